From an optimization exercise on the open Yosys and OpenROAD flow, aimed at small area and a short achievable clock period; shortcuts taken in it are not production practice.
Where RTL was checked, it was by simulation tests only, not by an equivalence proof against the original.
Runs are listed by start time; runs that overlapped did not see each other's results, and the first one shown may already differ from the original design.
Some runs may be left out. An edit can pass the tests and still lose a function that they never use.
Function not checked in runs 2 to 4, 11, 12, 14, 15, 21, 25 and 26: the RTL went through the layout flow alone.
Power is estimated from default activity; no workload was simulated.

$ cat design/flow/design.v
`timescale 1ns / 1ps
module FourBitBP(
    input clk,
    input [2:0] branchID,
    input outcome,
    input reset,
    output reg miss
    );
    integer i;
    reg [3:0] BHT [7:0];        
    reg [1:0] Counters [127:0];             
    always @ (posedge clk)
    begin
    if(reset == 1)
    begin
    for(i=0;i<128;i=i+1)                    
    begin
        if(i < 8)
            BHT[i] <= 4'b0000;
        Counters[i] <= 2'b00;
    end
    miss <= 0;
    end
    else
    begin
    if(Counters[{branchID,BHT[branchID]}][1] == outcome)             
    begin
        miss <= 0;
        if(outcome == 0 && Counters[{branchID,BHT[branchID]}] == 2'b01)
            Counters[{branchID,BHT[branchID]}] <= 2'b00;
        if(outcome == 1 && Counters[{branchID,BHT[branchID]}] == 2'b10)
            Counters[{branchID,BHT[branchID]}] <= 2'b11;
        BHT[branchID] <= {BHT[branchID][2], BHT[branchID][1], BHT[branchID][0], outcome};    
    end
    if(Counters[{branchID,BHT[branchID]}][1] != outcome)             
    begin
        miss <= 1;
        if(outcome == 0)                                                
            Counters[{branchID,BHT[branchID]}] <= Counters[{branchID,BHT[branchID]}] - 2'b01;    
        if(outcome == 1)
            Counters[{branchID,BHT[branchID]}] <= Counters[{branchID,BHT[branchID]}] + 2'b01;
        BHT[branchID] <= {BHT[branchID][2], BHT[branchID][1], BHT[branchID][0], outcome};
    end        
    end
  end
endmodule
$ cat design/flow/run.sh
#!/bin/bash
# synth_recipe.tcl (not shown) runs the flow's synth.tcl, then flattens the netlist and writes it again
# the make line also repeats each setting of config.mk as NAME=value (left out here)
make -C /OpenROAD-flow-scripts/flow DESIGN_CONFIG=/design/flow/config.mk WORK_HOME=/design/flow/orfs CLKGATE_MAP_FILE= SYNTH_SCRIPT=/design/flow/synth_recipe.tcl finish
$ cat design/flow/config.mk
export PLATFORM = sky130hd
export DESIGN_NAME = FourBitBP
export DESIGN_NICKNAME = FourBitBP
export VERILOG_FILES = /design/flow/design.v
export SDC_FILE = /design/flow/constraint.sdc
export NUM_CORES = 4
export LEC_CHECK = 0
export CAP_MARGIN = 20
export CORE_MARGIN = 2
export CORE_UTILIZATION = 40
export SLEW_MARGIN = 20
$ cat design/flow/constraint.sdc
create_clock -name core_clock -period 6.0 [get_ports {clk}]
set_input_delay 1.2000 -clock core_clock [delete_from_list [all_inputs] [get_ports {clk}]]
set_output_delay 1.2000 -clock core_clock [all_outputs]
set_load 0.01 [all_outputs]
==> results of run 1 <==
[area by class of cell]
class,instances,area [um^2]
repair buffers,224,2073
clock inverters,18,191.4
inverters,7,26.28
clock buffers,41,898.4
flip-flops and latches,289,8348
fillers,3381,19060
multi-input cells,934,6160
well taps,511,639.4
[tightest hold or removal path: stages (launching register included)]
cell and delay [ps]:
dfxtp_1 320, nand2_1 60, a21oi_1 50
[power by group]
part           leakage, uW  internal, uW  switching, uW  total, uW
combinational      0.00288           239            390        629
clock             0.000529          1240            829       2070
sequential         0.00291          2250           26.2       2270
[stage by stage]
step                power (uW)  area [um^2]  setup TNS, ps  hold WS (ps)  utilization
floorplan                 2640        15060              0         444.4            -
global placement          2921        17170        -211580         460.6       0.4590
detailed placement        2925        17170        -254720         477.6       0.4591
CTS                       4975        18270              0         482.8       0.4884
global route              5110        18340         -122.9         502.9       0.4903
finish                    4967        18340              0         479.6       0.4903
[logic make-up after synthesis]
group,count (synthesis),share of synthesized area
and+or+nand+nor,578,0.2025
DFF,289,0.5544
adders and majority gates,4,0.003324
muxes,87,0.06473
buffers and inverters,131,0.04479
AOI/OAI and AO/OA,265,0.1302
[cell usage in the layout, fill, tap and decap left out, types with 5 or more instances in the layout]
cell type / n
edfxtp_1: 256
nor2_1: 202
buf_4: 188
nand2_1: 149
o21bai_1: 82
nor3_2: 77
mux2i_1: 69
nand3_1: 39
clkbuf_16: 35
dfxtp_1: 33
a21o_1: 33
a21oi_1: 30
nor3_1: 30
buf_12: 30
nand2b_1: 20
o21ai_0: 17
a22oi_1: 17
a32oi_1: 16
nor4_2: 16
nand4_1: 10
mux2_2: 10
a211oi_1: 9
nor4_1: 8
inv_1: 7
mux4_2: 7
a22o_1: 6
clkbuf_1: 6
clkinv_1: 6
a221oi_1: 5
clkinv_2: 5
clkdlybuf4s50_1: 5
[path summary, 6_finish.rpt]
path                from          endpoint  slack, ps  cells past startpoint
min reg2reg    BHT[7][2]         BHT[7][2]        480                      2
max reg2reg    BHT[6][1]  Counters[115][0]       1240                     21
max          branchID[1]  Counters[115][0]        160                     25
min            BHT[7][2]         BHT[7][2]        480                      2
[state kept, by name (all words and copies together), names as in the netlist]
signal    flops
Counters    256
miss          1
BHT          32
[layer usage]
metal | track usage | part of all wire | vias up
li1 | - | - | 5284
met1 | 0.3416 | 0.41 | 5809
met2 | 0.4143 | 0.47 | 522
met3 | 0.04156 | 0.076 | 133
met4 | 0.1014 | 0.040 | 0
met5 | 0 | 0 | -
[what timing repair did]
| item | in CTS | in global routing |
|---|---|---|
| endpoints found under the setup margin | 142 | 435 |
| buffers inserted | 0 | 2 |
| gates resized for setup | 1 | 13 |
| pin swaps | 0 | 2 |
==> results.tsv, run 1 <==
metric	value	unit
Crit path max-delay family	buffers and inverters	
Most common cell on crit path	buf_4	
final setup fails	0	
DP HPWL	35620	um
GR Util All Layers	0.2550	
top-area cell type share of the netlist area	0.5106	
grt ovf	0	
clock latency on the worst-skew pair	520	ps
status	no timing/DRC/antenna violations	
n_diodes	0	
TritonCTS clock tree	built	
Max Cap Viol	0	
number of DRC markers in iteration 0	1246	
Final ANT Viol Nets	0	
pre-CTS WS	-697.2	ps
Avg WL per Cell	24.27	um
DR pass1 iterations	6	
YS warnings	2	
Worst Max-Slew Pin Slew	901.1	ps
Peak Freq	171.2	MHz
via count	11750	
first-pass GRT wire length	74180	um
HP Class	flop to flop	
EDFF count, synth	256	
count leader, synth	edfxtp_1	
period utilisation layout	0.9736	
Die Width	198.0	um
Synth Cell Area	15060	um^2
asr flop ratio synth	0	
Hold Fails Final Rpt	0	
crit-path max FO	16	
Top FF cell, synth	edfxtp_1	
die area	39210	um^2
port buffer count	6	
ranking of synthesized cells by area	edfxtp_1, nor2_1, nor3_2	
crit-path max cell delay	500	ps
placed insts	1963	
pin count of the biggest net entering global routing	78	
Slowest-stage cell, CP	clkdlybuf4s50_1	
PD cells	270.9	nW/um^2
Final Max Tran Viols	0	
Final Instance Count excl. Fillers	2024	
hold_buf cts	0	
post-route setup slack	158.6	ps
worst path bufs/invs	10	
FF+latch count, synth	289	
clk slew on worst S/H paths	60	ps
via/cell ratio	5.804	
Core ar.	37400	um^2
mean post-synth cell area	11.12	um^2
Setup crit start kind	primary input	
Post-Syn Nets	1364	
top cells by count, synth	edfxtp_1, nor2_1, nand2_1	
Placer Congestion	0.9857	
post-synth top area cell	edfxtp_1	
WP data arrival	6160	ps
Post-route DRC	0	
Mapped Cells	1354	
critical path capture point type	flop	
peak supply drop	195.6	uV
Die Ht	198.0	um
DRT Wirelength	49120	um
Clock Skew	15.09	ps
kind of critical path	primary input to flop	
I/O pin count	7	
vias in the first global route	11850	
Final min period	5841	ps
Lkg Pwr	0.006328	uW
initial antenna violation count	0	
TritonCTS Buffers	34	
cell row count	71	
CP Data Required Time	6320	ps
Nets	1500	
slew margin rel.	0.3960	
Area growth syn-to-layout	21.78	%
layout cells sized above 1	0.2670	
clk sink count	289	
CTS H-tree depth	2	
Starting Density	0.4026	
clock buffer depth	3	
register area share after synthesis	0.5544	
library cells used by synthesis	65	
root buffer cell	clkbuf_16	
==> inputs of run 2 (changes only) <==
==> design/flow/design.v (replaced) <==
module FourBitBP(
    input clk,
    input [2:0] branchID,
    input outcome,
    input reset,
    output reg miss
    );
    reg [3:0] BHT [0:7];
    reg [1:0] Counters [0:127];
    wire [1:0] cb [0:7];
    genvar b, j;
    generate
        for (b = 0; b < 8; b = b + 1) begin : g_rd
            assign cb[b] = Counters[{b[2:0], BHT[b]}];
        end
    endgenerate
    wire [1:0] c = cb[branchID];
    wire [1:0] nc = reset ? 2'b00 :
                    {(c[1] & c[0]) | (outcome & (c[1] | c[0])),
                     (c[1] & ~c[0]) | (outcome & (c[1] | ~c[0]))};
    always @(posedge clk) begin
        miss <= ~reset & (c[1] ^ outcome);
    end
    generate
        for (b = 0; b < 8; b = b + 1) begin : g_bht
            always @(posedge clk) begin
                if (reset)
                    BHT[b] <= 4'b0000;
                else if (branchID == b)
                    BHT[b] <= {BHT[b][2:0], outcome};
            end
            for (j = 0; j < 16; j = j + 1) begin : g_cnt
                always @(posedge clk) begin
                    if (reset | ((branchID == b) & (BHT[b] == j)))
                        Counters[b*16+j] <= nc;
                end
            end
        end
    endgenerate
endmodule
==> results.tsv, run 2 <==
metric	value	unit	change
via count	8719		-26%
Starting Density	0.4059		+0.003333
period utilisation layout	0.6881		-0.2854
pin count of the biggest net entering global routing	81		+3.8%
EDFF count, synth	256		unchanged
Max Cap Viol	0		unchanged
WHS	667.1	ps	+187.4 ps
DR pass1 iterations	7		+1
Total Neg Setup Slack	0	ps	unchanged
die area	34400	um^2	-12%
cell row count	66		-7.0%
peak supply drop	215.6	uV	+10%
first-pass GRT wire length	46790	um	-37%
DRT Wirelength	28970	um	-41%
YS warnings	3		+1
HP Start	BHT[1][2]		
DP HPWL	17720	um	-50%
Mapped Cells	1119		-17%
Post-Syn Nets	1125		-18%
count leader, synth	edfxtp_1		
GR Util All Layers	0.1696		-0.08539
FF+latch count, synth	289		unchanged
HP Class	flop to flop		
Reg with most FFs	Counters		
slew margin rel.	0.3869		-0.009070
RSZ-0062 raised after global routing	false		
post-CTS sizing	0		-1
TritonCTS Buffers	30		-12%
Die Width	185.5	um	-6.3%
Setup crit start kind	primary input		
I/O pin count	7		unchanged
final setup fails	0		unchanged
Power Total	4499	uW	-9.4%
register area share after synthesis	0.6337		+0.07925
Clock Skew	20.45	ps	+5.351 ps
postcts setup bufs	0		unchanged
hold_buf cts	0		unchanged
commonest non-fill, non-tap cells in the layout	edfxtp_1, nand2_1, o21ai_0, nand3_1, a21oi_1		
worst setup path startpoint	branchID[2]		
top cells by count, synth	edfxtp_1, nand2_1, o21ai_0		
n_diodes	0		unchanged
Post-route DRC	0		unchanged
fillers	2917		-14%
Nets	1082		-28%
Final Core Density	0.4444		-0.04584
initial antenna violation count	0		unchanged
Largest regs	Counters: 256 flops, BHT: 32 flops, miss: 1 flops		
CTS H-tree depth	1		-1
post-synth top area cell	edfxtp_1		
Core ar.	32450	um^2	-13%
port buffer count	6		unchanged
post-route setup slack	1871	ps	+1713 ps
Final ANT Viol Nets	0		unchanged
max reg flops	256		unchanged
clock latency on the worst-skew pair	560	ps	+40 ps
CP Data Required Time	6250	ps	-70 ps
critical path capture point type	flop		
Synth Cell Area	13170	um^2	-13%
kind of critical path	primary input to flop		
via/cell ratio	5.654		-2.6%
Peak Freq	242.2	MHz	+41%
library cells used by synthesis	79		+22%
layout cells sized above 1	0.08727		-0.1797
pre-CTS WS	1277	ps	+1974 ps
clk sink count	289		unchanged
root buffer cell	clkbuf_16		
Area growth syn-to-layout	9.488	%	
commonest non-fill, non-tap cell in the layout	edfxtp_1		
TritonCTS clock tree	built		
Hold Fails Final Rpt	0		unchanged
reg2reg start	BHT[4][3]		
WP data arrival	4380	ps	-1780 ps
Die Ht	185.5	um	-6.3%
Placer Congestion	0.8005		-19%
Worst Max-Slew Pin Slew	918.3	ps	+17.26 ps
top-area cell type share of the netlist area	0.5835		+0.07298
asr flop ratio synth	0		unchanged
number of DRC markers in iteration 0	715		-43%
Top FF cell, synth	edfxtp_1		
PD cells	311.9	nW/um^2	+15%
clk slew on worst S/H paths	60	ps	about the same
Avg WL per Cell	18.79	um	-23%
Final min period	4129	ps	-1713 ps
Lkg Pwr	0.004655	uW	-26%
Final Max Tran Viols	0		unchanged
mean post-synth cell area	11.77	um^2	+5.9%
ranking of synthesized cells by area	edfxtp_1, dfxtp_1, nand2_1		
clock buffer depth	3		unchanged
status	no timing/DRC/antenna violations		
vias in the first global route	8494		-28%
grt ovf	0		unchanged
crit-path max FO	76		+60
==> run 2: cell count changes after synthesis, sizes merged, moves of 17 or more <==
cell / previous run / this run
nor2: 204 / 36
nor3: 108 / 9
o21ai: 22 / 107
o21bai: 85 / 1
mux2i: 70 / 29
a21o: 33 / 1
o31ai: 2 / 29
nor4: 24 / 2
a21oi: 31 / 49
buf: 58 / 41
==> run 2: final timing paths <==
kind                                         to  slack (ps)  depth (start not counted)
worst max-delay path            Counters[25][0]        1870                          9
worst min-delay path                  BHT[1][3]         670                          3
worst max register to register  Counters[40][1]        2140                          9
worst min register to register        BHT[1][3]         670                          3
==> run 2: logic make-up after synthesis <==
family                   count (synthesis)  share of synthesized area
flip-flops                             289                     0.6337
AND/OR/NAND/NOR                        379                     0.1451
buffers and inverters                  111                    0.03562
multiplexers                            50                    0.04369
adder cells (fa/ha/maj)                  1                  0.0008547
AO/OA/AOI/OAI                          289                     0.1410
==> run 2: report_power, final <==
group          switching (uW)  internal, uW
clock                     755          1000
sequential               58.0          2430
combinational             179          75.5
==> run 2: layout make-up <==
| type | instances | area [um^2] | share of cell area |
|---|---|---|---|
| flip-flops and latches | 289 | 8348 | 0.5788 |
| multi-input cells | 719 | 4373 | 0.3032 |
| clock buffers | 45 | 877.1 | 0.06081 |
| well taps | 442 | 553.0 | 0.03834 |
| repair buffers | 17 | 137.6 | 0.009542 |
| inverters | 19 | 72.57 | 0.005031 |
| clock inverters | 11 | 62.56 | 0.004337 |
==> run 2: per-layer routing <==
metal	up-vias	global-route usage	wire (um)
li1	4148	-	-
met1	4326	0.2329	13090
met2	200	0.2851	14130
met3	45	0.02270	1201
met4	0	0.04222	546
met5	-	0	0
==> run 2: critical path, stage by stage <==
cell             delay [ps]
clkdlybuf4s50_1         720
nor3_4                  510
nand2_1                 190
or3_1                   380
o22ai_1                 220
a21oi_2                  70
maj3_2                  330
nor2_4                   90
buf_4                   610
==> run 2: stage by stage <==
stage / instance area, um^2 / cells
floorplan: 13180 / 1119
global placement: 13480 / 1486
detailed placement: 13480 / 1486
CTS: 14420 / 1542
global route: 14420 / 1542
finish: 14420 / 1542
==> inputs of run 3 (changes only) <==
==> design/flow/design.v (replaced) <==
module FourBitBP(
    input clk,
    input [2:0] branchID,
    input outcome,
    input reset,
    output reg miss
    );
    reg [3:0] BHT [0:7];
    reg [1:0] Counters [0:127];
    reg       rst_r;             
    reg [2:0] bid_r;             
    reg [3:0] h_r;               
    reg [1:0] c_r;               
    reg       o_r;               
    wire [1:0] nc_r = {(c_r[1] & c_r[0]) | (o_r & (c_r[1] | c_r[0])),
                       (c_r[1] & ~c_r[0]) | (o_r & (c_r[1] | ~c_r[0]))};
    wire       self_r = (h_r == {4{o_r}});
    wire [1:0] cb [0:7];
    genvar b, j;
    generate
        for (b = 0; b < 8; b = b + 1) begin : g_rd
            assign cb[b] = rst_r ? 2'b00 :
                           (self_r && bid_r == b) ? nc_r :
                           Counters[{b[2:0], BHT[b]}];
        end
    endgenerate
    wire [1:0] c = cb[branchID];
    always @(posedge clk) begin
        miss  <= ~reset & (c[1] ^ outcome);
        rst_r <= reset;
        bid_r <= branchID;
        h_r   <= BHT[branchID];
        c_r   <= c;
        o_r   <= outcome;
    end
    generate
        for (b = 0; b < 8; b = b + 1) begin : g_bht
            always @(posedge clk) begin
                if (reset)
                    BHT[b] <= 4'b0000;
                else if (branchID == b)
                    BHT[b] <= {BHT[b][2:0], outcome};
            end
            for (j = 0; j < 16; j = j + 1) begin : g_cnt
                always @(posedge clk) begin
                    if (rst_r)
                        Counters[b*16+j] <= 2'b00;
                    else if (bid_r == b && h_r == j)
                        Counters[b*16+j] <= nc_r;
                end
            end
        end
    endgenerate
endmodule
--- a/design/flow/config.mk
+++ b/design/flow/config.mk
@@ -6,6 +6,8 @@
 export NUM_CORES = 4
 export LEC_CHECK = 0
+export ABC_CLOCK_PERIOD_IN_PS = 2300
 export CAP_MARGIN = 20
 export CORE_MARGIN = 2
 export CORE_UTILIZATION = 40
+export SETUP_SLACK_MARGIN = 3.7
 export SLEW_MARGIN = 20
==> results.tsv, run 3 <==
metric	value	unit	change
vias in the first global route	12390		+46%
clock latency on the worst-skew pair	520	ps	-40 ps
register area share after synthesis	0.4110		-0.2227
Area growth syn-to-layout	12.86	%	
Largest regs	Counters: 256 flops, BHT: 32 flops, h_r: 4 flops		
Die Ht	195.1	um	+5.2%
clock buffer depth	3		unchanged
Total Neg Setup Slack	0	ps	unchanged
Setup crit start kind	flop		
CTS H-tree depth	2		+1
final setup fails	0		unchanged
Slowest-stage cell, CP	or4_4		
initial antenna violation count	2		+2
YS warnings	3		unchanged
TritonCTS clock tree	built		
reg2reg start	h_r[0]		
Mapped Cells	1893		+69%
Worst Max-Slew Pin Slew	1059	ps	+140.9 ps
slew margin rel.	0.2938		-0.09309
WP data arrival	2860	ps	-1520 ps
Post-Syn Nets	1899		+69%
Reg with most FFs	Counters		
post-synth top area cell	dfxtp_1		
Post-route DRC	0		unchanged
Die Width	195.1	um	+5.2%
Final Instance Count excl. Fillers	2288		+48%
DP HPWL	25640	um	+45%
top cells by count, synth	nand2_1, dfxtp_1, a21oi_1, nor2_1, clkbuf_1		
FF+latch count, synth	300		+3.8%
via count	13390		+54%
crit-path max cell delay	540	ps	-180 ps
number of DRC markers in iteration 0	1206		+69%
Avg WL per Cell	19.48	um	+3.7%
HP Start	Counters[48][0]		
post-route setup slack	3527	ps	+1655 ps
placed insts	2190		+47%
peak supply drop	185.9	uV	-14%
Crit path max-delay family	simple AND/OR/NAND/NOR gates		
Final ANT Viol Nets	0		unchanged
commonest non-fill, non-tap cell in the layout	nand2_1		
Lkg Pwr	0.005893	uW	+27%
root buffer cell	clkbuf_16		
period utilisation layout	0.4122		-0.2759
RSZ-0062 raised after global routing	true		
pin count of the biggest net entering global routing	75		-7.4%
HP Class	flop to flop		
clk sink count	300		+3.8%
max reg flops	256		unchanged
crit-path max FO	6		-92%
Starting Density	0.4030		-0.002927
cell row count	70		+6.1%
Core ar.	36260	um^2	+12%
worst setup path startpoint	h_r[0]		
Hold Fails Final Rpt	0		unchanged
clk slew on worst S/H paths	60	ps	about the same
TritonCTS Buffers	35		+17%
worst path bufs/invs	0		-2
CP Cell Sequence	or4_4 -> mux2_4 -> o221ai_2 -> a31oi_2 -> nor4_2 -> nor4b_4 -> or3_1 -> a21oi_1		
port buffer count	6		unchanged
kind of critical path	flop to flop		
DRT Wirelength	44580	um	+54%
status	no timing/DRC/antenna violations		
Top FF cell, synth	dfxtp_1		
mean post-synth cell area	7.719	um^2	-34%
WHS	452.3	ps	-214.7 ps
Final min period	2473	ps	-1655 ps
Max Cap Viol	0		unchanged
Placer Congestion	0.8792		+9.8%
EDFF count, synth	0		-100%
count leader, synth	nand2_1		
first-pass GRT wire length	69820	um	+49%
Synth Cell Area	14610	um^2	+11%
I/O pin count	7		unchanged
ranking of synthesized cells by area	dfxtp_1, mux2i_1, nand2_1		
Nets	1801		+66%
layout cells sized above 1	0.1215		+0.03422
library cells used by synthesis	72		-8.9%
via/cell ratio	5.851		+3.5%
PD cells	266.7	nW/um^2	-15%
commonest non-fill, non-tap cells in the layout	nand2_1, dfxtp_1, a21oi_1, nor2_1, mux2i_1		
GR Util All Layers	0.2287		+0.05909
die area	38080	um^2	+11%
CP Data Required Time	6380	ps	+130 ps
critical path capture point type	flop		
top-area cell type share of the netlist area	0.4110		-0.1725
Final Max Tran Viols	0		unchanged
grt ovf	0		unchanged
DR pass1 iterations	5		-2
pre-CTS WS	1853	ps	+575.9 ps
asr flop ratio synth	0		unchanged
Peak Freq	404.3	MHz	+67%
Clock Skew	10.40	ps	-10.05 ps
## run 3: changes by cell type in the layout (fill, tap and decap cells not counted), moves of 21 or more
cell | previous run | this run
nor2_1 | 34 | 197
nand2_1 | 166 | 312
mux2i_1 | 29 | 157
dfxtp_2 | 0 | 21
a21oi_1 | 46 | 205
buf_4 | 11 | 44
edfxtp_1 | 256 | 0
dfxtp_1 | 33 | 268
o31ai_1 | 29 | 4
nand3_1 | 49 | 109
## run 3: path summary, 6_finish.rpt
kind                                   endpoint  slack, ps  cells past startpoint
worst max register to register             miss       3530                      8
worst min register to register  Counters[48][0]        450                      2
worst min-delay path            Counters[48][0]        450                      2
worst max-delay path                       miss       3530                      8
## run 3: area by class of cell
class,count,area (um^2)
fillers,3629,19770
multi-input cells,1385,8160
flip-flops and latches,300,6073
clock buffers,57,1091
well taps,468,585.6
repair buffers,55,462.9
inverters,18,68.82
clock inverters,4,47.55
diodes,1,2.502
## run 3: layer usage
metal / track usage / share of wire
met5: 0 / 0
met4: 0.08425 / 0.035
met3: 0.04629 / 0.070
met2: 0.3671 / 0.45
met1: 0.3045 / 0.45
## run 3: cells by family (layout without fill, tap and decap cells)
group,after synthesis,count (layout),share of synthesized area
muxes,174,174,0.1224
xor gates and xnor gates,2,2,0.001199
and+or+nand+nor,760,760,0.2350
buffers and inverters,212,134,0.05591
other,0,1,0
AOI/OAI and AO/OA,443,443,0.1732
DFF,300,300,0.4110
adders and majority gates,2,6,0.001370
## run 3: timing repair
item,4_1_cts,5_1_grt
gates resized for setup,91,32
setup buffers,22,10
hold buffers,0,0
pin swaps,14,13
setup endpoints to repair,193,78
gates cloned,4,0
## run 3: where the power goes
group	switching (uW)	internal (uW)	leakage, uW
sequential	34.0	2000	0.00244
combinational	182	70.9	0.00290
clock	831	1280	0.000556
## run 3: worst min-delay path, cell delays in order, from the launching register on
cell	delay [ps]
dfxtp_1	300
nand2_1	50
a21oi_1	50
## run 3: per-stage QoR
step           utilization  power [uW]  cell area [um^2]
5_1_grt             0.4548        4523             16490
4_1_cts             0.4494        4409             16300
2_1_floorplan            -        2218             14670
3_3_place_gp        0.4066        2283             14740
6_report            0.4548        4398             16490
3_5_place_dp        0.4067        2285             14750
==> inputs of run 4 (changes only) <==
--- a/design/flow/config.mk
+++ b/design/flow/config.mk
@@ -6,8 +6,6 @@
 export NUM_CORES = 4
 export LEC_CHECK = 0
-export ABC_CLOCK_PERIOD_IN_PS = 2300
 export CAP_MARGIN = 20
 export CORE_MARGIN = 2
 export CORE_UTILIZATION = 40
-export SETUP_SLACK_MARGIN = 3.7
 export SLEW_MARGIN = 20
==> results.tsv, run 4 <==
metric	value	unit	change
period utilisation layout	0.6146		+0.2024
hold path depth	2		unchanged
DP HPWL	25380	um	-1.0%
die area	38080	um^2	unchanged
HP Class	flop to flop		
Mapped Cells	1893		unchanged
Core ar.	36260	um^2	unchanged
RSZ-0062 raised after global routing	false		
Slowest-stage cell, CP	clkdlybuf4s50_1		
main combinational cell family by area after synthesis	simple AND/OR/NAND/NOR gates		
Post-route DRC	0		unchanged
Avg WL per Cell	18.70	um	-4.0%
asr flop ratio synth	0		unchanged
Total Neg Setup Slack	0	ps	unchanged
Area growth syn-to-layout	8.442	%	
status	no timing/DRC/antenna violations		
CP Cell Sequence	clkdlybuf4s50_1 -> nor2b_1 -> nor2b_1 -> o21ai_0 -> o31ai_1 -> nor4b_4 -> or3_1 -> a21oi_1		
pin count of the biggest net entering global routing	97		+29%
port buffer count	6		unchanged
Crit path max-delay family	simple AND/OR/NAND/NOR gates		
HP Start	Counters[44][1]		
Post-Synth Adder-Cell Area	0.001370		unchanged
kind of critical path	primary input to flop		
commonest non-fill, non-tap cell in the layout	nand2_1		
via count	12930		-3.4%
Reg with most FFs	Counters		
Die Ht	195.1	um	unchanged
Final Core Density	0.4370		-0.01780
cell row count	70		unchanged
slew margin rel.	0.2226		-0.07121
final setup fails	0		unchanged
worst path bufs/invs	1		+1
Starting Density	0.4030		unchanged
DR pass1 iterations	7		+2
Top FF cell, synth	dfxtp_1		
register area share after synthesis	0.4110		unchanged
I/O pin count	7		unchanged
clock latency on the worst-skew pair	520	ps	about the same
Hold Fails Final Rpt	0		unchanged
clock buffer depth	3		unchanged
TritonCTS clock tree	built		
clk sink count	300		unchanged
library cells used by synthesis	72		unchanged
Clock Skew	13.83	ps	+3.436 ps
XOR/XNOR Fraction of Synth Area	0.001199		unchanged
vias in the first global route	12010		-3.1%
count leader, synth	nand2_1		
number of DRC markers in iteration 0	1418		+18%
WP data arrival	4140	ps	+1280 ps
Most common cell on crit path	nor2b_1		
DRT Wirelength	42060	um	-5.6%
reg2reg setup slack	2540	ps	-990 ps
fraction of synthesized area in multiplexers	0.1224		unchanged
root buffer cell	clkbuf_16		
reg2reg start	h_r[1]		
top cells by count, synth	nand2_1, dfxtp_1, a21oi_1, nor2_1, clkbuf_1		
YS warnings	3		unchanged
Synth Area in Simple Gates	0.2350		unchanged
initial antenna violation count	3		+1
crit-path max cell delay	730	ps	+190 ps
ranking of synthesized cells by area	dfxtp_1, mux2i_1, nand2_1		
Final Max Tran Viols	0		unchanged
Die Width	195.1	um	unchanged
worst reg2reg path endpoint	c_r[0]		
peak supply drop	215.0	uV	+16%
layout cells sized above 1	0.06404		-0.05745
first-pass GRT wire length	66480	um	-4.8%
CTS H-tree depth	2		unchanged
Worst Max-Slew Pin Slew	1165	ps	+105.6 ps
Post-Syn Nets	1899		unchanged
Setup crit start kind	primary input		
Final min period	3688	ps	+1214 ps
top-area cell type share of the netlist area	0.4110		unchanged
Final ANT Viol Nets	0		unchanged
via/cell ratio	5.751		-1.7%
Nets	1763		-2.1%
critical path capture point type	flop		
Hold EP	Counters[44][1]		
max reg flops	256		unchanged
PD cells	273.2	nW/um^2	+2.5%
GR Util All Layers	0.2183		-0.01046
Largest regs	Counters: 256 flops, BHT: 32 flops, h_r: 4 flops		
post-synthesis compound-gate area fraction	0.1732		unchanged
Placer Congestion	0.8889		+1.1%
TritonCTS Buffers	34		-2.9%
hold_buf cts	0		unchanged
postcts setup bufs	0		-100%
crit-path max FO	14		+8
EDFF count, synth	0		unchanged
CP Data Required Time	6450	ps	+70 ps
Peak Freq	271.2	MHz	-33%
R2R depth	7		-1
post-CTS sizing	0		-100%
grt ovf	0		unchanged
post-synth top area cell	dfxtp_1		
FF+latch count, synth	300		unchanged
commonest non-fill, non-tap cells in the layout	nand2_1, dfxtp_1, a21oi_1, nor2_1, mux2i_1		
clk slew on worst S/H paths	60	ps	about the same
Synth Cell Area	14610	um^2	unchanged
Lkg Pwr	0.005618	uW	-4.7%
Max Cap Viol	0		unchanged
mean post-synth cell area	7.719	um^2	unchanged
==> run 4: per-stage QoR <==
| stage | setup WS, ps | cell area (um^2) | hold slack (ps) | instances | power (uW) |
|---|---|---|---|---|---|
| final | 2312 | 15850 | 450.1 | 2249 | 4329 |
| after global routing | 2128 | 15840 | 468.5 | 2248 | 4454 |
| after global placement | 1885 | 14700 | 439.3 | 2188 | 2280 |
| after detailed placement | 1821 | 14710 | 443.9 | 2188 | 2281 |
| after floorplan | 3050 | 14610 | 431.2 | 1893 | 2214 |
| after CTS | 2349 | 15820 | 452.2 | 2247 | 4353 |
==> run 4: cell families (layout without fill, tap and decap cells) <==
group,after synthesis,count (layout)
AND/OR/NAND/NOR,760,760
AO/OA/AOI/OAI,443,443
flip-flops,300,300
buffers and inverters,212,99
multiplexers,174,174
adder cells (fa/ha/maj),2,2
XOR/XNOR,2,2
other,0,1
==> run 4: power breakdown <==
part	internal [uW]	switching [uW]
clock network	1240	844
logic	49.4	166
registers	2000	24.5
total	3300	1030
==> run 4: final cells by class <==
cell class,instances,area (um^2)
Fill cell,3651,20410
Multi-Input combinational cell,1381,7883
Sequential cell,300,6010
Clock buffer,48,994.7
Tap cell,468,585.6
Timing Repair Buffer,22,187.7
Clock inverter,11,116.4
Inverter,18,67.56
Antenna cell,1,2.502
==> run 4: worst min-delay path, delay by kind of cell, from the launching register on <==
family,cells,cell delay [ps]
AO/OA/AOI/OAI,1,50
AND/OR/NAND/NOR,1,50
flip-flops,1,300
==> run 4: metal layers <==
layer / GRT usage / wire, um / part of all wire
met5: 0.008940 / 57 / 0.0014
met2: 0.3426 / 18590 / 0.44
met3: 0.03938 / 2872 / 0.068
met4: 0.08482 / 1438 / 0.034
met1: 0.2974 / 19100 / 0.45
==> run 4: how the worst max path moves through the flow <==
stage / startpoint / end / cells after the start / slack [ps]
5_1_grt: branchID[1] / miss / 8 / 2130
4_1_cts: branchID[1] / miss / 8 / 2350
3_3_place_gp: branchID[1] / miss / 8 / 1890
3_5_place_dp: branchID[1] / miss / 8 / 1820
6_report: branchID[1] / miss / 8 / 2310
2_1_floorplan: branchID[1] / miss / 10 / 3050
==> inputs of run 5 (changes only) <==
==> design/flow/design.v (replaced) <==
module FourBitBP(
    input clk,
    input [2:0] branchID,
    input outcome,
    input reset,
    output reg miss
    );
    reg [3:0] BHT [0:7];
    reg [1:0] Counters [0:127];
    reg       rst_r;             
    reg [2:0] bid_r;             
    reg [3:0] h_r;               
    reg [1:0] c_r;               
    reg       o_r;               
    reg       self_r;            
    wire [1:0] wd_r = rst_r ? 2'b00 :
                      {(c_r[1] & c_r[0]) | (o_r & (c_r[1] | c_r[0])),
                       (c_r[1] & ~c_r[0]) | (o_r & (c_r[1] | ~c_r[0]))};
    wire [7:0]  we_b;
    wire [15:0] we_h;
    wire [1:0]  cb [0:7];
    genvar b, j;
    generate
        for (b = 0; b < 8; b = b + 1) begin : g_rd
            assign we_b[b] = rst_r | (bid_r == b);
            assign cb[b] = (rst_r | (self_r & (bid_r == b))) ? wd_r :
                           Counters[{b[2:0], BHT[b]}];
        end
        for (j = 0; j < 16; j = j + 1) begin : g_weh
            assign we_h[j] = rst_r | (h_r == j);
        end
    endgenerate
    wire [1:0] c = cb[branchID];
    wire [3:0] h = BHT[branchID];
    always @(posedge clk) begin
        miss   <= ~reset & (c[1] ^ outcome);
        rst_r  <= reset;
        bid_r  <= branchID;
        h_r    <= h;
        c_r    <= c;
        o_r    <= outcome;
        self_r <= (h == {4{outcome}});
    end
    generate
        for (b = 0; b < 8; b = b + 1) begin : g_bht
            always @(posedge clk) begin
                if (reset)
                    BHT[b] <= 4'b0000;
                else if (branchID == b)
                    BHT[b] <= {BHT[b][2:0], outcome};
            end
            for (j = 0; j < 16; j = j + 1) begin : g_cnt
                always @(posedge clk) begin
                    if (we_b[b] & we_h[j])
                        Counters[b*16+j] <= wd_r;
                end
            end
        end
    endgenerate
endmodule
--- a/design/flow/config.mk
+++ b/design/flow/config.mk
@@ -6,6 +6,8 @@
 export NUM_CORES = 4
 export LEC_CHECK = 0
+export ABC_CLOCK_PERIOD_IN_PS = 2300
 export CAP_MARGIN = 20
 export CORE_MARGIN = 2
 export CORE_UTILIZATION = 40
+export SETUP_SLACK_MARGIN = 3.7
 export SLEW_MARGIN = 20
==> results.tsv, run 5 <==
metric	value	unit	change
pin count of the biggest net entering global routing	102		+5.2%
commonest non-fill, non-tap cells in the layout	edfxtp_1, nor2_1, nand2_1, a21oi_1, buf_4		
clock latency on the worst-skew pair	560	ps	+40 ps
worst setup path startpoint	BHT[5][0]		
Setup crit start kind	flop		
Starting Density	0.4084		+0.005402
status	no timing/DRC/antenna violations		
port buffer count	6		unchanged
Final Max Tran Viols	0		unchanged
I/O pin count	7		unchanged
top-area cell type share of the netlist area	0.5742		+0.1632
PD cells	324.2	nW/um^2	+19%
R2R depth	6		-1
TritonCTS clock tree	built		
FF+latch count, synth	301		+0.33%
reg2reg start	BHT[5][0]		
clock power share	0.417		-0.065
n_diodes	0		-1
number of DRC markers in iteration 0	1131		-20%
layout cells sized above 1	0.1927		+0.1286
period utilisation layout	0.4058		-0.2089
commonest non-fill, non-tap cell in the layout	edfxtp_1		
register area share after synthesis	0.6414		+0.2304
Die Ht	187.0	um	-4.2%
Levels on crit path	6		-2
reg2reg setup slack	3570	ps	+1030 ps
worst path bufs/invs	0		-1
slew margin rel.	0.2474		+0.02477
DRT Wirelength	33840	um	-20%
final setup fails	0		unchanged
CP Data Required Time	6440	ps	about the same
Final ANT Viol Nets	0		unchanged
critical path capture point type	flop		
WP data arrival	2880	ps	-1260 ps
DR pass1 iterations	5		-2
first-pass GRT wire length	50680	um	-24%
Switching Share	0.2211		-0.01778
via/cell ratio	5.765		+0.25%
Final Core Density	0.4700		+0.03301
DP HPWL	20490	um	-19%
cell row count	66		-5.7%
root buffer cell	clkbuf_16		
clk sink count	301		+0.33%
Worst Max-Slew Pin Slew	1129	ps	-35.90 ps
Max Cap Viol	0		unchanged
TritonCTS Buffers	31		-8.8%
crit-path max FO	18		+4
Net Sw Power	1104	uW	+6.8%
Reg with most FFs	Counters		
max reg flops	256		unchanged
Mapped Cells	1086		-43%
pre-CTS WS	2139	ps	+318.3 ps
Synth Cell Area	13390	um^2	-8.4%
Internal	3892	uW	+18%
Top FF cell, synth	edfxtp_1		
Slowest-stage cell, CP	mux4_2		
crit-path max cell delay	520	ps	-210 ps
Post-Syn Nets	1092		-42%
peak supply drop	282.7	uV	+31%
Post-route DRC	0		unchanged
CP Cell Sequence	mux4_2 -> and2_1 -> o31ai_2 -> o221ai_1 -> nand4bb_4 -> mux2_4		
Comb pwr share	0.073		+0.023
asr flop ratio synth	0		unchanged
YS warnings	3		unchanged
ranking of synthesized cells by area	edfxtp_1, dfxtp_1, nor2_1		
worst reg2reg path endpoint	miss		
Crit path max-delay family	multiplexers		
clock buffer depth	3		unchanged
Avg WL per Cell	21.72	um	+16%
clk slew on worst S/H paths	70	ps	about the same
CTS H-tree depth	1		-1
die area	34950	um^2	-8.2%
hold path depth	2		unchanged
Peak Freq	410.7	MHz	+51%
Hold Fails Final Rpt	0		unchanged
count leader, synth	edfxtp_1		
mean post-synth cell area	12.33	um^2	+60%
kind of critical path	flop to flop		
Nets	1098		-38%
Clock Skew	11.93	ps	-1.903 ps
GR Util All Layers	0.1873		-0.03093
Total Neg Setup Slack	0	ps	unchanged
Die Width	187.0	um	-4.2%
post-synth top area cell	edfxtp_1		
Core ar.	32780	um^2	-9.6%
top cells by count, synth	edfxtp_1, nor2_1, nand2_1		
grt ovf	0		unchanged
post-route setup slack	3565	ps	+1253 ps
Placer Congestion	0.8889		unchanged
HP Class	flop to flop		
Lkg Pwr	0.005104	uW	-9.1%
Reg power frac	0.510		+0.042
Final min period	2435	ps	-1253 ps
vias in the first global route	8609		-28%
initial antenna violation count	0		-3
EDFF count, synth	256		+256
Area growth syn-to-layout	15.09	%	
crit path to	miss		
library cells used by synthesis	75		+4.2%
RSZ-0062 raised after global routing	true		
via count	8982		-31%
Largest regs	Counters: 256 flops, BHT: 32 flops, h_r: 4 flops		
hold_buf cts	0		unchanged
Power Total	4996	uW	+15%
run 5: power groups by stage:
| stage | combinational [uW] | sequential, uW | clock, uW |
|---|---|---|---|
| floorplan | 228 | 2570 | 0 |
| global placement | 333 | 2600 | 0 |
| detailed placement | 338 | 2600 | 0 |
| CTS | 353 | 2550 | 2110 |
| global route | 394 | 2560 | 2180 |
| finish | 363 | 2550 | 2080 |
run 5: area by class of cell:
cell class              count  area, um^2
repair buffers             56       536.8
clock inverters            19       274.0
flip-flops and latches    301        8665
fillers                  2924       17370
clock buffers              38       842.1
well taps                 442       553.0
inverters                  17       63.81
multi-input cells         685        4476
run 5: timing repair:
action,CTS,global route
endpoints found under the setup margin,183,106
resized for setup,72,35
setup buffers,17,10
cloned,1,1
pin swaps,13,15
run 5: cell families after synthesis:
group | count (synthesis) | synth area share
and+or+nand+nor | 403 | 0.1474
DFF | 301 | 0.6414
AOI/OAI and AO/OA | 215 | 0.1103
buffers and inverters | 100 | 0.03953
muxes | 67 | 0.06140
run 5: worst min path at each step:
stage / from / end / slack, ps
after floorplan: BHT[0][3] / h_r[3] / 590
after global placement: BHT[7][2] / BHT[7][2] / 640
after detailed placement: BHT[7][2] / BHT[7][2] / 660
after CTS: BHT[0][3] / BHT[0][3] / 560
after global routing: BHT[0][3] / BHT[0][3] / 590
final: BHT[0][3] / BHT[0][3] / 570
run 5: per-stage QoR:
stage | std cells | hold WS, ps | cell area [um^2]
after floorplan | 1086 | 591.7 | 13460
after global placement | 1472 | 639.7 | 13760
after detailed placement | 1472 | 657.8 | 13760
after CTS | 1547 | 564.8 | 15180
after global routing | 1558 | 589.1 | 15410
final | 1558 | 565.7 | 15410
run 5: worst reg2reg max path, stage by stage (launching register included):
cell and delay, ps:
dfxtp_4 470, mux4_2 530, and2_1 190, o31ai_2 370
o221ai_1 190, nand4bb_4 260, mux2_4 310
run 5: per-layer routing:
layer	up-vias	share of wire	track usage
met5	-	0	0
met2	322	0.47	0.3077
li1	4114	-	-
met1	4485	0.43	0.2552
met3	61	0.062	0.02589
met4	0	0.031	0.06654
==> inputs of run 6 (changes only) <==
--- a/design/flow/config.mk
+++ b/design/flow/config.mk
@@ -10,4 +10,6 @@
 export CORE_MARGIN = 2
 export CORE_UTILIZATION = 40
+export CTS_BUF_LIST = sky130_fd_sc_hd__clkbuf_4 sky130_fd_sc_hd__clkbuf_8
+export CTS_CLUSTER_SIZE = 30
 export SETUP_SLACK_MARGIN = 3.7
 export SLEW_MARGIN = 20
==> results.tsv, run 6 <==
metric	value	unit	change
status	no timing/DRC/antenna violations		
crit path to	miss		
CP Data Required Time	6460	ps	+20 ps
reg2reg setup slack	3580	ps	about the same
XOR/XNOR Fraction of Synth Area	0		unchanged
post-synthesis compound-gate area fraction	0.1103		unchanged
fillers	2974		+1.7%
Starting Density	0.4084		unchanged
clk sink count	301		unchanged
Top FF cell, synth	edfxtp_1		
Lkg Pwr	0.005121	uW	+0.32%
Placer Congestion	0.8889		unchanged
port buffer count	6		unchanged
WP data arrival	2880	ps	about the same
commonest non-fill, non-tap cells in the layout	edfxtp_1, nor2_1, nand2_1, clkbuf_8, a21oi_1		
number of DRC markers in iteration 0	1067		-5.7%
kind of critical path	flop to flop		
root buffer cell	clkbuf_8		
Avg WL per Cell	21.44	um	-1.3%
Post-Synth Adder-Cell Area	0		unchanged
layout cells sized above 1	0.2130		+0.02033
Die Width	187.0	um	unchanged
Synth Cell Area	13390	um^2	unchanged
crit-path max FO	18		unchanged
vias in the first global route	8703		+1.1%
reg2reg start	BHT[7][0]		
Final min period	2424	ps	-10.98 ps
Mapped Cells	1086		unchanged
EDFF count, synth	256		unchanged
library cells used by synthesis	75		unchanged
max reg flops	256		unchanged
grt ovf	0		unchanged
Area growth syn-to-layout	14.57	%	
HP Class	flop to flop		
YS warnings	3		unchanged
PD cells	309.2	nW/um^2	-4.6%
peak supply drop	308.0	uV	+9.0%
commonest non-fill, non-tap cell in the layout	edfxtp_1		
Die Ht	187.0	um	unchanged
initial antenna violation count	0		unchanged
critical path capture point type	flop		
pin count of the biggest net entering global routing	102		unchanged
cell area after layout	15340	um^2	-0.45%
Reg with most FFs	Counters		
TritonCTS clock tree	built		
via/cell ratio	5.689		-1.3%
Synth Area in Simple Gates	0.1474		unchanged
slew margin rel.	0.2602		+0.01283
Total Neg Setup Slack	0	ps	unchanged
DR pass1 iterations	5		unchanged
FF+latch count, synth	301		unchanged
Hold Fails Final Rpt	0		unchanged
Nets	1122		+2.2%
Peak Freq	412.6	MHz	+0.45%
placed cell area	13760	um^2	unchanged
clock buffer depth	3		unchanged
Max Cap Viol	0		unchanged
grt met3 use	0.03265		+0.006754
final setup fails	0		unchanged
post-synth top area cell	edfxtp_1		
Worst Max-Slew Pin Slew	1110	ps	-19.24 ps
top-area cell type share of the netlist area	0.5742		unchanged
clk slew on worst S/H paths	70	ps	about the same
first-pass GRT wire length	50940	um	+0.52%
clock latency on the worst-skew pair	570	ps	about the same
n_diodes	0		unchanged
via count	9085		+1.1%
Core ar.	32780	um^2	unchanged
GR Util met1	0.2520		-0.003234
DRT Wirelength	34240	um	+1.2%
main combinational cell family by area after synthesis	simple AND/OR/NAND/NOR gates		
Setup crit start kind	flop		
worst reg2reg path endpoint	miss		
Final ANT Viol Nets	0		unchanged
period utilisation layout	0.4039		-0.001830
top cells by count, synth	edfxtp_1, nor2_1, nand2_1		
TritonCTS Buffers	49		+58%
Final Max Tran Viols	0		unchanged
grt met2 use	0.3054		-0.002288
GR Util All Layers	0.1888		+0.001455
asr flop ratio synth	0		unchanged
cell row count	66		unchanged
hold_buf cts	0		unchanged
worst setup path startpoint	BHT[7][0]		
I/O pin count	7		unchanged
Post-Syn Nets	1092		unchanged
DP HPWL	20490	um	unchanged
R2R depth	7		+1
RSZ-0062 raised after global routing	true		
Clock Skew	23.34	ps	+11.41 ps
ranking of synthesized cells by area	edfxtp_1, dfxtp_1, nor2_1		
register area share after synthesis	0.6414		unchanged
count leader, synth	edfxtp_1		
Post-route DRC	0		unchanged
mean post-synth cell area	12.33	um^2	unchanged
die area	34950	um^2	unchanged
fraction of synthesized area in multiplexers	0.06140		unchanged
layer carrying the most global-route usage	met2		
Largest regs	Counters: 256 flops, BHT: 32 flops, h_r: 4 flops		
CTS H-tree depth	2		+1
==> run 6: cell counts after synthesis <==
Identical to the previous run, type by type.
==> run 6: worst min-delay path by stage <==
stage / start / cells after the start / to
after CTS: BHT[0][3] / 2 / BHT[0][3]
after global placement: BHT[7][2] / 2 / BHT[7][2]
after detailed placement: BHT[7][2] / 2 / BHT[7][2]
after global routing: BHT[0][3] / 2 / BHT[0][3]
after floorplan: BHT[0][3] / 2 / h_r[3]
final: BHT[0][3] / 2 / BHT[0][3]
==> run 6: power by group <==
part / internal (uW) / switching (uW)
logic: 108 / 256
clock network: 1040 / 789
registers: 2490 / 57.5
total: 3640 / 1100
==> run 6: kinds of logic (layout without fill, tap and decap cells) <==
kind of cell / count (synthesis) / in the layout
and+or+nand+nor: 403 / 403
AOI/OAI and AO/OA: 215 / 216
buffers and inverters: 100 / 168
muxes: 67 / 67
DFF: 301 / 301
==> run 6: final cells by class <==
| cell class | count | area, um^2 | share of cell area |
|---|---|---|---|
| Multi-Input combinational cell | 686 | 4471 | 0.2914 |
| Clock inverter | 16 | 120.1 | 0.007830 |
| Tap cell | 442 | 553.0 | 0.03605 |
| Clock buffer | 74 | 899.6 | 0.05865 |
| Sequential cell | 301 | 8662 | 0.5647 |
| Inverter | 17 | 63.81 | 0.004160 |
| Timing Repair Buffer | 61 | 570.5 | 0.03719 |
==> run 6: metrics by stage <==
stage / hold WS (ps) / utilization / worst slack [ps] / instances / power (uW)
floorplan: 591.7 / - / 3105 / 1086 / 2799
global placement: 639.7 / 0.4197 / 2179 / 1472 / 2931
detailed placement: 657.8 / 0.4197 / 2139 / 1472 / 2938
CTS: 561.5 / 0.4592 / 3465 / 1578 / 4761
global route: 588.1 / 0.4679 / 3494 / 1597 / 4906
finish: 560.4 / 0.4679 / 3576 / 1597 / 4744
==> run 6: timing repair <==
| item | in CTS | in global routing |
|---|---|---|
| pin swaps | 12 | 12 |
| hold endpoints to repair | 0 | 0 |
| gates resized for setup | 68 | 35 |
| setup endpoints to repair | 171 | 106 |
| cloned | 1 | 2 |
| buffers inserted | 15 | 17 |
==> run 6: metal layers <==
layer,routed length [um],vias up
met1,14550,4492
met5,0,-
met3,2304,73
li1,-,4182
met2,16180,338
met4,1201,0
==> run 6: critical path, cell delays in order (launching register included) <==
cell and delay (ps):
dfxtp_2 540, mux2_2 390, a21oi_1 170, a22oi_1 110, o31ai_1 370, o221a_2 300, nand4bb_4 120, mux2_4 310
==> inputs of run 7 (changes only) <==
--- a/design/flow/config.mk
+++ b/design/flow/config.mk
@@ -10,6 +10,5 @@
 export CORE_MARGIN = 2
 export CORE_UTILIZATION = 40
-export CTS_BUF_LIST = sky130_fd_sc_hd__clkbuf_4 sky130_fd_sc_hd__clkbuf_8
-export CTS_CLUSTER_SIZE = 30
+export CTS_BUF_LIST = sky130_fd_sc_hd__clkbuf_4
 export SETUP_SLACK_MARGIN = 3.7
 export SLEW_MARGIN = 20
==> results.tsv, run 7 <==
metric	value	unit	change
Nets	1138		+1.4%
TritonCTS Buffers	76		+55%
DRT Wirelength	34600	um	+1.1%
crit-path max FO	19		+1
layout cells sized above 1	0.2334		+0.02037
pin count of the biggest net entering global routing	102		unchanged
RSZ-0062 raised after global routing	true		
Clock Skew	40.32	ps	+16.97 ps
Total Neg Setup Slack	0	ps	unchanged
Reg with most FFs	Counters		
kind of critical path	flop to flop		
Post-route DRC	0		unchanged
status	no timing/DRC/antenna violations		
die area	34950	um^2	unchanged
Final ANT Viol Nets	0		unchanged
Peak Freq	411.6	MHz	-0.25%
worst setup path startpoint	BHT[4][0]		
Synth Cell Area	13390	um^2	unchanged
count leader, synth	edfxtp_1		
port buffer count	6		unchanged
Largest regs	Counters: 256 flops, BHT: 32 flops, h_r: 4 flops		
cell area after layout	15190	um^2	-0.98%
initial antenna violation count	1		+1
met2 wire length	16220	um	+0.25%
met3 WL	2326	um	+0.95%
fillers	3003		+0.98%
DP HPWL	20490	um	unchanged
area of the multi-input gates	4469	um^2	about the same
Lkg Pwr	0.005092	uW	-0.56%
max reg flops	256		unchanged
Area growth syn-to-layout	13.45	%	
I/O pin count	7		unchanged
HP Start	BHT[0][3]		
Core ar.	32780	um^2	unchanged
mean post-synth cell area	12.33	um^2	unchanged
EDFF count, synth	256		unchanged
register area share after synthesis	0.6414		unchanged
Top FF cell, synth	edfxtp_1		
FF+latch count, synth	301		unchanged
Die Ht	187.0	um	unchanged
Die Width	187.0	um	unchanged
post-route setup slack	3570	ps	-6.040 ps
clock buffer depth	3		unchanged
top-area cell type share of the netlist area	0.5742		unchanged
clk slew on worst S/H paths	70	ps	about the same
Placer Congestion	0.8889		unchanged
clock latency on the worst-skew pair	690	ps	+120 ps
number of DRC markers in iteration 0	1025		-3.9%
library cells used by synthesis	75		unchanged
vias in the first global route	9115		+4.7%
first-pass GRT wire length	51760	um	+1.6%
via count	9264		+2.0%
TritonCTS clock tree	built		
WP data arrival	2980	ps	+100 ps
commonest non-fill, non-tap cell in the layout	edfxtp_1		
DRT met1 WL	14510	um	-0.24%
Setup crit start kind	flop		
hold_buf cts	0		unchanged
Final min period	2430	ps	+6.040 ps
cell row count	66		unchanged
ranking of synthesized cells by area	edfxtp_1, dfxtp_1, nor2_1		
WHS	570.8	ps	+10.41 ps
pre-CTS WS	2139	ps	unchanged
YS warnings	3		unchanged
clk sink count	301		unchanged
root buffer cell	clkbuf_4		
placed cell area	13760	um^2	unchanged
grt ovf	0		unchanged
CP Data Required Time	6550	ps	+90 ps
PD cells	305.1	nW/um^2	-1.3%
reg2reg start	BHT[4][0]		
slew margin rel.	0.2676		+0.007390
Avg WL per Cell	21.23	um	-0.99%
Final Max Tran Viols	0		unchanged
GR Util All Layers	0.1926		+0.003766
DR top layer	met4		
Post-Syn Nets	1092		unchanged
post-synth top area cell	edfxtp_1		
via/cell ratio	5.683		about the same
Hold Fails Final Rpt	0		unchanged
peak supply drop	165.2	uV	-46%
DR pass1 iterations	5		unchanged
Mapped Cells	1086		unchanged
final setup fails	0		unchanged
Reg area	8672	um^2	+0.12%
CTS H-tree depth	3		+1
asr flop ratio synth	0		unchanged
period utilisation layout	0.4050		+0.001007
critical path capture point type	flop		
top cells by count, synth	edfxtp_1, nor2_1, nand2_1		
Starting Density	0.4084		unchanged
Max Cap Viol	0		unchanged
Worst Max-Slew Pin Slew	1099	ps	-11.08 ps
HP Class	flop to flop		
commonest non-fill, non-tap cells in the layout	edfxtp_1, nor2_1, clkbuf_4, nand2_1, a21oi_1		
## run 7: critical path: stages, from the launching register on
cell and delay [ps]:
dfxtp_4 490, mux4_2 530, and3_4 200, a2111oi_4 330, o221a_2 310, nand4bb_4 120, mux2_4 310
## run 7: worst paths after layout
kind,end,slack [ps],cells after the start
worst min-delay path,BHT[0][3],570,2
worst max-delay path,miss,3570,6
worst max register to register,miss,3570,6
worst min register to register,BHT[0][3],570,2
## run 7: timing repair
action,in CTS,in global routing
gates cloned,1,1
buffers inserted,17,5
setup endpoints to repair,172,54
gates resized for setup,71,38
pin swaps,11,9
## run 7: cell families after synthesis
logic type | after synthesis | share of synthesized area
and+or+nand+nor | 403 | 0.1474
DFF | 301 | 0.6414
AOI/OAI and AO/OA | 215 | 0.1103
buffers and inverters | 100 | 0.03953
muxes | 67 | 0.06140
## run 7: final cells by class
cell class / count / share of cell area
Sequential cell: 301 / 0.5709
Multi-Input combinational cell: 686 / 0.2942
Clock buffer: 108 / 0.05338
Tap cell: 442 / 0.03641
Timing Repair Buffer: 50 / 0.03040
Clock inverter: 25 / 0.01005
Inverter: 17 / 0.004448
Antenna cell: 1 / 0.0001647
## run 7: where the power goes
| part | total [uW] | switching [uW] | internal (uW) | leakage (uW) |
|---|---|---|---|---|
| clock network | 1730 | 810 | 916 | 0.000578 |
| logic | 361 | 257 | 104 | 0.00163 |
| registers | 2550 | 57.7 | 2490 | 0.00288 |
| total | 4630 | 1120 | 3510 | 0.00509 |
## run 7: per-layer routing
| layer | GRT usage | vias up |
|---|---|---|
| li1 | - | 4266 |
| met1 | 0.2465 | 4544 |
| met2 | 0.3084 | 363 |
| met3 | 0.03959 | 91 |
| met4 | 0.1032 | 0 |
| met5 | 0 | - |
## run 7: stage by stage
step | utilization | power [uW] | instances
floorplan | - | 2799 | 1086
global placement | 0.4197 | 2931 | 1472
detailed placement | 0.4197 | 2938 | 1472
CTS | 0.4584 | 4677 | 1623
global route | 0.4633 | 4826 | 1630
finish | 0.4633 | 4634 | 1630
==> inputs of run 8 (changes only) <==
--- a/design/flow/config.mk
+++ b/design/flow/config.mk
@@ -6,5 +6,5 @@
 export NUM_CORES = 4
 export LEC_CHECK = 0
-export ABC_CLOCK_PERIOD_IN_PS = 2300
+export ABC_AREA = 1
 export CAP_MARGIN = 20
 export CORE_MARGIN = 2
==> results.tsv, run 8 <==
metric	value	unit	change
Final min period	2349	ps	-81.06 ps
I/O pin count	7		unchanged
Nets	1372		+21%
CP Cell Sequence	buf_6		
ranking of synthesized cells by area	edfxtp_1, nand3_1, nor2_1		
TritonCTS Buffers	77		+1.3%
Avg WL per Cell	19.13	um	-9.9%
clk sink count	301		unchanged
crit-path max FO	1		-18
Final Max Tran Viols	0		unchanged
TritonCTS clock tree	built		
DRT Wirelength	34960	um	+1.1%
FF+latch count, synth	301		unchanged
via count	9780		+5.6%
asr flop ratio synth	0		unchanged
die area	33900	um^2	-3.0%
pin count of the biggest net entering global routing	74		-27%
final setup fails	0		unchanged
PD cells	321.5	nW/um^2	+5.4%
peak supply drop	127.4	uV	-23%
hold path depth	2		unchanged
worst path bufs/invs	1		+1
critical path capture point type	primary output		
grt ovf	0		unchanged
Max Cap Viol	0		unchanged
initial antenna violation count	1		unchanged
DR pass1 iterations	6		+1
RSZ-0062 raised after global routing	true		
Final ANT Viol Nets	0		unchanged
mean post-synth cell area	10.08	um^2	-18%
status	no timing/DRC/antenna violations		
commonest non-fill, non-tap cell in the layout	nor2_1		
register area share after synthesis	0.6617		+0.02028
via/cell ratio	5.350		-5.9%
commonest non-fill, non-tap cells in the layout	nor2_1, edfxtp_1, nand3_1, nand2_1, clkbuf_4		
top cells by count, synth	nor2_1, edfxtp_1, nand3_1		
Hold Fails Final Rpt	0		unchanged
Largest regs	Counters: 256 flops, BHT: 32 flops, h_r: 4 flops		
pre-CTS WS	2467	ps	+327.6 ps
period utilisation layout	0.3914		-0.01351
YS warnings	3		unchanged
max reg flops	256		unchanged
kind of critical path	flop to primary output		
Placer Congestion	0.9567		+7.6%
Area growth syn-to-layout	14.35	%	
EDFF count, synth	256		unchanged
Reg with most FFs	Counters		
R2R depth	11		+5
Core ar.	31720	um^2	-3.3%
crit-path max cell delay	350	ps	-180 ps
CTS H-tree depth	3		unchanged
placed insts	1688		+15%
post-route setup slack	3651	ps	+81.06 ps
clk slew on worst S/H paths	60	ps	about the same
DP HPWL	21990	um	+7.3%
Post-route DRC	0		unchanged
Levels on crit path	1		-5
Starting Density	0.4092		+0.0007874
vias in the first global route	9716		+6.6%
clock latency on the worst-skew pair	700	ps	about the same
Total Neg Setup Slack	0	ps	unchanged
number of DRC markers in iteration 0	771		-25%
Post-Syn Nets	1294		+18%
Synth Cell Area	12980	um^2	-3.1%
cell row count	65		-1.5%
Worst Max-Slew Pin Slew	1201	ps	+102.6 ps
Lkg Pwr	0.005840	uW	+15%
layout cells sized above 1	0.1524		-0.08097
Die Ht	184.1	um	-1.5%
count leader, synth	nor2_1		
CP Data Required Time	4800	ps	-1750 ps
GR Util All Layers	0.2097		+0.01711
Top FF cell, synth	edfxtp_1		
first-pass GRT wire length	53310	um	+3.0%
Die Width	184.1	um	-1.5%
post-synth top area cell	edfxtp_1		
root buffer cell	clkbuf_4		
Mapped Cells	1288		+19%
Peak Freq	425.8	MHz	+3.5%
Setup crit start kind	flop		
library cells used by synthesis	34		-55%
top-area cell type share of the netlist area	0.5923		+0.01816
WP data arrival	1150	ps	-1830 ps
HP Class	flop to flop		
Final Instance Count excl. Fillers	1828		+12%
Crit path max-delay family	flip-flops		
clock buffer depth	3		unchanged
Slowest-stage cell, CP	dfxtp_2		
Clock Skew	46.11	ps	+5.799 ps
slew margin rel.	0.1992		-0.06840
port buffer count	6		unchanged
run 8: timing repair:
item | CTS | global route
endpoints found under the setup margin | 21 | 4
endpoints found under the hold margin | 0 | 0
gates resized for setup | 20 | 10
hold buffers | 0 | 0
pin swaps | 1 | 0
setup buffers | 1 | 0
run 8: final timing paths:
check	to	startpoint	slack, ps
max	miss	miss	3650
min	BHT[0][2]	BHT[0][2]	510
max reg2reg	c_r[0]	bid_r[1]	3720
min reg2reg	BHT[0][2]	BHT[0][2]	510
run 8: per-layer routing:
layer | global-route usage | up-vias | routed length, um
li1 | - | 4711 | -
met1 | 0.2766 | 4696 | 15430
met2 | 0.3407 | 313 | 16480
met3 | 0.04051 | 60 | 2189
met4 | 0.08608 | 0 | 861
met5 | 0 | - | 0
run 8: power by group:
group	total, uW	switching, uW	internal, uW
combinational	352	282	70.3
clock	1860	831	1030
sequential	2560	58.8	2500
total	4770	1170	3600
run 8: cells by family after synthesis:
family | after synthesis | synth area share
DFF | 301 | 0.6617
AOI/OAI and AO/OA | 95 | 0.04531
and+or+nand+nor | 765 | 0.2557
buffers and inverters | 127 | 0.03731
run 8: final cells by class:
class	count	area, um^2
multi-input combinational	860	4135
clock inverter	11	95.09
clock buffer	126	945.9
sequential	301	8596
inverter	112	432.9
fill	3041	16880
timing repair buffer	14	128.9
antenna	2	5.005
tap	402	503.0
run 8: through the flow:
step	total power (uW)	instance area, um^2	hold WS (ps)	util
global placement	2946	13730	505.0	0.4328
finish	4772	14840	511.8	0.4679
floorplan	2799	13170	467.8	-
CTS	4809	14820	512.5	0.4673
global route	4973	14840	543.3	0.4679
detailed placement	2955	13750	507.1	0.4334
==> inputs of run 9 (changes only) <==
--- a/design/flow/config.mk
+++ b/design/flow/config.mk
@@ -6,8 +6,8 @@
 export NUM_CORES = 4
 export LEC_CHECK = 0
-export ABC_AREA = 1
+export ABC_CLOCK_PERIOD_IN_PS = 2300
 export CAP_MARGIN = 20
 export CORE_MARGIN = 2
-export CORE_UTILIZATION = 40
+export CORE_UTILIZATION = 65
 export CTS_BUF_LIST = sky130_fd_sc_hd__clkbuf_4
 export SETUP_SLACK_MARGIN = 3.7
==> results.tsv, run 9 <==
metric	value	unit	change
status	no timing/DRC/antenna violations		
Power Total	4636	uW	-2.8%
worst path bufs/invs	1		unchanged
post-synth top area cell	edfxtp_1		
Area growth syn-to-layout	12.16	%	
mean post-synth cell area	12.33	um^2	+22%
vias in the first global route	8916		-8.2%
Largest regs	Counters: 256 flops, BHT: 32 flops, h_r: 4 flops		
RSZ-0062 raised after global routing	true		
Slowest-stage cell, CP	a311oi_1		
clk sink count	301		unchanged
Worst Max-Slew Pin Slew	1167	ps	-34.22 ps
die area	21760	um^2	-36%
peak supply drop	217.3	uV	+71%
worst setup path startpoint	branchID[2]		
layout cells sized above 1	0.2389		+0.08651
GR Util All Layers	0.3124		+0.1028
crit-path max FO	15		+14
Clock Skew	35.09	ps	-11.02 ps
Placer Congestion	0.9638		+0.74%
register area share after synthesis	0.6414		-0.02028
cell row count	52		-20%
PD cells	308.7	nW/um^2	-4.0%
reg2reg start	BHT[1][0]		
root buffer cell	clkbuf_4		
pin count of the biggest net entering global routing	103		+39%
kind of critical path	primary input to flop		
ranking of synthesized cells by area	edfxtp_1, dfxtp_1, nor2_1		
Post-Syn Nets	1092		-16%
asr flop ratio synth	0		unchanged
Mapped Cells	1086		-16%
top-area cell type share of the netlist area	0.5742		-0.01816
HP Class	flop to flop		
clock latency on the worst-skew pair	680	ps	-20 ps
DRT Wirelength	33720	um	-3.6%
Most common cell on crit path	nor2_1		
grt ovf	0		unchanged
YS warnings	3		unchanged
Reg power frac	0.550		+0.014
CP Data Required Time	6560	ps	+1760 ps
commonest non-fill, non-tap cells in the layout	edfxtp_1, nor2_1, clkbuf_4, nand2_1, a21oi_1		
DP HPWL	19790	um	-10%
Starting Density	0.6617		+0.2525
Net Sw Power	1127	uW	-3.9%
WP data arrival	2980	ps	+1830 ps
slew margin rel.	0.2220		+0.02281
TritonCTS clock tree	built		
Core ar.	20230	um^2	-36%
final setup fails	0		unchanged
clock power share	0.368		-0.022
initial antenna violation count	1		unchanged
via/cell ratio	6.460		+21%
CTS H-tree depth	3		unchanged
Internal	3510	uW	-2.5%
TritonCTS Buffers	76		-1.3%
max reg flops	256		unchanged
library cells used by synthesis	75		+120%
Final ANT Viol Nets	0		unchanged
Switching Share	0.2430		-0.002596
Avg WL per Cell	23.03	um	+20%
Peak Freq	413.5	MHz	-2.9%
Max Cap Viol	0		unchanged
critical path capture point type	flop		
Die Width	147.5	um	-20%
number of DRC markers in iteration 0	936		+21%
Reg with most FFs	Counters		
period utilisation layout	0.4030		+0.01158
Top FF cell, synth	edfxtp_1		
via count	9457		-3.3%
crit-path max cell delay	450	ps	+100 ps
clk slew on worst S/H paths	80	ps	+20 ps
commonest non-fill, non-tap cell in the layout	edfxtp_1		
I/O pin count	7		unchanged
EDFF count, synth	256		unchanged
Setup crit start kind	primary input		
FF+latch count, synth	301		unchanged
Die Ht	147.5	um	-20%
DR pass1 iterations	6		unchanged
Crit path max-delay family	simple AND/OR/NAND/NOR gates		
port buffer count	6		unchanged
Synth Cell Area	13390	um^2	+3.2%
Lkg Pwr	0.005126	uW	-12%
Post-route DRC	0		unchanged
Nets	1144		-17%
top cells by count, synth	edfxtp_1, nor2_1, nand2_1		
Total Neg Setup Slack	0	ps	unchanged
Comb pwr share	0.082		+0.008
Final min period	2418	ps	+69.46 ps
hold_buf cts	0		unchanged
Final Max Tran Viols	0		unchanged
clock buffer depth	3		unchanged
CP Cell Sequence	buf_4 -> nor2_1 -> and2_1 -> o21ai_0 -> a311oi_1 -> nor2_1 -> nand4bb_4 -> mux2_4		
HP Start	BHT[0][1]		
Final Core Density	0.7421		+0.2742
Hold Fails Final Rpt	0		unchanged
count leader, synth	edfxtp_1		
first-pass GRT wire length	50870	um	-4.6%
==> run 9: area by class of cell <==
| type | instances | area [um^2] |
|---|---|---|
| flip-flops and latches | 301 | 8665 |
| fillers | 1373 | 5218 |
| multi-input cells | 687 | 4479 |
| clock buffers | 113 | 848.3 |
| repair buffers | 55 | 511.7 |
| well taps | 270 | 337.8 |
| clock inverters | 20 | 108.9 |
| inverters | 17 | 63.81 |
| diodes | 1 | 2.502 |
==> run 9: metrics by stage <==
step / cell area [um^2] / worst slack, ps / hold slack, ps / cells
global placement: 13530 / 2072 / 642.1 / 1297
CTS: 14920 / 3483 / 542.3 / 1458
floorplan: 13460 / 3105 / 591.7 / 1086
global route: 15020 / 3559 / 587.0 / 1464
finish: 15020 / 3582 / 572.1 / 1464
detailed placement: 13530 / 2031 / 648.9 / 1297
==> run 9: power by group through the flow <==
stage	Clock, uW	Sequential (uW)	Combinational [uW]
floorplan	0	2570	228
global placement	0	2600	329
detailed placement	0	2600	333
CTS	1730	2550	367
global route	1840	2560	405
finish	1710	2550	378
==> run 9: tightest hold or removal path, delay by kind of cell, from the launching register on <==
kind	cells	cell delay, ps
compound gates	1	70
flops	1	390
simple gates	1	70
==> run 9: metal layers <==
metal / vias up / share of wire / track usage
met5: - / 0 / 0
met4: 0 / 0.031 / 0.1236
met3: 81 / 0.10 / 0.07747
met2: 502 / 0.46 / 0.4658
met1: 4614 / 0.41 / 0.4488
li1: 4260 / - / -
==> run 9: cells by family (layout without fill, tap and decap cells) <==
logic type	count (synthesis)	after routing	share of synthesized area
buf+inv	100	205	0.03953
simple gates	403	403	0.1474
other cells	0	1	0
mux	67	67	0.06140
flops	301	301	0.6414
compound gates	215	217	0.1103
==> run 9: path summary, 6_finish.rpt <==
kind | to | slack, ps | cells after the start
setup reg to reg | miss | 3590 | 7
hold reg to reg | BHT[0][1] | 570 | 2
hold / removal | BHT[0][1] | 570 | 2
setup / recovery | miss | 3580 | 8
==> run 9: what timing repair did <==
action	CTS	global route
cloned	2	1
setup endpoints to repair	117	107
resized for setup	88	18
pin swaps	13	8
setup buffers	26	4
==> inputs of run 10 (changes only) <==
==> design/flow/config.mk (replaced) <==
export PLATFORM = sky130hd
export DESIGN_NAME = FourBitBP
export DESIGN_NICKNAME = FourBitBP
export VERILOG_FILES = /design/flow/design.v
export SDC_FILE = /design/flow/constraint.sdc
export NUM_CORES = 4
export LEC_CHECK = 0
export ABC_AREA = 1
export CAP_MARGIN = 20
export CORE_MARGIN = 2
export CORE_UTILIZATION = 40
export CTS_BUF_LIST = sky130_fd_sc_hd__clkbuf_16
export CTS_CLUSTER_DIAMETER = 100
export CTS_CLUSTER_SIZE = 16
export SETUP_SLACK_MARGIN = 3.7
export SLEW_MARGIN = 20
==> results.tsv, run 10 <==
metric	value	unit	change
Reg with most FFs	Counters		
EDFF count, synth	256		unchanged
grt met2 use	0.3423		-0.1235
R2R depth	12		+5
CP Data Required Time	6450	ps	-110 ps
I/O pin count	7		unchanged
TritonCTS Buffers	22		-71%
asr flop ratio synth	0		unchanged
Largest regs	Counters: 256 flops, BHT: 32 flops, h_r: 4 flops		
Setup crit start kind	flop		
layout cells sized above 1	0.08440		-0.1545
GR Util All Layers	0.2033		-0.1092
post-synthesis compound-gate area fraction	0.04531		-0.06496
clock buffer depth	3		unchanged
vias in the first global route	9144		+2.6%
Final min period	2316	ps	-102.1 ps
DP HPWL	21990	um	+11%
via/cell ratio	5.410		-16%
count leader, synth	nor2_1		
Crit path max-delay family	simple AND/OR/NAND/NOR gates		
mean post-synth cell area	10.08	um^2	-18%
Placer Congestion	0.9567		-0.74%
HP Start	BHT[0][2]		
area of the multi-input gates	4125	um^2	-7.9%
hold path depth	2		unchanged
Starting Density	0.4092		-0.2525
clk sink count	301		unchanged
root buffer cell	clkbuf_16		
DRT Wirelength	34140	um	+1.2%
Post-Syn Nets	1294		+18%
initial antenna violation count	1		unchanged
WP data arrival	2770	ps	-210 ps
Lkg Pwr	0.005577	uW	+8.8%
slew margin rel.	0.1970		-0.02505
Worst Max-Slew Pin Slew	1205	ps	+37.58 ps
Slowest-stage cell, CP	dfxtp_1		
GR Util met1	0.2837		-0.1651
DR pass1 iterations	6		unchanged
Avg WL per Cell	19.72	um	-14%
worst reg2reg path endpoint	miss		
CTS H-tree depth	1		-2
grt met3 use	0.02371		-0.05376
Area growth syn-to-layout	11.12	%	
ranking of synthesized cells by area	edfxtp_1, nand3_1, nor2_1		
status	no timing/DRC/antenna violations		
Hold Fails Final Rpt	0		unchanged
Reg area	8596	um^2	-0.79%
Peak Freq	431.8	MHz	+4.4%
HP Class	flop to flop		
top-area cell type share of the netlist area	0.5923		+0.01816
CP Cell Sequence	inv_2 -> o31ai_2 -> inv_2 -> nor2_2 -> a21oi_2 -> nand2_1 -> nand2_2 -> nor2_4 -> nand3_2 -> nand2_1 -> inv_1 -> nor2_1		
XOR/XNOR Fraction of Synth Area	0		unchanged
Die Width	184.1	um	+25%
die area	33900	um^2	+56%
Die Ht	184.1	um	+25%
post-synth top area cell	edfxtp_1		
Synth Area in Simple Gates	0.2557		+0.1083
post-route setup slack	3684	ps	+102.1 ps
via count	9364		-0.98%
reg2reg start	bid_r[0]		
reg2reg setup slack	3680	ps	+90 ps
Post-Synth Adder-Cell Area	0		unchanged
number of DRC markers in iteration 0	924		-1.3%
Final Max Tran Viols	0		unchanged
port buffer count	6		unchanged
Hold EP	BHT[0][2]		
final setup fails	0		unchanged
Nets	1318		+15%
grt ovf	0		unchanged
worst path bufs/invs	3		+2
Synth Cell Area	12980	um^2	-3.1%
Post-route DRC	0		unchanged
crit-path max cell delay	570	ps	+120 ps
clock latency on the worst-skew pair	530	ps	-150 ps
kind of critical path	flop to flop		
main combinational cell family by area after synthesis	simple AND/OR/NAND/NOR gates		
critical path capture point type	flop		
YS warnings	3		unchanged
FF+latch count, synth	301		unchanged
commonest non-fill, non-tap cells in the layout	nor2_1, edfxtp_1, nand3_1, nand2_1, inv_1		
pin count of the biggest net entering global routing	74		-28%
top cells by count, synth	nor2_1, edfxtp_1, nand3_1		
Core ar.	31720	um^2	+57%
PD cells	298.2	nW/um^2	-3.4%
Total Neg Setup Slack	0	ps	unchanged
first-pass GRT wire length	52080	um	+2.4%
pre-CTS WS	2467	ps	+435.8 ps
clk slew on worst S/H paths	70	ps	about the same
period utilisation layout	0.3860		-0.01702
crit-path max FO	17		+2
Max Cap Viol	0		unchanged
Final ANT Viol Nets	0		unchanged
Top FF cell, synth	edfxtp_1		
library cells used by synthesis	34		-55%
fraction of synthesized area in multiplexers	0		-0.06140
fillers	3026		+120%
RSZ-0062 raised after global routing	true		
max reg flops	256		unchanged
peak supply drop	182.9	uV	-16%
register area share after synthesis	0.6617		+0.02028
TritonCTS clock tree	built		
Mapped Cells	1288		+19%
commonest non-fill, non-tap cell in the layout	nor2_1		
layer carrying the most global-route usage	met2		
cell row count	65		+25%
Clock Skew	21.07	ps	-14.02 ps
run 10: through the flow:
stage	utilization	hold slack, ps	std cells	area, um^2	total power [uW]
after floorplan	-	467.8	1288	13170	2799
after global placement	0.4328	505.0	1687	13730	2946
after CTS	0.4539	513.5	1727	14400	4325
final	0.4547	515.2	1731	14420	4300
after detailed placement	0.4334	507.1	1688	13750	2955
after global routing	0.4546	544.7	1730	14420	4465
run 10: worst reg2reg max path, cell delays in order, from the launching register on:
cell	delay (ps)
dfxtp_1	570
inv_2	170
o31ai_2	370
inv_2	250
nor2_2	220
a21oi_2	80
nand2_1	130
nand2_2	90
nor2_4	90
nand3_2	70
nand2_1	60
inv_1	50
nor2_1	100
run 10: where the power goes:
| part | internal [uW] | switching [uW] | total [uW] | leakage, uW |
|---|---|---|---|---|
| Sequential | 2500 | 57.8 | 2560 | 0.00287 |
| Combinational | 69.4 | 282 | 352 | 0.00234 |
| Clock | 690 | 701 | 1390 | 0.000367 |
run 10: cell type report:
cell class              instances  area share
multi-input cells             860      0.2860
diodes                          2   0.0003470
inverters                     112     0.03028
clock buffers                  23     0.03991
well taps                     402     0.03488
flip-flops and latches        301      0.5960
clock inverters                16    0.004251
repair buffers                 15    0.008242
run 10: how the worst max path moves through the flow:
stage,slack [ps],startpoint,to,cells past startpoint
final,3680,bid_r[0],miss,12
after global routing,3610,rst_r,miss,11
after CTS,3530,branchID[0],self_r,10
after detailed placement,2470,branchID[0],self_r,10
after global placement,2510,branchID[0],self_r,10
after floorplan,3270,rst_r,miss,13
run 10: logic make-up after synthesis:
logic type / Yosys count
AND/OR/NAND/NOR: 765
flip-flops: 301
buffers and inverters: 127
AO/OA/AOI/OAI: 95
run 10: timing repair:
item	in CTS	in global routing
resized for setup	18	17
cloned	0	0
buffers inserted	0	2
setup endpoints to repair	40	16
hold buffers	0	0
pin swaps	0	1
run 10: metal layers:
metal / up-vias / part of all wire
li1: 4554 / -
met1: 4541 / 0.46
met2: 235 / 0.48
met3: 34 / 0.051
met4: 0 / 0.015
met5: - / 0
==> inputs of run 11 (changes only) <==
--- a/design/flow/design.v
+++ b/design/flow/design.v
@@ -13,5 +13,5 @@
     reg [1:0] c_r;               
     reg       o_r;               
-    reg       self_r;            
+    reg [7:0] byp_r;             
     wire [1:0] wd_r = rst_r ? 2'b00 :
                       {(c_r[1] & c_r[0]) | (o_r & (c_r[1] | c_r[0])),
@@ -24,6 +24,5 @@
         for (b = 0; b < 8; b = b + 1) begin : g_rd
             assign we_b[b] = rst_r | (bid_r == b);
-            assign cb[b] = (rst_r | (self_r & (bid_r == b))) ? wd_r :
-                           Counters[{b[2:0], BHT[b]}];
+            assign cb[b] = byp_r[b] ? wd_r : Counters[{b[2:0], BHT[b]}];
         end
         for (j = 0; j < 16; j = j + 1) begin : g_weh
@@ -32,13 +31,11 @@
     endgenerate
     wire [1:0] c = cb[branchID];
-    wire [3:0] h = BHT[branchID];
     always @(posedge clk) begin
         miss   <= ~reset & (c[1] ^ outcome);
         rst_r  <= reset;
         bid_r  <= branchID;
-        h_r    <= h;
+        h_r    <= BHT[branchID];
         c_r    <= c;
         o_r    <= outcome;
-        self_r <= (h == {4{outcome}});
     end
     generate
@@ -49,4 +46,7 @@
                 else if (branchID == b)
                     BHT[b] <= {BHT[b][2:0], outcome};
+            end
+            always @(posedge clk) begin
+                byp_r[b] <= reset | ((branchID == b) & (BHT[b] == {4{outcome}}));
             end
             for (j = 0; j < 16; j = j + 1) begin : g_cnt
==> results.tsv, run 11 <==
metric	value	unit	change
clk slew on worst S/H paths	80	ps	about the same
grt met2 use	0.3337		-0.008608
vias in the first global route	8964		-2.0%
post-synth top area cell	edfxtp_1		
Placer Congestion	0.9111		-4.8%
I/O pin count	7		unchanged
clock buffer depth	3		unchanged
mean post-synth cell area	9.988	um^2	-0.88%
layer carrying the most global-route usage	met2		
Peak Freq	441.2	MHz	+2.2%
Reg with most FFs	Counters		
layout cells sized above 1	0.06232		-0.02208
kind of critical path	primary input to flop		
GR Util met1	0.2854		+0.001749
Area growth syn-to-layout	10.90	%	
grt met3 use	0.02759		+0.003877
FF+latch count, synth	308		+2.3%
hold_buf cts	0		unchanged
Synth Cell Area	13190	um^2	+1.7%
period utilisation layout	0.3777		-0.008262
register area share after synthesis	0.6615		about the same
grt ovf	0		unchanged
Max Cap Viol	0		unchanged
Post-route DRC	0		unchanged
commonest non-fill, non-tap cells in the layout	nor2_1, edfxtp_1, nand3_1, nand2_1, inv_1		
first-pass GRT wire length	53090	um	+1.9%
pin count of the biggest net entering global routing	80		+8.1%
EDFF count, synth	256		unchanged
port buffer count	6		unchanged
DP HPWL	22450	um	+2.1%
YS warnings	3		unchanged
Largest regs	Counters: 256 flops, BHT: 32 flops, byp_r: 8 flops		
Hold Fails Final Rpt	0		unchanged
GR Util All Layers	0.2053		+0.002013
critical path capture point type	flop		
DR pass1 iterations	7		+1
Post-Syn Nets	1327		+2.6%
TritonCTS clock tree	built		
Avg WL per Cell	19.34	um	-1.9%
max reg flops	256		unchanged
CTS H-tree depth	1		unchanged
Top FF cell, synth	edfxtp_1		
cell row count	66		+1.5%
n_diodes	0		-2
root buffer cell	clkbuf_16		
slew margin rel.	0.2109		+0.01396
Worst Max-Slew Pin Slew	1184	ps	-20.93 ps
Starting Density	0.4055		-0.003677
clock latency on the worst-skew pair	530	ps	about the same
Mapped Cells	1321		+2.6%
Core ar.	32540	um^2	+2.6%
initial antenna violation count	0		-1
Final Max Tran Viols	0		unchanged
Lkg Pwr	0.005745	uW	+3.0%
Final ANT Viol Nets	0		unchanged
CP Data Required Time	6420	ps	-30 ps
clk sink count	308		+2.3%
WP data arrival	2690	ps	-80 ps
status	no timing/DRC/antenna violations		
via/cell ratio	5.311		-1.8%
DRT Wirelength	34930	um	+2.3%
TritonCTS Buffers	23		+4.5%
top cells by count, synth	nor2_1, edfxtp_1, nand3_1		
asr flop ratio synth	0		unchanged
top-area cell type share of the netlist area	0.5826		-0.009661
via count	9591		+2.4%
count leader, synth	nor2_1		
peak supply drop	228.9	uV	+25%
commonest non-fill, non-tap cell in the layout	nor2_1		
Clock Skew	21.45	ps	+0.3804 ps
Setup crit start kind	primary input		
Final min period	2266	ps	-49.57 ps
Total Neg Setup Slack	0	ps	unchanged
Nets	1354		+2.7%
Die Ht	185.6	um	+0.81%
PD cells	296.4	nW/um^2	-0.59%
die area	34450	um^2	+1.6%
crit-path max FO	7		-10
WHS	487.2	ps	-27.96 ps
number of DRC markers in iteration 0	1078		+17%
Die Width	185.6	um	+0.81%
RSZ-0062 raised after global routing	true		
final setup fails	0		unchanged
HP Class	flop to flop		
ranking of synthesized cells by area	edfxtp_1, nand3_1, dfxtp_1		
library cells used by synthesis	31		-8.8%
## run 11: metal layers
metal  vias up  share of wire  wire length, um
met4         0          0.033             1144
met3        60          0.056             1961
met5         -              0                0
li1       4620              -                -
met2       287           0.47            16370
met1      4624           0.44            15450
## run 11: area by class of cell
type	instances	area (um^2)
clock buffer	23	575.6
clock inverter	18	80.08
fill	3104	17900
inverter	121	460.4
multi-input combinational	875	4068
sequential	308	8737
tap	442	553.0
timing repair buffer	19	157.7
## run 11: cell families (layout without fill, tap and decap cells)
logic type,after synthesis,count (layout),synth area share
simple gates,759,759,0.2495
flops,308,308,0.6615
buf+inv,138,181,0.03945
compound gates,116,116,0.04950
## run 11: through the flow
stage / util / setup slack, ps / power [uW] / instances / area, um^2
6_report: 0.4497 / 3734 / 4337 / 1806 / 14630
3_3_place_gp: 0.4279 / 2894 / 2943 / 1761 / 13920
5_1_grt: 0.4497 / 3626 / 4482 / 1806 / 14630
3_5_place_dp: 0.4279 / 2844 / 2950 / 1761 / 13920
4_1_cts: 0.4493 / 3606 / 4370 / 1806 / 14620
2_1_floorplan: - / 3326 / 2799 / 1321 / 13240
## run 11: repair_timing
| item | in CTS | in global routing |
|---|---|---|
| buffers inserted | 4 | 0 |
| gates cloned | 0 | 0 |
| gates resized for setup | 11 | 8 |
| setup endpoints to repair | 108 | 86 |
| pin swaps | 2 | 1 |
## run 11: power by group
part | internal, uW | switching, uW | leakage (uW)
logic | 62.4 | 258 | 0.00243
clock network | 698 | 736 | 0.000381
registers | 2530 | 54.9 | 0.00293
## run 11: critical path, stage by stage
cell,delay (ps)
dlygate4sd2_1,360
inv_2,150
nor3_4,240
inv_2,110
a21oi_1,120
nand2_1,90
nand2_1,70
nor2_1,60
nand3_2,90
nand2_1,50
nand2_1,80
nor2_1,50
## run 11: final timing paths
kind / end / startpoint / depth (start not counted) / slack, ps
setup reg to reg: miss / rst_r / 13 / 3890
hold reg to reg: BHT[0][3] / BHT[0][3] / 2 / 490
setup / recovery: miss / branchID[1] / 12 / 3730
hold / removal: BHT[0][3] / BHT[0][3] / 2 / 490
==> inputs of run 12 (changes only) <==
--- a/design/flow/config.mk
+++ b/design/flow/config.mk
@@ -10,7 +10,7 @@
 export CORE_MARGIN = 2
 export CORE_UTILIZATION = 40
-export CTS_BUF_LIST = sky130_fd_sc_hd__clkbuf_16
-export CTS_CLUSTER_DIAMETER = 100
-export CTS_CLUSTER_SIZE = 16
+export CTS_BUF_LIST = sky130_fd_sc_hd__clkbuf_8
+export CTS_CLUSTER_DIAMETER = 60
+export CTS_CLUSTER_SIZE = 12
 export SETUP_SLACK_MARGIN = 3.7
 export SLEW_MARGIN = 20
==> results.tsv, run 12 <==
metric	value	unit	change
die area	34450	um^2	unchanged
CP Data Required Time	4800	ps	-1620 ps
post-synthesis compound-gate area fraction	0.04950		unchanged
clk slew on worst S/H paths	90	ps	about the same
commonest non-fill, non-tap cell in the layout	nor2_1		
clock latency on the worst-skew pair	620	ps	+90 ps
clock buffer depth	3		unchanged
Synth Cell Area	13190	um^2	unchanged
Hold EP	BHT[0][3]		
slew margin rel.	0.2176		+0.006670
Top FF cell, synth	edfxtp_1		
DR pass1 iterations	5		-2
Switching Share	0.2539		+0.01212
Reg with most FFs	Counters		
Core ar.	32540	um^2	unchanged
port buffer count	6		unchanged
Final ANT Viol Nets	0		unchanged
layout cells sized above 1	0.07458		+0.01227
YS warnings	3		unchanged
clock power share	0.305		-0.026
DP HPWL	22450	um	unchanged
Area growth syn-to-layout	10.36	%	
post-synth top area cell	edfxtp_1		
Placer Congestion	0.9111		unchanged
top-area cell type share of the netlist area	0.5826		unchanged
Mapped Cells	1321		unchanged
commonest non-fill, non-tap cells in the layout	nor2_1, edfxtp_1, nand3_1, nand2_1, inv_1		
kind of critical path	flop to primary output		
Setup crit start kind	flop		
peak supply drop	142.9	uV	-38%
critical path capture point type	primary output		
RSZ-0062 raised after global routing	true		
Die Ht	185.6	um	unchanged
Slowest-stage cell, CP	dfxtp_2		
EDFF count, synth	256		unchanged
via/cell ratio	5.306		about the same
Post-Syn Nets	1327		unchanged
Total Neg Setup Slack	0	ps	unchanged
Clock Skew	39.97	ps	+18.52 ps
final setup fails	0		unchanged
asr flop ratio synth	0		unchanged
Avg WL per Cell	19.28	um	-0.29%
Post-Synth Adder-Cell Area	0		unchanged
Largest regs	Counters: 256 flops, BHT: 32 flops, byp_r: 8 flops		
Net Sw Power	1060	uW	+1.1%
Peak Freq	435.4	MHz	-1.3%
DRT Wirelength	35150	um	+0.65%
TritonCTS Buffers	31		+35%
Final Instance Count excl. Fillers	1823		+0.94%
main combinational cell family by area after synthesis	simple AND/OR/NAND/NOR gates		
Hold Fails Final Rpt	0		unchanged
top cells by count, synth	nor2_1, edfxtp_1, nand3_1		
crit-path max FO	1		-6
R2R depth	14		+1
status	no timing/DRC/antenna violations		
Max Cap Viol	0		unchanged
WP data arrival	1100	ps	-1590 ps
max reg flops	256		unchanged
fraction of synthesized area in multiplexers	0		unchanged
Reg power frac	0.619		+0.023
I/O pin count	7		unchanged
FF+latch count, synth	308		unchanged
period utilisation layout	0.3828		+0.005067
Lkg Pwr	0.005720	uW	-0.44%
cell row count	66		unchanged
crit-path max cell delay	370	ps	about the same
hold path depth	2		unchanged
CTS H-tree depth	1		unchanged
TritonCTS clock tree	built		
Crit path max-delay family	flip-flops		
grt ovf	0		unchanged
Synth Area in Simple Gates	0.2495		unchanged
root buffer cell	clkbuf_8		
library cells used by synthesis	31		unchanged
first-pass GRT wire length	53550	um	+0.87%
Comb pwr share	0.077		+0.003
Die Width	185.6	um	unchanged
HP Class	flop to flop		
reg2reg start	BHT[4][3]		
n_diodes	0		unchanged
via count	9673		+0.85%
pin count of the biggest net entering global routing	80		unchanged
Final Max Tran Viols	0		unchanged
Worst Max-Slew Pin Slew	1174	ps	-10.00 ps
mean post-synth cell area	9.988	um^2	unchanged
number of DRC markers in iteration 0	1058		-1.9%
initial antenna violation count	0		unchanged
worst reg2reg path endpoint	miss		
Internal	3115	uW	-5.3%
register area share after synthesis	0.6615		unchanged
count leader, synth	nor2_1		
Post-route DRC	0		unchanged
HP Start	BHT[0][3]		
clk sink count	308		unchanged
Final min period	2297	ps	+30.40 ps
GR Util All Layers	0.2070		+0.001703
PD cells	286.8	nW/um^2	-3.3%
reg2reg setup slack	3870	ps	-20 ps
XOR/XNOR Fraction of Synth Area	0		unchanged
ranking of synthesized cells by area	edfxtp_1, nand3_1, dfxtp_1		
placed insts	1761		unchanged
worst path bufs/invs	1		-2
vias in the first global route	9108		+1.6%
Nets	1362		+0.59%
CP Cell Sequence	buf_6		
Starting Density	0.4055		unchanged
-- run 12: cell counts after synthesis --
Identical to the previous run, type by type.
-- run 12: cells by family (layout without fill, tap and decap cells) --
family                 count (synthesis)  in the layout
AOI/OAI and AO/OA                    116            116
and+or+nand+nor                      759            759
DFF                                  308            308
buffers and inverters                138            198
-- run 12: metrics by stage --
stage	power (uW)	setup WS, ps	instance area, um^2	utilization	hold WS [ps]
after floorplan	2799	3326	13240	-	458.6
after global placement	2943	2894	13920	0.4279	476.8
after detailed placement	2950	2844	13920	0.4279	473.4
after CTS	4207	3525	14540	0.4467	486.2
after global routing	4331	3668	14560	0.4475	510.2
final	4175	3703	14560	0.4475	488.0
-- run 12: repair_timing --
| action | in CTS | in global routing |
|---|---|---|
| setup endpoints to repair | 96 | 82 |
| gates resized for setup | 10 | 15 |
| setup buffers | 4 | 0 |
| hold buffers | 0 | 0 |
| pin swaps | 2 | 1 |
| hold endpoints to repair | 0 | 0 |
-- run 12: layout make-up --
cell class	instances	area, um^2
fill	3132	17980
sequential	308	8738
multi-input combinational	875	4075
tap	442	553.0
clock buffer	34	467.9
inverter	121	460.4
timing repair buffer	19	157.7
clock inverter	24	107.6
-- run 12: metal layers --
metal,GRT usage,up-vias,wire (um)
met5,0,-,0
met4,0.06740,0,1111
met3,0.02857,70,2475
met2,0.3379,338,16500
met1,0.2860,4633,15070
li1,-,4632,-
-- run 12: power groups by stage --
stage	Combinational (uW)	Sequential (uW)	Clock, uW
after detailed placement	317	2630	0
after floorplan	186	2610	0
final	321	2580	1270
after CTS	322	2580	1300
after global placement	313	2630	0
after global routing	352	2600	1380
-- run 12: worst max path at each step --
| stage | from | slack (ps) | to | cells after the start |
|---|---|---|---|---|
| 6_report | miss | 3700 | miss | 1 |
| 3_5_place_dp | branchID[2] | 2840 | miss | 12 |
| 2_1_floorplan | o_r | 3330 | miss | 11 |
| 4_1_cts | miss | 3530 | miss | 1 |
| 5_1_grt | miss | 3670 | miss | 1 |
| 3_3_place_gp | branchID[2] | 2890 | miss | 12 |
==> inputs of run 13 (changes only) <==
--- a/design/flow/design.v
+++ b/design/flow/design.v
@@ -13,5 +13,5 @@
     reg [1:0] c_r;               
     reg       o_r;               
-    reg [7:0] byp_r;             
+    reg       self_r;            
     wire [1:0] wd_r = rst_r ? 2'b00 :
                       {(c_r[1] & c_r[0]) | (o_r & (c_r[1] | c_r[0])),
@@ -24,5 +24,6 @@
         for (b = 0; b < 8; b = b + 1) begin : g_rd
             assign we_b[b] = rst_r | (bid_r == b);
-            assign cb[b] = byp_r[b] ? wd_r : Counters[{b[2:0], BHT[b]}];
+            assign cb[b] = (rst_r | (self_r & (bid_r == b))) ? wd_r :
+                           Counters[{b[2:0], BHT[b]}];
         end
         for (j = 0; j < 16; j = j + 1) begin : g_weh
@@ -31,11 +32,13 @@
     endgenerate
     wire [1:0] c = cb[branchID];
+    wire [3:0] h = BHT[branchID];
     always @(posedge clk) begin
         miss   <= ~reset & (c[1] ^ outcome);
         rst_r  <= reset;
         bid_r  <= branchID;
-        h_r    <= BHT[branchID];
+        h_r    <= h;
         c_r    <= c;
         o_r    <= outcome;
+        self_r <= (h == {4{outcome}});
     end
     generate
@@ -46,7 +49,4 @@
                 else if (branchID == b)
                     BHT[b] <= {BHT[b][2:0], outcome};
-            end
-            always @(posedge clk) begin
-                byp_r[b] <= reset | ((branchID == b) & (BHT[b] == {4{outcome}}));
             end
             for (j = 0; j < 16; j = j + 1) begin : g_cnt
==> results.tsv, run 13 <==
metric	value	unit	change
Final Core Density	0.4525		+0.004997
Placer Congestion	0.9567		+5.0%
Core ar.	31720	um^2	-2.5%
TritonCTS clock tree	built		
clock buffer depth	3		unchanged
DR top layer	met4		
Final ANT Viol Nets	0		unchanged
Max Cap Viol	0		unchanged
WP data arrival	1040	ps	-60 ps
Avg WL per Cell	19.69	um	+2.1%
Crit path max-delay family	flip-flops		
first-pass GRT wire length	52340	um	-2.3%
cell row count	65		-1.5%
fraction of synthesized area in multiplexers	0		unchanged
Post-Syn Nets	1294		-2.5%
Comb pwr share	0.085		+0.008
TritonCTS Buffers	30		-3.2%
layout cells sized above 1	0.09301		+0.01842
Final min period	2236	ps	-60.42 ps
Post-Synth Adder-Cell Area	0		unchanged
Top FF cell, synth	edfxtp_1		
period utilisation layout	0.3727		-0.01007
via/cell ratio	5.411		+2.0%
die area	33900	um^2	-1.6%
vias in the first global route	9256		+1.6%
Post-route DRC	0		unchanged
CP Data Required Time	4800	ps	about the same
Largest regs	Counters: 256 flops, BHT: 32 flops, h_r: 4 flops		
ranking of synthesized cells by area	edfxtp_1, nand3_1, nor2_1		
Synth Area in Simple Gates	0.2557		+0.006162
Net Sw Power	1052	uW	-0.74%
clk slew on worst S/H paths	90	ps	about the same
post-route setup slack	3764	ps	+60.42 ps
DR pass1 iterations	6		+1
DRT met1 WL	15770	um	+4.7%
CTS H-tree depth	1		unchanged
root buffer cell	clkbuf_8		
YS warnings	3		unchanged
register area share after synthesis	0.6617		about the same
mean post-synth cell area	10.08	um^2	+0.89%
Die Width	184.1	um	-0.80%
DP HPWL	21990	um	-2.0%
via count	9459		-2.2%
RSZ-0062 raised after global routing	true		
number of DRC markers in iteration 0	952		-10%
Starting Density	0.4092		+0.003677
Clock Skew	28.57	ps	-11.40 ps
count leader, synth	nor2_1		
initial antenna violation count	1		+1
pin count of the biggest net entering global routing	74		-7.5%
GR Util All Layers	0.2040		-0.003025
crit-path max cell delay	340	ps	-30 ps
Slowest-stage cell, CP	dfxtp_2		
library cells used by synthesis	34		+9.7%
crit-path max FO	1		unchanged
status	no timing/DRC/antenna violations		
Reg with most FFs	Counters		
post-synthesis compound-gate area fraction	0.04531		-0.004192
Reg power frac	0.617		-0.002
FF+latch count, synth	301		-2.3%
EDFF count, synth	256		unchanged
Switching Share	0.2538		about the same
Final Max Tran Viols	0		unchanged
Area growth syn-to-layout	10.59	%	
commonest non-fill, non-tap cell in the layout	nor2_1		
worst path bufs/invs	1		unchanged
max reg flops	256		unchanged
WHS	515.0	ps	+27.04 ps
hold_buf cts	0		unchanged
clock power share	0.298		-0.007
Setup crit start kind	flop		
DRT Wirelength	34420	um	-2.1%
kind of critical path	flop to primary output		
fillers	3042		-2.9%
Total Neg Setup Slack	0	ps	unchanged
commonest non-fill, non-tap cells in the layout	nor2_1, edfxtp_1, nand3_1, nand2_1, inv_1		
port buffer count	6		unchanged
critical path capture point type	primary output		
Mapped Cells	1288		-2.5%
final setup fails	0		unchanged
Worst Max-Slew Pin Slew	1184	ps	+9.926 ps
top cells by count, synth	nor2_1, edfxtp_1, nand3_1		
XOR/XNOR Fraction of Synth Area	0		unchanged
Internal	3094	uW	-0.69%
slew margin rel.	0.2110		-0.006618
clock latency on the worst-skew pair	600	ps	-20 ps
Lkg Pwr	0.005572	uW	-2.6%
PD cells	288.9	nW/um^2	+0.73%
HP Class	flop to flop		
asr flop ratio synth	0		unchanged
peak supply drop	158.7	uV	+11%
Hold Fails Final Rpt	0		unchanged
pre-CTS WS	2467	ps	-377.4 ps
Peak Freq	447.2	MHz	+2.7%
met3 WL	1744	um	-30%
main combinational cell family by area after synthesis	simple AND/OR/NAND/NOR gates		
post-synth top area cell	edfxtp_1		
CP Cell Sequence	buf_6		
clk sink count	301		-2.3%
Nets	1326		-2.6%
grt ovf	0		unchanged
Die Ht	184.1	um	-0.80%
met2 wire length	16030	um	-2.8%
Synth Cell Area	12980	um^2	-1.6%
top-area cell type share of the netlist area	0.5923		+0.009661
I/O pin count	7		unchanged
run 13: cell types whose count changed in the layout (fill, tap and decap cells not counted), sizes merged, moves of 11 or more:
cell / previous run / this run
nand2: 224 / 208
nand4: 14 / 33
nor2: 268 / 279
o21ai: 28 / 12
run 13: path summary, 6_finish.rpt:
check / start / endpoint / slack (ps) / cells past startpoint
max: miss / miss / 3760 / 1
min: BHT[0][2] / BHT[0][2] / 520 / 2
max reg2reg: rst_r / miss / 3860 / 13
min reg2reg: BHT[0][2] / BHT[0][2] / 520 / 2
run 13: cell families (layout without fill, tap and decap cells):
kind of cell,after synthesis,in the layout
simple gates,765,765
flops,301,301
compound gates,95,95
other cells,0,2
buf+inv,127,183
run 13: power groups by stage:
stage	clock [uW]	sequential [uW]	combinational, uW
after floorplan	0	2580	215
after global placement	0	2600	344
after detailed placement	0	2610	350
after CTS	1260	2560	352
after global routing	1360	2570	384
final	1240	2560	353
run 13: layer usage:
metal  track usage  up-vias
met5             0        -
met4       0.05920        0
met3       0.02588       54
met2        0.3392      234
met1        0.2813     4610
li1              -     4561
run 13: timing repair:
item                                    CTS  global route
endpoints found under the setup margin   32             8
resized for setup                        19            19
cloned                                    0             0
pin swaps                                 0             1
buffers inserted                          0             2
run 13: per-stage QoR:
stage / instance area (um^2) / power, uW / std cells
2_1_floorplan: 13170 / 2799 / 1288
3_3_place_gp: 13730 / 2946 / 1687
3_5_place_dp: 13750 / 2955 / 1688
4_1_cts: 14320 / 4173 / 1744
5_1_grt: 14350 / 4315 / 1747
6_report: 14350 / 4146 / 1748
run 13: layout make-up:
class                      instances  area [um^2]  share of cell area
multi-input combinational        860         4133              0.2879
sequential                       301         8597              0.5990
tap                              402        503.0             0.03504
clock buffer                      31        426.7             0.02973
clock inverter                    25        128.9            0.008979
inverter                         112        436.7             0.03042
timing repair buffer              15        122.6            0.008543
antenna                            2        5.005           0.0003487
==> inputs of run 14 (changes only) <==
--- a/design/flow/design.v
+++ b/design/flow/design.v
@@ -13,5 +13,5 @@
     reg [1:0] c_r;               
     reg       o_r;               
-    reg       self_r;            
+    reg [7:0] byp_r;             
     wire [1:0] wd_r = rst_r ? 2'b00 :
                       {(c_r[1] & c_r[0]) | (o_r & (c_r[1] | c_r[0])),
@@ -24,6 +24,12 @@
         for (b = 0; b < 8; b = b + 1) begin : g_rd
             assign we_b[b] = rst_r | (bid_r == b);
-            assign cb[b] = (rst_r | (self_r & (bid_r == b))) ? wd_r :
-                           Counters[{b[2:0], BHT[b]}];
+            wire [1:0] rd;
+            FourBitBP_rd16 u_rd (
+                .d({Counters[b*16+15], Counters[b*16+14], Counters[b*16+13], Counters[b*16+12],
+                    Counters[b*16+11], Counters[b*16+10], Counters[b*16+9],  Counters[b*16+8],
+                    Counters[b*16+7],  Counters[b*16+6],  Counters[b*16+5],  Counters[b*16+4],
+                    Counters[b*16+3],  Counters[b*16+2],  Counters[b*16+1],  Counters[b*16+0]}),
+                .s(BHT[b]), .y(rd));
+            assign cb[b] = byp_r[b] ? wd_r : rd;
         end
         for (j = 0; j < 16; j = j + 1) begin : g_weh
@@ -32,13 +38,11 @@
     endgenerate
     wire [1:0] c = cb[branchID];
-    wire [3:0] h = BHT[branchID];
     always @(posedge clk) begin
         miss   <= ~reset & (c[1] ^ outcome);
         rst_r  <= reset;
         bid_r  <= branchID;
-        h_r    <= h;
+        h_r    <= BHT[branchID];
         c_r    <= c;
         o_r    <= outcome;
-        self_r <= (h == {4{outcome}});
     end
     generate
@@ -49,4 +53,7 @@
                 else if (branchID == b)
                     BHT[b] <= {BHT[b][2:0], outcome};
+            end
+            always @(posedge clk) begin
+                byp_r[b] <= reset | ((branchID == b) & (BHT[b] == {4{outcome}}));
             end
             for (j = 0; j < 16; j = j + 1) begin : g_cnt
@@ -59,2 +66,9 @@
     endgenerate
 endmodule
+module FourBitBP_rd16(
+    input  [31:0] d,
+    input  [3:0]  s,
+    output [1:0]  y
+    );
+    assign y = d[s*2 +: 2];
+endmodule
--- a/design/flow/config.mk
+++ b/design/flow/config.mk
@@ -6,5 +6,4 @@
 export NUM_CORES = 4
 export LEC_CHECK = 0
-export ABC_AREA = 1
 export CAP_MARGIN = 20
 export CORE_MARGIN = 2
@@ -15,2 +14,3 @@
 export SETUP_SLACK_MARGIN = 3.7
 export SLEW_MARGIN = 20
+export SYNTH_HIERARCHICAL = 1
==> results.tsv, run 14 <==
metric	value	unit	change
n_diodes	0		-2
clock latency on the worst-skew pair	590	ps	about the same
EDFF count, synth	256		unchanged
initial antenna violation count	0		-1
DRT Wirelength	30750	um	-11%
Final Max Tran Viols	0		unchanged
Post-Synth Adder-Cell Area	0.0008591		+0.0008591
crit path to	miss		
Hold Fails Final Rpt	0		unchanged
Final ANT Viol Nets	0		unchanged
crit-path max FO	12		+11
FF+latch count, synth	308		+2.3%
Final min period	2685	ps	+448.2 ps
TritonCTS Buffers	29		-3.3%
worst reg2reg path endpoint	miss		
Worst Max-Slew Pin Slew	1109	ps	-74.77 ps
DP HPWL	18340	um	-17%
Die Ht	185.0	um	+0.48%
grt ovf	0		unchanged
post-synthesis compound-gate area fraction	0.05336		+0.008050
slew margin rel.	0.2608		+0.04985
main combinational cell family by area after synthesis	multiplexers		
Clock Skew	27.24	ps	-1.332 ps
Die Width	185.0	um	+0.48%
kind of critical path	primary input to flop		
GR Util All Layers	0.1813		-0.02266
WP data arrival	3160	ps	+2120 ps
TritonCTS clock tree	built		
vias in the first global route	7554		-18%
R2R depth	8		-5
YS warnings	11		+8
Top FF cell, synth	edfxtp_1		
mean post-synth cell area	14.79	um^2	+47%
reg2reg start	BHT[0][0]		
CP Data Required Time	6480	ps	+1680 ps
Mapped Cells	886		-31%
Synth Cell Area	13110	um^2	+0.99%
register area share after synthesis	0.6659		+0.004185
cell row count	66		+1.5%
root buffer cell	clkbuf_8		
Avg WL per Cell	22.33	um	+13%
Placer Congestion	0.8969		-6.3%
Largest regs	Counters: 256 flops, BHT: 32 flops, byp_r: 8 flops		
Max Cap Viol	0		unchanged
first-pass GRT wire length	45620	um	-13%
hold path depth	2		unchanged
placed cell area	13700	um^2	-0.36%
clk sink count	308		+2.3%
ranking of synthesized cells by area	edfxtp_1, dfxtp_1, mux4_1		
clk slew on worst S/H paths	80	ps	about the same
Setup crit start kind	primary input		
fraction of synthesized area in multiplexers	0.1481		+0.1481
CTS H-tree depth	1		unchanged
via/cell ratio	5.544		+2.5%
Area growth syn-to-layout	11.21	%	
port buffer count	6		unchanged
layout cells sized above 1	0.1829		+0.08988
Post-Syn Nets	892		-31%
clock buffer depth	3		unchanged
worst setup path startpoint	branchID[1]		
hold_buf cts	0		unchanged
period utilisation layout	0.4474		+0.07469
max reg flops	256		unchanged
cell area after layout	14580	um^2	+1.6%
via count	7634		-19%
peak supply drop	226.4	uV	+43%
Total Neg Setup Slack	0	ps	unchanged
Reg with most FFs	Counters		
Post-route DRC	0		unchanged
GR Util met1	0.2388		-0.04252
HP Class	flop to flop		
I/O pin count	7		unchanged
Core ar.	32370	um^2	+2.1%
Peak Freq	372.5	MHz	-17%
die area	34230	um^2	+0.97%
XOR/XNOR Fraction of Synth Area	0		unchanged
Synth Area in Simple Gates	0.1106		-0.1450
count leader, synth	edfxtp_1		
critical path capture point type	flop		
number of DRC markers in iteration 0	690		-28%
RSZ-0062 raised after global routing	true		
Lkg Pwr	0.005059	uW	-9.2%
grt met2 use	0.3233		-0.01587
DR pass1 iterations	7		+1
top cells by count, synth	edfxtp_1, nor2_1, dfxtp_1		
pin count of the biggest net entering global routing	73		-1.4%
status	no timing/DRC/antenna violations		
library cells used by synthesis	49		+44%
layer carrying the most global-route usage	met2		
top-area cell type share of the netlist area	0.5865		-0.005824
grt met3 use	0.01966		-0.006222
final setup fails	0		unchanged
reg2reg setup slack	3330	ps	-530 ps
asr flop ratio synth	0		unchanged
PD cells	285.8	nW/um^2	-1.1%
Starting Density	0.4049		-0.004275
commonest non-fill, non-tap cell in the layout	edfxtp_1		
post-synth top area cell	edfxtp_1		
Nets	920		-31%
commonest non-fill, non-tap cells in the layout	edfxtp_1, nor2_1, nand2_1, nand3_1, mux4_2		
==> run 14: final cells by class <==
class / count / area (um^2)
timing repair buffer: 39 / 355.3
fill: 2942 / 17790
multi-input combinational: 526 / 4339
clock buffer: 29 / 399.1
sequential: 308 / 8772
tap: 442 / 553.0
clock inverter: 23 / 116.4
inverter: 10 / 41.29
==> run 14: power breakdown <==
group	total [uW]	switching [uW]	internal, uW
Combinational	417	262	156
Sequential	2570	58.2	2510
Clock	1180	683	493
Total	4170	1000	3160
==> run 14: logic make-up after synthesis <==
logic type | count (synthesis)
AND/OR/NAND/NOR | 322
buffers and inverters | 54
adder cells (fa/ha/maj) | 1
flip-flops | 308
AO/OA/AOI/OAI | 106
multiplexers | 95
==> run 14: per-stage QoR <==
stage          worst slack (ps)  hold slack (ps)  power, uW  cells    util
2_1_floorplan              3206            470.1       2865    886       -
3_3_place_gp               2127            580.7       3008   1301  0.4229
3_5_place_dp               2065            581.5       3013   1301  0.4231
4_1_cts                    3340            595.0       4191   1370  0.4478
5_1_grt                    3289            635.9       4317   1377  0.4503
6_report                   3315            593.9       4166   1377  0.4503
==> run 14: Yosys stat by module (local to each module, per instance) <==
module | flops+latches | cell area, um^2 | cells inside
FourBitBP_rd16 | 0 | 269.0 | 21
FourBitBP | 308 | 10960 | 718
==> run 14: how the worst min path moves through the flow <==
stage,start,endpoint,slack (ps)
6_report,BHT[5][2],BHT[5][3],590
5_1_grt,BHT[5][2],BHT[5][3],640
4_1_cts,BHT[5][2],BHT[5][3],600
3_5_place_dp,BHT[5][2],BHT[5][3],580
3_3_place_gp,BHT[5][3],BHT[5][3],580
2_1_floorplan,BHT[0][1],BHT[0][2],470
==> run 14: routing by layer <==
| layer | up-vias | share of wire | wire length, um |
|---|---|---|---|
| met1 | 3883 | 0.41 | 12670 |
| met3 | 39 | 0.054 | 1650 |
| li1 | 3491 | - | - |
| met2 | 221 | 0.52 | 15920 |
| met4 | 0 | 0.017 | 514 |
| met5 | - | 0 | 0 |
==> run 14: critical path, stage by stage <==
cell	delay, ps
dlygate4sd2_1	330
buf_12	190
and3b_2	260
a32oi_1	200
o221ai_1	140
or4b_4	540
mux2_4	300
==> run 14: timing repair <==
action                                  CTS  global route
endpoints found under the setup margin  245            76
setup buffers                            14             7
pin swaps                                 7             4
gates resized for setup                  61             9
gates cloned                              3             0
==> inputs of run 15 (changes only) <==
--- a/design/flow/config.mk
+++ b/design/flow/config.mk
@@ -6,4 +6,5 @@
 export NUM_CORES = 4
 export LEC_CHECK = 0
+export ABC_AREA = 1
 export CAP_MARGIN = 20
 export CORE_MARGIN = 2
==> results.tsv, run 15 <==
metric	value	unit	change
Reg with most FFs	Counters		
Post-Syn Nets	1550		+74%
peak supply drop	153.8	uV	-32%
Comb pwr share	0.108		+0.008
Setup crit start kind	flop		
worst path bufs/invs	1		-1
Total Neg Setup Slack	0	ps	unchanged
Area growth syn-to-layout	7.107	%	
grt met3 use	0.02873		+0.009071
via/cell ratio	5.082		-8.3%
top cells by count, synth	nand2_1, edfxtp_1, inv_1		
port buffer count	6		unchanged
n_diodes	0		unchanged
status	no timing/DRC/antenna violations		
via count	10270		+34%
vias in the first global route	9902		+31%
Core ar.	34710	um^2	+7.2%
ranking of synthesized cells by area	edfxtp_1, nand2_1, dfxtp_1		
asr flop ratio synth	0		unchanged
clk slew on worst S/H paths	80	ps	about the same
Worst Max-Slew Pin Slew	1155	ps	+46.29 ps
FF+latch count, synth	308		unchanged
Peak Freq	438.7	MHz	+18%
main combinational cell family by area after synthesis	simple AND/OR/NAND/NOR gates		
CP Data Required Time	4800	ps	-1680 ps
count leader, synth	nand2_1		
top-area cell type share of the netlist area	0.5418		-0.04473
layout cells sized above 1	0.07540		-0.1075
Die Width	192.3	um	+4.0%
GR Util All Layers	0.1922		+0.01085
fraction of synthesized area in multiplexers	0		-0.1481
root buffer cell	clkbuf_8		
kind of critical path	flop to primary output		
Placer Congestion	0.9094		+1.4%
WP data arrival	1080	ps	-2080 ps
RSZ-0062 raised after global routing	true		
I/O pin count	7		unchanged
fillers	3437		+17%
die area	37000	um^2	+8.1%
Internal	3233	uW	+2.2%
Final min period	2279	ps	-405.1 ps
hold_buf cts	0		unchanged
PD cells	286.9	nW/um^2	+0.37%
Lkg Pwr	0.006366	uW	+26%
CP Cell Sequence	buf_6		
mean post-synth cell area	9.190	um^2	-38%
critical path capture point type	primary output		
Mapped Cells	1544		+74%
clk sink count	308		unchanged
HP Class	flop to flop		
clock buffer depth	3		unchanged
CTS H-tree depth	1		unchanged
clock power share	0.296		+0.014
max reg flops	256		unchanged
initial antenna violation count	1		+1
Clock Skew	19.65	ps	-7.583 ps
Final Max Tran Viols	0		unchanged
Synth Cell Area	14190	um^2	+8.3%
DRT Wirelength	34980	um	+14%
final setup fails	0		unchanged
Die Ht	192.3	um	+4.0%
Top FF cell, synth	edfxtp_1		
TritonCTS clock tree	built		
cell area after layout	15200	um^2	+4.3%
Largest regs	Counters: 256 flops, BHT: 32 flops, byp_r: 8 flops		
library cells used by synthesis	37		-24%
post-synthesis compound-gate area fraction	0.03730		-0.01606
Net Sw Power	1127	uW	+12%
layer carrying the most global-route usage	met2		
TritonCTS Buffers	30		+3.4%
Crit path max-delay family	flip-flops		
Post-Synth Adder-Cell Area	0		-0.0008591
slew margin rel.	0.2300		-0.03086
post-synth top area cell	edfxtp_1		
register area share after synthesis	0.6151		-0.05079
Post-route DRC	0		unchanged
Switching Share	0.2585		+0.01780
Final ANT Viol Nets	0		unchanged
first-pass GRT wire length	54180	um	+19%
YS warnings	11		unchanged
pin count of the biggest net entering global routing	69		-5.5%
grt ovf	0		unchanged
Nets	1547		+68%
grt met2 use	0.3200		-0.003290
Avg WL per Cell	17.32	um	-22%
clock latency on the worst-skew pair	610	ps	+20 ps
crit-path max FO	1		-11
period utilisation layout	0.3799		-0.06751
Power Total	4360	uW	+4.6%
cell row count	68		+3.0%
EDFF count, synth	256		unchanged
commonest non-fill, non-tap cell in the layout	nand2_1		
Reg power frac	0.596		-0.022
GR Util met1	0.2556		+0.01683
placed cell area	14560	um^2	+6.3%
DP HPWL	21650	um	+18%
number of DRC markers in iteration 0	961		+39%
crit-path max cell delay	370	ps	-170 ps
Slowest-stage cell, CP	dfxtp_2		
Starting Density	0.4088		+0.003857
XOR/XNOR Fraction of Synth Area	0		unchanged
DR pass1 iterations	6		-1
Synth Area in Simple Gates	0.2441		+0.1334
Max Cap Viol	0		unchanged
commonest non-fill, non-tap cells in the layout	nand2_1, inv_1, edfxtp_1, nand3_1, nor2_1		
Hold Fails Final Rpt	0		unchanged
## run 15: cell types whose count changed in the layout (fill, tap and decap cells not counted), sizes merged, moves of 16 or more
| cell | before | now |
|---|---|---|
| nor2b | 33 | 0 |
| buf | 35 | 8 |
| inv | 30 | 299 |
| mux4 | 69 | 0 |
| mux2i | 23 | 0 |
| a22oi | 17 | 1 |
| nand3 | 45 | 203 |
| nand2 | 47 | 413 |
## run 15: final timing paths
kind                                 from               end  slack [ps]  depth (start not counted)
worst max register to register   bid_r[2]  Counters[110][0]        3830                          4
worst min-delay path            BHT[0][3]         BHT[0][3]         570                          2
worst min register to register  BHT[0][3]         BHT[0][3]         570                          2
worst max-delay path                 miss              miss        3720                          1
## run 15: per-module statistics from Yosys (local to each module, per instance)
module          flops+latches  times used  area (um^2)  cells inside
FourBitBP_rd16              0           8        420.4            98
FourBitBP                 308           1        10830           760
## run 15: kinds of logic (layout without fill, tap and decap cells)
family / after synthesis / count (layout)
AND/OR/NAND/NOR: 820 / 820
buffers and inverters: 332 / 353
flip-flops: 308 / 308
AO/OA/AOI/OAI: 84 / 84
## run 15: repair_timing
action,CTS,global route
setup endpoints to repair,370,38
setup buffers,1,0
gates resized for setup,16,11
gates cloned,2,1
## run 15: per-stage QoR
stage               instances  utilization  setup slack [ps]  hold slack (ps)
floorplan                1544            -              3867            466.6
global placement         1960       0.4188              2535            531.2
detailed placement       1960       0.4195              2316            555.0
CTS                      2019       0.4372              3684            566.9
global route             2020       0.4378              3650            593.8
finish                   2020       0.4378              3721            573.2
## run 15: power by group through the flow
stage | sequential, uW | clock [uW] | combinational (uW)
2_1_floorplan | 2620 | 0 | 337
3_3_place_gp | 2650 | 0 | 455
3_5_place_dp | 2650 | 0 | 462
4_1_cts | 2600 | 1320 | 469
5_1_grt | 2620 | 1410 | 529
6_report | 2600 | 1290 | 469
## run 15: per-layer routing
| metal | wire length [um] | share of wire |
|---|---|---|
| met1 | 15260 | 0.44 |
| met2 | 16210 | 0.46 |
| met3 | 2324 | 0.066 |
| met4 | 1187 | 0.034 |
| met5 | 0 | 0 |
## run 15: cell type report
cell class | count | area (um^2) | area share
Clock inverter | 24 | 143.9 | 0.009467
Multi-Input combinational cell | 904 | 4079 | 0.2684
Clock buffer | 32 | 440.4 | 0.02898
Timing Repair Buffer | 13 | 110.1 | 0.007245
Inverter | 281 | 1087 | 0.07154
Timing Repair inverter | 3 | 22.52 | 0.001482
Sequential cell | 308 | 8746 | 0.5755
Tap cell | 455 | 569.3 | 0.03746
==> inputs of run 16 (changes only) <==
==> design/flow/design.v (replaced) <==
module FourBitBP(
    input clk,
    input [2:0] branchID,
    input outcome,
    input reset,
    output reg miss
    );
    reg [3:0] BHT [0:7];
    reg [1:0] Counters [0:127];
    reg       rst_r;             
    reg [2:0] bid_r;             
    reg [3:0] h_r;               
    reg [1:0] c_r;               
    reg       o_r;               
    reg       self_r;            
    wire [1:0] wd_r = rst_r ? 2'b00 :
                      {(c_r[1] & c_r[0]) | (o_r & (c_r[1] | c_r[0])),
                       (c_r[1] & ~c_r[0]) | (o_r & (c_r[1] | ~c_r[0]))};
    wire [7:0]  we_b;
    wire [15:0] we_h;
    wire [1:0]  cb [0:7];
    genvar b, j;
    generate
        for (b = 0; b < 8; b = b + 1) begin : g_rd
            assign we_b[b] = rst_r | (bid_r == b);
            assign cb[b] = (rst_r | (self_r & (bid_r == b))) ? wd_r :
                           Counters[{b[2:0], BHT[b]}];
        end
        for (j = 0; j < 16; j = j + 1) begin : g_weh
            assign we_h[j] = rst_r | (h_r == j);
        end
    endgenerate
    wire [1:0] c = cb[branchID];
    wire [3:0] h = BHT[branchID];
    always @(posedge clk) begin
        miss   <= ~reset & (c[1] ^ outcome);
        rst_r  <= reset;
        bid_r  <= branchID;
        h_r    <= h;
        c_r    <= c;
        o_r    <= outcome;
        self_r <= (h == {4{outcome}});
    end
    generate
        for (b = 0; b < 8; b = b + 1) begin : g_bht
            always @(posedge clk) begin
                if (reset)
                    BHT[b] <= 4'b0000;
                else if (branchID == b)
                    BHT[b] <= {BHT[b][2:0], outcome};
            end
            for (j = 0; j < 16; j = j + 1) begin : g_cnt
                always @(posedge clk) begin
                    if (we_b[b] & we_h[j])
                        Counters[b*16+j] <= wd_r;
                end
            end
        end
    endgenerate
endmodule
--- a/design/flow/config.mk
+++ b/design/flow/config.mk
@@ -13,5 +13,4 @@
 export CTS_CLUSTER_DIAMETER = 60
 export CTS_CLUSTER_SIZE = 12
-export SETUP_SLACK_MARGIN = 3.7
+export SETUP_SLACK_MARGIN = 3.9
 export SLEW_MARGIN = 20
-export SYNTH_HIERARCHICAL = 1
==> results.tsv, run 16 <==
metric	value	unit	change
CP Cell Sequence	buf_6		
Post-Synth Adder-Cell Area	0		unchanged
hold_buf cts	0		unchanged
met2 wire length	16130	um	-0.46%
DRT met1 WL	15390	um	+0.83%
grt ovf	0		unchanged
slew margin rel.	0.2453		+0.01535
worst path bufs/invs	1		unchanged
Synth Area in Simple Gates	0.2557		+0.01159
commonest non-fill, non-tap cells in the layout	edfxtp_1, nor2_1, nand3_1, nand2_1, inv_1		
TritonCTS clock tree	built		
Die Width	184.1	um	-4.3%
pin count of the biggest net entering global routing	71		+2.9%
Reg with most FFs	Counters		
fillers	3017		-12%
cell row count	65		-4.4%
Slowest-stage cell, CP	dfxtp_2		
area of the multi-input gates	4249	um^2	+4.2%
XOR/XNOR Fraction of Synth Area	0		unchanged
Area growth syn-to-layout	12.50	%	
CP Data Required Time	4800	ps	about the same
YS warnings	3		-8
Final Max Tran Viols	0		unchanged
status	no timing/DRC/antenna violations		
met3 WL	2264	um	-2.6%
Net Sw Power	1049	uW	-7.0%
Mapped Cells	1288		-17%
die area	33900	um^2	-8.4%
commonest non-fill, non-tap cell in the layout	edfxtp_1		
clock buffer depth	3		unchanged
first-pass GRT wire length	53390	um	-1.5%
CTS H-tree depth	1		unchanged
GR Util All Layers	0.2103		+0.01810
post-synthesis compound-gate area fraction	0.04531		+0.008012
Total Neg Setup Slack	0	ps	unchanged
Post-route DRC	0		unchanged
number of DRC markers in iteration 0	1050		+9.3%
Reg power frac	0.618		+0.022
WHS	522.9	ps	-50.33 ps
Nets	1343		-13%
vias in the first global route	9370		-5.4%
ranking of synthesized cells by area	edfxtp_1, nand3_1, nor2_1		
Die Ht	184.1	um	-4.3%
Lkg Pwr	0.005646	uW	-11%
clk slew on worst S/H paths	90	ps	about the same
Avg WL per Cell	19.88	um	+15%
Crit path max-delay family	flip-flops		
Setup crit start kind	flop		
FF+latch count, synth	301		-2.3%
Core ar.	31720	um^2	-8.6%
Placer Congestion	0.9089		about the same
Starting Density	0.4092		+0.0004183
final setup fails	0		unchanged
clk sink count	301		-2.3%
pre-CTS WS	2515	ps	+198.8 ps
fraction of synthesized area in multiplexers	0		unchanged
HP Class	flop to flop		
DRT Wirelength	35010	um	about the same
EDFF count, synth	256		unchanged
max reg flops	256		unchanged
kind of critical path	flop to primary output		
Post-Syn Nets	1294		-17%
crit-path max FO	1		unchanged
Final ANT Viol Nets	0		unchanged
top cells by count, synth	nor2_1, edfxtp_1, nand3_1		
Comb pwr share	0.093		-0.015
Clock Skew	12.93	ps	-6.728 ps
RSZ-0062 raised after global routing	true		
Final min period	2245	ps	-34.38 ps
Hold Fails Final Rpt	0		unchanged
port buffer count	6		unchanged
peak supply drop	146.5	uV	-4.7%
I/O pin count	7		unchanged
initial antenna violation count	0		-1
DR pass1 iterations	8		+2
period utilisation layout	0.3742		-0.005730
library cells used by synthesis	34		-8.1%
Synth Cell Area	12980	um^2	-8.5%
WP data arrival	1050	ps	-30 ps
layout cells sized above 1	0.1288		+0.05337
Top FF cell, synth	edfxtp_1		
post-route setup slack	3755	ps	+34.38 ps
via count	9592		-6.6%
Peak Freq	445.4	MHz	+1.5%
count leader, synth	nor2_1		
post-synth top area cell	edfxtp_1		
clock latency on the worst-skew pair	590	ps	-20 ps
Reg area	8613	um^2	-1.5%
Switching Share	0.2535		-0.005041
Internal	3089	uW	-4.5%
Max Cap Viol	0		unchanged
register area share after synthesis	0.6617		+0.04660
top-area cell type share of the netlist area	0.5923		+0.05056
mean post-synth cell area	10.08	um^2	+9.6%
DP HPWL	22670	um	+4.7%
main combinational cell family by area after synthesis	simple AND/OR/NAND/NOR gates		
clock power share	0.289		-0.007
TritonCTS Buffers	29		-3.3%
root buffer cell	clkbuf_8		
Largest regs	Counters: 256 flops, BHT: 32 flops, h_r: 4 flops		
crit-path max cell delay	360	ps	about the same
critical path capture point type	primary output		
PD cells	283.4	nW/um^2	-1.2%
via/cell ratio	5.447		+7.2%
DR top layer	met4		
n_diodes	0		unchanged
Worst Max-Slew Pin Slew	1132	ps	-23.02 ps
asr flop ratio synth	0		unchanged
## run 16: cell types whose count changed in the layout (fill, tap and decap cells not counted), sizes merged, moves of 5 or more
| cell | before | now |
|---|---|---|
| a211oi | 7 | 1 |
| a21oi | 46 | 63 |
| buf | 8 | 28 |
| clkinvlp | 5 | 0 |
| dfxtp | 52 | 45 |
| inv | 299 | 131 |
| nand2 | 413 | 208 |
| nand3 | 203 | 228 |
| nand4 | 15 | 33 |
| nor2 | 180 | 279 |
| nor3 | 4 | 9 |
| o21ai | 7 | 12 |
## run 16: routing by layer
layer | up-vias | GRT usage
met3 | 69 | 0.03379
li1 | 4596 | -
met5 | - | 0
met1 | 4631 | 0.2883
met2 | 296 | 0.3407
met4 | 0 | 0.07328
## run 16: worst register-to-register path, stage by stage (launching register included)
cell     delay [ps]
dfxtp_4         450
inv_8           130
o21ai_4         140
a21oi_4         180
buf_12          300
inv_1           250
o22ai_1         280
nand2_1         100
nand2_1         100
nor2_1           60
nand3_1          60
## run 16: cell families after synthesis
family,Yosys count
simple gates,765
flops,301
buf+inv,127
compound gates,95
## run 16: power by group through the flow
stage          Clock, uW  Sequential (uW)  Combinational [uW]
2_1_floorplan          0             2580                 215
3_3_place_gp           0             2600                 348
3_5_place_dp           0             2600                 352
4_1_cts             1220             2560                 376
5_1_grt             1310             2570                 420
6_report            1200             2560                 385
## run 16: per-stage QoR
stage          power (uW)  utilization  instances  area [um^2]
2_1_floorplan        2799            -       1288        13170
3_3_place_gp         2948       0.4335       1692        13750
3_5_place_dp         2956       0.4335       1692        13750
4_1_cts              4154       0.4539       1752        14400
5_1_grt              4303       0.4604       1761        14600
6_report             4137       0.4604       1761        14600
## run 16: path summary, 6_finish.rpt
path              from   endpoint  slack [ps]  cells past startpoint
max               miss       miss        3750                      1
min          BHT[1][1]  BHT[1][1]         520                      2
max reg2reg      rst_r     c_r[0]        3900                     10
min reg2reg  BHT[1][1]  BHT[1][1]         520                      2
## run 16: cell type report
type	count	share of cell area
repair buffers	31	0.01825
flip-flops and latches	301	0.5899
well taps	402	0.03445
clock inverters	23	0.007798
clock buffers	30	0.02828
inverters	112	0.03033
multi-input cells	862	0.2910
## run 16: repair_timing
| action | CTS | global route |
|---|---|---|
| setup endpoints to repair | 252 | 45 |
| buffers inserted | 5 | 9 |
| resized for setup | 44 | 53 |
| endpoints found under the hold margin | 0 | 0 |
| cloned | 2 | 0 |
| pin swaps | 3 | 6 |
==> inputs of run 17 (changes only) <==
--- a/design/flow/config.mk
+++ b/design/flow/config.mk
@@ -11,6 +11,6 @@
 export CORE_UTILIZATION = 40
 export CTS_BUF_LIST = sky130_fd_sc_hd__clkbuf_8
-export CTS_CLUSTER_DIAMETER = 60
-export CTS_CLUSTER_SIZE = 12
-export SETUP_SLACK_MARGIN = 3.9
+export CTS_CLUSTER_DIAMETER = 80
+export CTS_CLUSTER_SIZE = 18
+export SETUP_SLACK_MARGIN = 3.7
 export SLEW_MARGIN = 20
==> results.tsv, run 17 <==
metric	value	unit	change
DR pass1 iterations	6		-2
Placer Congestion	0.9567		+5.3%
clock buffer depth	3		unchanged
register area share after synthesis	0.6617		unchanged
TritonCTS clock tree	built		
Hold Fails Final Rpt	0		unchanged
WHS	522.6	ps	-0.2920 ps
clk sink count	301		unchanged
Nets	1316		-2.0%
number of DRC markers in iteration 0	907		-14%
DRT Wirelength	34180	um	-2.4%
clock latency on the worst-skew pair	570	ps	-20 ps
Peak Freq	447.2	MHz	+0.41%
Max Cap Viol	0		unchanged
kind of critical path	flop to primary output		
port buffer count	6		unchanged
CP Cell Sequence	buf_6		
period utilisation layout	0.3727		-0.001523
ranking of synthesized cells by area	edfxtp_1, nand3_1, nor2_1		
Die Ht	184.1	um	unchanged
CTS H-tree depth	1		unchanged
asr flop ratio synth	0		unchanged
TritonCTS Buffers	20		-31%
GR Util All Layers	0.2035		-0.006747
Post-route DRC	0		unchanged
peak supply drop	138.6	uV	-5.4%
Final Instance Count excl. Fillers	1728		-1.9%
RSZ-0062 raised after global routing	true		
Synth Cell Area	12980	um^2	unchanged
first-pass GRT wire length	52120	um	-2.4%
final setup fails	0		unchanged
commonest non-fill, non-tap cells in the layout	nor2_1, edfxtp_1, nand3_1, nand2_1, inv_1		
grt ovf	0		unchanged
critical path capture point type	primary output		
initial antenna violation count	1		+1
clk slew on worst S/H paths	120	ps	+30 ps
Starting Density	0.4092		unchanged
max reg flops	256		unchanged
Final ANT Viol Nets	0		unchanged
Setup crit start kind	flop		
post-route setup slack	3764	ps	+9.140 ps
top-area cell type share of the netlist area	0.5923		unchanged
Clock Skew	17.12	ps	+4.197 ps
slew margin rel.	0.1933		-0.05207
Post-Syn Nets	1294		unchanged
WP data arrival	1040	ps	about the same
Avg WL per Cell	19.78	um	-0.53%
post-synth top area cell	edfxtp_1		
fillers	3071		+1.8%
Reg with most FFs	Counters		
pre-CTS WS	2467	ps	-47.93 ps
via count	9404		-2.0%
Final Max Tran Viols	0		unchanged
Worst Max-Slew Pin Slew	1210	ps	+78.10 ps
Die Width	184.1	um	unchanged
CP Data Required Time	4800	ps	about the same
Slowest-stage cell, CP	dfxtp_2		
Lkg Pwr	0.005441	uW	-3.6%
Mapped Cells	1288		unchanged
commonest non-fill, non-tap cell in the layout	nor2_1		
Total Neg Setup Slack	0	ps	unchanged
FF+latch count, synth	301		unchanged
layout cells sized above 1	0.08384		-0.04493
count leader, synth	nor2_1		
I/O pin count	7		unchanged
status	no timing/DRC/antenna violations		
library cells used by synthesis	34		unchanged
Final min period	2236	ps	-9.140 ps
Largest regs	Counters: 256 flops, BHT: 32 flops, h_r: 4 flops		
cell row count	65		unchanged
via/cell ratio	5.442		about the same
HP Class	flop to flop		
YS warnings	3		unchanged
Crit path max-delay family	flip-flops		
DP HPWL	21990	um	-3.0%
Area growth syn-to-layout	8.946	%	
Core ar.	31720	um^2	unchanged
root buffer cell	clkbuf_8		
top cells by count, synth	nor2_1, edfxtp_1, nand3_1		
hold_buf cts	0		unchanged
EDFF count, synth	256		unchanged
placed insts	1688		-0.24%
worst path bufs/invs	1		unchanged
mean post-synth cell area	10.08	um^2	unchanged
PD cells	274.8	nW/um^2	-3.0%
die area	33900	um^2	unchanged
crit-path max FO	1		unchanged
Top FF cell, synth	edfxtp_1		
crit-path max cell delay	350	ps	about the same
vias in the first global route	9148		-2.4%
pin count of the biggest net entering global routing	74		+4.2%
run 17: path summary, 6_finish.rpt:
| kind | start | to | slack (ps) | cells after the start |
|---|---|---|---|---|
| setup / recovery | miss | miss | 3760 | 1 |
| hold / removal | BHT[0][2] | BHT[0][2] | 520 | 2 |
| setup reg to reg | bid_r[2] | c_r[0] | 3840 | 11 |
| hold reg to reg | BHT[0][2] | BHT[0][2] | 520 | 2 |
run 17: cells by family (layout without fill, tap and decap cells):
family,after synthesis,count (layout),synth area share
and+or+nand+nor,765,765,0.2557
other,0,2,0
DFF,301,301,0.6617
buffers and inverters,127,163,0.03731
AOI/OAI and AO/OA,95,95,0.04531
run 17: report_power, final:
group / total (uW) / switching [uW] / leakage, uW / internal, uW
clock: 977 / 646 / 0.000230 / 330
combinational: 353 / 282 / 0.00234 / 70.3
sequential: 2560 / 58.4 / 0.00287 / 2500
total: 3890 / 987 / 0.00544 / 2900
run 17: cell type report:
class                   count  area, um^2  share of cell area
repair buffers             15       120.1            0.008495
clock buffers              21       289.0             0.02044
clock inverters            15       58.81            0.004159
diodes                      2       5.005           0.0003540
flip-flops and latches    301        8597              0.6080
well taps                 402       503.0             0.03557
inverters                 112       436.7             0.03088
multi-input cells         860        4130              0.2921
run 17: metal layers:
| layer | vias up | wire length [um] | GRT usage | part of all wire |
|---|---|---|---|---|
| met5 | - | 0 | 0 | 0 |
| met4 | 0 | 607 | 0.04416 | 0.018 |
| met3 | 37 | 1890 | 0.02766 | 0.055 |
| met2 | 233 | 16150 | 0.3442 | 0.47 |
| met1 | 4592 | 15530 | 0.2806 | 0.45 |
| li1 | 4542 | - | - | - |
run 17: repair_timing:
item	in CTS	in global routing
gates resized for setup	18	18
hold endpoints to repair	0	0
setup buffers	0	2
pin swaps	0	1
setup endpoints to repair	35	13
run 17: through the flow:
step | utilization | total power, uW | area, um^2
after CTS | 0.4448 | 3913 | 14110
after global placement | 0.4328 | 2946 | 13730
final | 0.4458 | 3886 | 14140
after floorplan | - | 2799 | 13170
after global routing | 0.4457 | 4053 | 14140
after detailed placement | 0.4334 | 2955 | 13750
==> inputs of run 18 (changes only) <==
--- a/design/flow/config.mk
+++ b/design/flow/config.mk
@@ -11,6 +11,6 @@
 export CORE_UTILIZATION = 40
 export CTS_BUF_LIST = sky130_fd_sc_hd__clkbuf_8
-export CTS_CLUSTER_DIAMETER = 80
-export CTS_CLUSTER_SIZE = 18
-export SETUP_SLACK_MARGIN = 3.7
+export CTS_CLUSTER_DIAMETER = 70
+export CTS_CLUSTER_SIZE = 15
+export SETUP_SLACK_MARGIN = 3.55
 export SLEW_MARGIN = 20
==> results.tsv, run 18 <==
metric	value	unit	change
status	no timing/DRC/antenna violations		
pin count of the biggest net entering global routing	89		+20%
I/O pin count	7		unchanged
peak supply drop	213.9	uV	+54%
Area growth syn-to-layout	9.072	%	
Hold Fails Final Rpt	0		unchanged
fillers	3025		-1.5%
Worst Max-Slew Pin Slew	1052	ps	-158.3 ps
worst path bufs/invs	1		unchanged
clock latency on the worst-skew pair	570	ps	about the same
asr flop ratio synth	0		unchanged
clk slew on worst S/H paths	90	ps	-30 ps
via/cell ratio	5.430		-0.22%
via count	9438		+0.36%
CTS H-tree depth	1		unchanged
Starting Density	0.4092		unchanged
hold_buf cts	0		unchanged
first-pass GRT wire length	51980	um	-0.26%
Lkg Pwr	0.005505	uW	+1.2%
WP data arrival	1170	ps	+130 ps
Reg with most FFs	Counters		
number of DRC markers in iteration 0	981		+8.2%
port buffer count	6		unchanged
kind of critical path	flop to primary output		
ranking of synthesized cells by area	edfxtp_1, nand3_1, nor2_1		
n_diodes	0		-2
placed insts	1690		+0.12%
CP Cell Sequence	dlygate4sd2_1		
Placer Congestion	0.9777		+2.2%
RSZ-0062 raised after global routing	true		
vias in the first global route	8934		-2.3%
Total Neg Setup Slack	0	ps	unchanged
grt ovf	0		unchanged
Core ar.	31720	um^2	unchanged
YS warnings	3		unchanged
Post-route DRC	0		unchanged
PD cells	282.1	nW/um^2	+2.7%
Crit path max-delay family	flip-flops		
Avg WL per Cell	19.68	um	-0.50%
Nets	1324		+0.61%
cell row count	65		unchanged
Final min period	2368	ps	+131.9 ps
max reg flops	256		unchanged
TritonCTS Buffers	24		+20%
commonest non-fill, non-tap cell in the layout	nor2_1		
mean post-synth cell area	10.08	um^2	unchanged
layout cells sized above 1	0.07859		-0.005244
clock buffer depth	3		unchanged
register area share after synthesis	0.6617		unchanged
Die Ht	184.1	um	unchanged
critical path capture point type	primary output		
Reg area	8593	um^2	about the same
final setup fails	0		unchanged
top-area cell type share of the netlist area	0.5923		unchanged
EDFF count, synth	256		unchanged
DP HPWL	22190	um	+0.91%
HP Class	flop to flop		
TritonCTS clock tree	built		
crit-path max FO	1		unchanged
slew margin rel.	0.2988		+0.1055
DRT Wirelength	34200	um	about the same
count leader, synth	nor2_1		
Slowest-stage cell, CP	dfxtp_2		
root buffer cell	clkbuf_8		
Final Max Tran Viols	0		unchanged
die area	33900	um^2	unchanged
Setup crit start kind	flop		
GR Util All Layers	0.2022		-0.001312
commonest non-fill, non-tap cells in the layout	nor2_1, edfxtp_1, nand3_1, nand2_1, inv_1		
Power Total	3994	uW	+2.8%
Largest regs	Counters: 256 flops, BHT: 32 flops, h_r: 4 flops		
Post-Syn Nets	1294		unchanged
clk sink count	301		unchanged
Synth Cell Area	12980	um^2	unchanged
Final ANT Viol Nets	0		unchanged
Die Width	184.1	um	unchanged
Clock Skew	27.66	ps	+10.54 ps
crit-path max cell delay	350	ps	about the same
DR pass1 iterations	9		+3
area of the multi-input gates	4050	um^2	-1.9%
FF+latch count, synth	301		unchanged
library cells used by synthesis	34		unchanged
CP Data Required Time	4800	ps	about the same
top cells by count, synth	nor2_1, edfxtp_1, nand3_1		
post-synth top area cell	edfxtp_1		
Peak Freq	422.3	MHz	-5.6%
Final Instance Count excl. Fillers	1738		+0.58%
Mapped Cells	1288		unchanged
initial antenna violation count	0		-1
Max Cap Viol	0		unchanged
period utilisation layout	0.3946		+0.02198
Top FF cell, synth	edfxtp_1		
[run 18: cell counts after synthesis]
Identical to the previous run, type by type.
[run 18: final timing paths]
path / from / end / slack [ps] / depth (start not counted)
setup / recovery: miss / miss / 3630 / 1
hold / removal: BHT[0][2] / BHT[0][2] / 510 / 2
setup reg to reg: c_r[1] / Counters[6][1] / 3680 / 4
hold reg to reg: BHT[0][2] / BHT[0][2] / 510 / 2
[run 18: cell families (layout without fill, tap and decap cells)]
| logic type | Yosys count | in the layout | share of synthesized area |
|---|---|---|---|
| DFF | 301 | 301 | 0.6617 |
| buffers and inverters | 127 | 174 | 0.03731 |
| AOI/OAI and AO/OA | 95 | 96 | 0.04531 |
| and+or+nand+nor | 765 | 765 | 0.2557 |
[run 18: stage by stage]
| stage | utilization | area [um^2] | setup WS, ps | hold slack, ps |
|---|---|---|---|---|
| global placement | 0.4302 | 13640 | 2703 | 500.7 |
| detailed placement | 0.4302 | 13640 | 2615 | 498.1 |
| floorplan | - | 13040 | 3270 | 467.8 |
| CTS | 0.4449 | 14110 | 3547 | 510.9 |
| finish | 0.4463 | 14160 | 3632 | 513.1 |
| global route | 0.4463 | 14160 | 3527 | 538.8 |
[run 18: area by class of cell]
type | count | area share
inverters | 112 | 0.03023
well taps | 402 | 0.03553
clock inverters | 17 | 0.004861
repair buffers | 18 | 0.009988
multi-input cells | 861 | 0.2861
clock buffers | 27 | 0.02625
flip-flops and latches | 301 | 0.6070
[run 18: repair_timing]
action	CTS	global route
pin swaps	0	2
setup buffers	0	2
gates resized for setup	11	11
cloned	0	1
endpoints found under the setup margin	169	6
[run 18: per-layer routing]
metal / routed length (um) / track usage
met5: 0 / 0
met4: 985 / 0.05536
met3: 2055 / 0.02470
met2: 16050 / 0.3295
met1: 15110 / 0.2866
[run 18: report_power, final]
part | total, uW | internal [uW] | switching (uW)
Clock | 1090 | 417 | 670
Combinational | 351 | 69.4 | 281
Sequential | 2560 | 2500 | 59.3
Total | 3990 | 2980 | 1010
==> inputs of run 19 (changes only) <==
--- a/design/flow/config.mk
+++ b/design/flow/config.mk
@@ -7,5 +7,5 @@
 export LEC_CHECK = 0
 export ABC_AREA = 1
-export CAP_MARGIN = 20
+export CAP_MARGIN = 0
 export CORE_MARGIN = 2
 export CORE_UTILIZATION = 40
@@ -13,4 +13,4 @@
 export CTS_CLUSTER_DIAMETER = 70
 export CTS_CLUSTER_SIZE = 15
-export SETUP_SLACK_MARGIN = 3.55
-export SLEW_MARGIN = 20
+export SETUP_SLACK_MARGIN = 3.7
+export SLEW_MARGIN = 0
==> results.tsv, run 19 <==
metric	value	unit	change
Final ANT Viol Nets	0		unchanged
port buffer count	6		unchanged
kind of critical path	primary input to flop		
Final Instance Count excl. Fillers	1731		-0.40%
Peak Freq	439.3	MHz	+4.0%
peak supply drop	165.3	uV	-23%
CP Data Required Time	6450	ps	+1650 ps
register area share after synthesis	0.6617		unchanged
crit-path max cell delay	390	ps	+40 ps
Synth Cell Area	12980	um^2	unchanged
Largest regs	Counters: 256 flops, BHT: 32 flops, h_r: 4 flops		
Most common cell on crit path	a21oi_1		
Max Cap Viol	0		unchanged
status	no timing/DRC/antenna violations		
cell row count	65		unchanged
layout cells sized above 1	0.08810		+0.009510
CTS H-tree depth	1		unchanged
Starting Density	0.4092		unchanged
Die Width	184.1	um	unchanged
grt ovf	0		unchanged
Core ar.	31720	um^2	unchanged
CP Cell Sequence	clkdlybuf4s15_2 -> inv_6 -> nand3_4 -> nor2_1 -> nor4_2 -> nand4_1 -> a21oi_2 -> inv_1 -> a21oi_1 -> a21oi_1		
DP HPWL	21810	um	-1.7%
ranking of synthesized cells by area	edfxtp_1, nand3_1, nor2_1		
RSZ-0062 raised after global routing	true		
final setup fails	0		unchanged
pin count of the biggest net entering global routing	74		-17%
post-route setup slack	3723	ps	+91.25 ps
Total Neg Setup Slack	0	ps	unchanged
Nets	1318		-0.45%
period utilisation layout	0.3794		-0.01521
post-synth top area cell	edfxtp_1		
Final min period	2277	ps	-91.25 ps
clk sink count	301		unchanged
placed cell area	13730	um^2	+0.61%
commonest non-fill, non-tap cell in the layout	nor2_1		
asr flop ratio synth	0		unchanged
clk slew on worst S/H paths	90	ps	about the same
crit-path max FO	7		+6
Final Max Tran Viols	0		unchanged
clock buffer depth	3		unchanged
Placer Congestion	0.9567		-2.1%
Area growth syn-to-layout	9.506	%	
via count	9421		-0.18%
number of DRC markers in iteration 0	981		unchanged
Avg WL per Cell	19.76	um	+0.39%
DRT Wirelength	34200	um	about the same
Post-route DRC	0		unchanged
GR Util All Layers	0.2030		+0.0007593
Slowest-stage cell, CP	clkdlybuf4s15_2		
Worst Max-Slew Pin Slew	1224	ps	+172.3 ps
placed insts	1687		-0.18%
DR pass1 iterations	5		-4
I/O pin count	7		unchanged
count leader, synth	nor2_1		
Hold Fails Final Rpt	0		unchanged
EDFF count, synth	256		unchanged
mean post-synth cell area	10.08	um^2	unchanged
cell area after layout	14210	um^2	+0.40%
clock latency on the worst-skew pair	570	ps	about the same
top cells by count, synth	nor2_1, edfxtp_1, nand3_1		
critical path capture point type	flop		
Mapped Cells	1288		unchanged
YS warnings	3		unchanged
die area	33900	um^2	unchanged
via/cell ratio	5.443		+0.22%
pre-CTS WS	2464	ps	-150.9 ps
first-pass GRT wire length	52000	um	about the same
Top FF cell, synth	edfxtp_1		
HP Class	flop to flop		
top-area cell type share of the netlist area	0.5923		unchanged
Post-Syn Nets	1294		unchanged
Reg with most FFs	Counters		
WP data arrival	2730	ps	+1560 ps
TritonCTS Buffers	24		unchanged
Clock Skew	30.23	ps	+2.577 ps
FF+latch count, synth	301		unchanged
max reg flops	256		unchanged
Setup crit start kind	primary input		
Final Core Density	0.4481		+0.001775
PD cells	282.5	nW/um^2	+0.14%
commonest non-fill, non-tap cells in the layout	nor2_1, edfxtp_1, nand3_1, nand2_1, inv_1		
vias in the first global route	9102		+1.9%
Lkg Pwr	0.005475	uW	-0.53%
TritonCTS clock tree	built		
root buffer cell	clkbuf_8		
initial antenna violation count	0		unchanged
slew margin rel.	0.1839		-0.1149
Die Ht	184.1	um	unchanged
library cells used by synthesis	34		unchanged
-- run 19: cell type report --
| cell class | instances | area [um^2] |
|---|---|---|
| Antenna cell | 1 | 2.502 |
| Clock buffer | 25 | 344.1 |
| Clock inverter | 17 | 97.59 |
| Fill cell | 3068 | 17510 |
| Inverter | 112 | 436.7 |
| Multi-Input combinational cell | 860 | 4130 |
| Sequential cell | 301 | 8597 |
| Tap cell | 402 | 503.0 |
| Timing Repair Buffer | 13 | 101.3 |
-- run 19: cells by family (layout without fill, tap and decap cells) --
group                  Yosys count  in the layout  synth area share
and+or+nand+nor                765            765            0.2557
AOI/OAI and AO/OA               95             95           0.04531
DFF                            301            301            0.6617
buffers and inverters          127            167           0.03731
other                            0              1                 0
-- run 19: worst max-delay path: cells and delay by family --
family	cells	cell delay [ps]
buffers and inverters	3	550
and+or+nand+nor	4	650
AOI/OAI and AO/OA	3	310
-- run 19: per-stage QoR --
stage	hold slack, ps	power [uW]
CTS	512.8	4035
finish	509.8	4015
global placement	505.0	2946
floorplan	467.8	2799
detailed placement	498.3	2953
global route	548.6	4169
-- run 19: worst paths after layout --
| path | end | depth (start not counted) | startpoint | slack (ps) |
|---|---|---|---|---|
| worst min-delay path | BHT[0][2] | 2 | BHT[0][2] | 510 |
| worst max register to register | miss | 13 | rst_r | 3860 |
| worst min register to register | BHT[0][2] | 2 | BHT[0][2] | 510 |
| worst max-delay path | self_r | 10 | branchID[1] | 3720 |
-- run 19: metal layers --
layer | track usage | part of all wire | vias up | wire (um)
met5 | 0 | 0 | - | 0
met4 | 0.05472 | 0.025 | 0 | 871
met3 | 0.03003 | 0.060 | 56 | 2058
met2 | 0.3316 | 0.46 | 313 | 15770
met1 | 0.2839 | 0.45 | 4519 | 15500
li1 | - | - | 4533 | -
-- run 19: repair_timing --
item / 4_1_cts / 5_1_grt
pin swaps: 1 / 0
gates resized for setup: 18 / 18
hold buffers: 0 / 0
setup endpoints to repair: 32 / 8
hold endpoints to repair: 0 / 0
buffers inserted: 1 / 0
gates cloned: 0 / 0
-- run 19: power breakdown --
| group | internal, uW | switching, uW | total, uW |
|---|---|---|---|
| logic | 68.3 | 282 | 350 |
| clock network | 434 | 675 | 1110 |
| registers | 2500 | 58.7 | 2560 |
| total | 3000 | 1020 | 4020 |
==> inputs of run 20 (changes only) <==
--- a/design/flow/config.mk
+++ b/design/flow/config.mk
@@ -7,5 +7,5 @@
 export LEC_CHECK = 0
 export ABC_AREA = 1
-export CAP_MARGIN = 0
+export CAP_MARGIN = 20
 export CORE_MARGIN = 2
 export CORE_UTILIZATION = 40
@@ -14,3 +14,3 @@
 export CTS_CLUSTER_SIZE = 15
 export SETUP_SLACK_MARGIN = 3.7
-export SLEW_MARGIN = 0
+export SLEW_MARGIN = 20
==> results.tsv, run 20 <==
metric	value	unit	change
clock latency on the worst-skew pair	600	ps	+30 ps
clk slew on worst S/H paths	100	ps	about the same
reg2reg setup slack	3850	ps	about the same
I/O pin count	7		unchanged
crit-path max FO	1		-6
Internal	2961	uW	-1.3%
slew margin rel.	0.2232		+0.03929
cell row count	65		unchanged
top cells by count, synth	nor2_1, edfxtp_1, nand3_1		
critical path capture point type	primary output		
Switching Share	0.2574		+0.004557
Max Cap Viol	0		unchanged
DR pass1 iterations	8		+3
period utilisation layout	0.3734		-0.006053
Die Ht	184.1	um	unchanged
WP data arrival	1040	ps	-1690 ps
Peak Freq	446.4	MHz	+1.6%
grt ovf	0		unchanged
final setup fails	0		unchanged
placed insts	1688		+0.059%
status	no timing/DRC/antenna violations		
cell area after layout	14220	um^2	about the same
Final ANT Viol Nets	0		unchanged
Top FF cell, synth	edfxtp_1		
HP Class	flop to flop		
Core ar.	31720	um^2	unchanged
commonest non-fill, non-tap cell in the layout	nor2_1		
Largest regs	Counters: 256 flops, BHT: 32 flops, h_r: 4 flops		
placed cell area	13750	um^2	+0.14%
layout cells sized above 1	0.08634		-0.001766
top-area cell type share of the netlist area	0.5923		unchanged
crit-path max cell delay	350	ps	-40 ps
Die Width	184.1	um	unchanged
R2R depth	13		unchanged
mean post-synth cell area	10.08	um^2	unchanged
Reg area	8597	um^2	unchanged
fillers	3075		+0.23%
Post-Syn Nets	1294		unchanged
post-synth top area cell	edfxtp_1		
EDFF count, synth	256		unchanged
Setup crit start kind	flop		
via/cell ratio	5.394		-0.89%
clock buffer depth	3		unchanged
DP HPWL	21990	um	+0.83%
vias in the first global route	9152		+0.55%
Nets	1320		+0.15%
ranking of synthesized cells by area	edfxtp_1, nand3_1, nor2_1		
RSZ-0062 raised after global routing	true		
Worst Max-Slew Pin Slew	1165	ps	-58.94 ps
die area	33900	um^2	unchanged
layer carrying the most global-route usage	met2		
kind of critical path	flop to primary output		
grt met3 use	0.02786		-0.002173
clk sink count	301		unchanged
Final Core Density	0.4483		about the same
Final Instance Count excl. Fillers	1735		+0.23%
CTS H-tree depth	1		unchanged
root buffer cell	clkbuf_8		
Area growth syn-to-layout	9.563	%	about the same
hold_buf cts	0		unchanged
initial antenna violation count	1		+1
Mapped Cells	1288		unchanged
GR Util met1	0.2801		-0.003766
Power Total	3987	uW	-0.71%
GR Util All Layers	0.2036		+0.0006469
number of DRC markers in iteration 0	921		-6.1%
Synth Cell Area	12980	um^2	unchanged
Final min period	2240	ps	-36.32 ps
CP Cell Sequence	buf_6		
TritonCTS Buffers	24		unchanged
pin count of the biggest net entering global routing	74		unchanged
clock power share	0.270		-0.006
Net Sw Power	1026	uW	+1.1%
Lkg Pwr	0.005494	uW	+0.33%
Slowest-stage cell, CP	dfxtp_2		
TritonCTS clock tree	built		
Hold Fails Final Rpt	0		unchanged
Post-route DRC	0		unchanged
Crit path max-delay family	flip-flops		
port buffer count	6		unchanged
Placer Congestion	0.9567		unchanged
area of the multi-input gates	4130	um^2	unchanged
Reg power frac	0.641		+0.004
Total Neg Setup Slack	0	ps	unchanged
max reg flops	256		unchanged
Avg WL per Cell	19.76	um	about the same
worst path bufs/invs	1		-2
Final Max Tran Viols	0		unchanged
Starting Density	0.4092		unchanged
peak supply drop	151.4	uV	-8.4%
Reg with most FFs	Counters		
PD cells	280.4	nW/um^2	-0.77%
via count	9359		-0.66%
grt met2 use	0.3420		+0.01042
hold path depth	2		unchanged
FF+latch count, synth	301		unchanged
Clock Skew	46.10	ps	+15.86 ps
Levels on crit path	1		-9
commonest non-fill, non-tap cells in the layout	nor2_1, edfxtp_1, nand3_1, nand2_1, inv_1		
Comb pwr share	0.088		about the same
YS warnings	3		unchanged
DRT Wirelength	34280	um	+0.23%
first-pass GRT wire length	52180	um	+0.36%
library cells used by synthesis	34		unchanged
CP Data Required Time	4800	ps	-1650 ps
register area share after synthesis	0.6617		unchanged
count leader, synth	nor2_1		
asr flop ratio synth	0		unchanged
==> run 20: logic make-up (layout without fill, tap and decap cells) <==
logic type      Yosys count  in the layout  synth area share
compound gates           95             95           0.04531
buf+inv                 127            171           0.03731
other cells               0              1                 0
flops                   301            301            0.6617
simple gates            765            765            0.2557
==> run 20: cell type report <==
type | instances | share of cell area
inverter | 112 | 0.03071
antenna | 1 | 0.0001760
clock inverter | 19 | 0.005895
multi-input combinational | 860 | 0.2905
clock buffer | 25 | 0.02420
sequential | 301 | 0.6046
tap | 402 | 0.03537
timing repair buffer | 15 | 0.008623
==> run 20: through the flow <==
stage	hold WS, ps	setup slack [ps]
2_1_floorplan	467.8	3270
3_3_place_gp	505.0	2511
3_5_place_dp	507.1	2467
4_1_cts	517.6	3583
5_1_grt	548.9	3645
6_report	520.4	3760
==> run 20: power by group through the flow <==
| stage | Combinational, uW | Clock [uW] | Sequential [uW] |
|---|---|---|---|
| 2_1_floorplan | 215 | 0 | 2580 |
| 3_3_place_gp | 344 | 0 | 2600 |
| 3_5_place_dp | 350 | 0 | 2610 |
| 4_1_cts | 351 | 1100 | 2560 |
| 5_1_grt | 384 | 1180 | 2570 |
| 6_report | 352 | 1080 | 2560 |
==> run 20: timing repair <==
action	in CTS	in global routing
setup buffers	0	2
setup endpoints to repair	32	11
gates resized for setup	18	19
pin swaps	0	1
==> run 20: path summary, 6_finish.rpt <==
kind / start / endpoint
max reg2reg: rst_r / miss
min reg2reg: BHT[0][2] / BHT[0][2]
min: BHT[0][2] / BHT[0][2]
max: miss / miss
==> run 20: routing by layer <==
layer  wire length, um  vias up
li1                  -     4548
met1             15690     4539
met2             16100      224
met3              1653       48
met4               837        0
met5                 0        -
==> inputs of run 21 (changes only) <==
--- a/design/flow/design.v
+++ b/design/flow/design.v
@@ -10,5 +10,5 @@
     reg       rst_r;             
     reg [2:0] bid_r;             
-    reg [3:0] h_r;               
+    reg       h3_r;              
     reg [1:0] c_r;               
     reg       o_r;               
@@ -17,4 +17,5 @@
                       {(c_r[1] & c_r[0]) | (o_r & (c_r[1] | c_r[0])),
                        (c_r[1] & ~c_r[0]) | (o_r & (c_r[1] | ~c_r[0]))};
+    wire [3:0]  h_r = {h3_r, BHT[bid_r][3:1]};
     wire [7:0]  we_b;
     wire [15:0] we_h;
@@ -31,4 +32,11 @@
         end
     endgenerate
+    wire [7:0] h0, h1;
+    generate
+        for (b = 0; b < 8; b = b + 1) begin : g_hx
+            assign h0[b] = (BHT[b] == 4'b0000);
+            assign h1[b] = (BHT[b] == 4'b1111);
+        end
+    endgenerate
     wire [1:0] c = cb[branchID];
     wire [3:0] h = BHT[branchID];
@@ -37,8 +45,8 @@
         rst_r  <= reset;
         bid_r  <= branchID;
-        h_r    <= h;
+        h3_r   <= h[3];
         c_r    <= c;
         o_r    <= outcome;
-        self_r <= (h == {4{outcome}});
+        self_r <= outcome ? h1[branchID] : h0[branchID];
     end
     generate
==> results.tsv, run 21 <==
metric	value	unit	change
Final ANT Viol Nets	0		unchanged
Post-Synth Adder-Cell Area	0		unchanged
Setup crit start kind	flop		
PD cells	281.8	nW/um^2	+0.52%
slew margin rel.	0.4955		+0.2723
root buffer cell	clkbuf_8		
register area share after synthesis	0.6548		-0.006963
Reg power frac	0.614		-0.027
count leader, synth	nor2_1		
Internal	3053	uW	+3.1%
Top FF cell, synth	edfxtp_1		
Final Instance Count excl. Fillers	1813		+4.5%
Nets	1358		+2.9%
Comb pwr share	0.134		+0.046
clk sink count	298		-1.0%
Post-Syn Nets	1303		+0.70%
die area	34020	um^2	+0.35%
HP Class	flop to flop		
XOR/XNOR Fraction of Synth Area	0		unchanged
Levels on crit path	1		unchanged
TritonCTS Buffers	24		unchanged
worst path bufs/invs	1		unchanged
Mapped Cells	1297		+0.70%
Hold Fails Final Rpt	0		unchanged
crit-path max cell delay	360	ps	about the same
Final Max Tran Viols	0		unchanged
CTS H-tree depth	1		unchanged
post-synthesis compound-gate area fraction	0.06292		+0.01761
Total Neg Setup Slack	0	ps	unchanged
Switching Share	0.2744		+0.01705
layout cells sized above 1	0.1350		+0.04870
hold path depth	2		unchanged
initial antenna violation count	1		unchanged
clock latency on the worst-skew pair	570	ps	-30 ps
clock buffer depth	3		unchanged
commonest non-fill, non-tap cell in the layout	edfxtp_1		
peak supply drop	173.7	uV	+15%
R2R depth	11		-2
Starting Density	0.4034		-0.005797
number of DRC markers in iteration 0	793		-14%
Core ar.	32290	um^2	+1.8%
period utilisation layout	0.3785		+0.005105
ranking of synthesized cells by area	edfxtp_1, nand3_1, nor2_1		
Die Width	184.5	um	+0.17%
Lkg Pwr	0.005736	uW	+4.4%
commonest non-fill, non-tap cells in the layout	edfxtp_1, nand3_1, nor2_1, nand2_1, inv_1		
I/O pin count	7		unchanged
first-pass GRT wire length	54080	um	+3.6%
Clock Skew	18.41	ps	-27.69 ps
Final Core Density	0.4624		+0.01409
kind of critical path	flop to primary output		
pin count of the biggest net entering global routing	77		+4.1%
via count	9729		+4.0%
Area growth syn-to-layout	14.63	%	
final setup fails	0		unchanged
CP Cell Sequence	buf_2		
via/cell ratio	5.366		-0.52%
Post-route DRC	0		unchanged
max reg flops	256		unchanged
hold_buf cts	0		unchanged
port buffer count	6		unchanged
fillers	3025		-1.6%
Slowest-stage cell, CP	dfxtp_2		
RSZ-0062 raised after global routing	true		
main combinational cell family by area after synthesis	simple AND/OR/NAND/NOR gates		
Reg with most FFs	Counters		
TritonCTS clock tree	built		
Placer Congestion	0.8916		-6.8%
placed insts	1731		+2.5%
FF+latch count, synth	298		-1.0%
status	no timing/DRC/antenna violations		
Avg WL per Cell	19.80	um	+0.24%
top cells by count, synth	nor2_1, edfxtp_1, nand3_1		
clock power share	0.253		-0.017
clk slew on worst S/H paths	100	ps	about the same
mean post-synth cell area	10.04	um^2	-0.34%
Net Sw Power	1155	uW	+13%
top-area cell type share of the netlist area	0.5902		-0.002105
DR pass1 iterations	6		-2
WP data arrival	1070	ps	+30 ps
critical path capture point type	primary output		
Final min period	2271	ps	+30.63 ps
Crit path max-delay family	flip-flops		
EDFF count, synth	256		unchanged
Synth Cell Area	13020	um^2	+0.36%
CP Data Required Time	4800	ps	about the same
post-synth top area cell	edfxtp_1		
DRT Wirelength	35910	um	+4.7%
cell row count	66		+1.5%
fraction of synthesized area in multiplexers	0		unchanged
Die Ht	184.5	um	+0.17%
GR Util All Layers	0.2130		+0.009379
crit-path max FO	1		unchanged
library cells used by synthesis	34		unchanged
Largest regs	Counters: 256 flops, BHT: 32 flops, bid_r: 3 flops		
grt ovf	0		unchanged
asr flop ratio synth	0		unchanged
Peak Freq	440.4	MHz	-1.3%
YS warnings	3		unchanged
Max Cap Viol	0		unchanged
Worst Max-Slew Pin Slew	749.8	ps	-415.4 ps
DP HPWL	22870	um	+4.0%
vias in the first global route	9193		+0.45%
Synth Area in Simple Gates	0.2469		-0.008786
==> run 21: cell types whose count changed after synthesis, moves of 5 or more <==
cell / previous run / this run
o21ai_0: 10 / 38
nand2_1: 206 / 190
nand3_1: 225 / 241
o22ai_1: 1 / 13
a21oi_2: 2 / 12
inv_2: 14 / 5
nand4_1: 33 / 24
inv_1: 97 / 89
a21oi_1: 59 / 52
nor2_1: 274 / 267
clkinv_1: 1 / 7
clkbuf_1: 11 / 16
o211ai_1: 6 / 1
==> run 21: area by class of cell <==
type,count,area (um^2),share of cell area
repair buffers,50,589.3,0.03947
multi-input cells,877,4410,0.2954
clock buffers,25,344.1,0.02305
inverters,101,392.9,0.02631
flip-flops and latches,298,8549,0.5726
clock inverters,19,88.84,0.005950
diodes,1,2.502,0.0001676
well taps,442,553.0,0.03704
==> run 21: path summary, 6_finish.rpt <==
check,from,to,slack [ps]
hold reg to reg,BHT[6][0],BHT[6][0],540
setup reg to reg,bid_r[2],Counters[3][0],3740
setup / recovery,miss,miss,3730
hold / removal,BHT[6][0],BHT[6][0],540
==> run 21: cell families (layout without fill, tap and decap cells) <==
kind of cell           Yosys count  in the layout
and+or+nand+nor                744            744
DFF                            298            298
AOI/OAI and AO/OA              133            133
buffers and inverters          122            195
other                            0              1
==> run 21: metal layers <==
metal | vias to the layer above | global-route usage | wire (um)
met1 | 4770 | 0.2933 | 15730
met4 | 0 | 0.07520 | 1220
met2 | 247 | 0.3463 | 17010
met5 | - | 0 | 0
met3 | 58 | 0.02905 | 1953
li1 | 4654 | - | -
==> run 21: power groups by stage <==
stage / sequential, uW / clock (uW) / combinational (uW)
after floorplan: 2610 / 0 / 300
after global placement: 2630 / 0 / 474
after detailed placement: 2630 / 0 / 478
after CTS: 2580 / 1090 / 530
after global routing: 2600 / 1150 / 612
final: 2580 / 1060 / 562
==> run 21: what timing repair did <==
item | CTS | global route
resized for setup | 64 | 59
setup buffers | 30 | 7
pin swaps | 16 | 10
cloned | 0 | 0
endpoints found under the setup margin | 406 | 337
==> run 21: per-stage QoR <==
step	hold WS [ps]	power, uW	setup slack, ps	instance area, um^2
global placement	521.4	3103	2657	13660
CTS	533.1	4203	3697	14670
floorplan	480.6	2908	3068	13080
finish	538.3	4208	3729	14930
global route	580.7	4364	3622	14930
detailed placement	519.5	3110	2706	13660
==> inputs of run 22 (changes only) <==
--- a/design/flow/design.v
+++ b/design/flow/design.v
@@ -10,5 +10,5 @@
     reg       rst_r;             
     reg [2:0] bid_r;             
-    reg       h3_r;              
+    reg [3:0] h_r;               
     reg [1:0] c_r;               
     reg       o_r;               
@@ -17,5 +17,4 @@
                       {(c_r[1] & c_r[0]) | (o_r & (c_r[1] | c_r[0])),
                        (c_r[1] & ~c_r[0]) | (o_r & (c_r[1] | ~c_r[0]))};
-    wire [3:0]  h_r = {h3_r, BHT[bid_r][3:1]};
     wire [7:0]  we_b;
     wire [15:0] we_h;
@@ -32,11 +31,4 @@
         end
     endgenerate
-    wire [7:0] h0, h1;
-    generate
-        for (b = 0; b < 8; b = b + 1) begin : g_hx
-            assign h0[b] = (BHT[b] == 4'b0000);
-            assign h1[b] = (BHT[b] == 4'b1111);
-        end
-    endgenerate
     wire [1:0] c = cb[branchID];
     wire [3:0] h = BHT[branchID];
@@ -45,8 +37,8 @@
         rst_r  <= reset;
         bid_r  <= branchID;
-        h3_r   <= h[3];
+        h_r    <= h;
         c_r    <= c;
         o_r    <= outcome;
-        self_r <= outcome ? h1[branchID] : h0[branchID];
+        self_r <= (h == {4{outcome}});
     end
     generate
--- a/design/flow/config.mk
+++ b/design/flow/config.mk
@@ -13,4 +13,5 @@
 export CTS_CLUSTER_DIAMETER = 70
 export CTS_CLUSTER_SIZE = 15
+export PLACE_DENSITY = 0.75
 export SETUP_SLACK_MARGIN = 3.7
 export SLEW_MARGIN = 20
==> results.tsv, run 22 <==
metric	value	unit	change
root buffer cell	clkbuf_8		
via/cell ratio	5.530		+3.1%
hold_buf cts	0		unchanged
CP Data Required Time	6470	ps	+1670 ps
max reg flops	256		unchanged
top-area cell type share of the netlist area	0.5923		+0.002105
Final Max Tran Viols	0		unchanged
Setup crit start kind	primary input		
HP Start	BHT[6][1]		
FF+latch count, synth	301		+1.0%
XOR/XNOR Fraction of Synth Area	0		unchanged
DP HPWL	21270	um	-7.0%
worst reg2reg path endpoint	c_r[0]		
grt ovf	0		unchanged
Die Ht	184.1	um	-0.17%
kind of critical path	primary input to flop		
mean post-synth cell area	10.08	um^2	+0.34%
Clock Skew	33.92	ps	+15.51 ps
clk sink count	301		+1.0%
Placer Congestion	0.9552		+7.1%
RSZ-0062 raised after global routing	true		
Final min period	2261	ps	-9.600 ps
I/O pin count	7		unchanged
TritonCTS Buffers	24		unchanged
fraction of synthesized area in multiplexers	0		unchanged
library cells used by synthesis	34		unchanged
cell row count	65		-1.5%
Hold EP	BHT[6][1]		
register area share after synthesis	0.6617		+0.006963
asr flop ratio synth	0		unchanged
initial antenna violation count	0		-1
DR pass1 iterations	7		+1
peak supply drop	146.6	uV	-16%
main combinational cell family by area after synthesis	simple AND/OR/NAND/NOR gates		
ranking of synthesized cells by area	edfxtp_1, nand3_1, nor2_1		
pin count of the biggest net entering global routing	74		-3.9%
slew margin rel.	0.2519		-0.2437
Reg with most FFs	Counters		
status	no timing/DRC/antenna violations		
fillers	2939		-2.8%
post-synth top area cell	edfxtp_1		
YS warnings	3		unchanged
period utilisation layout	0.3769		-0.001600
reg2reg setup slack	3850	ps	+110 ps
commonest non-fill, non-tap cells in the layout	nor2_1, edfxtp_1, nand3_1, nand2_1, inv_1		
Final ANT Viol Nets	0		unchanged
number of DRC markers in iteration 0	1235		+56%
Worst Max-Slew Pin Slew	1122	ps	+372.4 ps
top cells by count, synth	nor2_1, edfxtp_1, nand3_1		
Top FF cell, synth	edfxtp_1		
CTS H-tree depth	1		unchanged
n_diodes	0		-1
Core ar.	31720	um^2	-1.8%
vias in the first global route	9353		+1.7%
Largest regs	Counters: 256 flops, BHT: 32 flops, h_r: 4 flops		
clock latency on the worst-skew pair	580	ps	about the same
Starting Density	0.4092		+0.005797
Die Width	184.1	um	-0.17%
Synth Area in Simple Gates	0.2557		+0.008786
commonest non-fill, non-tap cell in the layout	nor2_1		
Max Cap Viol	0		unchanged
critical path capture point type	flop		
via count	9589		-1.4%
reg2reg start	rst_r		
clock buffer depth	3		unchanged
WP data arrival	2730	ps	+1660 ps
Avg WL per Cell	18.90	um	-4.6%
R2R depth	10		-1
Post-route DRC	0		unchanged
Peak Freq	442.2	MHz	+0.42%
layout cells sized above 1	0.08634		-0.04870
crit-path max FO	7		+6
port buffer count	6		unchanged
first-pass GRT wire length	51010	um	-5.7%
Nets	1320		-2.8%
Area growth syn-to-layout	9.476	%	
Synth Cell Area	12980	um^2	-0.36%
HP Class	flop to flop		
post-synthesis compound-gate area fraction	0.04531		-0.01761
hold path depth	2		unchanged
count leader, synth	nor2_1		
final setup fails	0		unchanged
Post-Synth Adder-Cell Area	0		unchanged
EDFF count, synth	256		unchanged
PD cells	279.8	nW/um^2	-0.71%
clk slew on worst S/H paths	100	ps	about the same
Post-Syn Nets	1294		-0.69%
Hold Fails Final Rpt	0		unchanged
Mapped Cells	1288		-0.69%
GR Util All Layers	0.1944		-0.01862
DRT Wirelength	32770	um	-8.7%
Lkg Pwr	0.005490	uW	-4.3%
Final Core Density	0.4480		-0.01444
Total Neg Setup Slack	0	ps	unchanged
TritonCTS clock tree	built		
die area	33900	um^2	-0.35%
## run 22: cell types whose count changed after synthesis, moves of 5 or more
cell,change
o21ai_0,-28
nand2_1,+16
nand3_1,-16
o22ai_1,-12
a21oi_2,-10
inv_2,+9
nand4_1,+9
inv_1,+8
a21oi_1,+7
nor2_1,+7
clkinv_1,-6
clkbuf_1,-5
o211ai_1,+5
## run 22: repair_timing
item / CTS / global route
buffers inserted: 1 / 1
pin swaps: 1 / 1
setup endpoints to repair: 98 / 19
resized for setup: 18 / 16
## run 22: metal layers
metal / routed length, um / vias to the layer above / global-route usage
li1: - / 4526 / -
met1: 13580 / 4604 / 0.2538
met2: 15700 / 394 / 0.3298
met3: 2368 / 65 / 0.02628
met4: 1123 / 0 / 0.07488
met5: 0 / - / 0
## run 22: kinds of logic (layout without fill, tap and decap cells)
kind of cell           Yosys count  after routing
buffers and inverters          127            171
and+or+nand+nor                765            765
AOI/OAI and AO/OA               95             95
DFF                            301            301
## run 22: per-stage QoR
| stage | instance area (um^2) | setup slack [ps] | hold slack (ps) | cells | power [uW] |
|---|---|---|---|---|---|
| after floorplan | 13170 | 3270 | 467.8 | 1288 | 2799 |
| after global placement | 13730 | 2489 | 499.1 | 1688 | 2930 |
| after detailed placement | 13730 | 2455 | 518.1 | 1688 | 2946 |
| after CTS | 14190 | 3528 | 533.8 | 1733 | 3994 |
| after global routing | 14210 | 3660 | 558.0 | 1734 | 4114 |
| final | 14210 | 3739 | 536.0 | 1734 | 3976 |
## run 22: worst max path at each step
stage | from | cells after the start | slack [ps] | end
CTS | branchID[2] | 10 | 3530 | self_r
global placement | branchID[0] | 10 | 2490 | self_r
detailed placement | branchID[0] | 10 | 2460 | self_r
global route | branchID[2] | 10 | 3660 | self_r
floorplan | rst_r | 13 | 3270 | miss
finish | branchID[0] | 10 | 3740 | self_r
## run 22: power breakdown
| part | switching (uW) | internal [uW] | leakage (uW) |
|---|---|---|---|
| Combinational | 277 | 69.5 | 0.00233 |
| Clock | 668 | 406 | 0.000284 |
| Sequential | 58.5 | 2500 | 0.00287 |
## run 22: critical path, stage by stage
cell and delay (ps):
buf_2 240, inv_2 150, nand3_4 140, nor2_1 80, nor4_2 350, nand4_1 160
a21oi_2 160, inv_1 80, a21oi_1 120, a21oi_1 50
## run 22: area by class of cell
cell class / count / area [um^2] / share of cell area
multi-input cells: 860 / 4121 / 0.2901
clock inverters: 18 / 80.08 / 0.005636
clock buffers: 26 / 357.8 / 0.02518
flip-flops and latches: 301 / 8596 / 0.6050
well taps: 402 / 503.0 / 0.03540
repair buffers: 15 / 113.9 / 0.008013
inverters: 112 / 436.7 / 0.03073
==> inputs of run 23 (changes only) <==
--- a/design/flow/config.mk
+++ b/design/flow/config.mk
@@ -13,5 +13,5 @@
 export CTS_CLUSTER_DIAMETER = 70
 export CTS_CLUSTER_SIZE = 15
-export PLACE_DENSITY = 0.75
+export PLACE_DENSITY = 0.45
 export SETUP_SLACK_MARGIN = 3.7
 export SLEW_MARGIN = 20
==> results.tsv, run 23 <==
metric	value	unit	change
pin count of the biggest net entering global routing	96		+30%
met2 wire length	16860	um	+7.4%
PD cells	284.7	nW/um^2	+1.7%
Total Neg Setup Slack	0	ps	unchanged
peak supply drop	185.5	uV	+26%
placed insts	1699		+0.65%
Comb pwr share	0.090		+0.003
TritonCTS clock tree	built		
post-synth top area cell	edfxtp_1		
clk sink count	301		unchanged
status	no timing/DRC/antenna violations		
CTS H-tree depth	1		unchanged
ranking of synthesized cells by area	edfxtp_1, nand3_1, nor2_1		
clk slew on worst S/H paths	100	ps	about the same
Mapped Cells	1288		unchanged
Worst Max-Slew Pin Slew	1162	ps	+39.93 ps
count leader, synth	nor2_1		
GR Util All Layers	0.2275		+0.03316
clock buffer depth	3		unchanged
Reg with most FFs	Counters		
Core ar.	31720	um^2	unchanged
Clock Skew	18.47	ps	-15.44 ps
layout cells sized above 1	0.08793		+0.001592
vias in the first global route	9116		-2.5%
TritonCTS Buffers	25		+4.2%
DR top layer	met4		
n_diodes	0		unchanged
top-area cell type share of the netlist area	0.5923		unchanged
Internal	3022	uW	+1.6%
clock latency on the worst-skew pair	570	ps	about the same
number of DRC markers in iteration 0	829		-33%
RSZ-0062 raised after global routing	true		
Switching Share	0.2555		+0.003307
Synth Cell Area	12980	um^2	unchanged
library cells used by synthesis	34		unchanged
FF+latch count, synth	301		unchanged
met3 WL	1894	um	-20%
CP Data Required Time	6470	ps	about the same
Placer Congestion	0.9367		-1.9%
HP Class	flop to flop		
Post-Syn Nets	1294		unchanged
crit-path max FO	17		+10
YS warnings	3		unchanged
mean post-synth cell area	10.08	um^2	unchanged
DRT met1 WL	18000	um	+33%
Max Cap Viol	0		unchanged
Hold Fails Final Rpt	0		unchanged
DP HPWL	25700	um	+21%
clock power share	0.280		+0.010
pre-CTS WS	2605	ps	+150.1 ps
EDFF count, synth	256		unchanged
Reg power frac	0.630		-0.013
Power Total	4059	uW	+2.1%
final setup fails	0		unchanged
Avg WL per Cell	21.61	um	+14%
Area growth syn-to-layout	9.872	%	
Lkg Pwr	0.005534	uW	+0.82%
register area share after synthesis	0.6617		unchanged
commonest non-fill, non-tap cells in the layout	nor2_1, edfxtp_1, nand3_1, nand2_1, inv_1		
die area	33900	um^2	unchanged
post-route setup slack	3728	ps	-11.19 ps
slew margin rel.	0.2252		-0.02662
Post-route DRC	0		unchanged
Largest regs	Counters: 256 flops, BHT: 32 flops, h_r: 4 flops		
Final min period	2273	ps	+11.19 ps
initial antenna violation count	1		+1
asr flop ratio synth	0		unchanged
Final ANT Viol Nets	0		unchanged
Nets	1331		+0.83%
period utilisation layout	0.3788		+0.001865
via/cell ratio	5.386		-2.6%
WP data arrival	2750	ps	+20 ps
Final Instance Count excl. Fillers	1744		+0.58%
Net Sw Power	1037	uW	+3.4%
WHS	530.3	ps	-5.697 ps
port buffer count	6		unchanged
commonest non-fill, non-tap cell in the layout	nor2_1		
Top FF cell, synth	edfxtp_1		
Die Width	184.1	um	unchanged
top cells by count, synth	nor2_1, edfxtp_1, nand3_1		
DR pass1 iterations	6		-1
Setup crit start kind	flop		
Peak Freq	440.0	MHz	-0.49%
max reg flops	256		unchanged
via count	9394		-2.0%
Final Max Tran Viols	0		unchanged
grt ovf	0		unchanged
Starting Density	0.4092		unchanged
root buffer cell	clkbuf_8		
first-pass GRT wire length	56840	um	+11%
critical path capture point type	flop		
Die Ht	184.1	um	unchanged
cell row count	65		unchanged
I/O pin count	7		unchanged
kind of critical path	flop to flop		
DRT Wirelength	37690	um	+15%
-- run 23: cell counts after synthesis --
No cell type changed its count.
-- run 23: stage by stage --
step,utilization,instance area (um^2)
global route,0.4496,14260
detailed placement,0.4342,13770
global placement,0.4342,13770
finish,0.4496,14260
floorplan,-,13170
CTS,0.4493,14250
-- run 23: cell type report --
| type | instances | area [um^2] |
|---|---|---|
| clock buffer | 26 | 357.8 |
| multi-input combinational | 860 | 4069 |
| inverter | 112 | 436.7 |
| clock inverter | 18 | 105.1 |
| fill | 3110 | 17460 |
| timing repair buffer | 25 | 191.4 |
| sequential | 301 | 8597 |
| tap | 402 | 503.0 |
-- run 23: logic make-up (layout without fill, tap and decap cells) --
family | count (synthesis) | count (layout) | synth area share
buffers and inverters | 127 | 181 | 0.03731
DFF | 301 | 301 | 0.6617
AOI/OAI and AO/OA | 95 | 95 | 0.04531
and+or+nand+nor | 765 | 765 | 0.2557
-- run 23: critical path, cell delays in order, from the launching register on --
cell	delay, ps
dfxtp_2	450
inv_2	110
o31ai_2	410
inv_2	280
nor2_2	250
inv_1	90
nand3_1	140
nand2_1	80
nand2_2	100
nor2_4	40
nand3_2	50
nand2_1	50
inv_1	70
nor2_1	40
-- run 23: power groups by stage --
stage | clock network [uW] | registers (uW) | logic (uW)
after detailed placement | 0 | 2610 | 370
after global placement | 0 | 2610 | 369
after floorplan | 0 | 2580 | 215
after global routing | 1250 | 2580 | 404
final | 1140 | 2560 | 366
after CTS | 1180 | 2560 | 370
-- run 23: layer usage --
metal / GRT usage / vias to the layer above
met5: 0 / -
li1: - / 4547
met2: 0.3553 / 232
met1: 0.3377 / 4573
met3: 0.02845 / 42
met4: 0.05632 / 0
-- run 23: final timing paths --
kind	startpoint	end	slack (ps)	cells after the start
setup / recovery	bid_r[2]	miss	3730	13
setup reg to reg	bid_r[2]	miss	3730	13
hold / removal	BHT[0][2]	BHT[0][2]	530	2
hold reg to reg	BHT[0][2]	BHT[0][2]	530	2
-- run 23: timing repair --
action                                  4_1_cts  5_1_grt
hold buffers                                  0        0
endpoints found under the hold margin         0        0
endpoints found under the setup margin       92       87
pin swaps                                     0        2
gates resized for setup                      14       15
setup buffers                                 0        1
==> inputs of run 24 (changes only) <==
--- a/design/flow/config.mk
+++ b/design/flow/config.mk
@@ -10,8 +10,7 @@
 export CORE_MARGIN = 2
 export CORE_UTILIZATION = 40
-export CTS_BUF_LIST = sky130_fd_sc_hd__clkbuf_8
+export CTS_BUF_LIST = sky130_fd_sc_hd__clkbuf_8 sky130_fd_sc_hd__clkbuf_16
 export CTS_CLUSTER_DIAMETER = 70
 export CTS_CLUSTER_SIZE = 15
-export PLACE_DENSITY = 0.45
 export SETUP_SLACK_MARGIN = 3.7
 export SLEW_MARGIN = 20
==> results.tsv, run 24 <==
metric	value	unit	change
Post-route DRC	0		unchanged
pre-CTS WS	2467	ps	-138.5 ps
slew margin rel.	0.2063		-0.01891
Core ar.	31720	um^2	unchanged
Final ANT Viol Nets	0		unchanged
via/cell ratio	5.432		+0.84%
post-synthesis compound-gate area fraction	0.04531		unchanged
Reg with most FFs	Counters		
DR pass1 iterations	6		unchanged
status	no timing/DRC/antenna violations		
TritonCTS Buffers	24		-4.0%
mean post-synth cell area	10.08	um^2	unchanged
CP Cell Sequence	buf_2 -> inv_2 -> nand3_4 -> nor2_1 -> nor4_2 -> nand4_1 -> a21oi_2 -> inv_1 -> a21oi_1 -> a21oi_1		
final setup fails	0		unchanged
clk sink count	301		unchanged
Slowest-stage cell, CP	nor4_2		
Final Max Tran Viols	0		unchanged
port buffer count	6		unchanged
Area growth syn-to-layout	11.70	%	
cell row count	65		unchanged
grt ovf	0		unchanged
vias in the first global route	9177		+0.67%
I/O pin count	7		unchanged
clock latency on the worst-skew pair	530	ps	-40 ps
EDFF count, synth	256		unchanged
number of DRC markers in iteration 0	786		-5.2%
Nets	1320		-0.83%
Hold EP	BHT[0][2]		
reg2reg start	BHT[4][1]		
Avg WL per Cell	19.71	um	-8.8%
DRT Wirelength	34210	um	-9.2%
PD cells	302.7	nW/um^2	+6.3%
Synth Cell Area	12980	um^2	unchanged
die area	33900	um^2	unchanged
Synth Area in Simple Gates	0.2557		unchanged
kind of critical path	primary input to flop		
CP Data Required Time	6430	ps	-40 ps
peak supply drop	201.9	uV	+8.9%
Placer Congestion	0.9567		+2.1%
Post-Syn Nets	1294		unchanged
hold path depth	2		unchanged
via count	9424		+0.32%
max reg flops	256		unchanged
period utilisation layout	0.3798		+0.001040
commonest non-fill, non-tap cell in the layout	nor2_1		
Die Width	184.1	um	unchanged
Starting Density	0.4092		unchanged
pin count of the biggest net entering global routing	74		-23%
reg2reg setup slack	3840	ps	+110 ps
met3 WL	1937	um	+2.3%
critical path capture point type	flop		
HP Class	flop to flop		
post-synth top area cell	edfxtp_1		
ranking of synthesized cells by area	edfxtp_1, nand3_1, nor2_1		
clk slew on worst S/H paths	70	ps	-30 ps
Post-Synth Adder-Cell Area	0		unchanged
Total Neg Setup Slack	0	ps	unchanged
Final min period	2279	ps	+6.240 ps
DP HPWL	21990	um	-14%
Mapped Cells	1288		unchanged
R2R depth	15		+2
top cells by count, synth	nor2_1, edfxtp_1, nand3_1		
TritonCTS clock tree	built		
HP Start	BHT[0][2]		
Die Ht	184.1	um	unchanged
asr flop ratio synth	0		unchanged
fillers	3027		-2.7%
YS warnings	3		unchanged
first-pass GRT wire length	52130	um	-8.3%
fraction of synthesized area in multiplexers	0		unchanged
Top FF cell, synth	edfxtp_1		
XOR/XNOR Fraction of Synth Area	0		unchanged
met2 wire length	16080	um	-4.6%
DRT met1 WL	15280	um	-15%
layout cells sized above 1	0.08784		-0.00009063
main combinational cell family by area after synthesis	simple AND/OR/NAND/NOR gates		
clock buffer depth	3		unchanged
Setup crit start kind	primary input		
WP data arrival	2700	ps	-50 ps
RSZ-0062 raised after global routing	true		
post-route setup slack	3721	ps	-6.240 ps
Worst Max-Slew Pin Slew	1190	ps	+28.36 ps
DR top layer	met4		
top-area cell type share of the netlist area	0.5923		unchanged
Lkg Pwr	0.005619	uW	+1.5%
count leader, synth	nor2_1		
commonest non-fill, non-tap cells in the layout	nor2_1, edfxtp_1, nand3_1, nand2_1, inv_1		
Hold Fails Final Rpt	0		unchanged
root buffer cell	clkbuf_16		
crit-path max FO	7		-10
CTS H-tree depth	1		unchanged
Max Cap Viol	0		unchanged
Crit path max-delay family	simple AND/OR/NAND/NOR gates		
initial antenna violation count	1		unchanged
Most common cell on crit path	a21oi_1		
Peak Freq	438.8	MHz	-0.27%
crit-path max cell delay	320	ps	-130 ps
library cells used by synthesis	34		unchanged
GR Util All Layers	0.2030		-0.02453
Final Instance Count excl. Fillers	1735		-0.52%
register area share after synthesis	0.6617		unchanged
FF+latch count, synth	301		unchanged
worst path bufs/invs	3		-1
worst reg2reg path endpoint	miss		
placed insts	1688		-0.65%
Largest regs	Counters: 256 flops, BHT: 32 flops, h_r: 4 flops		
Clock Skew	24.86	ps	+6.389 ps
hold_buf cts	0		unchanged
run 24: per-stage QoR:
step	hold WS, ps	util	total power [uW]	instance area, um^2
floorplan	467.8	-	2799	13170
finish	512.8	0.4571	4388	14500
detailed placement	507.1	0.4334	2955	13750
global route	543.9	0.4571	4550	14500
CTS	513.1	0.4559	4410	14460
global placement	505.0	0.4328	2946	13730
run 24: what timing repair did:
| item | in CTS | in global routing |
|---|---|---|
| buffers inserted | 0 | 2 |
| gates resized for setup | 17 | 20 |
| cloned | 0 | 0 |
| setup endpoints to repair | 40 | 16 |
| pin swaps | 0 | 1 |
run 24: where the power goes:
group	internal, uW	switching, uW	total (uW)
clock	753	726	1480
combinational	69.3	282	351
sequential	2500	58.2	2560
total	3320	1070	4390
run 24: logic make-up (layout without fill, tap and decap cells):
group / after synthesis / after routing
simple gates: 765 / 765
compound gates: 95 / 95
other cells: 0 / 1
buf+inv: 127 / 171
flops: 301 / 301
run 24: routing by layer:
layer | track usage | vias up
met5 | 0 | -
met4 | 0.05184 | 0
met3 | 0.03181 | 53
met2 | 0.3399 | 262
met1 | 0.2768 | 4553
li1 | - | 4556
run 24: area by class of cell:
cell class | count | area [um^2] | area share
timing repair buffer | 15 | 113.9 | 0.007854
clock inverter | 19 | 83.83 | 0.005782
antenna | 1 | 2.502 | 0.0001726
clock buffer | 25 | 625.6 | 0.04315
multi-input combinational | 860 | 4135 | 0.2852
sequential | 301 | 8597 | 0.5930
tap | 402 | 503.0 | 0.03469
inverter | 112 | 436.7 | 0.03012
run 24: worst max-delay path by stage:
stage                     cells after the start        start     end  slack, ps
final                                        10  branchID[0]  self_r       3720
after global routing                         10  branchID[0]  self_r       3650
after CTS                                    10  branchID[0]  self_r       3530
after detailed placement                     10  branchID[0]  self_r       2470
after global placement                       10  branchID[0]  self_r       2510
after floorplan                              13        rst_r    miss       3270
run 24: tightest hold or removal path: stages, from the launching register on:
cell     delay [ps]
dfxtp_1         340
nand2_1          70
a21oi_1          60
==> inputs of run 25 (changes only) <==
--- a/design/flow/design.v
+++ b/design/flow/design.v
@@ -13,5 +13,5 @@
     reg [1:0] c_r;               
     reg       o_r;               
-    reg       self_r;            
+    reg [7:0] byp_r;             
     wire [1:0] wd_r = rst_r ? 2'b00 :
                       {(c_r[1] & c_r[0]) | (o_r & (c_r[1] | c_r[0])),
@@ -24,6 +24,5 @@
         for (b = 0; b < 8; b = b + 1) begin : g_rd
             assign we_b[b] = rst_r | (bid_r == b);
-            assign cb[b] = (rst_r | (self_r & (bid_r == b))) ? wd_r :
-                           Counters[{b[2:0], BHT[b]}];
+            assign cb[b] = byp_r[b] ? wd_r : Counters[{b[2:0], BHT[b]}];
         end
         for (j = 0; j < 16; j = j + 1) begin : g_weh
@@ -32,13 +31,11 @@
     endgenerate
     wire [1:0] c = cb[branchID];
-    wire [3:0] h = BHT[branchID];
     always @(posedge clk) begin
         miss   <= ~reset & (c[1] ^ outcome);
         rst_r  <= reset;
         bid_r  <= branchID;
-        h_r    <= h;
+        h_r    <= BHT[branchID];
         c_r    <= c;
         o_r    <= outcome;
-        self_r <= (h == {4{outcome}});
     end
     generate
@@ -49,4 +46,7 @@
                 else if (branchID == b)
                     BHT[b] <= {BHT[b][2:0], outcome};
+            end
+            always @(posedge clk) begin
+                byp_r[b] <= reset | ((branchID == b) & (BHT[b] == {4{outcome}}));
             end
             for (j = 0; j < 16; j = j + 1) begin : g_cnt
--- a/design/flow/config.mk
+++ b/design/flow/config.mk
@@ -10,5 +10,5 @@
 export CORE_MARGIN = 2
 export CORE_UTILIZATION = 40
-export CTS_BUF_LIST = sky130_fd_sc_hd__clkbuf_8 sky130_fd_sc_hd__clkbuf_16
+export CTS_BUF_LIST = sky130_fd_sc_hd__clkbuf_8
 export CTS_CLUSTER_DIAMETER = 70
 export CTS_CLUSTER_SIZE = 15
==> results.tsv, run 25 <==
metric	value	unit	change
slew margin rel.	0.2430		+0.03664
Worst Max-Slew Pin Slew	1136	ps	-54.96 ps
Max Cap Viol	0		unchanged
Mapped Cells	1321		+2.6%
vias in the first global route	8998		-2.0%
Comb pwr share	0.080		about the same
EDFF count, synth	256		unchanged
mean post-synth cell area	9.988	um^2	-0.88%
main combinational cell family by area after synthesis	simple AND/OR/NAND/NOR gates		
Placer Congestion	0.9111		-4.8%
YS warnings	3		unchanged
clock buffer depth	3		unchanged
first-pass GRT wire length	52970	um	+1.6%
post-synthesis compound-gate area fraction	0.04950		+0.004192
top cells by count, synth	nor2_1, edfxtp_1, nand3_1		
fraction of synthesized area in multiplexers	0		unchanged
TritonCTS clock tree	built		
kind of critical path	flop to primary output		
clk sink count	308		+2.3%
Post-Syn Nets	1327		+2.6%
Peak Freq	428.7	MHz	-2.3%
Synth Cell Area	13190	um^2	+1.7%
library cells used by synthesis	31		-8.8%
clock power share	0.276		-0.061
TritonCTS Buffers	25		+4.2%
initial antenna violation count	0		-1
HP Class	flop to flop		
Lkg Pwr	0.005643	uW	+0.42%
Net Sw Power	1023	uW	-4.1%
Post-Synth Adder-Cell Area	0		unchanged
die area	34450	um^2	+1.6%
cell row count	66		+1.5%
Power Total	4011	uW	-8.6%
CTS H-tree depth	1		unchanged
DP HPWL	22450	um	+2.1%
reg2reg start	rst_r		
Setup crit start kind	flop		
Reg with most FFs	Counters		
XOR/XNOR Fraction of Synth Area	0		unchanged
Reg power frac	0.644		+0.061
crit path to	miss		
worst reg2reg path endpoint	Counters[54][1]		
layout cells sized above 1	0.06866		-0.01917
Hold Fails Final Rpt	0		unchanged
fillers	3142		+3.8%
Largest regs	Counters: 256 flops, BHT: 32 flops, byp_r: 8 flops		
period utilisation layout	0.3888		+0.008997
peak supply drop	135.1	uV	-33%
grt ovf	0		unchanged
Avg WL per Cell	19.35	um	-1.9%
DR pass1 iterations	5		-1
Die Ht	185.6	um	+0.81%
Nets	1356		+2.7%
clock latency on the worst-skew pair	590	ps	+60 ps
WP data arrival	1130	ps	-1570 ps
Final Max Tran Viols	0		unchanged
Switching Share	0.2549		+0.01200
Area growth syn-to-layout	9.218	%	
Reg area	8737	um^2	+1.6%
Final ANT Viol Nets	0		unchanged
clk slew on worst S/H paths	110	ps	+40 ps
I/O pin count	7		unchanged
RSZ-0062 raised after global routing	true		
max reg flops	256		unchanged
WHS	490.3	ps	-22.50 ps
Levels on crit path	1		-9
critical path capture point type	primary output		
hold_buf cts	0		unchanged
Synth Area in Simple Gates	0.2495		-0.006162
CP Cell Sequence	clkbuf_2		
post-synth top area cell	edfxtp_1		
Starting Density	0.4055		-0.003677
commonest non-fill, non-tap cells in the layout	nor2_1, edfxtp_1, nand3_1, nand2_1, inv_1		
DRT Wirelength	35040	um	+2.4%
worst setup path startpoint	miss		
number of DRC markers in iteration 0	1016		+29%
CP Data Required Time	4800	ps	-1630 ps
Post-route DRC	0		unchanged
Crit path max-delay family	flip-flops		
commonest non-fill, non-tap cell in the layout	nor2_1		
Die Width	185.6	um	+0.81%
worst path bufs/invs	1		-2
ranking of synthesized cells by area	edfxtp_1, nand3_1, dfxtp_1		
Final Core Density	0.4429		-0.01419
Internal	2988	uW	-10%
register area share after synthesis	0.6615		about the same
crit-path max cell delay	390	ps	+70 ps
port buffer count	6		unchanged
top-area cell type share of the netlist area	0.5826		-0.009661
n_diodes	0		-1
area of the multi-input gates	4068	um^2	-1.6%
FF+latch count, synth	308		+2.3%
R2R depth	5		-10
via/cell ratio	5.320		-2.1%
root buffer cell	clkbuf_8		
Slowest-stage cell, CP	dfxtp_1		
reg2reg setup slack	3880	ps	+40 ps
count leader, synth	nor2_1		
Clock Skew	25.55	ps	+0.6874 ps
via count	9634		+2.2%
GR Util All Layers	0.2050		+0.002049
Core ar.	32540	um^2	+2.6%
Total Neg Setup Slack	0	ps	unchanged
final setup fails	0		unchanged
status	no timing/DRC/antenna violations		
crit-path max FO	1		-6
Top FF cell, synth	edfxtp_1		
asr flop ratio synth	0		unchanged
Final min period	2333	ps	+53.98 ps
PD cells	278.3	nW/um^2	-8.0%
pin count of the biggest net entering global routing	80		+8.1%
==> run 25: changes by cell type after synthesis, sizes merged, moves of 4 or more <==
cell,delta
nor2,-11
nand3b,+4
clkbuf,+4
nand4,-19
nor3,+7
dfxtp,+7
inv,+10
o21ai,+16
nand2,+16
==> run 25: power groups by stage <==
| stage | Clock [uW] | Sequential (uW) | Combinational [uW] |
|---|---|---|---|
| 6_report | 1110 | 2580 | 321 |
| 5_1_grt | 1210 | 2600 | 351 |
| 4_1_cts | 1130 | 2580 | 322 |
| 3_5_place_dp | 0 | 2630 | 317 |
| 3_3_place_gp | 0 | 2630 | 313 |
| 2_1_floorplan | 0 | 2610 | 186 |
==> run 25: how the worst min path moves through the flow <==
stage / start / depth (start not counted) / slack (ps) / end
floorplan: BHT[0][3] / 2 / 460 / BHT[0][3]
global placement: BHT[0][3] / 2 / 480 / BHT[0][3]
detailed placement: BHT[0][3] / 2 / 470 / BHT[0][3]
CTS: BHT[0][3] / 2 / 490 / BHT[0][3]
global route: BHT[0][3] / 2 / 510 / BHT[0][3]
finish: BHT[0][3] / 2 / 490 / BHT[0][3]
==> run 25: repair_timing <==
item	4_1_cts	5_1_grt
endpoints found under the setup margin	98	84
gates resized for setup	9	13
pin swaps	2	1
setup buffers	4	0
==> run 25: logic make-up after synthesis <==
logic type	count (synthesis)
AO/OA/AOI/OAI	116
AND/OR/NAND/NOR	759
buffers and inverters	138
flip-flops	308
==> run 25: layout make-up <==
| type | instances | area share |
|---|---|---|
| Clock buffer | 25 | 0.02388 |
| Clock inverter | 21 | 0.006686 |
| Inverter | 121 | 0.03195 |
| Multi-Input combinational cell | 875 | 0.2823 |
| Sequential cell | 308 | 0.6063 |
| Tap cell | 442 | 0.03838 |
| Timing Repair Buffer | 19 | 0.01051 |
==> run 25: metrics by stage <==
step / area (um^2) / cells / setup slack [ps]
finish: 14410 / 1811 / 3667
global route: 14410 / 1811 / 3637
CTS: 14400 / 1811 / 3532
detailed placement: 13920 / 1761 / 2844
global placement: 13920 / 1761 / 2894
floorplan: 13240 / 1321 / 3326
==> run 25: per-layer routing <==
metal  share of wire  wire length (um)  vias to the layer above  GRT usage
met5               0                 0                        -          0
met4           0.031              1081                        0    0.06803
met3           0.068              2366                       66    0.02641
met2            0.47             16340                      308     0.3342
met1            0.44             15250                     4635     0.2845
li1                -                 -                     4625          -
==> run 25: tightest hold or removal path, delay by kind of cell, from the launching register on <==
| kind | cells | cell delay (ps) |
|---|---|---|
| AOI/OAI and AO/OA | 1 | 50 |
| DFF | 1 | 340 |
| and+or+nand+nor | 1 | 60 |
==> inputs of run 26 (changes only) <==
--- a/design/flow/config.mk
+++ b/design/flow/config.mk
@@ -13,4 +13,4 @@
 export CTS_CLUSTER_DIAMETER = 70
 export CTS_CLUSTER_SIZE = 15
-export SETUP_SLACK_MARGIN = 3.7
+export SETUP_SLACK_MARGIN = 3.8
 export SLEW_MARGIN = 20
==> results.tsv, run 26 <==
metric	value	unit	change
status	no timing/DRC/antenna violations		
slew margin rel.	0.2201		-0.02293
Max Cap Viol	0		unchanged
top-area cell type share of the netlist area	0.5826		unchanged
YS warnings	3		unchanged
Synth Cell Area	13190	um^2	unchanged
Area growth syn-to-layout	9.550	%	
GR Util All Layers	0.2050		about the same
HP Start	BHT[0][3]		
commonest non-fill, non-tap cell in the layout	nor2_1		
cell area after layout	14450	um^2	+0.30%
commonest non-fill, non-tap cells in the layout	nor2_1, edfxtp_1, nand3_1, nand2_1, inv_1		
Final ANT Viol Nets	0		unchanged
post-synth top area cell	edfxtp_1		
via count	9608		-0.27%
Setup crit start kind	flop		
root buffer cell	clkbuf_8		
max reg flops	256		unchanged
Reg with most FFs	Counters		
grt met2 use	0.3336		-0.0005970
worst path bufs/invs	1		unchanged
layout cells sized above 1	0.07216		+0.003494
asr flop ratio synth	0		unchanged
Avg WL per Cell	19.31	um	-0.19%
fillers	3142		unchanged
layer carrying the most global-route usage	met2		
I/O pin count	7		unchanged
top cells by count, synth	nor2_1, edfxtp_1, nand3_1		
EDFF count, synth	256		unchanged
peak supply drop	134.0	uV	-0.78%
cell row count	66		unchanged
CP Data Required Time	4800	ps	about the same
register area share after synthesis	0.6615		unchanged
post-route setup slack	3732	ps	+64.89 ps
period utilisation layout	0.3780		-0.01082
PD cells	277.7	nW/um^2	-0.23%
Total Neg Setup Slack	0	ps	unchanged
ranking of synthesized cells by area	edfxtp_1, nand3_1, dfxtp_1		
reg2reg start	BHT[4][3]		
Core ar.	32540	um^2	unchanged
clk slew on worst S/H paths	110	ps	about the same
Crit path max-delay family	flip-flops		
Post-route DRC	0		unchanged
DR pass1 iterations	6		+1
Hold Fails Final Rpt	0		unchanged
n_diodes	0		unchanged
Post-Syn Nets	1327		unchanged
WP data arrival	1070	ps	-60 ps
Largest regs	Counters: 256 flops, BHT: 32 flops, byp_r: 8 flops		
Final Max Tran Viols	0		unchanged
Top FF cell, synth	edfxtp_1		
library cells used by synthesis	31		unchanged
placed cell area	13920	um^2	unchanged
TritonCTS clock tree	built		
Peak Freq	441.0	MHz	+2.9%
R2R depth	14		+9
Die Ht	185.6	um	unchanged
HP Class	flop to flop		
count leader, synth	nor2_1		
kind of critical path	flop to primary output		
Slowest-stage cell, CP	dfxtp_2		
Lkg Pwr	0.005652	uW	+0.16%
CTS H-tree depth	1		unchanged
Placer Congestion	0.9111		unchanged
die area	34450	um^2	unchanged
pre-CTS WS	2844	ps	unchanged
mean post-synth cell area	9.988	um^2	unchanged
final setup fails	0		unchanged
number of DRC markers in iteration 0	937		-7.8%
crit-path max FO	1		unchanged
via/cell ratio	5.297		-0.43%
crit-path max cell delay	370	ps	-20 ps
worst reg2reg path endpoint	miss		
Final min period	2268	ps	-64.89 ps
hold path depth	2		unchanged
Worst Max-Slew Pin Slew	1170	ps	+34.39 ps
Nets	1359		+0.22%
Hold EP	BHT[0][3]		
Starting Density	0.4055		unchanged
DP HPWL	22450	um	unchanged
TritonCTS Buffers	25		unchanged
GR Util met1	0.2848		+0.0003473
Clock Skew	21.94	ps	-3.615 ps
vias in the first global route	8988		-0.11%
port buffer count	6		unchanged
Mapped Cells	1321		unchanged
grt met3 use	0.02641		unchanged
RSZ-0062 raised after global routing	true		
clock latency on the worst-skew pair	590	ps	about the same
pin count of the biggest net entering global routing	80		unchanged
initial antenna violation count	0		unchanged
first-pass GRT wire length	52950	um	about the same
clk sink count	308		unchanged
hold_buf cts	0		unchanged
Die Width	185.6	um	unchanged
grt ovf	0		unchanged
reg2reg setup slack	3900	ps	+20 ps
CP Cell Sequence	buf_6		
critical path capture point type	primary output		
DRT Wirelength	35030	um	about the same
clock buffer depth	3		unchanged
FF+latch count, synth	308		unchanged
run 26: worst max path at each step:
stage | start | end | cells past startpoint
after detailed placement | branchID[2] | miss | 12
final | miss | miss | 1
after global routing | branchID[1] | miss | 12
after floorplan | o_r | miss | 11
after global placement | branchID[2] | miss | 12
after CTS | miss | miss | 1
run 26: cell type report:
type                       count  area, um^2  share of cell area
clock inverter                21       96.34            0.006665
sequential                   308        8738              0.6046
inverter                     121       464.2             0.03212
clock buffer                  25       344.1             0.02381
tap                          442       553.0             0.03826
timing repair buffer          21       182.7             0.01264
multi-input combinational    875        4068              0.2814
timing repair inverter         1       7.507           0.0005194
run 26: per-stage QoR:
stage	total power, uW	utilization	hold slack [ps]	std cells
2_1_floorplan	2799	-	458.6	1321
3_3_place_gp	2943	0.4279	476.8	1761
3_5_place_dp	2950	0.4279	473.4	1761
4_1_cts	4036	0.4427	490.4	1811
5_1_grt	4160	0.4442	514.9	1814
6_report	4014	0.4442	490.5	1814
run 26: what timing repair did:
action	4_1_cts	5_1_grt
gates cloned	0	1
pin swaps	2	2
setup buffers	4	2
resized for setup	16	11
endpoints found under the setup margin	115	89
run 26: logic make-up after synthesis:
family | synth area share
flops | 0.6615
buf+inv | 0.03945
simple gates | 0.2495
compound gates | 0.04950
run 26: power breakdown:
part,internal [uW],leakage (uW),switching [uW]
Combinational,64.7,0.00244,258
Sequential,2530,0.00293,54.7
Clock,399,0.000282,710
run 26: routing by layer:
layer / vias up / wire length [um]
li1: 4635 / -
met1: 4611 / 15620
met2: 298 / 16280
met3: 64 / 2015
met4: 0 / 1114
met5: - / 0
==> inputs of run 27 (changes only) <==
--- a/design/flow/design.v
+++ b/design/flow/design.v
@@ -13,5 +13,5 @@
     reg [1:0] c_r;               
     reg       o_r;               
-    reg [7:0] byp_r;             
+    reg       self_r;            
     wire [1:0] wd_r = rst_r ? 2'b00 :
                       {(c_r[1] & c_r[0]) | (o_r & (c_r[1] | c_r[0])),
@@ -24,5 +24,6 @@
         for (b = 0; b < 8; b = b + 1) begin : g_rd
             assign we_b[b] = rst_r | (bid_r == b);
-            assign cb[b] = byp_r[b] ? wd_r : Counters[{b[2:0], BHT[b]}];
+            assign cb[b] = (rst_r | (self_r & (bid_r == b))) ? wd_r :
+                           Counters[{b[2:0], BHT[b]}];
         end
         for (j = 0; j < 16; j = j + 1) begin : g_weh
@@ -31,11 +32,13 @@
     endgenerate
     wire [1:0] c = cb[branchID];
+    wire [3:0] h = BHT[branchID];
     always @(posedge clk) begin
         miss   <= ~reset & (c[1] ^ outcome);
         rst_r  <= reset;
         bid_r  <= branchID;
-        h_r    <= BHT[branchID];
+        h_r    <= h;
         c_r    <= c;
         o_r    <= outcome;
+        self_r <= (h == {4{outcome}});
     end
     generate
@@ -46,7 +49,4 @@
                 else if (branchID == b)
                     BHT[b] <= {BHT[b][2:0], outcome};
-            end
-            always @(posedge clk) begin
-                byp_r[b] <= reset | ((branchID == b) & (BHT[b] == {4{outcome}}));
             end
             for (j = 0; j < 16; j = j + 1) begin : g_cnt
--- a/design/flow/config.mk
+++ b/design/flow/config.mk
@@ -12,5 +12,5 @@
 export CTS_BUF_LIST = sky130_fd_sc_hd__clkbuf_8
 export CTS_CLUSTER_DIAMETER = 70
-export CTS_CLUSTER_SIZE = 15
-export SETUP_SLACK_MARGIN = 3.8
+export CTS_CLUSTER_SIZE = 14
+export SETUP_SLACK_MARGIN = 3.7
 export SLEW_MARGIN = 20
==> results.tsv, run 27 <==
metric	value	unit	change
EDFF count, synth	256		unchanged
clock power share	0.267		-0.009
TritonCTS clock tree	built		
DP HPWL	21990	um	-2.0%
initial antenna violation count	1		+1
RSZ-0062 raised after global routing	true		
commonest non-fill, non-tap cells in the layout	nor2_1, edfxtp_1, nand3_1, nand2_1, inv_1		
Starting Density	0.4092		+0.003677
cell row count	65		-1.5%
layout cells sized above 1	0.08777		+0.01561
clock latency on the worst-skew pair	570	ps	-20 ps
PD cells	279.0	nW/um^2	+0.49%
slew margin rel.	0.1987		-0.02138
first-pass GRT wire length	51770	um	-2.2%
clk slew on worst S/H paths	100	ps	about the same
Max Cap Viol	0		unchanged
peak supply drop	150.2	uV	+12%
post-route setup slack	3762	ps	+29.93 ps
Top FF cell, synth	edfxtp_1		
CP Data Required Time	6450	ps	+1650 ps
ranking of synthesized cells by area	edfxtp_1, nand3_1, nor2_1		
Final min period	2238	ps	-29.93 ps
Post-Syn Nets	1294		-2.5%
Final Core Density	0.4480		+0.003769
Clock Skew	16.11	ps	-5.831 ps
pre-CTS WS	2467	ps	-377.4 ps
crit-path max FO	7		+6
Final Max Tran Viols	0		unchanged
Reg power frac	0.645		+0.002
Net Sw Power	1006	uW	-1.6%
Core ar.	31720	um^2	-2.5%
Avg WL per Cell	19.65	um	+1.7%
Final ANT Viol Nets	0		unchanged
count leader, synth	nor2_1		
grt ovf	0		unchanged
Final Instance Count excl. Fillers	1736		-4.3%
status	no timing/DRC/antenna violations		
DRT Wirelength	34110	um	-2.6%
DR pass1 iterations	6		unchanged
TritonCTS Buffers	25		unchanged
FF+latch count, synth	301		-2.3%
Synth Cell Area	12980	um^2	-1.6%
die area	33900	um^2	-1.6%
root buffer cell	clkbuf_8		
Die Width	184.1	um	-0.80%
Setup crit start kind	primary input		
register area share after synthesis	0.6617		about the same
number of DRC markers in iteration 0	905		-3.4%
pin count of the biggest net entering global routing	74		-7.5%
critical path capture point type	flop		
Nets	1321		-2.8%
Post-route DRC	0		unchanged
via count	9411		-2.1%
top cells by count, synth	nor2_1, edfxtp_1, nand3_1		
commonest non-fill, non-tap cell in the layout	nor2_1		
Placer Congestion	0.9567		+5.0%
clock buffer depth	3		unchanged
WP data arrival	2690	ps	+1620 ps
Total Neg Setup Slack	0	ps	unchanged
final setup fails	0		unchanged
Lkg Pwr	0.005494	uW	-2.8%
hold_buf cts	0		unchanged
library cells used by synthesis	34		+9.7%
port buffer count	6		unchanged
kind of critical path	primary input to flop		
Worst Max-Slew Pin Slew	1202	ps	+32.07 ps
period utilisation layout	0.3730		-0.004988
max reg flops	256		unchanged
Hold Fails Final Rpt	0		unchanged
Switching Share	0.2538		-0.001053
Internal	2959	uW	-1.1%
CTS H-tree depth	1		unchanged
HP Class	flop to flop		
I/O pin count	7		unchanged
clk sink count	301		-2.3%
Largest regs	Counters: 256 flops, BHT: 32 flops, h_r: 4 flops		
top-area cell type share of the netlist area	0.5923		+0.009661
vias in the first global route	9124		+1.5%
Die Ht	184.1	um	-0.80%
via/cell ratio	5.421		+2.4%
Mapped Cells	1288		-2.5%
YS warnings	3		unchanged
Comb pwr share	0.089		+0.009
GR Util All Layers	0.2021		-0.002921
post-synth top area cell	edfxtp_1		
mean post-synth cell area	10.08	um^2	+0.89%
placed insts	1688		-4.1%
Reg with most FFs	Counters		
Peak Freq	446.8	MHz	+1.3%
Area growth syn-to-layout	9.486	%	about the same
asr flop ratio synth	0		unchanged
## run 27: repair_timing
item,CTS,global route
gates resized for setup,18,19
hold endpoints to repair,0,0
pin swaps,0,1
buffers inserted,0,2
endpoints found under the setup margin,35,13
## run 27: metrics by stage
stage / power [uW] / hold WS [ps] / area [um^2]
3_5_place_dp: 2955 / 507.1 / 13750
4_1_cts: 3984 / 517.1 / 14180
3_3_place_gp: 2946 / 505.0 / 13730
2_1_floorplan: 2799 / 467.8 / 13170
6_report: 3965 / 517.7 / 14210
5_1_grt: 4123 / 548.7 / 14210
## run 27: worst paths after layout
kind / startpoint / end / slack [ps] / cells after the start
worst min-delay path: BHT[0][2] / BHT[0][2] / 520 / 2
worst max-delay path: branchID[0] / self_r / 3760 / 10
worst min register to register: BHT[0][2] / BHT[0][2] / 520 / 2
worst max register to register: bid_r[2] / c_r[0] / 3890 / 11
## run 27: power by group through the flow
stage	registers, uW	logic [uW]	clock network [uW]
3_3_place_gp	2600	344	0
4_1_cts	2560	350	1080
5_1_grt	2570	382	1170
6_report	2560	351	1060
2_1_floorplan	2580	215	0
3_5_place_dp	2610	350	0
## run 27: area by class of cell
class	count	area, um^2
Antenna cell	1	2.502
Sequential cell	301	8597
Fill cell	3056	17510
Multi-Input combinational cell	860	4135
Tap cell	402	503.0
Clock buffer	25	344.1
Inverter	112	436.7
Timing Repair Buffer	15	113.9
Clock inverter	20	77.57
## run 27: cells by family after synthesis
| kind of cell | after synthesis | share of synthesized area |
|---|---|---|
| buf+inv | 127 | 0.03731 |
| flops | 301 | 0.6617 |
| compound gates | 95 | 0.04531 |
| simple gates | 765 | 0.2557 |
## run 27: worst max-delay path: stages
cell,delay (ps)
buf_2,240
inv_2,150
nand3_4,140
nor2_1,80
nor4_2,310
nand4_1,170
a21oi_2,150
inv_1,70
a21oi_1,130
a21oi_1,50
## run 27: per-layer routing
layer / global-route usage / up-vias / share of wire
li1: - / 4554 / -
met1: 0.2779 / 4561 / 0.45
met2: 0.3386 / 254 / 0.47
met3: 0.02806 / 42 / 0.055
met4: 0.05120 / 0 / 0.023
met5: 0 / - / 0

==> port drivers added, routing unchanged <==
The results above use ideal ports. As a check the final layouts listed here were re-extracted and re-timed, cells and wires unchanged. Step 1, drivers: a clkbuf_16 drives clk and a buf_2 each remaining input, both assumed. Step 2 adds t to the input delays and takes it off the output delays; t is the mean of the earliest and latest rising clock arrival at the registers after step 1. Input paths then give back, and output paths get back, about the clock's delay inside the block. a / b / c = ideal ports / drivers / drivers and shift; a / b = the first two.
run	t (ns)	slack for setup (ns)	slew at the worst register clock pin (ns)
run 1	0.575	0.159 / 0.189 / -0.385	0.06 / 0.06
run 2	0.597	1.871 / 1.874 / 1.277	0.07 / 0.07
run 3	0.560	3.527 / 3.487 / 2.926	0.06 / 0.06
run 4	0.570	2.312 / 2.289 / 1.719	0.06 / 0.06
run 5	0.602	3.565 / 3.542 / 2.940	0.07 / 0.07
run 6	0.607	3.576 / 3.576 / 2.984	0.07 / 0.07
run 7	0.714	3.570 / 3.570 / 2.961	0.07 / 0.07
run 8	0.728	3.651 / 3.604 / 3.026	0.08 / 0.08
run 9	0.704	3.582 / 3.587 / 2.883	0.08 / 0.08
run 10	0.572	3.684 / 3.684 / 3.205	0.08 / 0.08
run 11	0.566	3.734 / 3.690 / 3.161	0.08 / 0.08
run 12	0.651	3.703 / 3.655 / 3.166	0.09 / 0.09
run 13	0.628	3.764 / 3.721 / 3.197	0.09 / 0.09
run 14	0.623	3.315 / 3.332 / 2.710	0.09 / 0.09
run 15	0.646	3.721 / 3.671 / 3.127	0.09 / 0.09
run 16	0.633	3.755 / 3.706 / 3.319	0.09 / 0.09
run 17	0.603	3.764 / 3.720 / 3.152	0.12 / 0.12
run 18	0.603	3.632 / 3.589 / 3.146	0.11 / 0.11
run 19	0.605	3.723 / 3.707 / 3.105	0.11 / 0.11
run 20	0.617	3.760 / 3.717 / 3.183	0.11 / 0.11
run 21	0.610	3.729 / 3.682 / 3.236	0.10 / 0.10
run 22	0.610	3.739 / 3.718 / 3.126	0.11 / 0.11
run 23	0.611	3.727 / 3.718 / 3.147	0.10 / 0.10
run 24	0.570	3.721 / 3.694 / 3.125	0.07 / 0.07
run 25	0.630	3.667 / 3.618 / 3.193	0.11 / 0.11
run 26	0.627	3.732 / 3.683 / 3.180	0.11 / 0.11
run 27	0.605	3.762 / 3.721 / 3.123	0.10 / 0.10
With both steps, setup timing fails in run 1, where it was met with ideal ports. For run 9, which loses most, drivers alone change the setup slack by +0.005 ns; drivers and shift together by -0.699 ns.
